This is an optimization exercise on Yosys and OpenROAD, whose aim is small area, not a production implementation. Function was checked by simulation only, so behaviour that the tests miss may differ from the original. Runs are listed by start time; runs that overlapped did not see each other's results, and the first one shown may already differ from the original design. Not every run is shown, and edits may drop behaviour that the tests do not exercise.

[run.sh]
#!/bin/bash
# synth_recipe.tcl (not shown) runs the flow's synth.tcl, then flattens the netlist and writes it again
# the make line also repeats each setting of config.mk as NAME=value (left out here)
make -C /OpenROAD-flow-scripts/flow DESIGN_CONFIG=/design/flow/config.mk WORK_HOME=/design/flow/orfs CLKGATE_MAP_FILE= SYNTH_SCRIPT=/design/flow/synth_recipe.tcl finish
[config.mk]
export PLATFORM = sky130hd
export DESIGN_NAME = matching_cost
export DESIGN_NICKNAME = matching_cost
export VERILOG_FILES = /design/flow/design.v
export SDC_FILE = /design/flow/constraint.sdc
export NUM_CORES = 8
export LEC_CHECK = 0
export CAP_MARGIN = 20
export CORE_MARGIN = 2
export CORE_UTILIZATION = 40
export SLEW_MARGIN = 20
[constraint.sdc]
create_clock -name core_clock -period 6.67 [get_ports {clk}]
set_input_delay 1.3340 -clock core_clock [delete_from_list [all_inputs] [get_ports {clk}]]
set_output_delay 1.3340 -clock core_clock [all_outputs]
set_load 0.01 [all_outputs]
[design.v]
`timescale 1 ns / 1 ps
module matching_cost_pc62 (input wire [61:0] x, output wire [5:0] y);
  wire s1, c2;
  assign s1 = x[0] ^ x[10] ^ x[11];
  assign c2 = (x[0] & x[10]) | (x[0] & x[11]) | (x[10] & x[11]);
  wire s3, c4;
  assign s3 = x[12] ^ x[13] ^ x[14];
  assign c4 = (x[12] & x[13]) | (x[12] & x[14]) | (x[13] & x[14]);
  wire s5, c6;
  assign s5 = x[15] ^ x[16] ^ x[17];
  assign c6 = (x[15] & x[16]) | (x[15] & x[17]) | (x[16] & x[17]);
  wire s7, c8;
  assign s7 = x[18] ^ x[19] ^ x[1];
  assign c8 = (x[18] & x[19]) | (x[18] & x[1]) | (x[19] & x[1]);
  wire s9, c10;
  assign s9 = x[20] ^ x[21] ^ x[22];
  assign c10 = (x[20] & x[21]) | (x[20] & x[22]) | (x[21] & x[22]);
  wire s11, c12;
  assign s11 = x[23] ^ x[24] ^ x[25];
  assign c12 = (x[23] & x[24]) | (x[23] & x[25]) | (x[24] & x[25]);
  wire s13, c14;
  assign s13 = x[26] ^ x[27] ^ x[28];
  assign c14 = (x[26] & x[27]) | (x[26] & x[28]) | (x[27] & x[28]);
  wire s15, c16;
  assign s15 = x[29] ^ x[2] ^ x[30];
  assign c16 = (x[29] & x[2]) | (x[29] & x[30]) | (x[2] & x[30]);
  wire s17, c18;
  assign s17 = x[31] ^ x[32] ^ x[33];
  assign c18 = (x[31] & x[32]) | (x[31] & x[33]) | (x[32] & x[33]);
  wire s19, c20;
  assign s19 = x[34] ^ x[35] ^ x[36];
  assign c20 = (x[34] & x[35]) | (x[34] & x[36]) | (x[35] & x[36]);
  wire s21, c22;
  assign s21 = x[37] ^ x[38] ^ x[39];
  assign c22 = (x[37] & x[38]) | (x[37] & x[39]) | (x[38] & x[39]);
  wire s23, c24;
  assign s23 = x[3] ^ x[40] ^ x[41];
  assign c24 = (x[3] & x[40]) | (x[3] & x[41]) | (x[40] & x[41]);
  wire s25, c26;
  assign s25 = x[42] ^ x[43] ^ x[44];
  assign c26 = (x[42] & x[43]) | (x[42] & x[44]) | (x[43] & x[44]);
  wire s27, c28;
  assign s27 = x[45] ^ x[46] ^ x[47];
  assign c28 = (x[45] & x[46]) | (x[45] & x[47]) | (x[46] & x[47]);
  wire s29, c30;
  assign s29 = x[48] ^ x[49] ^ x[4];
  assign c30 = (x[48] & x[49]) | (x[48] & x[4]) | (x[49] & x[4]);
  wire s31, c32;
  assign s31 = x[50] ^ x[51] ^ x[52];
  assign c32 = (x[50] & x[51]) | (x[50] & x[52]) | (x[51] & x[52]);
  wire s33, c34;
  assign s33 = x[53] ^ x[54] ^ x[55];
  assign c34 = (x[53] & x[54]) | (x[53] & x[55]) | (x[54] & x[55]);
  wire s35, c36;
  assign s35 = x[56] ^ x[57] ^ x[58];
  assign c36 = (x[56] & x[57]) | (x[56] & x[58]) | (x[57] & x[58]);
  wire s37, c38;
  assign s37 = x[59] ^ x[5] ^ x[60];
  assign c38 = (x[59] & x[5]) | (x[59] & x[60]) | (x[5] & x[60]);
  wire s39, c40;
  assign s39 = x[61] ^ x[6] ^ x[7];
  assign c40 = (x[61] & x[6]) | (x[61] & x[7]) | (x[6] & x[7]);
  wire s41, c42;
  assign s41 = x[8] ^ x[9] ^ s1;
  assign c42 = (x[8] & x[9]) | (x[8] & s1) | (x[9] & s1);
  wire s43, c44;
  assign s43 = s11 ^ s13 ^ s15;
  assign c44 = (s11 & s13) | (s11 & s15) | (s13 & s15);
  wire s45, c46;
  assign s45 = s17 ^ s19 ^ s21;
  assign c46 = (s17 & s19) | (s17 & s21) | (s19 & s21);
  wire s47, c48;
  assign s47 = s23 ^ s25 ^ s27;
  assign c48 = (s23 & s25) | (s23 & s27) | (s25 & s27);
  wire s49, c50;
  assign s49 = s29 ^ s3 ^ s31;
  assign c50 = (s29 & s3) | (s29 & s31) | (s3 & s31);
  wire s51, c52;
  assign s51 = s33 ^ s35 ^ s37;
  assign c52 = (s33 & s35) | (s33 & s37) | (s35 & s37);
  wire s53, c54;
  assign s53 = s39 ^ s5 ^ s7;
  assign c54 = (s39 & s5) | (s39 & s7) | (s5 & s7);
  wire s55, c56;
  assign s55 = s9 ^ s41 ^ s43;
  assign c56 = (s9 & s41) | (s9 & s43) | (s41 & s43);
  wire s57, c58;
  assign s57 = s45 ^ s47 ^ s49;
  assign c58 = (s45 & s47) | (s45 & s49) | (s47 & s49);
  wire s59, c60;
  assign s59 = s51 ^ s53 ^ s55;
  assign c60 = (s51 & s53) | (s51 & s55) | (s53 & s55);
  wire s61, c62;
  assign s61 = s57 ^ s59;
  assign c62 = s57 & s59;
  wire s63, c64;
  assign s63 = c10 ^ c12 ^ c14;
  assign c64 = (c10 & c12) | (c10 & c14) | (c12 & c14);
  wire s65, c66;
  assign s65 = c16 ^ c18 ^ c2;
  assign c66 = (c16 & c18) | (c16 & c2) | (c18 & c2);
  wire s67, c68;
  assign s67 = c20 ^ c22 ^ c24;
  assign c68 = (c20 & c22) | (c20 & c24) | (c22 & c24);
  wire s69, c70;
  assign s69 = c26 ^ c28 ^ c30;
  assign c70 = (c26 & c28) | (c26 & c30) | (c28 & c30);
  wire s71, c72;
  assign s71 = c32 ^ c34 ^ c36;
  assign c72 = (c32 & c34) | (c32 & c36) | (c34 & c36);
  wire s73, c74;
  assign s73 = c38 ^ c4 ^ c40;
  assign c74 = (c38 & c4) | (c38 & c40) | (c4 & c40);
  wire s75, c76;
  assign s75 = c6 ^ c8 ^ c42;
  assign c76 = (c6 & c8) | (c6 & c42) | (c8 & c42);
  wire s77, c78;
  assign s77 = c44 ^ c46 ^ c48;
  assign c78 = (c44 & c46) | (c44 & c48) | (c46 & c48);
  wire s79, c80;
  assign s79 = c50 ^ c52 ^ c54;
  assign c80 = (c50 & c52) | (c50 & c54) | (c52 & c54);
  wire s81, c82;
  assign s81 = s63 ^ s65 ^ s67;
  assign c82 = (s63 & s65) | (s63 & s67) | (s65 & s67);
  wire s83, c84;
  assign s83 = s69 ^ s71 ^ s73;
  assign c84 = (s69 & s71) | (s69 & s73) | (s71 & s73);
  wire s85, c86;
  assign s85 = c56 ^ c58 ^ s75;
  assign c86 = (c56 & c58) | (c56 & s75) | (c58 & s75);
  wire s87, c88;
  assign s87 = s77 ^ s79 ^ s81;
  assign c88 = (s77 & s79) | (s77 & s81) | (s79 & s81);
  wire s89, c90;
  assign s89 = s83 ^ c60 ^ s85;
  assign c90 = (s83 & c60) | (s83 & s85) | (c60 & s85);
  wire s91, c92;
  assign s91 = s87 ^ c62 ^ s89;
  assign c92 = (s87 & c62) | (s87 & s89) | (c62 & s89);
  wire s93, c94;
  assign s93 = c64 ^ c66 ^ c68;
  assign c94 = (c64 & c66) | (c64 & c68) | (c66 & c68);
  wire s95, c96;
  assign s95 = c70 ^ c72 ^ c74;
  assign c96 = (c70 & c72) | (c70 & c74) | (c72 & c74);
  wire s97, c98;
  assign s97 = c76 ^ c78 ^ c80;
  assign c98 = (c76 & c78) | (c76 & c80) | (c78 & c80);
  wire s99, c100;
  assign s99 = c82 ^ c84 ^ s93;
  assign c100 = (c82 & c84) | (c82 & s93) | (c84 & s93);
  wire s101, c102;
  assign s101 = s95 ^ c86 ^ c88;
  assign c102 = (s95 & c86) | (s95 & c88) | (c86 & c88);
  wire s103, c104;
  assign s103 = s97 ^ s99 ^ c90;
  assign c104 = (s97 & s99) | (s97 & c90) | (s99 & c90);
  wire s105, c106;
  assign s105 = s101 ^ c92 ^ s103;
  assign c106 = (s101 & c92) | (s101 & s103) | (c92 & s103);
  wire s107, c108;
  assign s107 = c94 ^ c96 ^ c98;
  assign c108 = (c94 & c96) | (c94 & c98) | (c96 & c98);
  wire s109, c110;
  assign s109 = c100 ^ c102 ^ s107;
  assign c110 = (c100 & c102) | (c100 & s107) | (c102 & s107);
  wire s111, c112;
  assign s111 = c104 ^ s109 ^ c106;
  assign c112 = (c104 & s109) | (c104 & c106) | (s109 & c106);
  wire s113, c114;
  assign s113 = c108 ^ c110 ^ c112;
  assign c114 = (c108 & c110) | (c108 & c112) | (c110 & c112);
  assign y = {c114, s113, s111, s105, s91, s61};
endmodule
module matching_cost
#(
	parameter  MAXDISPARITY = 64 ,
	parameter  MATCHINGCOSTBITWID = 6 ,
	parameter  INPUTDATAWID = 63,
	parameter  OUTPUTDATAWID = 385
  )
(
	input wire                      clk ,
	input wire                      en ,
	input wire[INPUTDATAWID-1:0]    leftCTstream ,
	input wire[INPUTDATAWID-1:0]    rightCTstream ,
	output wire[OUTPUTDATAWID-1:0]  MatchingCost ,
	input  wire                     rst_n
);
localparam RD = 70;    
localparam LD = 7;    
reg [61:0] r [0:RD-1];
reg [62:0] l [0:LD-1];
reg [6:0]  cnt;          
integer i;
always @(posedge clk)
if (en) begin
	r[0] <= rightCTstream[61:0];
	for (i = 1; i < RD; i = i + 1)
		r[i] <= r[i-1];
end
always @(posedge clk)
if (!rst_n)
	l[0] <= 63'd0;
else if (en)
	l[0] <= leftCTstream;
always @(posedge clk)
if (en) begin
	for (i = 1; i < LD; i = i + 1)
		l[i] <= l[i-1];
end
always @(posedge clk)
if (!rst_n)
	cnt <= 7'd0;
else if (en && cnt != 7'd70)
	cnt <= cnt + 7'd1;
wire [61:0] lw = l[LD-1][61:0];
wire [5:0]  pcl;
matching_cost_pc62 u_pcl (.x(lw), .y(pcl));
wire [OUTPUTDATAWID-1:0] cost;
genvar k;
generate
for (k = 0; k < MAXDISPARITY; k = k + 1) begin : disp
	wire [5:0] pc;
	matching_cost_pc62 u_pc (.x(lw ^ r[6+k]), .y(pc));
	assign cost[6*k+5:6*k] = (cnt >= 7+k) ? pc : pcl;
end
endgenerate
assign cost[OUTPUTDATAWID-1] = l[LD-1][62];
reg [OUTPUTDATAWID-1:0] out;
always @(posedge clk)
if (en)
	out <= cost;
assign MatchingCost = out;
endmodule
==> results.toml, run 1 <==
[run_status]
status = "no timing/DRC/antenna violations"

[grt]
grt_start_max_net_pins = 197
antenna_found_initial = 105
grt_pass1_vias = 150000
grt_use_total_pct = 23.0
overflow = 0
grt_pass1_wl_mm = 1140

[cts]
root_buffer = "clkbuf_16"
clk_pin_slew_ps = 60
clockBufferDepth = 4
cts_tree = "yes"
clock-sinks = 5173
clk_latency_ps = 1130
numCtsBuffers = 588
postCtsHoldBufs = 0
cts_htree_levels = 6

[flow_run]
drv_cap = 0

[drt]
ant_nets = 0
wl_mm = 826
drc = 0
vias_per_cell = 4.86
post_drt_wl_per_cell_um = 28.6
drtIter0Drc = 14700
vias = 141000
drt-pass1-iter-count = 6

[worst_hold_path]
hp-class = "reg -> reg"
hold_depth = 0

[logic_synthesis]
async_reset_ff_share_pct = 0
ys_ff_latch = 5173
syn_nets = 21600
synth_flop_cell = "edfxtp_1"
synth_area_um2 = 285000
synth-edff-count = 5103
seq_area_frac_synth_pct = 54.2
syn_inst = 17700
syn_avg_cell_area_um2 = 16.1
ys_types = 57
synth.yosys.warnings = 3

[sta]
rsz0062_at_grt = "true"
post-route-min-period_ps = 6590
tightest_slew_ps = 1370
max_freq_mhz = 152
slew_viol_final = 0
skew_ps = 62.0
maxSlewHeadroom_pct = 8.59
worst_slack_ps = 77.3
finalHoldViolCount = 0
setup_violations = 0
fin_crit_sh_pct = 98.8

[layout]
n_fill_cell = 62000
layout-drive-gt1-share_pct = 9.17
seqCellArea_um2 = 155000
multi_input_comb_area_um2 = 116000
areaGrowthSynthToFinish_pct = 14.4
fin_nets = 22700

[placement]
hpwl_mm = 653
place_ws_ps = -32.0
gp_congestion = 0.921
portBuffers = 512

[setup_path]
critPathMaxFanout = 8
path_class = "reg -> reg"
arrival_ps = 7410
end_kind = "flip-flop"
reg2reg_depth = 20
required_ps = 7490
cp-start-kind = "flip-flop"

[die]
die_width_um = 849
die_height_um = 849
start_util_pct = 40.1
core_um2 = 712000
num_rows = 310
die-area_um2 = 720000
io_pins = 514
layer usage:
layer  up-vias  GRT usage (%)  wire [µm]
met2      5873           38.3     402000
met1     75100           30.2     320000
met5         -              0         99
met4        14           8.64      37100
li1      58400              -          -
met3      1141           4.26      66300
flip-flops by register name, summed over array words and instances (netlist names):
signal / cells
cnt: 7
r: 4340
l: 441
out: 385
layout make-up:
cell class	instances	area share [%]
Sequential cell	5173	47.4
Multi-Input combinational cell	8573	35.4
Clock buffer	709	4.74
Inverter	3457	3.97
Timing Repair Buffer	1068	3.77
Tap cell	9516	3.65
Clock inverter	348	1.01
Antenna cell	58	0.0445
what timing repair did:
action | in CTS | in global routing
gates resized for setup | 1 | 38
setup endpoints to repair | 2 | 74
buffers inserted | 2 | 16
gates cloned | 0 | 2
pin swaps | 1 | 10
stage by stage:
step | instance area, µm² | hold slack, ps | TNS, ps | std cells | utilization, %
finish | 326000 | 387 | 0 | 28900 | 45.9
global route | 326000 | 410 | -45.1 | 28800 | 45.9
CTS | 326000 | 383 | 0 | 28800 | 45.8
detailed placement | 307000 | 405 | -69.3 | 27800 | 43.2
global placement | 307000 | 400 | -32.3 | 27800 | 43.2
floorplan | 285000 | 400 | 0 | 17700 | -
cell usage in the layout (no fill, tap or decap), types with 90 or more instances in the layout:
| cell | n |
|---|---|
| ha_1 | 127 |
| mux2_2 | 308 |
| clkinv_2 | 90 |
| buf_12 | 228 |
| clkbuf_16 | 599 |
| xor2_1 | 2542 |
| clkbuf_1 | 102 |
| xnor2_1 | 1485 |
| inv_1 | 3454 |
| edfxtp_1 | 5103 |
| clkinv_1 | 136 |
| clkdlybuf4s50_1 | 510 |
| buf_4 | 310 |
| fa_1 | 3565 |
logic make-up after synthesis:
| kind of cell | Yosys count | synth area share (%) |
|---|---|---|
| AO/OA/AOI/OAI | 180 | 0.437 |
| XOR/XNOR | 4032 | 12.4 |
| buffers and inverters | 3983 | 5.33 |
| adder cells (fa/ha/maj) | 3708 | 25.7 |
| flip-flops | 5173 | 54.2 |
| AND/OR/NAND/NOR | 260 | 0.494 |
| multiplexers | 393 | 1.51 |
Yosys cell counts (4+ instances only):
master / n / area share, %
nand3_1: 7 / 0.012
clkbuf_1: 122 / 0.16
xor2_1: 2544 / 7.8
a21oi_4: 4 / 0.023
nand2_1: 62 / 0.082
and3_1: 4 / 0.0088
mux2_2: 310 / 1.2
nor2b_1: 65 / 0.14
a21oi_1: 90 / 0.16
a21oi_2: 19 / 0.058
a21o_1: 9 / 0.024
dfxtp_1: 70 / 0.49
edfxtp_1: 5103 / 54
buf_1: 222 / 0.29
buf_4: 7 / 0.018
or3_1: 6 / 0.013
o21ai_0: 24 / 0.042
buf_2: 174 / 0.31
and2_1: 9 / 0.020
nor2_1: 33 / 0.043
o21ai_2: 9 / 0.028
mux2i_1: 83 / 0.29
xnor2_1: 1488 / 4.6
ha_1: 128 / 0.56
nand2b_1: 60 / 0.13
inv_1: 3457 / 4.5
fa_1: 3580 / 25
worst paths after layout:
kind	startpoint	endpoint	slack, ps
worst max-delay path	l[6][0]	out[124]	80
worst min-delay path	l[5][9]	l[6][9]	390
worst max register to register	l[6][0]	out[124]	80
worst min register to register	l[5][9]	l[6][9]	390
critical path, stage by stage (launching register included):
cell	delay, ps
edfxtp_1	420
buf_12	180
fa_1	580
inv_1	80
fa_2	590
inv_1	80
fa_1	500
inv_1	50
fa_1	410
inv_1	80
fa_1	420
inv_2	80
fa_4	220
inv_1	50
fa_4	480
fa_4	520
fa_4	730
buf_4	190
buf_12	140
buf_12	160
mux2_2	300
Power of run 1 is left out: the tool's default activity adds up to more than one toggle a clock period on the data nets, which glitch-free logic cannot reach.
==> inputs of run 2 (changes only) <==
==> design.v (replaced) <==
`timescale 1 ns / 1 ps
module matching_cost_pc62 (input wire [61:0] x, output wire [5:0] y);
  wire [61:0] xi = ~x;
  wire s1, c2;
  assign s1 = ~(xi[0] ^ xi[10]);
  assign c2 = xi[0] | xi[10];
  wire s3, c4;
  assign {c4, s3} = xi[11] + xi[12] + xi[13];
  wire s5, c6;
  assign {c6, s5} = xi[14] + xi[15] + xi[16];
  wire s7, c8;
  assign {c8, s7} = xi[17] + xi[18] + xi[19];
  wire s9, c10;
  assign {c10, s9} = xi[1] + xi[20] + xi[21];
  wire s11, c12;
  assign {c12, s11} = xi[22] + xi[23] + xi[24];
  wire s13, c14;
  assign {c14, s13} = xi[25] + xi[26] + xi[27];
  wire s15, c16;
  assign {c16, s15} = xi[28] + xi[29] + xi[2];
  wire s17, c18;
  assign {c18, s17} = xi[30] + xi[31] + xi[32];
  wire s19, c20;
  assign {c20, s19} = xi[33] + xi[34] + xi[35];
  wire s21, c22;
  assign {c22, s21} = xi[36] + xi[37] + xi[38];
  wire s23, c24;
  assign {c24, s23} = xi[39] + xi[3] + xi[40];
  wire s25, c26;
  assign {c26, s25} = xi[41] + xi[42] + xi[43];
  wire s27, c28;
  assign {c28, s27} = xi[44] + xi[45] + xi[46];
  wire s29, c30;
  assign {c30, s29} = xi[47] + xi[48] + xi[49];
  wire s31, c32;
  assign {c32, s31} = xi[4] + xi[50] + xi[51];
  wire s33, c34;
  assign {c34, s33} = xi[52] + xi[53] + xi[54];
  wire s35, c36;
  assign {c36, s35} = xi[55] + xi[56] + xi[57];
  wire s37, c38;
  assign {c38, s37} = xi[58] + xi[59] + xi[5];
  wire s39, c40;
  assign {c40, s39} = xi[60] + xi[61] + xi[6];
  wire s41, c42;
  assign {c42, s41} = xi[7] + xi[8] + xi[9];
  wire s43, c44;
  assign {c44, s43} = s1 + s11 + s13;
  wire s45, c46;
  assign {c46, s45} = s15 + s17 + s19;
  wire s47, c48;
  assign {c48, s47} = s21 + s23 + s25;
  wire s49, c50;
  assign {c50, s49} = s27 + s29 + s3;
  wire s51, c52;
  assign {c52, s51} = s31 + s33 + s35;
  wire s53, c54;
  assign {c54, s53} = s37 + s39 + s41;
  wire s55, c56;
  assign {c56, s55} = s5 + s7 + s9;
  wire s57, c58;
  assign {c58, s57} = s43 + s45 + s47;
  wire s59, c60;
  assign {c60, s59} = s49 + s51 + s53;
  wire s61, c62;
  assign {c62, s61} = s55 + s57 + s59;
  wire s63, c64;
  assign {c64, s63} = c2 + c10 + c12;
  wire s65, c66;
  assign {c66, s65} = c14 + c16 + c18;
  wire s67, c68;
  assign {c68, s67} = c20 + c22 + c24;
  wire s69, c70;
  assign {c70, s69} = c26 + c28 + c30;
  wire s71, c72;
  assign {c72, s71} = c32 + c34 + c36;
  wire s73, c74;
  assign {c74, s73} = c38 + c4 + c40;
  wire s75, c76;
  assign {c76, s75} = c42 + c6 + c8;
  wire s77, c78;
  assign {c78, s77} = c44 + c46 + c48;
  wire s79, c80;
  assign {c80, s79} = c50 + c52 + c54;
  wire s81, c82;
  assign {c82, s81} = c56 + s63 + s65;
  wire s83, c84;
  assign {c84, s83} = s67 + s69 + s71;
  wire s85, c86;
  assign {c86, s85} = s73 + s75 + c58;
  wire s87, c88;
  assign {c88, s87} = c60 + s77 + s79;
  wire s89, c90;
  assign {c90, s89} = s81 + s83 + c62;
  wire s91, c92;
  assign {c92, s91} = s85 + s87 + s89;
  wire s93, c94;
  assign {c94, s93} = c64 + c66 + c68;
  wire s95, c96;
  assign {c96, s95} = c70 + c72 + c74;
  wire s97, c98;
  assign {c98, s97} = c76 + c78 + c80;
  wire s99, c100;
  assign {c100, s99} = c82 + c84 + s93;
  wire s101, c102;
  assign {c102, s101} = s95 + c86 + c88;
  wire s103, c104;
  assign {c104, s103} = s97 + s99 + c90;
  wire s105, c106;
  assign {c106, s105} = s101 + c92 + s103;
  wire s107, c108;
  assign {c108, s107} = c94 + c96 + c98;
  wire s109, c110;
  assign {c110, s109} = c100 + c102 + s107;
  wire s111, c112;
  assign {c112, s111} = c104 + s109 + c106;
  wire s113, c114;
  assign {c114, s113} = c108 + c110 + c112;
  assign y = ~{c114, s113, s111, s105, s91, s61};
endmodule
module matching_cost
#(
	parameter  MAXDISPARITY = 64 ,
	parameter  MATCHINGCOSTBITWID = 6 ,
	parameter  INPUTDATAWID = 63,
	parameter  OUTPUTDATAWID = 385
  )
(
	input wire                      clk ,
	input wire                      en ,
	input wire[INPUTDATAWID-1:0]    leftCTstream ,
	input wire[INPUTDATAWID-1:0]    rightCTstream ,
	output wire[OUTPUTDATAWID-1:0]  MatchingCost ,
	input  wire                     rst_n
);
reg [61:0] r [0:62];       
reg [62:0] l [0:6];        
reg [6:0]  cnt;              
integer i;
always @(posedge clk)
if (en) begin
	r[0] <= rightCTstream[61:0];
	for (i = 1; i < 63; i = i + 1)
		r[i] <= r[i-1];
	l[0] <= leftCTstream;
	for (i = 1; i < 7; i = i + 1)
		l[i] <= l[i-1];
end
always @(posedge clk)
if (!rst_n)
	cnt <= 7'd0;
else if (en && cnt != 7'd70)
	cnt <= cnt + 7'd1;
wire        lvalid = (cnt >= 7'd7);      
wire [5:0]  pcl;
matching_cost_pc62 u_pcl (.x(l[6][61:0]), .y(pcl));
wire [5:0]  pcl0 = lvalid ? pcl : 6'd0;      
reg [OUTPUTDATAWID-1:0] out;
assign MatchingCost = out;
always @(posedge clk)
if (en)
	out[OUTPUTDATAWID-1] <= lvalid & l[6][62];
wire [5:0] pc0;
matching_cost_pc62 u_pc0 (.x(l[6][61:0] ^ r[6]), .y(pc0));
always @(posedge clk)
if (en)
	out[5:0] <= (cnt >= 7'd7) ? pc0 : pcl0;
wire [5:0] pc1;
matching_cost_pc62 u_pc1 (.x(l[6][61:0] ^ r[7]), .y(pc1));
always @(posedge clk)
if (en)
	out[11:6] <= (cnt >= 7'd8) ? pc1 : pcl0;
wire [5:0] pc2;
matching_cost_pc62 u_pc2 (.x(l[6][61:0] ^ r[8]), .y(pc2));
always @(posedge clk)
if (en)
	out[17:12] <= (cnt >= 7'd9) ? pc2 : pcl0;
wire [5:0] pc3;
matching_cost_pc62 u_pc3 (.x(l[6][61:0] ^ r[9]), .y(pc3));
always @(posedge clk)
if (en)
	out[23:18] <= (cnt >= 7'd10) ? pc3 : pcl0;
wire [5:0] pc4;
matching_cost_pc62 u_pc4 (.x(l[6][61:0] ^ r[10]), .y(pc4));
always @(posedge clk)
if (en)
	out[29:24] <= (cnt >= 7'd11) ? pc4 : pcl0;
wire [5:0] pc5;
matching_cost_pc62 u_pc5 (.x(l[6][61:0] ^ r[11]), .y(pc5));
always @(posedge clk)
if (en)
	out[35:30] <= (cnt >= 7'd12) ? pc5 : pcl0;
wire [5:0] pc6;
matching_cost_pc62 u_pc6 (.x(l[6][61:0] ^ r[12]), .y(pc6));
always @(posedge clk)
if (en)
	out[41:36] <= (cnt >= 7'd13) ? pc6 : pcl0;
wire [5:0] pc7;
matching_cost_pc62 u_pc7 (.x(l[6][61:0] ^ r[13]), .y(pc7));
always @(posedge clk)
if (en)
	out[47:42] <= (cnt >= 7'd14) ? pc7 : pcl0;
wire [5:0] pc8;
matching_cost_pc62 u_pc8 (.x(l[6][61:0] ^ r[14]), .y(pc8));
always @(posedge clk)
if (en)
	out[53:48] <= (cnt >= 7'd15) ? pc8 : pcl0;
wire [5:0] pc9;
matching_cost_pc62 u_pc9 (.x(l[6][61:0] ^ r[15]), .y(pc9));
always @(posedge clk)
if (en)
	out[59:54] <= (cnt >= 7'd16) ? pc9 : pcl0;
wire [5:0] pc10;
matching_cost_pc62 u_pc10 (.x(l[6][61:0] ^ r[16]), .y(pc10));
always @(posedge clk)
if (en)
	out[65:60] <= (cnt >= 7'd17) ? pc10 : pcl0;
wire [5:0] pc11;
matching_cost_pc62 u_pc11 (.x(l[6][61:0] ^ r[17]), .y(pc11));
always @(posedge clk)
if (en)
	out[71:66] <= (cnt >= 7'd18) ? pc11 : pcl0;
wire [5:0] pc12;
matching_cost_pc62 u_pc12 (.x(l[6][61:0] ^ r[18]), .y(pc12));
always @(posedge clk)
if (en)
	out[77:72] <= (cnt >= 7'd19) ? pc12 : pcl0;
wire [5:0] pc13;
matching_cost_pc62 u_pc13 (.x(l[6][61:0] ^ r[19]), .y(pc13));
always @(posedge clk)
if (en)
	out[83:78] <= (cnt >= 7'd20) ? pc13 : pcl0;
wire [5:0] pc14;
matching_cost_pc62 u_pc14 (.x(l[6][61:0] ^ r[20]), .y(pc14));
always @(posedge clk)
if (en)
	out[89:84] <= (cnt >= 7'd21) ? pc14 : pcl0;
wire [5:0] pc15;
matching_cost_pc62 u_pc15 (.x(l[6][61:0] ^ r[21]), .y(pc15));
always @(posedge clk)
if (en)
	out[95:90] <= (cnt >= 7'd22) ? pc15 : pcl0;
wire [5:0] pc16;
matching_cost_pc62 u_pc16 (.x(l[6][61:0] ^ r[22]), .y(pc16));
always @(posedge clk)
if (en)
	out[101:96] <= (cnt >= 7'd23) ? pc16 : pcl0;
wire [5:0] pc17;
matching_cost_pc62 u_pc17 (.x(l[6][61:0] ^ r[23]), .y(pc17));
always @(posedge clk)
if (en)
	out[107:102] <= (cnt >= 7'd24) ? pc17 : pcl0;
wire [5:0] pc18;
matching_cost_pc62 u_pc18 (.x(l[6][61:0] ^ r[24]), .y(pc18));
always @(posedge clk)
if (en)
	out[113:108] <= (cnt >= 7'd25) ? pc18 : pcl0;
wire [5:0] pc19;
matching_cost_pc62 u_pc19 (.x(l[6][61:0] ^ r[25]), .y(pc19));
always @(posedge clk)
if (en)
	out[119:114] <= (cnt >= 7'd26) ? pc19 : pcl0;
wire [5:0] pc20;
matching_cost_pc62 u_pc20 (.x(l[6][61:0] ^ r[26]), .y(pc20));
always @(posedge clk)
if (en)
	out[125:120] <= (cnt >= 7'd27) ? pc20 : pcl0;
wire [5:0] pc21;
matching_cost_pc62 u_pc21 (.x(l[6][61:0] ^ r[27]), .y(pc21));
always @(posedge clk)
if (en)
	out[131:126] <= (cnt >= 7'd28) ? pc21 : pcl0;
wire [5:0] pc22;
matching_cost_pc62 u_pc22 (.x(l[6][61:0] ^ r[28]), .y(pc22));
always @(posedge clk)
if (en)
	out[137:132] <= (cnt >= 7'd29) ? pc22 : pcl0;
wire [5:0] pc23;
matching_cost_pc62 u_pc23 (.x(l[6][61:0] ^ r[29]), .y(pc23));
always @(posedge clk)
if (en)
	out[143:138] <= (cnt >= 7'd30) ? pc23 : pcl0;
wire [5:0] pc24;
matching_cost_pc62 u_pc24 (.x(l[6][61:0] ^ r[30]), .y(pc24));
always @(posedge clk)
if (en)
	out[149:144] <= (cnt >= 7'd31) ? pc24 : pcl0;
wire [5:0] pc25;
matching_cost_pc62 u_pc25 (.x(l[6][61:0] ^ r[31]), .y(pc25));
always @(posedge clk)
if (en)
	out[155:150] <= (cnt >= 7'd32) ? pc25 : pcl0;
wire [5:0] pc26;
matching_cost_pc62 u_pc26 (.x(l[6][61:0] ^ r[32]), .y(pc26));
always @(posedge clk)
if (en)
	out[161:156] <= (cnt >= 7'd33) ? pc26 : pcl0;
wire [5:0] pc27;
matching_cost_pc62 u_pc27 (.x(l[6][61:0] ^ r[33]), .y(pc27));
always @(posedge clk)
if (en)
	out[167:162] <= (cnt >= 7'd34) ? pc27 : pcl0;
wire [5:0] pc28;
matching_cost_pc62 u_pc28 (.x(l[6][61:0] ^ r[34]), .y(pc28));
always @(posedge clk)
if (en)
	out[173:168] <= (cnt >= 7'd35) ? pc28 : pcl0;
wire [5:0] pc29;
matching_cost_pc62 u_pc29 (.x(l[6][61:0] ^ r[35]), .y(pc29));
always @(posedge clk)
if (en)
	out[179:174] <= (cnt >= 7'd36) ? pc29 : pcl0;
wire [5:0] pc30;
matching_cost_pc62 u_pc30 (.x(l[6][61:0] ^ r[36]), .y(pc30));
always @(posedge clk)
if (en)
	out[185:180] <= (cnt >= 7'd37) ? pc30 : pcl0;
wire [5:0] pc31;
matching_cost_pc62 u_pc31 (.x(l[6][61:0] ^ r[37]), .y(pc31));
always @(posedge clk)
if (en)
	out[191:186] <= (cnt >= 7'd38) ? pc31 : pcl0;
wire [5:0] pc32;
matching_cost_pc62 u_pc32 (.x(l[6][61:0] ^ r[38]), .y(pc32));
always @(posedge clk)
if (en)
	out[197:192] <= (cnt >= 7'd39) ? pc32 : pcl0;
wire [5:0] pc33;
matching_cost_pc62 u_pc33 (.x(l[6][61:0] ^ r[39]), .y(pc33));
always @(posedge clk)
if (en)
	out[203:198] <= (cnt >= 7'd40) ? pc33 : pcl0;
wire [5:0] pc34;
matching_cost_pc62 u_pc34 (.x(l[6][61:0] ^ r[40]), .y(pc34));
always @(posedge clk)
if (en)
	out[209:204] <= (cnt >= 7'd41) ? pc34 : pcl0;
wire [5:0] pc35;
matching_cost_pc62 u_pc35 (.x(l[6][61:0] ^ r[41]), .y(pc35));
always @(posedge clk)
if (en)
	out[215:210] <= (cnt >= 7'd42) ? pc35 : pcl0;
wire [5:0] pc36;
matching_cost_pc62 u_pc36 (.x(l[6][61:0] ^ r[42]), .y(pc36));
always @(posedge clk)
if (en)
	out[221:216] <= (cnt >= 7'd43) ? pc36 : pcl0;
wire [5:0] pc37;
matching_cost_pc62 u_pc37 (.x(l[6][61:0] ^ r[43]), .y(pc37));
always @(posedge clk)
if (en)
	out[227:222] <= (cnt >= 7'd44) ? pc37 : pcl0;
wire [5:0] pc38;
matching_cost_pc62 u_pc38 (.x(l[6][61:0] ^ r[44]), .y(pc38));
always @(posedge clk)
if (en)
	out[233:228] <= (cnt >= 7'd45) ? pc38 : pcl0;
wire [5:0] pc39;
matching_cost_pc62 u_pc39 (.x(l[6][61:0] ^ r[45]), .y(pc39));
always @(posedge clk)
if (en)
	out[239:234] <= (cnt >= 7'd46) ? pc39 : pcl0;
wire [5:0] pc40;
matching_cost_pc62 u_pc40 (.x(l[6][61:0] ^ r[46]), .y(pc40));
always @(posedge clk)
if (en)
	out[245:240] <= (cnt >= 7'd47) ? pc40 : pcl0;
wire [5:0] pc41;
matching_cost_pc62 u_pc41 (.x(l[6][61:0] ^ r[47]), .y(pc41));
always @(posedge clk)
if (en)
	out[251:246] <= (cnt >= 7'd48) ? pc41 : pcl0;
wire [5:0] pc42;
matching_cost_pc62 u_pc42 (.x(l[6][61:0] ^ r[48]), .y(pc42));
always @(posedge clk)
if (en)
	out[257:252] <= (cnt >= 7'd49) ? pc42 : pcl0;
wire [5:0] pc43;
matching_cost_pc62 u_pc43 (.x(l[6][61:0] ^ r[49]), .y(pc43));
always @(posedge clk)
if (en)
	out[263:258] <= (cnt >= 7'd50) ? pc43 : pcl0;
wire [5:0] pc44;
matching_cost_pc62 u_pc44 (.x(l[6][61:0] ^ r[50]), .y(pc44));
always @(posedge clk)
if (en)
	out[269:264] <= (cnt >= 7'd51) ? pc44 : pcl0;
wire [5:0] pc45;
matching_cost_pc62 u_pc45 (.x(l[6][61:0] ^ r[51]), .y(pc45));
always @(posedge clk)
if (en)
	out[275:270] <= (cnt >= 7'd52) ? pc45 : pcl0;
wire [5:0] pc46;
matching_cost_pc62 u_pc46 (.x(l[6][61:0] ^ r[52]), .y(pc46));
always @(posedge clk)
if (en)
	out[281:276] <= (cnt >= 7'd53) ? pc46 : pcl0;
wire [5:0] pc47;
matching_cost_pc62 u_pc47 (.x(l[6][61:0] ^ r[53]), .y(pc47));
always @(posedge clk)
if (en)
	out[287:282] <= (cnt >= 7'd54) ? pc47 : pcl0;
wire [5:0] pc48;
matching_cost_pc62 u_pc48 (.x(l[6][61:0] ^ r[54]), .y(pc48));
always @(posedge clk)
if (en)
	out[293:288] <= (cnt >= 7'd55) ? pc48 : pcl0;
wire [5:0] pc49;
matching_cost_pc62 u_pc49 (.x(l[6][61:0] ^ r[55]), .y(pc49));
always @(posedge clk)
if (en)
	out[299:294] <= (cnt >= 7'd56) ? pc49 : pcl0;
wire [5:0] pc50;
matching_cost_pc62 u_pc50 (.x(l[6][61:0] ^ r[56]), .y(pc50));
always @(posedge clk)
if (en)
	out[305:300] <= (cnt >= 7'd57) ? pc50 : pcl0;
wire [5:0] pc51;
matching_cost_pc62 u_pc51 (.x(l[6][61:0] ^ r[57]), .y(pc51));
always @(posedge clk)
if (en)
	out[311:306] <= (cnt >= 7'd58) ? pc51 : pcl0;
wire [5:0] pc52;
matching_cost_pc62 u_pc52 (.x(l[6][61:0] ^ r[58]), .y(pc52));
always @(posedge clk)
if (en)
	out[317:312] <= (cnt >= 7'd59) ? pc52 : pcl0;
wire [5:0] pc53;
matching_cost_pc62 u_pc53 (.x(l[6][61:0] ^ r[59]), .y(pc53));
always @(posedge clk)
if (en)
	out[323:318] <= (cnt >= 7'd60) ? pc53 : pcl0;
wire [5:0] pc54;
matching_cost_pc62 u_pc54 (.x(l[6][61:0] ^ r[60]), .y(pc54));
always @(posedge clk)
if (en)
	out[329:324] <= (cnt >= 7'd61) ? pc54 : pcl0;
wire [5:0] pc55;
matching_cost_pc62 u_pc55 (.x(l[6][61:0] ^ r[61]), .y(pc55));
always @(posedge clk)
if (en)
	out[335:330] <= (cnt >= 7'd62) ? pc55 : pcl0;
wire [5:0] pc56;
matching_cost_pc62 u_pc56 (.x(l[6][61:0] ^ r[62]), .y(pc56));
always @(posedge clk)
if (en)
	out[341:336] <= (cnt >= 7'd63) ? pc56 : pcl0;
wire [5:0] pc57;
matching_cost_pc62 u_pc57 (.x(l[5][61:0] ^ r[62]), .y(pc57));
reg [5:0] res57 [0:0];
always @(posedge clk)
if (en) begin
	res57[0] <= pc57;
end
always @(posedge clk)
if (en)
	out[347:342] <= (cnt >= 7'd64) ? res57[0] : pcl0;
wire [5:0] pc58;
matching_cost_pc62 u_pc58 (.x(l[4][61:0] ^ r[62]), .y(pc58));
reg [5:0] res58 [0:1];
always @(posedge clk)
if (en) begin
	res58[0] <= pc58;
	res58[1] <= res58[0];
end
always @(posedge clk)
if (en)
	out[353:348] <= (cnt >= 7'd65) ? res58[1] : pcl0;
wire [5:0] pc59;
matching_cost_pc62 u_pc59 (.x(l[3][61:0] ^ r[62]), .y(pc59));
reg [5:0] res59 [0:2];
always @(posedge clk)
if (en) begin
	res59[0] <= pc59;
	res59[1] <= res59[0];
	res59[2] <= res59[1];
end
always @(posedge clk)
if (en)
	out[359:354] <= (cnt >= 7'd66) ? res59[2] : pcl0;
wire [5:0] pc60;
matching_cost_pc62 u_pc60 (.x(l[2][61:0] ^ r[62]), .y(pc60));
reg [5:0] res60 [0:3];
always @(posedge clk)
if (en) begin
	res60[0] <= pc60;
	res60[1] <= res60[0];
	res60[2] <= res60[1];
	res60[3] <= res60[2];
end
always @(posedge clk)
if (en)
	out[365:360] <= (cnt >= 7'd67) ? res60[3] : pcl0;
wire [5:0] pc61;
matching_cost_pc62 u_pc61 (.x(l[1][61:0] ^ r[62]), .y(pc61));
reg [5:0] res61 [0:4];
always @(posedge clk)
if (en) begin
	res61[0] <= pc61;
	res61[1] <= res61[0];
	res61[2] <= res61[1];
	res61[3] <= res61[2];
	res61[4] <= res61[3];
end
always @(posedge clk)
if (en)
	out[371:366] <= (cnt >= 7'd68) ? res61[4] : pcl0;
wire [5:0] pc62;
matching_cost_pc62 u_pc62 (.x(l[0][61:0] ^ r[62]), .y(pc62));
reg [5:0] res62 [0:5];
always @(posedge clk)
if (en) begin
	res62[0] <= pc62;
	res62[1] <= res62[0];
	res62[2] <= res62[1];
	res62[3] <= res62[2];
	res62[4] <= res62[3];
	res62[5] <= res62[4];
end
always @(posedge clk)
if (en)
	out[377:372] <= (cnt >= 7'd69) ? res62[5] : pcl0;
wire [5:0] pc63;
matching_cost_pc62 u_pc63 (.x(leftCTstream[61:0] ^ r[62]), .y(pc63));
reg [5:0] res63 [0:6];
always @(posedge clk)
if (en) begin
	res63[0] <= pc63;
	res63[1] <= res63[0];
	res63[2] <= res63[1];
	res63[3] <= res63[2];
	res63[4] <= res63[3];
	res63[5] <= res63[4];
	res63[6] <= res63[5];
end
always @(posedge clk)
if (en)
	out[383:378] <= (cnt >= 7'd70) ? res63[6] : pcl0;
endmodule
--- a/config.mk
+++ b/config.mk
@@ -7,5 +7,6 @@
 export LEC_CHECK = 0
 export CAP_MARGIN = 20
 export CORE_MARGIN = 2
-export CORE_UTILIZATION = 40
+export CORE_UTILIZATION = 65
+export PLACE_DENSITY = 0.75
 export SLEW_MARGIN = 20
==> run 2 against run 1 <==
Against the previous run: the layout now fails its checks (negative setup slack); first-iteration DRC count rose by 64%; clock skew rose by 9.8 ps; fmax fell by 1.9%; synthesized cell count fell by 19%; routed wire length rose by 20%; sequential cell count fell by 266; final cell count fell by 25%; final area fell by 8.2%; die area fell by 43%; critical endpoint is now out[219].
==> results.toml, run 2 <==
[run_status]
status = "complete, but fails checks"
check-failures = "negative setup slack"

[drt]
vias_per_cell = 6.69
drt-pass1-iter-count = 8
vias = 144000
drtIter0Drc = 24100
drc = 0
wl_mm = 988
post_drt_wl_per_cell_um = 45.8
ant_nets = 0

[cts]
clock-sinks = 4907
cts_tree = "yes"
clk_latency_ps = 1110
clk_pin_slew_ps = 70
cts_htree_levels = 6
numCtsBuffers = 527
clockBufferDepth = 4
root_buffer = "clkbuf_16"

[die]
die_width_um = 642
num_rows = 234
core_um2 = 406000
start_util_pct = 65.2
io_pins = 514
die_height_um = 642
die-area_um2 = 412000

[worst_hold_path]
hold_depth = 0
min_to = "r[6][12]"
min_from = "r[5][12]"
hp-class = "reg -> reg"

[sta]
worst_slack_ps = -51.9
skew_ps = 71.8
setup_violations = 1
holdWs_ps = 407
post-route-min-period_ps = 6720
max_freq_mhz = 149
finalHoldViolCount = 0
tightest_slew_ps = 1320
fin_crit_sh_pct = 101
slew_viol_final = 0
maxSlewHeadroom_pct = 11.8

[layout]
layout-drive-gt1-share_pct = 10.1
seqCellArea_um2 = 147000
areaGrowthSynthToFinish_pct = 13.4
largest-register = "r"
fin_nets = 19300
n_fill_cell = 23300
final_common_cell = "edfxtp_1"
multi_input_comb_area_um2 = 114000
reg_top3 = "r x3906, l x441, out x385"
largest_reg_flops = 3906
layout_common_cells = "edfxtp_1, xor2_1, fa_1"

[placement]
hpwl_mm = 747
gp_congestion = 1.12
portBuffers = 512

[logic_synthesis]
synth.yosys.warnings = 19
syn_inst = 14400
synth_area_leaders = "edfxtp_1, fa_1, xor2_1"
synth-edff-count = 4900
ys_types = 61
synth_area_um2 = 264000
synth.top_cell.area_share_pct = 55.6
synth_common_cells = "edfxtp_1, xor2_1, fa_1"
synth_most_common_cell = "edfxtp_1"
synth_flop_cell = "edfxtp_1"
seq_area_frac_synth_pct = 55.7
async_reset_ff_share_pct = 0
syn_nets = 18200
syn_avg_cell_area_um2 = 18.4
yosysTopAreaCell = "edfxtp_1"
ys_ff_latch = 4907

[setup_path]
r2r_end = "out[219]"
critPathBufInv = 10
end_kind = "flip-flop"
arrival_ps = 7640
crit_path_start = "l[6][57]"
max_stage_delay_ps = 560
r2r-start = "l[6][57]"
path_class = "reg -> reg"
critPathMaxFanout = 22
cp-start-kind = "flip-flop"
required_ps = 7590
reg2reg_slack_ps = -50
reg2reg_depth = 20
cp_slowest_cell = "fa_2"
cp_top_family = "adder cells"
crit_path_cell_trace = "buf_12 > buf_12 > inv_1 > fa_1 > inv_1 > fa_1 > fa_1 > inv_1 > fa_1 > inv_1 > fa_1 > fa_1 > fa_1 > inv_1 > fa_2 > a21o_4 > buf_12 > buf_4 > o21ai_1 > buf_4"
cp_common_cell = "fa_1"

[flow_run]
drv_cap = 0

[grt]
grt_start_max_net_pins = 186
grt_pass1_wl_mm = 1300
overflow = 0
grt_pass1_vias = 150000
antenna_found_initial = 140
grt_use_total_pct = 48.2
==> run 2: cells by family after synthesis <==
family          Yosys count  synth area share [%]
buf+inv                 934                  1.45
compound gates          410                 0.882
mux                      83                 0.351
fa+ha+maj              3708                  27.9
flops                  4907                  55.7
xor+xnor               3971                  13.2
simple gates            373                 0.582
==> run 2: worst max-delay path by stage <==
stage | end | slack [ps] | cells past startpoint
2_1_floorplan | out[100] | 320 | 23
3_3_place_gp | res63[0][4] | -320 | 13
3_5_place_dp | out[299] | -310 | 21
4_1_cts | out[299] | 3 | 20
5_1_grt | out[106] | -30 | 16
6_report | out[219] | -50 | 20
==> run 2: layout make-up <==
cell class | instances | area share (%)
Inverter | 310 | 0.388
Clock buffer | 615 | 4.60
Timing Repair Buffer | 1199 | 4.29
Clock inverter | 323 | 1.22
Antenna cell | 258 | 0.215
Sequential cell | 4907 | 49.1
Tap cell | 5428 | 2.27
Multi-Input combinational cell | 8545 | 37.9
==> run 2: metal layers <==
| layer | wire (µm) | global-route usage [%] | vias to the layer above |
|---|---|---|---|
| li1 | - | - | 51000 |
| met1 | 308000 | 59.0 | 76200 |
| met2 | 424000 | 68.0 | 13800 |
| met3 | 143000 | 17.5 | 3205 |
| met4 | 112000 | 42.3 | 66 |
| met5 | 930 | 0.335 | - |
==> run 2: worst reg2reg max path, delay by kind of cell, from the launching register on <==
family | cells | cell delay (ps)
compound gates | 2 | 810
fa+ha+maj | 8 | 3620
buf+inv | 10 | 1710
flops | 1 | 380
==> run 2: metrics by stage <==
step / utilization (%) / area, µm² / setup slack [ps] / instances / TNS, ps
after floorplan: - / 264000 / 316 / 14400 / 0
after global placement: 69.3 / 281000 / -324 / 20400 / -11930
after detailed placement: 69.3 / 281000 / -307 / 20400 / -14850
after CTS: 73.7 / 299000 / 2.64 / 21300 / 0
after global routing: 73.9 / 300000 / -29.2 / 21500 / -38.6
final: 73.9 / 300000 / -51.9 / 21600 / -51.9
==> run 2: repair_timing <==
action,4_1_cts,5_1_grt
cloned,0,2
setup buffers,15,14
pin swaps,0,4
hold buffers,0,0
hold endpoints to repair,0,0
gates resized for setup,8,41
endpoints found under the setup margin,120,105
Power of run 2 is not shown: the default activity estimate is doubtful for this run.
==> inputs of run 3 (changes only) <==
--- a/design.v
+++ b/design.v
@@ -118,6 +118,123 @@
   assign {c114, s113} = c108 + c110 + c112;
   assign y = ~{c114, s113, s111, s105, s91, s61};
 endmodule
+module matching_cost_pc62p (input wire [61:0] x, output wire [5:0] y);
+  wire s1, c2;
+  assign {c2, s1} = x[0] + x[10];
+  wire s3, c4;
+  assign {c4, s3} = x[11] + x[12] + x[13];
+  wire s5, c6;
+  assign {c6, s5} = x[14] + x[15] + x[16];
+  wire s7, c8;
+  assign {c8, s7} = x[17] + x[18] + x[19];
+  wire s9, c10;
+  assign {c10, s9} = x[1] + x[20] + x[21];
+  wire s11, c12;
+  assign {c12, s11} = x[22] + x[23] + x[24];
+  wire s13, c14;
+  assign {c14, s13} = x[25] + x[26] + x[27];
+  wire s15, c16;
+  assign {c16, s15} = x[28] + x[29] + x[2];
+  wire s17, c18;
+  assign {c18, s17} = x[30] + x[31] + x[32];
+  wire s19, c20;
+  assign {c20, s19} = x[33] + x[34] + x[35];
+  wire s21, c22;
+  assign {c22, s21} = x[36] + x[37] + x[38];
+  wire s23, c24;
+  assign {c24, s23} = x[39] + x[3] + x[40];
+  wire s25, c26;
+  assign {c26, s25} = x[41] + x[42] + x[43];
+  wire s27, c28;
+  assign {c28, s27} = x[44] + x[45] + x[46];
+  wire s29, c30;
+  assign {c30, s29} = x[47] + x[48] + x[49];
+  wire s31, c32;
+  assign {c32, s31} = x[4] + x[50] + x[51];
+  wire s33, c34;
+  assign {c34, s33} = x[52] + x[53] + x[54];
+  wire s35, c36;
+  assign {c36, s35} = x[55] + x[56] + x[57];
+  wire s37, c38;
+  assign {c38, s37} = x[58] + x[59] + x[5];
+  wire s39, c40;
+  assign {c40, s39} = x[60] + x[61] + x[6];
+  wire s41, c42;
+  assign {c42, s41} = x[7] + x[8] + x[9];
+  wire s43, c44;
+  assign {c44, s43} = s1 + s11 + s13;
+  wire s45, c46;
+  assign {c46, s45} = s15 + s17 + s19;
+  wire s47, c48;
+  assign {c48, s47} = s21 + s23 + s25;
+  wire s49, c50;
+  assign {c50, s49} = s27 + s29 + s3;
+  wire s51, c52;
+  assign {c52, s51} = s31 + s33 + s35;
+  wire s53, c54;
+  assign {c54, s53} = s37 + s39 + s41;
+  wire s55, c56;
+  assign {c56, s55} = s5 + s7 + s9;
+  wire s57, c58;
+  assign {c58, s57} = s43 + s45 + s47;
+  wire s59, c60;
+  assign {c60, s59} = s49 + s51 + s53;
+  wire s61, c62;
+  assign {c62, s61} = s55 + s57 + s59;
+  wire s63, c64;
+  assign {c64, s63} = c2 + c10 + c12;
+  wire s65, c66;
+  assign {c66, s65} = c14 + c16 + c18;
+  wire s67, c68;
+  assign {c68, s67} = c20 + c22 + c24;
+  wire s69, c70;
+  assign {c70, s69} = c26 + c28 + c30;
+  wire s71, c72;
+  assign {c72, s71} = c32 + c34 + c36;
+  wire s73, c74;
+  assign {c74, s73} = c38 + c4 + c40;
+  wire s75, c76;
+  assign {c76, s75} = c42 + c6 + c8;
+  wire s77, c78;
+  assign {c78, s77} = c44 + c46 + c48;
+  wire s79, c80;
+  assign {c80, s79} = c50 + c52 + c54;
+  wire s81, c82;
+  assign {c82, s81} = c56 + s63 + s65;
+  wire s83, c84;
+  assign {c84, s83} = s67 + s69 + s71;
+  wire s85, c86;
+  assign {c86, s85} = s73 + s75 + c58;
+  wire s87, c88;
+  assign {c88, s87} = c60 + s77 + s79;
+  wire s89, c90;
+  assign {c90, s89} = s81 + s83 + c62;
+  wire s91, c92;
+  assign {c92, s91} = s85 + s87 + s89;
+  wire s93, c94;
+  assign {c94, s93} = c64 + c66 + c68;
+  wire s95, c96;
+  assign {c96, s95} = c70 + c72 + c74;
+  wire s97, c98;
+  assign {c98, s97} = c76 + c78 + c80;
+  wire s99, c100;
+  assign {c100, s99} = c82 + c84 + s93;
+  wire s101, c102;
+  assign {c102, s101} = s95 + c86 + c88;
+  wire s103, c104;
+  assign {c104, s103} = s97 + s99 + c90;
+  wire s105, c106;
+  assign {c106, s105} = s101 + c92 + s103;
+  wire s107, c108;
+  assign {c108, s107} = c94 + c96 + c98;
+  wire s109, c110;
+  assign {c110, s109} = c100 + c102 + s107;
+  wire s111, c112;
+  assign {c112, s111} = c104 + s109 + c106;
+  wire s113, c114;
+  assign {c114, s113} = c108 + c110 + c112;
+  assign y = {c114, s113, s111, s105, s91, s61};
+endmodule
 module matching_cost
 #(
 	parameter  MAXDISPARITY = 64 ,
@@ -149,302 +266,310 @@
 always @(posedge clk)
 if (!rst_n)
 	cnt <= 7'd0;
-else if (en && cnt != 7'd70)
+else if (en && cnt != 7'd71)
 	cnt <= cnt + 7'd1;
 wire        lvalid = (cnt >= 7'd7);      
 wire [5:0]  pcl;
-matching_cost_pc62 u_pcl (.x(l[6][61:0]), .y(pcl));
-wire [5:0]  pcl0 = lvalid ? pcl : 6'd0;      
-reg [OUTPUTDATAWID-1:0] out;
-assign MatchingCost = out;
+matching_cost_pc62p u_pcl (.x(l[6][61:0]), .y(pcl));
+reg [OUTPUTDATAWID-1:0] out;     
+reg [5:0]  pcl0;                 
 always @(posedge clk)
-if (en)
+if (en) begin
 	out[OUTPUTDATAWID-1] <= lvalid & l[6][62];
+	pcl0 <= lvalid ? pcl : 6'd0;
+end
+assign MatchingCost[OUTPUTDATAWID-1] = out[OUTPUTDATAWID-1];
+genvar g;
+generate
+for (g = 0; g < MAXDISPARITY; g = g + 1) begin : sel
+	assign MatchingCost[6*g+5:6*g] = (cnt >= 8+g) ? out[6*g+5:6*g] : pcl0;
+end
+endgenerate
 wire [5:0] pc0;
 matching_cost_pc62 u_pc0 (.x(l[6][61:0] ^ r[6]), .y(pc0));
 always @(posedge clk)
 if (en)
-	out[5:0] <= (cnt >= 7'd7) ? pc0 : pcl0;
+	out[5:0] <= pc0;
 wire [5:0] pc1;
 matching_cost_pc62 u_pc1 (.x(l[6][61:0] ^ r[7]), .y(pc1));
 always @(posedge clk)
 if (en)
-	out[11:6] <= (cnt >= 7'd8) ? pc1 : pcl0;
+	out[11:6] <= pc1;
 wire [5:0] pc2;
 matching_cost_pc62 u_pc2 (.x(l[6][61:0] ^ r[8]), .y(pc2));
 always @(posedge clk)
 if (en)
-	out[17:12] <= (cnt >= 7'd9) ? pc2 : pcl0;
+	out[17:12] <= pc2;
 wire [5:0] pc3;
 matching_cost_pc62 u_pc3 (.x(l[6][61:0] ^ r[9]), .y(pc3));
 always @(posedge clk)
 if (en)
-	out[23:18] <= (cnt >= 7'd10) ? pc3 : pcl0;
+	out[23:18] <= pc3;
 wire [5:0] pc4;
 matching_cost_pc62 u_pc4 (.x(l[6][61:0] ^ r[10]), .y(pc4));
 always @(posedge clk)
 if (en)
-	out[29:24] <= (cnt >= 7'd11) ? pc4 : pcl0;
+	out[29:24] <= pc4;
 wire [5:0] pc5;
 matching_cost_pc62 u_pc5 (.x(l[6][61:0] ^ r[11]), .y(pc5));
 always @(posedge clk)
 if (en)
-	out[35:30] <= (cnt >= 7'd12) ? pc5 : pcl0;
+	out[35:30] <= pc5;
 wire [5:0] pc6;
 matching_cost_pc62 u_pc6 (.x(l[6][61:0] ^ r[12]), .y(pc6));
 always @(posedge clk)
 if (en)
-	out[41:36] <= (cnt >= 7'd13) ? pc6 : pcl0;
+	out[41:36] <= pc6;
 wire [5:0] pc7;
 matching_cost_pc62 u_pc7 (.x(l[6][61:0] ^ r[13]), .y(pc7));
 always @(posedge clk)
 if (en)
-	out[47:42] <= (cnt >= 7'd14) ? pc7 : pcl0;
+	out[47:42] <= pc7;
 wire [5:0] pc8;
 matching_cost_pc62 u_pc8 (.x(l[6][61:0] ^ r[14]), .y(pc8));
 always @(posedge clk)
 if (en)
-	out[53:48] <= (cnt >= 7'd15) ? pc8 : pcl0;
+	out[53:48] <= pc8;
 wire [5:0] pc9;
 matching_cost_pc62 u_pc9 (.x(l[6][61:0] ^ r[15]), .y(pc9));
 always @(posedge clk)
 if (en)
-	out[59:54] <= (cnt >= 7'd16) ? pc9 : pcl0;
+	out[59:54] <= pc9;
 wire [5:0] pc10;
 matching_cost_pc62 u_pc10 (.x(l[6][61:0] ^ r[16]), .y(pc10));
 always @(posedge clk)
 if (en)
-	out[65:60] <= (cnt >= 7'd17) ? pc10 : pcl0;
+	out[65:60] <= pc10;
 wire [5:0] pc11;
 matching_cost_pc62 u_pc11 (.x(l[6][61:0] ^ r[17]), .y(pc11));
 always @(posedge clk)
 if (en)
-	out[71:66] <= (cnt >= 7'd18) ? pc11 : pcl0;
+	out[71:66] <= pc11;
 wire [5:0] pc12;
 matching_cost_pc62 u_pc12 (.x(l[6][61:0] ^ r[18]), .y(pc12));
 always @(posedge clk)
 if (en)
-	out[77:72] <= (cnt >= 7'd19) ? pc12 : pcl0;
+	out[77:72] <= pc12;
 wire [5:0] pc13;
 matching_cost_pc62 u_pc13 (.x(l[6][61:0] ^ r[19]), .y(pc13));
 always @(posedge clk)
 if (en)
-	out[83:78] <= (cnt >= 7'd20) ? pc13 : pcl0;
+	out[83:78] <= pc13;
 wire [5:0] pc14;
 matching_cost_pc62 u_pc14 (.x(l[6][61:0] ^ r[20]), .y(pc14));
 always @(posedge clk)
 if (en)
-	out[89:84] <= (cnt >= 7'd21) ? pc14 : pcl0;
+	out[89:84] <= pc14;
 wire [5:0] pc15;
 matching_cost_pc62 u_pc15 (.x(l[6][61:0] ^ r[21]), .y(pc15));
 always @(posedge clk)
 if (en)
-	out[95:90] <= (cnt >= 7'd22) ? pc15 : pcl0;
+	out[95:90] <= pc15;
 wire [5:0] pc16;
 matching_cost_pc62 u_pc16 (.x(l[6][61:0] ^ r[22]), .y(pc16));
 always @(posedge clk)
 if (en)
-	out[101:96] <= (cnt >= 7'd23) ? pc16 : pcl0;
+	out[101:96] <= pc16;
 wire [5:0] pc17;
 matching_cost_pc62 u_pc17 (.x(l[6][61:0] ^ r[23]), .y(pc17));
 always @(posedge clk)
 if (en)
-	out[107:102] <= (cnt >= 7'd24) ? pc17 : pcl0;
+	out[107:102] <= pc17;
 wire [5:0] pc18;
 matching_cost_pc62 u_pc18 (.x(l[6][61:0] ^ r[24]), .y(pc18));
 always @(posedge clk)
 if (en)
-	out[113:108] <= (cnt >= 7'd25) ? pc18 : pcl0;
+	out[113:108] <= pc18;
 wire [5:0] pc19;
 matching_cost_pc62 u_pc19 (.x(l[6][61:0] ^ r[25]), .y(pc19));
 always @(posedge clk)
 if (en)
-	out[119:114] <= (cnt >= 7'd26) ? pc19 : pcl0;
+	out[119:114] <= pc19;
 wire [5:0] pc20;
 matching_cost_pc62 u_pc20 (.x(l[6][61:0] ^ r[26]), .y(pc20));
 always @(posedge clk)
 if (en)
-	out[125:120] <= (cnt >= 7'd27) ? pc20 : pcl0;
+	out[125:120] <= pc20;
 wire [5:0] pc21;
 matching_cost_pc62 u_pc21 (.x(l[6][61:0] ^ r[27]), .y(pc21));
 always @(posedge clk)
 if (en)
-	out[131:126] <= (cnt >= 7'd28) ? pc21 : pcl0;
+	out[131:126] <= pc21;
 wire [5:0] pc22;
 matching_cost_pc62 u_pc22 (.x(l[6][61:0] ^ r[28]), .y(pc22));
 always @(posedge clk)
 if (en)
-	out[137:132] <= (cnt >= 7'd29) ? pc22 : pcl0;
+	out[137:132] <= pc22;
 wire [5:0] pc23;
 matching_cost_pc62 u_pc23 (.x(l[6][61:0] ^ r[29]), .y(pc23));
 always @(posedge clk)
 if (en)
-	out[143:138] <= (cnt >= 7'd30) ? pc23 : pcl0;
+	out[143:138] <= pc23;
 wire [5:0] pc24;
 matching_cost_pc62 u_pc24 (.x(l[6][61:0] ^ r[30]), .y(pc24));
 always @(posedge clk)
 if (en)
-	out[149:144] <= (cnt >= 7'd31) ? pc24 : pcl0;
+	out[149:144] <= pc24;
 wire [5:0] pc25;
 matching_cost_pc62 u_pc25 (.x(l[6][61:0] ^ r[31]), .y(pc25));
 always @(posedge clk)
 if (en)
-	out[155:150] <= (cnt >= 7'd32) ? pc25 : pcl0;
+	out[155:150] <= pc25;
 wire [5:0] pc26;
 matching_cost_pc62 u_pc26 (.x(l[6][61:0] ^ r[32]), .y(pc26));
 always @(posedge clk)
 if (en)
-	out[161:156] <= (cnt >= 7'd33) ? pc26 : pcl0;
+	out[161:156] <= pc26;
 wire [5:0] pc27;
 matching_cost_pc62 u_pc27 (.x(l[6][61:0] ^ r[33]), .y(pc27));
 always @(posedge clk)
 if (en)
-	out[167:162] <= (cnt >= 7'd34) ? pc27 : pcl0;
+	out[167:162] <= pc27;
 wire [5:0] pc28;
 matching_cost_pc62 u_pc28 (.x(l[6][61:0] ^ r[34]), .y(pc28));
 always @(posedge clk)
 if (en)
-	out[173:168] <= (cnt >= 7'd35) ? pc28 : pcl0;
+	out[173:168] <= pc28;
 wire [5:0] pc29;
 matching_cost_pc62 u_pc29 (.x(l[6][61:0] ^ r[35]), .y(pc29));
 always @(posedge clk)
 if (en)
-	out[179:174] <= (cnt >= 7'd36) ? pc29 : pcl0;
+	out[179:174] <= pc29;
 wire [5:0] pc30;
 matching_cost_pc62 u_pc30 (.x(l[6][61:0] ^ r[36]), .y(pc30));
 always @(posedge clk)
 if (en)
-	out[185:180] <= (cnt >= 7'd37) ? pc30 : pcl0;
+	out[185:180] <= pc30;
 wire [5:0] pc31;
 matching_cost_pc62 u_pc31 (.x(l[6][61:0] ^ r[37]), .y(pc31));
 always @(posedge clk)
 if (en)
-	out[191:186] <= (cnt >= 7'd38) ? pc31 : pcl0;
+	out[191:186] <= pc31;
 wire [5:0] pc32;
 matching_cost_pc62 u_pc32 (.x(l[6][61:0] ^ r[38]), .y(pc32));
 always @(posedge clk)
 if (en)
-	out[197:192] <= (cnt >= 7'd39) ? pc32 : pcl0;
+	out[197:192] <= pc32;
 wire [5:0] pc33;
 matching_cost_pc62 u_pc33 (.x(l[6][61:0] ^ r[39]), .y(pc33));
 always @(posedge clk)
 if (en)
-	out[203:198] <= (cnt >= 7'd40) ? pc33 : pcl0;
+	out[203:198] <= pc33;
 wire [5:0] pc34;
 matching_cost_pc62 u_pc34 (.x(l[6][61:0] ^ r[40]), .y(pc34));
 always @(posedge clk)
 if (en)
-	out[209:204] <= (cnt >= 7'd41) ? pc34 : pcl0;
+	out[209:204] <= pc34;
 wire [5:0] pc35;
 matching_cost_pc62 u_pc35 (.x(l[6][61:0] ^ r[41]), .y(pc35));
 always @(posedge clk)
 if (en)
-	out[215:210] <= (cnt >= 7'd42) ? pc35 : pcl0;
+	out[215:210] <= pc35;
 wire [5:0] pc36;
 matching_cost_pc62 u_pc36 (.x(l[6][61:0] ^ r[42]), .y(pc36));
 always @(posedge clk)
 if (en)
-	out[221:216] <= (cnt >= 7'd43) ? pc36 : pcl0;
+	out[221:216] <= pc36;
 wire [5:0] pc37;
 matching_cost_pc62 u_pc37 (.x(l[6][61:0] ^ r[43]), .y(pc37));
 always @(posedge clk)
 if (en)
-	out[227:222] <= (cnt >= 7'd44) ? pc37 : pcl0;
+	out[227:222] <= pc37;
 wire [5:0] pc38;
 matching_cost_pc62 u_pc38 (.x(l[6][61:0] ^ r[44]), .y(pc38));
 always @(posedge clk)
 if (en)
-	out[233:228] <= (cnt >= 7'd45) ? pc38 : pcl0;
+	out[233:228] <= pc38;
 wire [5:0] pc39;
 matching_cost_pc62 u_pc39 (.x(l[6][61:0] ^ r[45]), .y(pc39));
 always @(posedge clk)
 if (en)
-	out[239:234] <= (cnt >= 7'd46) ? pc39 : pcl0;
+	out[239:234] <= pc39;
 wire [5:0] pc40;
 matching_cost_pc62 u_pc40 (.x(l[6][61:0] ^ r[46]), .y(pc40));
 always @(posedge clk)
 if (en)
-	out[245:240] <= (cnt >= 7'd47) ? pc40 : pcl0;
+	out[245:240] <= pc40;
 wire [5:0] pc41;
 matching_cost_pc62 u_pc41 (.x(l[6][61:0] ^ r[47]), .y(pc41));
 always @(posedge clk)
 if (en)
-	out[251:246] <= (cnt >= 7'd48) ? pc41 : pcl0;
+	out[251:246] <= pc41;
 wire [5:0] pc42;
 matching_cost_pc62 u_pc42 (.x(l[6][61:0] ^ r[48]), .y(pc42));
 always @(posedge clk)
 if (en)
-	out[257:252] <= (cnt >= 7'd49) ? pc42 : pcl0;
+	out[257:252] <= pc42;
 wire [5:0] pc43;
 matching_cost_pc62 u_pc43 (.x(l[6][61:0] ^ r[49]), .y(pc43));
 always @(posedge clk)
 if (en)
-	out[263:258] <= (cnt >= 7'd50) ? pc43 : pcl0;
+	out[263:258] <= pc43;
 wire [5:0] pc44;
 matching_cost_pc62 u_pc44 (.x(l[6][61:0] ^ r[50]), .y(pc44));
 always @(posedge clk)
 if (en)
-	out[269:264] <= (cnt >= 7'd51) ? pc44 : pcl0;
+	out[269:264] <= pc44;
 wire [5:0] pc45;
 matching_cost_pc62 u_pc45 (.x(l[6][61:0] ^ r[51]), .y(pc45));
 always @(posedge clk)
 if (en)
-	out[275:270] <= (cnt >= 7'd52) ? pc45 : pcl0;
+	out[275:270] <= pc45;
 wire [5:0] pc46;
 matching_cost_pc62 u_pc46 (.x(l[6][61:0] ^ r[52]), .y(pc46));
 always @(posedge clk)
 if (en)
-	out[281:276] <= (cnt >= 7'd53) ? pc46 : pcl0;
+	out[281:276] <= pc46;
 wire [5:0] pc47;
 matching_cost_pc62 u_pc47 (.x(l[6][61:0] ^ r[53]), .y(pc47));
 always @(posedge clk)
 if (en)
-	out[287:282] <= (cnt >= 7'd54) ? pc47 : pcl0;
+	out[287:282] <= pc47;
 wire [5:0] pc48;
 matching_cost_pc62 u_pc48 (.x(l[6][61:0] ^ r[54]), .y(pc48));
 always @(posedge clk)
 if (en)
-	out[293:288] <= (cnt >= 7'd55) ? pc48 : pcl0;
+	out[293:288] <= pc48;
 wire [5:0] pc49;
 matching_cost_pc62 u_pc49 (.x(l[6][61:0] ^ r[55]), .y(pc49));
 always @(posedge clk)
 if (en)
-	out[299:294] <= (cnt >= 7'd56) ? pc49 : pcl0;
+	out[299:294] <= pc49;
 wire [5:0] pc50;
 matching_cost_pc62 u_pc50 (.x(l[6][61:0] ^ r[56]), .y(pc50));
 always @(posedge clk)
 if (en)
-	out[305:300] <= (cnt >= 7'd57) ? pc50 : pcl0;
+	out[305:300] <= pc50;
 wire [5:0] pc51;
 matching_cost_pc62 u_pc51 (.x(l[6][61:0] ^ r[57]), .y(pc51));
 always @(posedge clk)
 if (en)
-	out[311:306] <= (cnt >= 7'd58) ? pc51 : pcl0;
+	out[311:306] <= pc51;
 wire [5:0] pc52;
 matching_cost_pc62 u_pc52 (.x(l[6][61:0] ^ r[58]), .y(pc52));
 always @(posedge clk)
 if (en)
-	out[317:312] <= (cnt >= 7'd59) ? pc52 : pcl0;
+	out[317:312] <= pc52;
 wire [5:0] pc53;
 matching_cost_pc62 u_pc53 (.x(l[6][61:0] ^ r[59]), .y(pc53));
 always @(posedge clk)
 if (en)
-	out[323:318] <= (cnt >= 7'd60) ? pc53 : pcl0;
+	out[323:318] <= pc53;
 wire [5:0] pc54;
 matching_cost_pc62 u_pc54 (.x(l[6][61:0] ^ r[60]), .y(pc54));
 always @(posedge clk)
 if (en)
-	out[329:324] <= (cnt >= 7'd61) ? pc54 : pcl0;
+	out[329:324] <= pc54;
 wire [5:0] pc55;
 matching_cost_pc62 u_pc55 (.x(l[6][61:0] ^ r[61]), .y(pc55));
 always @(posedge clk)
 if (en)
-	out[335:330] <= (cnt >= 7'd62) ? pc55 : pcl0;
+	out[335:330] <= pc55;
 wire [5:0] pc56;
 matching_cost_pc62 u_pc56 (.x(l[6][61:0] ^ r[62]), .y(pc56));
 always @(posedge clk)
 if (en)
-	out[341:336] <= (cnt >= 7'd63) ? pc56 : pcl0;
+	out[341:336] <= pc56;
 wire [5:0] pc57;
 matching_cost_pc62 u_pc57 (.x(l[5][61:0] ^ r[62]), .y(pc57));
 reg [5:0] res57 [0:0];
@@ -454,7 +579,7 @@
 end
 always @(posedge clk)
 if (en)
-	out[347:342] <= (cnt >= 7'd64) ? res57[0] : pcl0;
+	out[347:342] <= res57[0];
 wire [5:0] pc58;
 matching_cost_pc62 u_pc58 (.x(l[4][61:0] ^ r[62]), .y(pc58));
 reg [5:0] res58 [0:1];
@@ -465,7 +590,7 @@
 end
 always @(posedge clk)
 if (en)
-	out[353:348] <= (cnt >= 7'd65) ? res58[1] : pcl0;
+	out[353:348] <= res58[1];
 wire [5:0] pc59;
 matching_cost_pc62 u_pc59 (.x(l[3][61:0] ^ r[62]), .y(pc59));
 reg [5:0] res59 [0:2];
@@ -477,7 +602,7 @@
 end
 always @(posedge clk)
 if (en)
-	out[359:354] <= (cnt >= 7'd66) ? res59[2] : pcl0;
+	out[359:354] <= res59[2];
 wire [5:0] pc60;
 matching_cost_pc62 u_pc60 (.x(l[2][61:0] ^ r[62]), .y(pc60));
 reg [5:0] res60 [0:3];
@@ -490,7 +615,7 @@
 end
 always @(posedge clk)
 if (en)
-	out[365:360] <= (cnt >= 7'd67) ? res60[3] : pcl0;
+	out[365:360] <= res60[3];
 wire [5:0] pc61;
 matching_cost_pc62 u_pc61 (.x(l[1][61:0] ^ r[62]), .y(pc61));
 reg [5:0] res61 [0:4];
@@ -504,7 +629,7 @@
 end
 always @(posedge clk)
 if (en)
-	out[371:366] <= (cnt >= 7'd68) ? res61[4] : pcl0;
+	out[371:366] <= res61[4];
 wire [5:0] pc62;
 matching_cost_pc62 u_pc62 (.x(l[0][61:0] ^ r[62]), .y(pc62));
 reg [5:0] res62 [0:5];
@@ -519,7 +644,7 @@
 end
 always @(posedge clk)
 if (en)
-	out[377:372] <= (cnt >= 7'd69) ? res62[5] : pcl0;
+	out[377:372] <= res62[5];
 wire [5:0] pc63;
 matching_cost_pc62 u_pc63 (.x(leftCTstream[61:0] ^ r[62]), .y(pc63));
 reg [5:0] res63 [0:6];
@@ -535,5 +660,5 @@
 end
 always @(posedge clk)
 if (en)
-	out[383:378] <= (cnt >= 7'd70) ? res63[6] : pcl0;
+	out[383:378] <= res63[6];
 endmodule
--- a/config.mk
+++ b/config.mk
@@ -7,6 +7,5 @@
 export LEC_CHECK = 0
 export CAP_MARGIN = 20
 export CORE_MARGIN = 2
-export CORE_UTILIZATION = 65
-export PLACE_DENSITY = 0.75
+export CORE_UTILIZATION = 40
 export SLEW_MARGIN = 20
==> run 3 against run 2 <==
Against the previous run: the run now finishes clean; critical path depth is 14 lower; synthesized area is essentially flat; hold slack got worse by 2.4 ps; clock skew shrank 0.54 ps; fmax up 1.9%; setup slack gained 120 ps.
==> results.toml, run 3 <==
[drt]
drtIter0Drc = 16000
ant_nets = 0
vias = 128000
vias_per_cell = 5.29
drt-pass1-iter-count = 5
post_drt_wl_per_cell_um = 35.3
wl_mm = 852
drc = 0

[setup_path]
crit_path_start = "cnt[1]"
crit_path_cell_trace = "inv_1 > ha_1 > or3_1 > a31oi_2 > mux2_2 > clkdlybuf4s50_1"
arrival_ps = 5260
critPathMaxFanout = 19
cp_slowest_cell = "a31oi_2"
path_class = "reg -> out"
r2r-start = "l[6][41]"
required_ps = 5340
cp-start-kind = "flip-flop"
end_kind = "primary output"
max_stage_delay_ps = 760

[run_status]
status = "no timing/DRC/antenna violations"

[sta]
fin_crit_sh_pct = 98.9
maxSlewHeadroom_pct = 17.5
rsz0062_at_grt = "false"
slew_viol_final = 0
max_freq_mhz = 152
finalHoldViolCount = 0
post-route-min-period_ps = 6600
skew_ps = 71.3
tightest_slew_ps = 1240
setup_violations = 0

[logic_synthesis]
yosysTopAreaCell = "edfxtp_1"
ys_ff_latch = 4913
ys_types = 63
synth-edff-count = 4906
synth_most_common_cell = "edfxtp_1"
synth_area_um2 = 265000
syn_inst = 14000
syn_avg_cell_area_um2 = 18.9
synth_area_leaders = "edfxtp_1, fa_1, xor2_1"
synth_common_cells = "edfxtp_1, xor2_1, fa_1"
seq_area_frac_synth_pct = 55.7
synth_flop_cell = "edfxtp_1"
synth.yosys.warnings = 19
synth.top_cell.area_share_pct = 55.7
syn_nets = 17800
async_reset_ff_share_pct = 0

[grt]
overflow = 0
grt_start_max_net_pins = 196
grt_pass1_wl_mm = 1150
grt_use_total_pct = 25.5
grt_pass1_vias = 133000
antenna_found_initial = 73

[layout]
layout_common_cells = "edfxtp_1, xor2_1, fa_1"
reg_top3 = "r x3906, l x441, out x385"
fin_nets = 18700
n_fill_cell = 55800
final_common_cell = "edfxtp_1"
utilization_pct = 45.9
largest-register = "r"
largest_reg_flops = 3906
layout-drive-gt1-share_pct = 10.8
areaGrowthSynthToFinish_pct = 14.4

[cts]
numCtsBuffers = 547
clk_pin_slew_ps = 60
clockBufferDepth = 4
cts_htree_levels = 6
root_buffer = "clkbuf_16"
clk_latency_ps = 1110
postCtsHoldBufs = 0
cts_tree = "yes"
clock-sinks = 4913

[placement]
hpwl_mm = 674
gp_congestion = 0.945
portBuffers = 512

[die]
die-area_um2 = 668000
die_height_um = 817
start_util_pct = 40.2
die_width_um = 817
io_pins = 514
core_um2 = 659000
num_rows = 298

[flow_run]
drv_cap = 0

[worst_hold_path]
min_from = "res57[0][0]"
hp-class = "reg -> reg"
run 3: cell types whose count changed after synthesis, moves of 39 or more:
cell,change
mux2_2,+276
a21oi_1,-212
nor2_1,-205
buf_2,-124
o21ai_0,-101
inv_1,-97
buf_1,+93
nand2_1,-40
xnor2_1,-39
run 3: area by class of cell:
cell class / instances / area (µm²) / share of cell area (%)
Inverter: 213 / 800 / 0.264
Clock buffer: 645 / 14200 / 4.70
Sequential cell: 4913 / 147000 / 48.7
Antenna cell: 60 / 150 / 0.0496
Timing Repair Buffer: 968 / 11200 / 3.69
Multi-Input combinational cell: 8264 / 114000 / 37.7
Clock inverter: 341 / 3890 / 1.28
Tap cell: 8700 / 10900 / 3.60
run 3: stage by stage:
| step | instance area (µm²) | hold WS [ps] | cells | setup slack, ps | TNS [ps] |
|---|---|---|---|---|---|
| after CTS | 303000 | 399 | 24000 | 79.6 | 0 |
| after global placement | 284000 | 400 | 23100 | -88.4 | -112 |
| final | 303000 | 405 | 24100 | 71.9 | 0 |
| after detailed placement | 284000 | 405 | 23100 | -152 | -242 |
| after global routing | 303000 | 417 | 24100 | 83.6 | 0 |
| after floorplan | 265000 | 400 | 14000 | 634 | 0 |
run 3: critical path, delay by kind of cell, from the launching register on:
family          cells  cell delay [ps]
buf+inv             2             1010
simple gates        1              740
mux                 1              520
compound gates      1              760
flops               1              730
fa+ha+maj           1              420
run 3: repair_timing:
| action | CTS | global route |
|---|---|---|
| endpoints found under the setup margin | 13 | 0 |
| gates resized for setup | 2 | 0 |
| buffers inserted | 1 | 0 |
run 3: worst paths after layout:
check / to / slack, ps / cells past startpoint
worst max-delay path: MatchingCost[323] / 70 / 6
worst min-delay path: out[342] / 400 / 0
worst max register to register: out[76] / 460 / 12
worst min register to register: out[342] / 400 / 0
run 3: cell families after synthesis:
logic type / after synthesis / share of synthesized area (%)
buf+inv: 791 / 1.19
compound gates: 118 / 0.374
flops: 4913 / 55.7
simple gates: 114 / 0.216
fa+ha+maj: 3708 / 27.9
mux: 356 / 1.51
xor+xnor: 3968 / 13.1
run 3: routing by layer:
layer	part of all wire, %	wire length, µm	vias up	track usage [%]
li1	-	-	49600	-
met1	42	358000	70300	36.8
met2	44	375000	6493	37.9
met3	9.4	79900	1120	6.14
met4	4.6	39000	16	9.43
met5	0.013	110	-	0
Power of run 3 is not shown: the default activity estimate is doubtful for this run.
==> inputs of run 4 (changes only) <==
--- a/design.v
+++ b/design.v
@@ -279,10 +279,20 @@
 	pcl0 <= lvalid ? pcl : 6'd0;
 end
 assign MatchingCost[OUTPUTDATAWID-1] = out[OUTPUTDATAWID-1];
+wire [8:0] hi_gt, hi_eq;
+wire [7:0] lo_ge;
 genvar g;
 generate
+for (g = 0; g < 9; g = g + 1) begin : pre_hi
+	assign hi_gt[g] = (cnt[6:3] > g);
+	assign hi_eq[g] = (cnt[6:3] == g);
+end
+for (g = 0; g < 8; g = g + 1) begin : pre_lo
+	assign lo_ge[g] = (cnt[2:0] >= g);
+end
 for (g = 0; g < MAXDISPARITY; g = g + 1) begin : sel
-	assign MatchingCost[6*g+5:6*g] = (cnt >= 8+g) ? out[6*g+5:6*g] : pcl0;
+	wire valid = hi_gt[(8+g)/8] | (hi_eq[(8+g)/8] & lo_ge[(8+g)%8]);
+	assign MatchingCost[6*g+5:6*g] = valid ? out[6*g+5:6*g] : pcl0;
 end
 endgenerate
 wire [5:0] pc0;
==> flow/run.sh (new file) <==
#!/bin/bash
# Own layout flow: the standard flow (standard.sh: synthesis, floorplan,
# placement, CTS, routing, finish) with two changes:
#  - the ports are buffered with sky130_fd_sc_hd__buf_1 (one buffer per port, as
#    in the standard flow) instead of the cell buffer_ports picks by default;
#  - CTS runs with the arguments below (sink clustering settings).
# Every tool's output goes to its own log under orfs/logs/ (ORFS's per-step logs);
# make's own output goes to make.log in the work folder.
set -euo pipefail
export BUFFER_PORTS_ARGS="-buffer_cell sky130_fd_sc_hd__buf_1"
bash standard.sh > make.log 2>&1
==> standard.sh (new file) <==
#!/bin/bash
# synth_recipe.tcl (not shown) runs the flow's synth.tcl, then flattens the netlist and writes it again
# the make line also repeats each setting of config.mk as NAME=value (left out here)
make -C /OpenROAD-flow-scripts/flow DESIGN_CONFIG=/design/flow/config.mk WORK_HOME=/design/flow/orfs CLKGATE_MAP_FILE= SYNTH_SCRIPT=/design/flow/synth_recipe.tcl "${@:-finish}"
--- a/config.mk
+++ b/config.mk
@@ -8,4 +8,6 @@
 export CAP_MARGIN = 20
 export CORE_MARGIN = 2
 export CORE_UTILIZATION = 40
+export CTS_CLUSTER_DIAMETER = 80
+export CTS_CLUSTER_SIZE = 25
 export SLEW_MARGIN = 20
removed: run.sh
==> run 4 against run 3 <==
Against the previous run: still clean; utilization decreased by 1.7 points; die area about the same; critical path depth increased by 5; synthesized cell count shrank 0.29%; final cell count down 2.3%; synthesized area hardly changed; clock skew decreased by 9.7 ps; critical endpoint is now out[268].
==> results.toml, run 4 <==
[setup_path]
reg2reg_slack_ps = 360
reg2reg_depth = 11
r2r_end = "out[268]"
end_kind = "flip-flop"
arrival_ps = 7040
path_class = "reg -> reg"
cp-start-kind = "flip-flop"
critPathMaxFanout = 12
r2r-start = "l[6][37]"
required_ps = 7400

[logic_synthesis]
synth-edff-count = 4906
synth_common_cells = "edfxtp_1, xor2_1, fa_1"
syn_inst = 13900
synth_area_um2 = 265000
synth.yosys.warnings = 19
synth_area_leaders = "edfxtp_1, fa_1, xor2_1"
ys_ff_latch = 4913
yosysTopAreaCell = "edfxtp_1"
seq_area_frac_synth_pct = 55.7
synth_most_common_cell = "edfxtp_1"
syn_nets = 17800
synth_top_family_by_area = "adder cells"
synth.top_cell.area_share_pct = 55.6
syn_avg_cell_area_um2 = 19.0
async_reset_ff_share_pct = 0
synthMuxAreaShare_pct = 1.66
synthXorXnorAreaFrac_pct = 13.1
synthAdderAreaFrac_pct = 27.8
ys_types = 58
synth_compound_area_share_pct = 0.270
yosys.area_share.simple_pct = 0.164
synth_flop_cell = "edfxtp_1"

[grt]
grt_use_total_pct = 24.2
grt_pass1_wl_mm = 1100
grt_pass1_vias = 130000
antenna_found_initial = 43
overflow = 0
grt_start_max_net_pins = 211

[sta]
post-route-min-period_ps = 6310
max_freq_mhz = 159
holdWs_ps = 411
maxSlewHeadroom_pct = 20.7
slew_viol_final = 0
fin_crit_sh_pct = 94.6
rsz0062_at_grt = "false"
finalSetupTns_ps = 0
worst_slack_ps = 361
skew_ps = 61.5
setup_violations = 0
finalHoldViolCount = 0
tightest_slew_ps = 1190

[placement]
place_ws_ps = 234
gp_congestion = 0.923
portBuffers = 512
hpwl_mm = 624

[die]
die-area_um2 = 669000
start_util_pct = 40.2
die_width_um = 818
die_height_um = 818
core_um2 = 659000
io_pins = 514
num_rows = 298

[layout]
layout-drive-gt1-share_pct = 9.28
reg_top3 = "r x3906, l x441, out x385"
largest-register = "r"
layout_common_cells = "edfxtp_1, xor2_1, fa_1"
fin_nets = 18400
final_common_cell = "edfxtp_1"
largest_reg_flops = 3906
utilization_pct = 44.2
areaGrowthSynthToFinish_pct = 10.1

[cts]
postCtsHoldBufs = 0
clockBufferDepth = 4
numCtsBuffers = 318
cts_resized = 0
clk_latency_ps = 1040
cts_tree = "yes"
clk_pin_slew_ps = 90
cts_htree_levels = 5
clock-sinks = 4913
root_buffer = "clkbuf_16"
cts_setup_buffers = 0

[drt]
drtIter0Drc = 14000
drt-pass1-iter-count = 6
ant_nets = 0
drc = 0
vias = 123000
vias_per_cell = 5.24
wl_mm = 807
post_drt_wl_per_cell_um = 34.3

[worst_hold_path]
hold_depth = 0
min_to = "res61[3][4]"
min_from = "res61[2][4]"
hp-class = "reg -> reg"

[flow_run]
drv_cap = 0

[run_status]
status = "no timing/DRC/antenna violations"
run 4: worst max-delay path by stage:
| stage | from | endpoint | slack [ps] | depth (start not counted) |
|---|---|---|---|---|
| 2_1_floorplan | leftCTstream[7] | res63[0][4] | 650 | 10 |
| 3_3_place_gp | leftCTstream[7] | res63[0][4] | 280 | 11 |
| 3_5_place_dp | leftCTstream[7] | res63[0][4] | 230 | 11 |
| 4_1_cts | l[6][37] | out[280] | 380 | 11 |
| 5_1_grt | l[6][37] | out[268] | 190 | 11 |
| 6_report | l[6][37] | out[268] | 360 | 11 |
run 4: logic make-up (layout without fill, tap and decap cells):
kind of cell,count (synthesis),count (layout)
buffers and inverters,812,1707
flip-flops,4913,4913
AND/OR/NAND/NOR,71,71
AO/OA/AOI/OAI,74,74
other,0,15
XOR/XNOR,3969,3969
adder cells (fa/ha/maj),3709,3709
multiplexers,380,380
run 4: routing by layer:
layer  track usage (%)  share of wire [%]  up-vias
met5                 0              0.012        -
met2              37.4                 46     5360
met1              34.7                 42    68600
met4              7.87                4.0       14
met3              4.55                7.9      891
li1                  -                  -    48500
run 4: layout make-up:
class / count / area, µm²
clock inverters: 229 / 3120
fillers: 57000 / 368000
repair buffers: 903 / 7120
clock buffers: 330 / 8070
multi-input cells: 8203 / 114000
inverters: 245 / 920
flip-flops and latches: 4913 / 147000
diodes: 15 / 37.5
well taps: 8700 / 10900
run 4: critical path, cell delays in order (launching register included):
cell and delay (ps):
edfxtp_1 920, buf_4 440, xor2_1 220, fa_1 500, fa_1 510, fa_1 550
fa_1 410, fa_1 430, fa_1 500, fa_1 480, fa_1 460, fa_1 570
run 4: metrics by stage:
stage	instances	cell area, µm²
2_1_floorplan	13900	265000
3_3_place_gp	23000	280000
3_5_place_dp	23000	280000
4_1_cts	23500	292000
5_1_grt	23500	292000
6_report	23500	292000
Power of run 4 is not shown: the default activity estimate is doubtful for this run.
==> inputs of run 5 (changes only) <==
--- a/flow/run.sh
+++ b/flow/run.sh
@@ -8,4 +8,5 @@
 # make's own output goes to make.log in the work folder.
 set -euo pipefail
 export BUFFER_PORTS_ARGS="-buffer_cell sky130_fd_sc_hd__buf_1"
+export CTS_ARGS="-sink_clustering_enable -repair_clock_nets -sink_clustering_size 25 -sink_clustering_max_diameter 80 -dont_use_dummy_load"
 bash standard.sh > make.log 2>&1
==> run 5 against run 4 <==
Against the previous run: the layout now fails its checks (antenna violations); global-route usage hardly changed; first-iteration DRC count is 0.85% lower; fmax is 0.65% higher; clock-buffer cell count is 12 lower; hold slack worse by 47 ps; setup slack better by 41 ps; critical path depth stayed put; synthesized area stayed put; clock skew is 61 ps higher; via count is 0.60% lower; final cell count is 0.97% lower.
==> results.toml, run 5 <==
[run_status]
status = "complete, but fails checks"
check-failures = "antenna violations"

[setup_path]
cp_common_cell = "fa_1"
reg2reg_slack_ps = 400
arrival_ps = 6980
r2r-start = "l[6][37]"
max_stage_delay_ps = 920
required_ps = 7380
crit_path_start = "l[6][37]"
critPathMaxFanout = 12
crit_path_cell_trace = "buf_4 > xor2_1 > fa_1 > fa_1 > fa_1 > fa_1 > fa_1 > fa_1 > fa_1 > fa_1 > fa_1"
cp_slowest_cell = "edfxtp_1"
end_kind = "flip-flop"
cp-start-kind = "flip-flop"
path_class = "reg -> reg"

[cts]
root_buffer = "clkbuf_16"
clock-sinks = 4913
cts_tree = "yes"
clk_pin_slew_ps = 90
cts_htree_levels = 5
clk_latency_ps = 1020
numCtsBuffers = 318
cts_resized = 0
clockBufferDepth = 4
cts_setup_buffers = 0
postCtsHoldBufs = 0

[placement]
hpwl_mm = 624
portBuffers = 512
place_ws_ps = 234
gp_congestion = 0.923

[die]
io_pins = 514
die_width_um = 818
start_util_pct = 40.2
die_height_um = 818
core_um2 = 659000
die-area_um2 = 669000
num_rows = 298

[worst_hold_path]
hp-class = "reg -> reg"
min_from = "res60[1][1]"

[layout]
layout_common_cells = "edfxtp_1, xor2_1, fa_1"
largest-register = "r"
fin_nets = 18400
layout-drive-gt1-share_pct = 7.93
seqCellArea_um2 = 147000
multi_input_comb_area_um2 = 114000
n_fill_cell = 57300
areaGrowthSynthToFinish_pct = 8.92
reg_top3 = "r x3906, l x441, out x385"
largest_reg_flops = 3906
final_common_cell = "edfxtp_1"
utilization_pct = 43.8

[drt]
drtIter0Drc = 13900
post_drt_wl_per_cell_um = 34.6
vias = 123000
ant_nets = 1
drt-pass1-iter-count = 5
vias_per_cell = 5.26
wl_mm = 806
drc = 0

[sta]
tightest_slew_ps = 1140
fin_crit_sh_pct = 94.0
finalSetupTns_ps = 0
setup_violations = 0
maxSlewHeadroom_pct = 23.9
max_freq_mhz = 160
post-route-min-period_ps = 6270
slew_viol_final = 0
holdWs_ps = 364
skew_ps = 123
finalHoldViolCount = 0
rsz0062_at_grt = "false"
worst_slack_ps = 402

[logic_synthesis]
async_reset_ff_share_pct = 0
synth_area_um2 = 265000
synth_area_leaders = "edfxtp_1, fa_1, xor2_1"
synth.top_cell.area_share_pct = 55.6
yosysTopAreaCell = "edfxtp_1"
synth_flop_cell = "edfxtp_1"
seq_area_frac_synth_pct = 55.7
syn_inst = 13900
synth_most_common_cell = "edfxtp_1"
synth_common_cells = "edfxtp_1, xor2_1, fa_1"
syn_nets = 17800
syn_avg_cell_area_um2 = 19.0
synth.yosys.warnings = 19
ys_ff_latch = 4913
synth-edff-count = 4906
ys_types = 58

[grt]
met2_usage_pct = 37.4
overflow = 0
use_met3_pct = 4.39
grt_start_max_net_pins = 211
use_met1_pct = 34.8
grt_use_total_pct = 24.1
grt_pass1_vias = 130000
antenna_found_initial = 45
top_usage_layer = "met2"
grt_pass1_wl_mm = 1100

[flow_run]
drv_cap = 0
## run 5: cell counts after synthesis
Identical to the previous run, type by type.
## run 5: critical path: cells and delay by family (launching register included)
kind / cells / cell delay (ps)
xor+xnor: 1 / 220
fa+ha+maj: 9 / 4400
buf+inv: 1 / 450
flops: 1 / 920
## run 5: layer usage
metal	wire length, µm	up-vias
met3	64800	877
met4	32100	14
met2	369000	5255
li1	-	48200
met1	340000	68200
met5	92	-
## run 5: cell type report
cell class                 instances  share of cell area, %
tap                             8700                   3.77
multi-input combinational       8203                   39.5
antenna                           27                 0.0234
inverter                         245                  0.319
sequential                      4913                   51.1
timing repair buffer             903                   2.47
clock buffer                     318                   2.76
## run 5: through the flow
stage          instances  cell area (µm²)
5_1_grt            23300           288000
2_1_floorplan      13900           265000
3_5_place_dp       23000           280000
3_3_place_gp       23000           280000
4_1_cts            23300           288000
6_report           23300           288000
## run 5: path summary, 6_finish.rpt
path	endpoint	cells after the start
worst max-delay path	out[268]	11
worst max register to register	out[268]	11
worst min register to register	res60[2][1]	0
worst min-delay path	res60[2][1]	0
## run 5: cells by family after synthesis
kind of cell	after synthesis	share of synthesized area (%)
AO/OA/AOI/OAI	74	0.270
XOR/XNOR	3969	13.1
adder cells (fa/ha/maj)	3709	27.8
buffers and inverters	812	1.27
flip-flops	4913	55.7
multiplexers	380	1.66
AND/OR/NAND/NOR	71	0.164
Power of run 5 is not shown: the default activity estimate is doubtful for this run.
==> inputs of run 6 (changes only) <==
--- a/flow/run.sh
+++ b/flow/run.sh
@@ -9,4 +9,5 @@
 set -euo pipefail
 export BUFFER_PORTS_ARGS="-buffer_cell sky130_fd_sc_hd__buf_1"
 export CTS_ARGS="-sink_clustering_enable -repair_clock_nets -sink_clustering_size 25 -sink_clustering_max_diameter 80 -dont_use_dummy_load"
+export MAX_REPAIR_ANTENNAS_ITER_DRT=12
 bash standard.sh > make.log 2>&1
==> run 6 against run 5 <==
Against the previous run: the run now finishes clean; hold slack unchanged; final area about the same; sequential share of layout area barely moved; via count about the same; setup slack about the same; global-route usage unchanged.
==> results.toml, run 6 <==
[setup_path]
end_kind = "flip-flop"
critPathMaxFanout = 12
required_ps = 7380
path_class = "reg -> reg"
arrival_ps = 6980
cp-start-kind = "flip-flop"

[placement]
gp_congestion = 0.923
dp_cells = 23000
portBuffers = 512
hpwl_mm = 624

[logic_synthesis]
async_reset_ff_share_pct = 0
synth_area_um2 = 265000
synth_common_cells = "edfxtp_1, xor2_1, fa_1"
syn_avg_cell_area_um2 = 19.0
yosysTopAreaCell = "edfxtp_1"
seq_area_frac_synth_pct = 55.7
synth_most_common_cell = "edfxtp_1"
synth_flop_cell = "edfxtp_1"
synth.yosys.warnings = 19
synth.top_cell.area_share_pct = 55.6
synth-edff-count = 4906
syn_inst = 13900
ys_ff_latch = 4913
ys_types = 58
syn_nets = 17800
synth_area_leaders = "edfxtp_1, fa_1, xor2_1"

[sta]
slew_viol_final = 0
maxSlewHeadroom_pct = 23.9
post-route-min-period_ps = 6270
skew_ps = 123
setup_violations = 0
max_freq_mhz = 160
finalHoldViolCount = 0
rsz0062_at_grt = "false"
fin_crit_sh_pct = 94.0
tightest_slew_ps = 1140
finalSetupTns_ps = 0

[cts]
numCtsBuffers = 318
clk_latency_ps = 1020
root_buffer = "clkbuf_16"
postCtsHoldBufs = 0
clk_pin_slew_ps = 90
cts_resized = 0
clockBufferDepth = 4
cts_tree = "yes"
clock-sinks = 4913
cts_htree_levels = 5
cts_setup_buffers = 0

[grt]
overflow = 0
grt_pass1_vias = 130000
grt_start_max_net_pins = 211
antenna_found_initial = 45
grt_use_total_pct = 24.1
grt_pass1_wl_mm = 1100

[die]
die-area_um2 = 669000
die_height_um = 818
start_util_pct = 40.2
num_rows = 298
io_pins = 514
core_um2 = 659000
die_width_um = 818

[layout]
final_common_cell = "edfxtp_1"
instances_no_fill = 23300
reg_top3 = "r x3906, l x441, out x385"
areaGrowthSynthToFinish_pct = 8.92
largest-register = "r"
fin_nets = 18400
utilization_pct = 43.8
largest_reg_flops = 3906
layout_common_cells = "edfxtp_1, xor2_1, fa_1"
layout-drive-gt1-share_pct = 7.93

[drt]
drtIter0Drc = 13900
vias = 123000
drc = 0
wl_mm = 806
post_drt_wl_per_cell_um = 34.6
drt-pass1-iter-count = 5
vias_per_cell = 5.26
ant_nets = 0

[flow_run]
drv_cap = 0

[worst_hold_path]
hp-class = "reg -> reg"

[run_status]
status = "no timing/DRC/antenna violations"
## run 6: critical path: stages (launching register included)
cell	delay, ps
edfxtp_1	920
buf_4	450
xor2_1	220
fa_1	500
fa_1	510
fa_1	560
fa_1	410
fa_1	430
fa_1	500
fa_1	470
fa_1	460
fa_1	560
## run 6: through the flow
step,hold WS [ps],setup WS (ps),cell area [µm²]
after floorplan,400,653,265000
after global placement,400,285,280000
after detailed placement,405,234,280000
after CTS,372,375,288000
after global routing,366,206,288000
final,364,402,288000
## run 6: final timing paths
path                                  start     endpoint  slack [ps]  cells past startpoint
worst max register to register     l[6][37]     out[268]         400                     11
worst min register to register  res60[1][1]  res60[2][1]         360                      0
worst min-delay path            res60[1][1]  res60[2][1]         360                      0
worst max-delay path               l[6][37]     out[268]         400                     11
## run 6: layout make-up
cell class                 instances  area, µm²
multi-input combinational       8203     114000
fill                           57300     371000
sequential                      4913     147000
inverter                         245        920
timing repair buffer             903       7120
clock buffer                     318       7960
antenna                           28       70.1
tap                             8700      10900
## run 6: logic make-up after synthesis
kind of cell	after synthesis	share of synthesized area [%]
flops	4913	55.7
simple gates	71	0.164
xor+xnor	3969	13.1
fa+ha+maj	3709	27.8
buf+inv	812	1.27
mux	380	1.66
compound gates	74	0.270
## run 6: routing by layer
layer	vias to the layer above	GRT usage (%)	wire length, µm
met5	-	0	92
met3	875	4.39	64900
met1	68200	34.8	340000
met2	5258	37.4	369000
met4	14	7.88	32100
li1	48200	-	-
Power of run 6 is not shown: the default activity estimate is doubtful for this run.
==> inputs of run 7 (changes only) <==
--- a/flow/run.sh
+++ b/flow/run.sh
@@ -9,5 +9,4 @@
 set -euo pipefail
 export BUFFER_PORTS_ARGS="-buffer_cell sky130_fd_sc_hd__buf_1"
 export CTS_ARGS="-sink_clustering_enable -repair_clock_nets -sink_clustering_size 25 -sink_clustering_max_diameter 80 -dont_use_dummy_load"
-export MAX_REPAIR_ANTENNAS_ITER_DRT=12
 bash standard.sh > make.log 2>&1
--- a/config.mk
+++ b/config.mk
@@ -7,7 +7,6 @@
 export LEC_CHECK = 0
 export CAP_MARGIN = 20
 export CORE_MARGIN = 2
-export CORE_UTILIZATION = 40
-export CTS_CLUSTER_DIAMETER = 80
-export CTS_CLUSTER_SIZE = 25
+export CORE_UTILIZATION = 60
+export PLACE_DENSITY = 0.72
 export SLEW_MARGIN = 20
==> run 7 against run 6 <==
Against the previous run: hold slack gained 37 ps; sequential share of layout area grew 1.0 points; die area fell by 33%; sequential cell count unchanged; non-clock buffer count is 76 lower; utilization rose by 20 points; fmax down 1.2%; critical path depth unchanged; final area down 2.0%; clock-buffer cell count fell by 56; first-iteration DRC count increased by 24%.
==> results.toml, run 7 <==
[run_status]
status = "no timing/DRC/antenna violations"

[setup_path]
cp_common_cell = "fa_1"
cp-start-kind = "flip-flop"
arrival_ps = 7050
required_ps = 7380
max_stage_delay_ps = 940
path_class = "reg -> reg"
r2r-start = "l[6][47]"
crit_path_start = "l[6][47]"
cp_slowest_cell = "edfxtp_1"
end_kind = "flip-flop"
crit_path_cell_trace = "buf_12 > xor2_1 > fa_1 > fa_1 > fa_1 > fa_1 > fa_1 > fa_1 > fa_1 > fa_1 > fa_1"
critPathMaxFanout = 24

[sta]
max_freq_mhz = 158
maxSlewHeadroom_pct = 18.6
worst_slack_ps = 325
post-route-min-period_ps = 6340
tightest_slew_ps = 1220
slew_viol_final = 0
fin_crit_sh_pct = 95.1
setup_violations = 0
skew_ps = 70.2
rsz0062_at_grt = "false"
finalSetupTns_ps = 0
finalHoldViolCount = 0

[logic_synthesis]
synth-edff-count = 4906
async_reset_ff_share_pct = 0
synth_area_leaders = "edfxtp_1, fa_1, xor2_1"
syn_nets = 17800
seq_area_frac_synth_pct = 55.7
syn_avg_cell_area_um2 = 19.0
synth_common_cells = "edfxtp_1, xor2_1, fa_1"
yosysTopAreaCell = "edfxtp_1"
synth.top_cell.area_share_pct = 55.6
synth.yosys.warnings = 19
ys_types = 58
synth_area_um2 = 265000
synth_most_common_cell = "edfxtp_1"
synth_flop_cell = "edfxtp_1"
ys_ff_latch = 4913
syn_inst = 13900

[drt]
drt-pass1-iter-count = 6
vias_per_cell = 6.19
drtIter0Drc = 17200
vias = 126000
post_drt_wl_per_cell_um = 37.8
wl_mm = 770
ant_nets = 0
drc = 0

[cts]
clockBufferDepth = 4
numCtsBuffers = 262
root_buffer = "clkbuf_16"
cts_resized = 0
clk_latency_ps = 980
clk_pin_slew_ps = 90
clock-sinks = 4913
cts_tree = "yes"
cts_htree_levels = 5
postCtsHoldBufs = 0
cts_setup_buffers = 0

[layout]
seqCellArea_um2 = 147000
final_common_cell = "edfxtp_1"
largest_reg_flops = 3906
utilization_pct = 64.2
n_fill_cell = 29900
areaGrowthSynthToFinish_pct = 6.73
fin_area_um2 = 283000
largest-register = "r"
reg_top3 = "r x3906, l x441, out x385"
layout_common_cells = "edfxtp_1, xor2_1, fa_1"
fin_nets = 18300
layout-drive-gt1-share_pct = 7.06
multi_input_comb_area_um2 = 114000

[grt]
grt_pass1_vias = 134000
grt_use_total_pct = 35.3
grt_start_max_net_pins = 189
grt_pass1_wl_mm = 1060
overflow = 0
antenna_found_initial = 38

[placement]
hpwl_mm = 585
place_ws_ps = 247
gp_congestion = 0.957
portBuffers = 512
placed_area_um2 = 276000

[worst_hold_path]
min_from = "r[1][28]"
hp-class = "reg -> reg"

[flow_run]
drv_cap = 0

[die]
start_util_pct = 60.1
io_pins = 514
core_um2 = 441000
die_width_um = 668
die-area_um2 = 447000
num_rows = 244
die_height_um = 668
-- run 7: area by class of cell --
type	count	share of cell area, %
diodes	22	0.0195
clock buffers	262	2.32
inverters	245	0.325
multi-input cells	8203	40.3
flip-flops and latches	4913	52.2
well taps	5904	2.61
repair buffers	827	2.21
-- run 7: through the flow --
stage,hold slack (ps),instances
2_1_floorplan,400,13900
3_3_place_gp,400,20100
3_5_place_dp,405,20100
4_1_cts,402,20400
5_1_grt,402,20400
6_report,401,20400
-- run 7: worst paths after layout --
path | to | slack [ps] | cells past startpoint
worst max-delay path | out[58] | 330 | 11
worst min-delay path | r[2][28] | 400 | 0
worst max register to register | out[58] | 330 | 11
worst min register to register | r[2][28] | 400 | 0
-- run 7: logic make-up (layout without fill, tap and decap cells) --
family	after synthesis	in the layout	share of synthesized area [%]
flip-flops	4913	4913	55.7
buffers and inverters	812	1334	1.27
adder cells (fa/ha/maj)	3709	3709	27.8
AO/OA/AOI/OAI	74	74	0.270
AND/OR/NAND/NOR	71	71	0.164
other	0	22	0
XOR/XNOR	3969	3969	13.1
multiplexers	380	380	1.66
-- run 7: worst max-delay path: cells and delay by family, from the launching register on --
family,cells,cell delay [ps]
XOR/XNOR,1,270
buffers and inverters,1,380
adder cells (fa/ha/maj),9,4440
flip-flops,1,940
-- run 7: metal layers --
metal  routed length [µm]  track usage, %
met2               343000            51.5
met5                  105          0.0651
met4                39800            14.8
met1               305000            52.2
met3                82200            7.70
Power of run 7 is not shown: the default activity estimate is doubtful for this run.
==> inputs of run 8 (changes only) <==
--- a/flow/run.sh
+++ b/flow/run.sh
@@ -9,4 +9,5 @@
 set -euo pipefail
 export BUFFER_PORTS_ARGS="-buffer_cell sky130_fd_sc_hd__buf_1"
 export CTS_ARGS="-sink_clustering_enable -repair_clock_nets -sink_clustering_size 25 -sink_clustering_max_diameter 80 -dont_use_dummy_load"
+export MAX_REPAIR_ANTENNAS_ITER_DRT=12
 bash standard.sh > make.log 2>&1
--- a/config.mk
+++ b/config.mk
@@ -7,6 +7,6 @@
 export LEC_CHECK = 0
 export CAP_MARGIN = 20
 export CORE_MARGIN = 2
-export CORE_UTILIZATION = 60
-export PLACE_DENSITY = 0.72
+export CORE_UTILIZATION = 70
+export PLACE_DENSITY = 0.8
 export SLEW_MARGIN = 20
==> run 8 against run 7 <==
Against the previous run: hold slack worse by 9.4 ps; utilization is 11 points higher; final cell count is 4.6% lower; via count is 1.7% higher; clock-buffer cell count is 28 lower; largest cell class unchanged; fmax is 2.5% lower; die area is 14% lower; synthesized cell count stayed put; non-clock buffer count is 12 higher; clock skew is 120 ps higher; routed wire length is 2.4% lower; setup slack worse by 160 ps.
==> results.toml, run 8 <==
[setup_path]
cp_common_cell = "fa_1"
cp-start-kind = "flip-flop"
crit_path_cell_trace = "buf_12 > xor2_1 > fa_1 > fa_1 > fa_1 > fa_1 > fa_1 > fa_1 > fa_1 > fa_1 > fa_1"
required_ps = 7410
cp_slowest_cell = "edfxtp_1"
max_stage_delay_ps = 1140
arrival_ps = 7240
critPathBufInv = 1
cp_top_family = "adder cells"
critPathMaxFanout = 17
end_kind = "flip-flop"
path_class = "reg -> reg"

[cts]
clock-sinks = 4913
clockBufferDepth = 4
numCtsBuffers = 234
postCtsHoldBufs = 0
clk_pin_slew_ps = 100
root_buffer = "clkbuf_16"
cts_setup_buffers = 0
cts_resized = 0
cts_htree_levels = 4
clk_latency_ps = 1040
cts_tree = "yes"

[die]
die-area_um2 = 383000
io_pins = 514
core_um2 = 376000
start_util_pct = 70.4
die_width_um = 619
die_height_um = 619
num_rows = 225

[logic_synthesis]
syn_inst = 13900
synth_flop_cell = "edfxtp_1"
async_reset_ff_share_pct = 0
syn_nets = 17800
ys_ff_latch = 4913
ys_types = 58
synth.yosys.warnings = 19
synth_most_common_cell = "edfxtp_1"
yosysTopAreaCell = "edfxtp_1"
synth-edff-count = 4906
syn_avg_cell_area_um2 = 19.0
synth_area_um2 = 265000
synth.top_cell.area_share_pct = 55.6
seq_area_frac_synth_pct = 55.7
synth_area_leaders = "edfxtp_1, fa_1, xor2_1"
synth_common_cells = "edfxtp_1, xor2_1, fa_1"

[layout]
largest_reg_flops = 3906
areaGrowthSynthToFinish_pct = 6.08
largest-register = "r"
layout_common_cells = "edfxtp_1, xor2_1, fa_1"
fin_nets = 18300
n_fill_cell = 21300
final_common_cell = "edfxtp_1"
reg_top3 = "r x3906, l x441, out x385"
multi_input_comb_area_um2 = 114000
seqCellArea_um2 = 147000
layout-drive-gt1-share_pct = 6.96

[placement]
portBuffers = 512
gp_congestion = 1.02
hpwl_mm = 573

[drt]
drtIter0Drc = 19100
vias = 128000
post_drt_wl_per_cell_um = 38.6
drt-pass1-iter-count = 7
vias_per_cell = 6.60
wl_mm = 751
ant_nets = 0
drc = 0

[sta]
max_freq_mhz = 154
post-route-min-period_ps = 6510
rsz0062_at_grt = "false"
skew_ps = 191
tightest_slew_ps = 1250
finalSetupTns_ps = 0
slew_viol_final = 0
fin_crit_sh_pct = 97.6
setup_violations = 0
finalHoldViolCount = 0
maxSlewHeadroom_pct = 16.3

[grt]
grt_use_total_pct = 40.5
antenna_found_initial = 31
overflow = 0
grt_pass1_vias = 136000
grt_pass1_wl_mm = 1050
grt_start_max_net_pins = 173

[run_status]
status = "no timing/DRC/antenna violations"

[worst_hold_path]
hp-class = "reg -> reg"

[flow_run]
drv_cap = 0
[run 8: cell counts after synthesis]
No cell type changed its count.
[run 8: logic make-up (layout without fill, tap and decap cells)]
logic type	count (synthesis)	count (layout)	share of synthesized area, %
muxes	380	380	1.66
and+or+nand+nor	71	71	0.164
buffers and inverters	812	1318	1.27
DFF	4913	4913	55.7
xor gates and xnor gates	3969	3969	13.1
AOI/OAI and AO/OA	74	74	0.270
adders and majority gates	3709	3709	27.8
other	0	17	0
[run 8: stage by stage]
step	worst slack, ps	hold slack (ps)	cell area, µm²	std cells	utilization, %
2_1_floorplan	653	400	265000	13900	-
4_1_cts	193	390	281000	19400	74.7
6_report	162	392	281000	19400	74.7
3_3_place_gp	160	400	275000	19200	73.1
3_5_place_dp	162	405	275000	19200	73.1
5_1_grt	37.8	401	281000	19400	74.7
[run 8: metal layers]
layer	up-vias	share of wire (%)	global-route usage (%)
met5	-	0.028	0.227
met4	16	6.7	21.7
met3	1615	13	11.8
met2	9599	44	57.7
met1	69300	36	57.9
li1	47800	-	-
[run 8: final cells by class]
| type | instances | area share (%) |
|---|---|---|
| repair buffers | 839 | 2.27 |
| flip-flops and latches | 4913 | 52.5 |
| diodes | 17 | 0.0151 |
| well taps | 4994 | 2.22 |
| multi-input cells | 8203 | 40.6 |
| inverters | 245 | 0.327 |
| clock buffers | 234 | 2.08 |
[run 8: worst reg2reg max path: stages (launching register included)]
cell      delay [ps]
edfxtp_1        1140
buf_12           330
xor2_1           290
fa_1             470
fa_1             530
fa_1             630
fa_1             490
fa_1             440
fa_1             510
fa_1             470
fa_1             460
fa_1             490
[run 8: worst paths after layout]
| check | slack, ps | cells past startpoint | to | start |
|---|---|---|---|---|
| worst max-delay path | 160 | 11 | out[100] | l[6][8] |
| worst min-delay path | 390 | 0 | r[4][11] | r[3][11] |
| worst max register to register | 160 | 11 | out[100] | l[6][8] |
| worst min register to register | 390 | 0 | r[4][11] | r[3][11] |
Power of run 8 is not shown: the default activity estimate is doubtful for this run.
==> inputs of run 9 (changes only) <==
--- a/config.mk
+++ b/config.mk
@@ -5,8 +5,8 @@
 export SDC_FILE = /design/flow/constraint.sdc
 export NUM_CORES = 8
 export LEC_CHECK = 0
-export CAP_MARGIN = 20
+export CAP_MARGIN = 5
 export CORE_MARGIN = 2
 export CORE_UTILIZATION = 70
 export PLACE_DENSITY = 0.8
-export SLEW_MARGIN = 20
+export SLEW_MARGIN = 5
==> run 9 against run 8 <==
Against the previous run: non-clock buffer count decreased by 1; register-to-register slack got worse by 20 ps; clock-buffer cell count decreased by 1; setup slack got worse by 18 ps; global-route usage about the same; hold slack improved by 14 ps; clock skew decreased by 58 ps; sequential share of layout area about the same; final area about the same; critical path type unchanged.
==> results.toml, run 9 <==
[layout]
areaGrowthSynthToFinish_pct = 6.06
largest-register = "r"
final_common_cell = "edfxtp_1"
reg_top3 = "r x3906, l x441, out x385"
fin_nets = 18300
n_fill_cell = 21400
largest_reg_flops = 3906
layout-drive-gt1-share_pct = 6.94
layout_common_cells = "edfxtp_1, xor2_1, fa_1"

[worst_hold_path]
min_from = "l[1][62]"
min_to = "l[2][62]"
hp-class = "reg -> reg"
hold_depth = 0

[drt]
drt-pass1-iter-count = 6
ant_nets = 0
wl_mm = 751
post_drt_wl_per_cell_um = 38.6
drtIter0Drc = 18700
vias = 128000
vias_per_cell = 6.59
drc = 0

[logic_synthesis]
synthAdderAreaFrac_pct = 27.8
synthXorXnorAreaFrac_pct = 13.1
synth_most_common_cell = "edfxtp_1"
yosysTopAreaCell = "edfxtp_1"
synth.yosys.warnings = 19
synth.top_cell.area_share_pct = 55.6
synth_area_leaders = "edfxtp_1, fa_1, xor2_1"
syn_inst = 13900
seq_area_frac_synth_pct = 55.7
ys_types = 58
synthMuxAreaShare_pct = 1.66
syn_avg_cell_area_um2 = 19.0
synth_top_family_by_area = "adder cells"
synth-edff-count = 4906
synth_area_um2 = 265000
yosys.area_share.simple_pct = 0.164
async_reset_ff_share_pct = 0
syn_nets = 17800
synth_flop_cell = "edfxtp_1"
synth_common_cells = "edfxtp_1, xor2_1, fa_1"
ys_ff_latch = 4913
synth_compound_area_share_pct = 0.270

[cts]
cts_htree_levels = 4
clock-sinks = 4913
postCtsHoldBufs = 0
root_buffer = "clkbuf_16"
cts_setup_buffers = 0
clk_pin_slew_ps = 90
clockBufferDepth = 4
numCtsBuffers = 233
cts_resized = 0
clk_latency_ps = 1020
cts_tree = "yes"

[placement]
gp_congestion = 1.02
hpwl_mm = 572
portBuffers = 512

[setup_path]
reg2reg_depth = 11
arrival_ps = 7240
reg2reg_slack_ps = 140
crit_path_cell_trace = "buf_4 > xor2_1 > fa_1 > fa_1 > fa_1 > fa_1 > fa_1 > fa_1 > fa_1 > fa_1 > fa_1"
cp-start-kind = "flip-flop"
critPathMaxFanout = 7
cp_slowest_cell = "edfxtp_1"
end_kind = "flip-flop"
max_stage_delay_ps = 1100
path_class = "reg -> reg"
r2r_end = "out[256]"
required_ps = 7380
r2r-start = "l[6][7]"
cp_common_cell = "fa_1"

[grt]
overflow = 0
grt_pass1_vias = 136000
grt_pass1_wl_mm = 1050
met2_usage_pct = 57.9
top_usage_layer = "met1"
use_met1_pct = 58.3
grt_start_max_net_pins = 173
grt_use_total_pct = 40.6
use_met3_pct = 11.3
antenna_found_initial = 28

[run_status]
status = "no timing/DRC/antenna violations"

[sta]
finalHoldViolCount = 0
max_freq_mhz = 153
skew_ps = 133
tightest_slew_ps = 1370
rsz0062_at_grt = "false"
setup_violations = 0
slew_viol_final = 0
finalSetupTns_ps = 0
post-route-min-period_ps = 6530
maxSlewHeadroom_pct = 8.68
fin_crit_sh_pct = 97.8

[die]
io_pins = 514
die-area_um2 = 383000
die_width_um = 619
die_height_um = 619
num_rows = 225
core_um2 = 376000
start_util_pct = 70.4

[flow_run]
drv_cap = 0
-- run 9: worst max-delay path by stage --
stage | cells past startpoint | slack [ps] | start | end
6_report | 11 | 140 | l[6][7] | out[256]
4_1_cts | 11 | 220 | l[6][8] | out[100]
3_3_place_gp | 11 | 160 | leftCTstream[25] | res63[0][4]
5_1_grt | 11 | 30 | l[6][7] | out[238]
3_5_place_dp | 11 | 150 | leftCTstream[25] | res63[0][4]
2_1_floorplan | 10 | 650 | leftCTstream[7] | res63[0][4]
-- run 9: kinds of logic after synthesis --
family / count (synthesis)
flops: 4913
xor+xnor: 3969
fa+ha+maj: 3709
buf+inv: 812
mux: 380
compound gates: 74
simple gates: 71
-- run 9: critical path, delay by kind of cell, from the launching register on --
kind	cells	cell delay [ps]
adder cells (fa/ha/maj)	9	4430
flip-flops	1	1100
buffers and inverters	1	390
XOR/XNOR	1	250
-- run 9: stage by stage --
stage	setup slack, ps	instance area, µm²	util, %	cells	hold WS, ps
4_1_cts	218	281000	74.7	19400	400
2_1_floorplan	653	265000	-	13900	400
3_3_place_gp	160	275000	73.1	19200	400
3_5_place_dp	146	275000	73.1	19200	405
5_1_grt	28.1	281000	74.7	19400	404
6_report	144	281000	74.7	19400	406
-- run 9: area by class of cell --
| cell class | count | area, µm² | share of cell area, % |
|---|---|---|---|
| clock buffer | 233 | 5830 | 2.08 |
| timing repair buffer | 838 | 6350 | 2.26 |
| multi-input combinational | 8203 | 114000 | 40.6 |
| sequential | 4913 | 147000 | 52.5 |
| antenna | 17 | 42.5 | 0.0151 |
| inverter | 245 | 920 | 0.327 |
| tap | 4994 | 6250 | 2.22 |
-- run 9: routing by layer --
metal,share of wire (%),wire (µm),vias to the layer above
met5,0.013,99,-
met4,6.6,49600,14
met3,13,99200,1584
met2,44,330000,9685
met1,36,273000,69100
li1,-,-,47800
Power of run 9 is not shown: the default activity estimate is doubtful for this run.
==> inputs of run 10 (changes only) <==
--- a/flow/run.sh
+++ b/flow/run.sh
@@ -8,6 +8,6 @@
 # make's own output goes to make.log in the work folder.
 set -euo pipefail
 export BUFFER_PORTS_ARGS="-buffer_cell sky130_fd_sc_hd__buf_1"
-export CTS_ARGS="-sink_clustering_enable -repair_clock_nets -sink_clustering_size 25 -sink_clustering_max_diameter 80 -dont_use_dummy_load"
+export CTS_ARGS="-sink_clustering_enable -repair_clock_nets -sink_clustering_size 30 -sink_clustering_max_diameter 50 -dont_use_dummy_load"
 export MAX_REPAIR_ANTENNAS_ITER_DRT=12
 bash standard.sh > make.log 2>&1
--- a/config.mk
+++ b/config.mk
@@ -5,8 +5,8 @@
 export SDC_FILE = /design/flow/constraint.sdc
 export NUM_CORES = 8
 export LEC_CHECK = 0
-export CAP_MARGIN = 5
+export CAP_MARGIN = 20
 export CORE_MARGIN = 2
 export CORE_UTILIZATION = 70
 export PLACE_DENSITY = 0.8
-export SLEW_MARGIN = 5
+export SLEW_MARGIN = 20
==> run 10 against run 9 <==
Against the previous run: clock skew fell by 37 ps; sequential share of layout area fell by 1.1 points; synthesized area did not move; routed wire length rose by 1.2%; global-route usage rose by 0.48 points; synthesized cell count did not move; non-clock buffer count rose by 1; critical path depth did not move; setup slack improved by 46 ps; clock-buffer cell count rose by 235; critical path type unchanged; critical endpoint is now out[244].
==> results.toml, run 10 <==
[grt]
grt_start_max_net_pins = 173
grt_use_total_pct = 41.0
grt_pass1_wl_mm = 1060
overflow = 0
grt_pass1_vias = 139000
antenna_found_initial = 34

[logic_synthesis]
syn_avg_cell_area_um2 = 19.0
ys_types = 58
synth-edff-count = 4906
syn_inst = 13900
synth_area_um2 = 265000
synth_common_cells = "edfxtp_1, xor2_1, fa_1"
synth.yosys.warnings = 19
ys_ff_latch = 4913
synth_top_family_by_area = "adder cells"
yosys.area_share.simple_pct = 0.164
synthXorXnorAreaFrac_pct = 13.1
yosysTopAreaCell = "edfxtp_1"
syn_nets = 17800
synth.top_cell.area_share_pct = 55.6
synth_area_leaders = "edfxtp_1, fa_1, xor2_1"
synth_most_common_cell = "edfxtp_1"
synth_flop_cell = "edfxtp_1"
synthMuxAreaShare_pct = 1.66
seq_area_frac_synth_pct = 55.7
synthAdderAreaFrac_pct = 27.8
async_reset_ff_share_pct = 0
synth_compound_area_share_pct = 0.270

[setup_path]
reg2reg_slack_ps = 190
end_kind = "flip-flop"
path_class = "reg -> reg"
reg2reg_depth = 11
required_ps = 7350
arrival_ps = 7160
critPathBufInv = 1
r2r-start = "l[6][7]"
cp_top_family = "adder cells"
crit_path_cell_trace = "buf_4 > xor2_1 > fa_1 > fa_1 > fa_1 > fa_1 > fa_1 > fa_1 > fa_1 > fa_1 > fa_1"
cp_common_cell = "fa_1"
path_depth = 11
critPathMaxFanout = 7
crit_path_start = "l[6][7]"
max_stage_delay_ps = 1070
r2r_end = "out[244]"
cp-start-kind = "flip-flop"
cp-endpoint = "out[244]"
cp_slowest_cell = "edfxtp_1"

[layout]
areaGrowthSynthToFinish_pct = 8.28
fin_nets = 18500
largest_reg_flops = 3906
layout-drive-gt1-share_pct = 8.45
largest-register = "r"
n_fill_cell = 20600
reg_top3 = "r x3906, l x441, out x385"
layout_common_cells = "edfxtp_1, xor2_1, fa_1"
final_common_cell = "edfxtp_1"

[run_status]
status = "no timing/DRC/antenna violations"

[drt]
drtIter0Drc = 19300
vias_per_cell = 6.60
drc = 0
drt-pass1-iter-count = 6
vias = 130000
ant_nets = 0
wl_mm = 760
post_drt_wl_per_cell_um = 38.7

[cts]
root_buffer = "clkbuf_16"
cts_htree_levels = 5
clock-sinks = 4913
clk_latency_ps = 1020
cts_resized = 0
cts_tree = "yes"
clk_pin_slew_ps = 80
clockBufferDepth = 4
cts_setup_buffers = 0
postCtsHoldBufs = 0
numCtsBuffers = 468

[sta]
maxSlewHeadroom_pct = 17.4
finalSetupTns_ps = 0
tightest_slew_ps = 1240
fin_crit_sh_pct = 97.1
slew_viol_final = 0
setup_violations = 0
rsz0062_at_grt = "false"
finalHoldViolCount = 0
post-route-min-period_ps = 6480
max_freq_mhz = 154
skew_ps = 96.2

[die]
core_um2 = 376000
die-area_um2 = 383000
num_rows = 225
die_height_um = 619
die_width_um = 619
io_pins = 514
start_util_pct = 70.4

[flow_run]
drv_cap = 0

[worst_hold_path]
hold_depth = 0
min_from = "res60[0][4]"
hp-class = "reg -> reg"

[placement]
portBuffers = 512
hpwl_mm = 573
gp_congestion = 1.02
## run 10: changes by cell type in the layout (fill, tap and decap cells not counted), sizes merged
cell    delta
buf        +1
clkbuf   +235
diode      -7
## run 10: routing by layer
metal  vias up  wire length (µm)  global-route usage [%]
li1      48300                 -                       -
met1     69500            273000                    58.7
met2     10300            330000                    58.1
met3      1785            104000                    11.9
met4        24             52800                    22.4
met5         -               273                   0.227
## run 10: how the worst min path moves through the flow
stage	to
floorplan	l[1][62]
global placement	r[4][27]
detailed placement	l[5][62]
CTS	res60[1][4]
global route	res60[1][4]
finish	res60[1][4]
## run 10: final cells by class
type	count	area [µm²]	share of cell area, %
well taps	4994	6250	2.18
multi-input cells	8203	114000	39.8
flip-flops and latches	4913	147000	51.4
inverters	245	920	0.321
repair buffers	839	6370	2.22
diodes	10	25.0	0.00873
clock buffers	468	11700	4.08
## run 10: metrics by stage
| step | area, µm² | util (%) | setup slack, ps | hold WS, ps | cells |
|---|---|---|---|---|---|
| floorplan | 265000 | - | 653 | 400 | 13900 |
| global placement | 275000 | 73.1 | 160 | 400 | 19200 |
| detailed placement | 275000 | 73.1 | 162 | 405 | 19200 |
| CTS | 287000 | 76.2 | 225 | 377 | 19700 |
| global route | 287000 | 76.2 | 110 | 392 | 19700 |
| finish | 287000 | 76.3 | 190 | 378 | 19700 |
## run 10: cells by family (layout without fill, tap and decap cells)
| group | Yosys count | count (layout) |
|---|---|---|
| other | 0 | 10 |
| AND/OR/NAND/NOR | 71 | 71 |
| XOR/XNOR | 3969 | 3969 |
| adder cells (fa/ha/maj) | 3709 | 3709 |
| AO/OA/AOI/OAI | 74 | 74 |
| flip-flops | 4913 | 4913 |
| multiplexers | 380 | 380 |
| buffers and inverters | 812 | 1552 |
Power of run 10 is not shown: the default activity estimate is doubtful for this run.
==> inputs of run 11 (changes only) <==
--- a/flow/run.sh
+++ b/flow/run.sh
@@ -8,6 +8,7 @@
 # make's own output goes to make.log in the work folder.
 set -euo pipefail
 export BUFFER_PORTS_ARGS="-buffer_cell sky130_fd_sc_hd__buf_1"
-export CTS_ARGS="-sink_clustering_enable -repair_clock_nets -sink_clustering_size 30 -sink_clustering_max_diameter 50 -dont_use_dummy_load"
+export CTS_ARGS="-sink_clustering_enable -repair_clock_nets -sink_clustering_size 25 -sink_clustering_max_diameter 80 -dont_use_dummy_load"
 export MAX_REPAIR_ANTENNAS_ITER_DRT=12
+export RECOVER_POWER=100
 bash standard.sh > make.log 2>&1
==> run 11 against run 10 <==
Against the previous run: the layout now fails its checks (max-capacitance violations, max-slew violations); die area unchanged; setup slack got worse by 340 ps; clock skew increased by 91 ps; synthesized cell count unchanged; via count decreased by 1.1%; critical path type is now reg -> out.
==> results.toml, run 11 <==
[setup_path]
end_kind = "primary output"
arrival_ps = 5490
cp-start-kind = "flip-flop"
path_class = "reg -> out"
reg2reg_depth = 11
r2r_end = "out[100]"
required_ps = 5340
critPathMaxFanout = 13
cp-endpoint = "MatchingCost[92]"
r2r-start = "l[6][8]"
crit_path_start = "cnt[1]"
reg2reg_slack_ps = 150

[logic_synthesis]
yosysTopAreaCell = "edfxtp_1"
syn_nets = 17800
synth_area_um2 = 265000
syn_inst = 13900
ys_types = 58
ys_ff_latch = 4913
synth_most_common_cell = "edfxtp_1"
syn_avg_cell_area_um2 = 19.0
synth-edff-count = 4906
synth_common_cells = "edfxtp_1, xor2_1, fa_1"
synth_area_leaders = "edfxtp_1, fa_1, xor2_1"
synth.top_cell.area_share_pct = 55.6
synth.yosys.warnings = 19
synth_flop_cell = "edfxtp_1"
async_reset_ff_share_pct = 0
seq_area_frac_synth_pct = 55.7

[drt]
vias_per_cell = 6.60
post_drt_wl_per_cell_um = 38.6
ant_nets = 0
drt-pass1-iter-count = 6
drc = 0
wl_mm = 751
vias = 128000
drtIter0Drc = 18800

[cts]
clock-sinks = 4913
clk_pin_slew_ps = 100
cts_tree = "yes"
postCtsHoldBufs = 0
cts_resized = 0
root_buffer = "clkbuf_16"
numCtsBuffers = 234
clockBufferDepth = 4
cts_htree_levels = 4
cts_setup_buffers = 0
clk_latency_ps = 1050

[sta]
skew_ps = 188
finalHoldViolCount = 0
rsz0062_at_grt = "false"
holdWs_ps = 390
max_freq_mhz = 147
tightest_slew_ps = 5080
fin_crit_sh_pct = 102
post-route-min-period_ps = 6820
slew_viol_final = 2538
maxSlewHeadroom_pct = -238
setup_violations = 6

[layout]
largest_reg_flops = 3906
largest-register = "r"
n_fill_cell = 21500
layout-drive-gt1-share_pct = 5.65
final_common_cell = "edfxtp_1"
areaGrowthSynthToFinish_pct = 5.75
reg_top3 = "r x3906, l x441, out x385"
layout_common_cells = "edfxtp_1, xor2_1, fa_1"
fin_nets = 18300

[die]
die_height_um = 619
num_rows = 225
die-area_um2 = 383000
die_width_um = 619
io_pins = 514
core_um2 = 376000
start_util_pct = 70.4

[grt]
overflow = 0
grt_pass1_wl_mm = 1050
grt_pass1_vias = 136000
antenna_found_initial = 37
grt_start_max_net_pins = 173
grt_use_total_pct = 40.5

[run_status]
check-failures = "max-capacitance violations, max-slew violations"
status = "complete, but fails checks"

[placement]
portBuffers = 512
hpwl_mm = 573
gp_congestion = 1.02

[flow_run]
drv_cap = 43

[worst_hold_path]
hp-class = "reg -> reg"
-- run 11: changes by cell type in the layout (fill, tap and decap cells not counted), moves of 14 or more --
| cell | change |
|---|---|
| mux2_1 | +104 |
| buf_12 | -27 |
| mux2_2 | -92 |
| clkbuf_16 | -234 |
| a21oi_2 | -17 |
| buf_4 | -56 |
| clkbuf_4 | +14 |
| clkbuf_2 | +30 |
| a21oi_1 | +21 |
| clkbuf_1 | +40 |
-- run 11: layer usage --
layer	wire, µm	vias to the layer above	GRT usage [%]
met4	50900	20	21.7
met1	270000	69200	57.9
met2	329000	9736	57.7
met5	213	-	0.227
li1	-	47800	-
met3	101000	1640	11.8
-- run 11: layout make-up --
cell class	instances	area [µm²]	share of cell area [%]
timing repair buffer	839	5810	2.07
inverter	245	920	0.328
multi-input combinational	8203	114000	40.6
sequential	4913	147000	52.6
antenna	19	47.5	0.0170
tap	4994	6250	2.23
clock buffer	234	5860	2.09
-- run 11: worst min path at each step --
stage	from	endpoint	slack, ps	cells after the start
detailed placement	l[4][62]	l[5][62]	400	0
global route	r[3][11]	r[4][11]	400	0
global placement	r[3][27]	r[4][27]	400	0
CTS	r[3][11]	r[4][11]	390	0
finish	r[3][11]	r[4][11]	390	0
floorplan	l[0][62]	l[1][62]	400	0
-- run 11: through the flow --
stage / setup TNS (ps) / utilization, % / area (µm²) / std cells / worst slack (ps)
6_report: -638 / 74.5 / 280000 / 19400 / -154
5_1_grt: 0 / 74.5 / 280000 / 19400 / 37.8
4_1_cts: 0 / 74.7 / 281000 / 19400 / 193
3_5_place_dp: 0 / 73.1 / 275000 / 19200 / 162
3_3_place_gp: 0 / 73.1 / 275000 / 19200 / 160
2_1_floorplan: 0 / - / 265000 / 13900 / 653
-- run 11: worst max-delay path, stage by stage (launching register included) --
cell	delay, ps
dfxtp_1	530
clkbuf_2	540
ha_1	450
ha_1	240
a31oi_1	1110
a21oi_1	910
mux2_1	590
buf_1	140
-- run 11: kinds of logic (layout without fill, tap and decap cells) --
| group | count (synthesis) | count (layout) | synth area share (%) |
|---|---|---|---|
| flops | 4913 | 4913 | 55.7 |
| compound gates | 74 | 74 | 0.270 |
| mux | 380 | 380 | 1.66 |
| fa+ha+maj | 3709 | 3709 | 27.8 |
| simple gates | 71 | 71 | 0.164 |
| other cells | 0 | 19 | 0 |
| xor+xnor | 3969 | 3969 | 13.1 |
| buf+inv | 812 | 1318 | 1.27 |
Power of run 11 is not shown: the default activity estimate is doubtful for this run.
==> inputs of run 12 (changes only) <==
==> flow/run.sh (replaced) <==
#!/bin/bash
# Own layout flow: the standard flow (standard.sh) with these changes:
#  - after the standard synthesis (run unchanged), flow/polarity_fix.py removes
#    inverters between full adders (a full adder fed with complemented inputs
#    gives complemented outputs, so each full adder is used in the polarity that
#    needs the fewest inverters); flow/simcheck.py then compares the netlist
#    before and after on random vectors (every register input and output port),
#    and the unmodified netlist is kept if they differ. Registers are untouched.
#  - the ports are buffered with sky130_fd_sc_hd__buf_1 (one buffer per port, as
#    in the standard flow) instead of the cell buffer_ports picks by default;
#  - CTS runs with the sink clustering settings below and without dummy loads;
#  - detailed routing gets more antenna repair iterations.
# Every tool's output goes to its own log: ORFS's per-step logs under orfs/logs/,
# make's output in make_synth.log and make.log, the netlist pass in polarity.log.
set -euo pipefail
export BUFFER_PORTS_ARGS="-buffer_cell sky130_fd_sc_hd__buf_1"
export CTS_ARGS="-sink_clustering_enable -repair_clock_nets -sink_clustering_size 25 -sink_clustering_max_diameter 80 -dont_use_dummy_load"
export MAX_REPAIR_ANTENNAS_ITER_DRT=12
bash standard.sh synth > make_synth.log 2>&1
R=orfs/results/${FLOW_PLATFORM:-sky130hd}/matching_cost/base
cp "$R/1_2_yosys.v" standard_synth.v
if python3 flow/polarity_fix.py "$R/1_2_yosys.v" > polarity.log 2>&1 &&
   python3 flow/simcheck.py standard_synth.v "$R/1_2_yosys.v" 20 >> polarity.log 2>&1; then
  echo "netlist pass applied" >> polarity.log
else
  echo "netlist pass not applied" >> polarity.log
  cp standard_synth.v "$R/1_2_yosys.v"
fi
rm -f "$R/1_synth.odb" "$R/1_synth.sdc"
bash standard.sh > make.log 2>&1
==> flow/polarity_fix.py (new file) <==
#!/usr/bin/env python3
"""Remove inverters between full adders in a flat Yosys netlist (in place).

A full adder is self-dual: FA(~a, ~b, ~c) = (~sum, ~carry). So any full adder may
be replaced by the same cell fed with the complements of its inputs, and its
outputs are then the complements of the original ones. This script picks, for
every sky130_fd_sc_hd__fa_1, whether to use it that way, so as to need as few
inverters as possible between full adders; an XOR/XNOR gate that feeds only one
full-adder input may be swapped for its complement instead of inverting its
output. Registers, ports and every other cell are left as they are.

usage: polarity_fix.py NETLIST.v
"""
import re, sys, collections, random

path = sys.argv[1]
txt = open(path).read()
CELL = re.compile(r'\n  (sky130_fd_sc_hd__\w+) (\\\S+ |\S+) \((.*?)\n  \);', re.S)
PIN = re.compile(r'\.(\w+)\(([^()]*)\)')
OUTPINS = {'X', 'Y', 'Q', 'Q_N', 'SUM', 'COUT', 'HI', 'LO'}

def norm(n):
    n = n.strip()
    return n + ' ' if n.startswith('\\') else n

cells = []
for m in CELL.finditer(txt):
    typ, name, body = m.group(1), m.group(2), m.group(3)
    pins = [(p, norm(n)) for p, n in PIN.findall(body)]
    cells.append({'typ': typ, 'name': name, 'pins': dict(pins), 'order': [p for p, _ in pins],
                  'span': m.span()})
byname = {c['name']: c for c in cells}
drv = {}
loads = collections.defaultdict(list)
for c in cells:
    for p, n in c['pins'].items():
        if p in OUTPINS:
            drv[n] = (c['name'], p)
        else:
            loads[n].append((c['name'], p))

def typ(name): return byname[name]['typ']
def is_fa(name): return typ(name) == 'sky130_fd_sc_hd__fa_1'
def is_inv(name): return typ(name) == 'sky130_fd_sc_hd__inv_1'
def is_x(name): return typ(name) in ('sky130_fd_sc_hd__xor2_1', 'sky130_fd_sc_hd__xnor2_1')

fas = [c['name'] for c in cells if is_fa(c['name'])]
idx = {n: i for i, n in enumerate(fas)}
N = len(fas)

# consumer pins of FA outputs (directly, or through one inverter)
# each entry: (consumer cell, pin, source net, currently inverted)
cons = []
handled_invs = set()
for u in fas:
    for op in ('SUM', 'COUT'):
        n = byname[u]['pins'][op]
        for (l, lp) in loads[n]:
            if is_inv(l):
                handled_invs.add(l)
                m = byname[l]['pins']['Y']
                for (l2, lp2) in loads[m]:
                    cons.append((l2, lp2, n, 1))
            else:
                cons.append((l, lp, n, 0))
# an inverter of an FA output that also feeds an inverter (or a port) is left alone
for l in list(handled_invs):
    m = byname[l]['pins']['Y']
    if any(is_inv(x) for x, _ in loads[m]) or m not in loads or not loads[m] or \
            re.match(r'^(MatchingCost|leftCTstream|rightCTstream)', m):
        handled_invs.discard(l)
cons = [c for c in cons if not (c[3] == 1 and drv[c[2]] and False)]

# leaf XOR/XNOR gates that feed exactly one FA input (directly)
leaf_of = {}   # (fa, pin) -> xor cell name
for v in fas:
    for p in ('A', 'B', 'CIN'):
        n = byname[v]['pins'][p]
        d = drv.get(n)
        if d and is_x(d[0]) and len(loads[n]) == 1:
            leaf_of[(v, p)] = d[0]

edges = []        # (u, v, c): FA u output -> FA v input, c = currently inverted
fixed = []        # (x, c): one inverter if q[x] ^ c
for (l, lp, n, c) in cons:
    u = drv[n][0]
    if is_fa(l) and lp in ('A', 'B', 'CIN'):
        edges.append((idx[u], idx[l], c))
    else:
        fixed.append((idx[u], c))
for v in fas:
    for p in ('A', 'B', 'CIN'):
        n = byname[v]['pins'][p]
        d = drv.get(n)
        if (v, p) in leaf_of:
            continue
        if d and is_fa(d[0]):
            continue
        if d and is_inv(d[0]) and d[0] in handled_invs:
            continue
        # some other producer: the input keeps its polarity unless v flips
        fixed.append((idx[v], 0))
adj = collections.defaultdict(list)
for u, v, c in edges:
    adj[u].append((v, c)); adj[v].append((u, c))
fx = collections.defaultdict(list)
for x, c in fixed:
    fx[x].append(c)

def cost(q):
    return sum(c ^ q[u] ^ q[v] for u, v, c in edges) + sum(c ^ q[x] for x, c in fixed)

rng = random.Random(1)
# connected components (one per adder tree), each optimised on its own
comp = [-1] * N
comps = []
for s0 in range(N):
    if comp[s0] >= 0:
        continue
    stack, members = [s0], []
    comp[s0] = len(comps)
    while stack:
        x = stack.pop(); members.append(x)
        for y, _ in adj[x]:
            if comp[y] < 0:
                comp[y] = len(comps); stack.append(y)
    comps.append(members)

def ccost(q, members):
    t = 0
    for x in members:
        t += sum(c ^ q[x] ^ q[y] for y, c in adj[x] if y > x or comp[y] != comp[x])
        t += sum(c ^ q[x] for c in fx[x])
    return t

def local(q, members):
    improved = True
    while improved:
        improved = False
        for x in members:
            d = sum((c ^ (1 - q[x]) ^ q[y]) - (c ^ q[x] ^ q[y]) for y, c in adj[x])
            d += sum((c ^ (1 - q[x])) - (c ^ q[x]) for c in fx[x])
            if d < 0:
                q[x] ^= 1; improved = True

q = [0] * N
for members in comps:
    best, bestv = None, None
    for trial in range(4):
        if trial:
            for x in members: q[x] = rng.randint(0, 1)
        else:
            for x in members: q[x] = 0
        local(q, members)
        cst = ccost(q, members)
        for it in range(400):
            saved = {x: q[x] for x in members}
            for _ in range(rng.randint(1, 4)):
                x = rng.choice(members); q[x] ^= 1
                for y, c in adj[x]:
                    if rng.random() < 0.5: q[y] ^= 1
            local(q, members)
            c2 = ccost(q, members)
            if c2 <= cst:
                cst = c2
            else:
                for x in members: q[x] = saved[x]
        if best is None or cst < best:
            best, bestv = cst, {x: q[x] for x in members}
    for x in members: q[x] = bestv[x]
best = cost(q)
bestq = q
q = bestq
print(f"full adders {N}, inverters between them now {cost([0]*N)}, after {best}")

# ---- rewrite ----
newpins = {c['name']: dict(c['pins']) for c in cells}
newtyp = {c['name']: c['typ'] for c in cells}
invnets = {}      # source net -> inverted net (new inverter)
newcells = []
newwires = []
def inverted(n):
    if n not in invnets:
        k = len(invnets)
        net = f"_polinv_{k}_"
        invnets[n] = net
        newwires.append(net)
        newcells.append(('sky130_fd_sc_hd__inv_1', f"_polinv_cell_{k}_", [('A', n), ('Y', net)]))
    return invnets[n]

for (l, lp, n, c) in cons:
    u = drv[n][0]
    qu = q[idx[u]]
    qv = q[idx[l]] if (is_fa(l) and lp in ('A', 'B', 'CIN')) else 0
    need = c ^ qu ^ qv
    newpins[l][lp] = inverted(n) if need else n
for v in fas:
    if not q[idx[v]]:
        continue
    for p in ('A', 'B', 'CIN'):
        n = byname[v]['pins'][p]
        d = drv.get(n)
        if (v, p) in leaf_of:
            x = leaf_of[(v, p)]
            if newtyp[x] == 'sky130_fd_sc_hd__xor2_1':
                newtyp[x] = 'sky130_fd_sc_hd__xnor2_1'
                newpins[x]['Y'] = newpins[x].pop('X')
            else:
                newtyp[x] = 'sky130_fd_sc_hd__xor2_1'
                newpins[x]['X'] = newpins[x].pop('Y')
        elif d and is_fa(d[0]):
            pass   # handled through cons
        elif d and is_inv(d[0]) and d[0] in handled_invs:
            pass
        else:
            newpins[v][p] = inverted(n)

# drop old inverters that no longer drive anything
used = collections.Counter()
for name, pins in newpins.items():
    for p, n in pins.items():
        if p not in OUTPINS:
            used[n] += 1
for _, _, pins in newcells:
    for p, n in pins:
        if p == 'A':
            used[n] += 1
dropped = set()
dropped_nets = set()
for l in handled_invs:
    y = newpins[l]['Y']
    if used[y] == 0 and not re.match(r'^(MatchingCost)', y):
        dropped.add(l); dropped_nets.add(y)
print(f"old inverters removed {len(dropped)}, new inverters {len(newcells)}")

out = []
pos = 0
for c in cells:
    s, e = c['span']
    out.append(txt[pos:s])
    pos = e
    if c['name'] in dropped:
        continue
    t = newtyp[c['name']]
    pins = newpins[c['name']]
    order = [p for p in c['order'] if p in pins] + [p for p in pins if p not in c['order']]
    body = ",\n".join(f"    .{p}({pins[p]})" for p in order)
    out.append(f"\n  {t} {c['name']} (\n{body}\n  );")
rest = txt[pos:]
add = "".join(f"\n  {t} {nm} (\n" + ",\n".join(f"    .{p}({n})" for p, n in pins) + "\n  );"
              for t, nm, pins in newcells)
i = rest.rfind('\nendmodule')
out.append(rest[:i] + add + rest[i:])
res = "".join(out)
# wire declarations: add the new nets, drop the dead ones
decl = "".join(f"  wire {w};\n" for w in newwires)
res = re.sub(r'(\n  wire [^;\n]*;\n)', lambda m: m.group(1) + decl, res, count=1)
for w in dropped_nets:
    res = res.replace(f"\n  wire {w};", "", 1)
open(path, 'w').write(res)
==> flow/simcheck.py (new file) <==
#!/usr/bin/env python3
"""Random-vector check that two flat netlists compute the same next-state and
output functions (registers and ports matched by name). Cells are evaluated
from the liberty 'function' strings, 64 vectors at a time."""
import re, sys, random, collections
import os
LIB = os.path.join(os.environ.get('FLOW_HOME', '/OpenROAD-flow-scripts/flow'), 'platforms/sky130hd/lib/sky130_fd_sc_hd__tt_025C_1v80.lib')
lib = open(LIB).read()
funcs = {}
for m in re.finditer(r'\n    cell \("(sky130_fd_sc_hd__\w+)"\)', lib):
    name = m.group(1)
    j = lib.find('\n    cell (', m.end())
    body = lib[m.end(): j if j > 0 else len(lib)]
    f = {}
    for pm in re.finditer(r'\n        pin \("(\w+)"\) \{(.*?)\n        \}', body, re.S):
        fm = re.search(r'function : "([^"]+)"', pm.group(2))
        if fm: f[pm.group(1)] = fm.group(1)
    funcs[name] = f
def tr(expr):
    e = expr.replace('!', ' ~').replace('*', ' & ').replace('+', ' | ').replace('^', ' ^ ')
    return re.sub(r'\b([A-Z][A-Z0-9_]*)\b', r"v['\1']", e)
compiled = {}
def getf(t, p):
    k = (t, p)
    if k not in compiled:
        compiled[k] = eval('lambda v: ' + tr(funcs[t][p]))
    return compiled[k]
CELL = re.compile(r'\n  (sky130_fd_sc_hd__\w+) (\\\S+ |\S+) \((.*?)\n  \);', re.S)
PIN = re.compile(r'\.(\w+)\(([^()]*)\)')
def norm(n):
    n = n.strip(); return n
def load(path):
    txt = open(path).read()
    cells = []
    for m in CELL.finditer(txt):
        pins = {p: norm(n) for p, n in PIN.findall(m.group(3))}
        cells.append((m.group(1), m.group(2), pins))
    return cells
MASK = (1 << 64) - 1
def run(cells, seed_vals):
    val = dict(seed_vals)
    seq = {}   # flop name -> (D value later)
    comb = []
    for t, nm, pins in cells:
        if 'dfxtp' in t or 'edfxtp' in t or 'dfrtp' in t:
            seq[nm] = (t, pins)
        else:
            comb.append((t, nm, pins))
    # flop outputs are free inputs, keyed by flop name
    for nm, (t, pins) in seq.items():
        val[pins['Q']] = seed_vals.get('FF:' + nm, 0)
    drv = {}
    for t, nm, pins in comb:
        for p, n in pins.items():
            if p in funcs[t]: drv[n] = (t, nm, pins, p)
    sys.setrecursionlimit(100000)
    def ev(n):
        if n in val: return val[n]
        if n not in drv:
            if n in ("1'h0",): return 0
            if n in ("1'h1",): return MASK
            raise KeyError(n)
        t, nm, pins, p = drv[n]
        v = {q: ev(pins[q]) for q in pins if q not in funcs[t]}
        r = getf(t, p)(v) & MASK
        val[n] = r
        return r
    outs = {}
    for nm, (t, pins) in seq.items():
        for p in pins:
            if p in ('D', 'DE'): outs[nm + '.' + p] = ev(pins[p])
    for n in list(drv):
        if n.startswith('MatchingCost'): outs[n] = ev(n)
    return outs
a, b = load(sys.argv[1]), load(sys.argv[2])
rng = random.Random(7)
ins = set()
for t, nm, pins in a:
    for p, n in pins.items():
        if re.match(r'^(leftCTstream|rightCTstream|en|rst_n)\b', n): ins.add(n)
flops = [nm for t, nm, pins in a if 'dfxtp' in t]
for it in range(int(sys.argv[3]) if len(sys.argv) > 3 else 4):
    seed = {n: rng.getrandbits(64) for n in ins}
    for f in flops: seed['FF:' + f] = rng.getrandbits(64)
    oa, ob = run(a, seed), run(b, seed)
    assert oa.keys() == ob.keys(), (len(oa), len(ob))
    bad = [k for k in oa if oa[k] != ob[k]]
    print(f"round {it}: {len(oa)} signals compared, {len(bad)} differ", bad[:5])
    if bad: sys.exit(1)
==> run 12 against run 11 <==
Against the previous run: the run now finishes clean; clock-buffer cell count unchanged; critical path depth rose by 4; hold slack better by 23 ps; sequential cell count is the same; synthesized area is 0.30% lower; global-route usage up 1.2 points; register-to-register slack worse by 99 ps; first-iteration DRC count fell by 0.63%; die area is 0.30% lower; utilization is 0.11 points higher; critical endpoint is now out[4].
==> results.toml, run 12 <==
[die]
die_height_um = 618
die-area_um2 = 382000
io_pins = 514
num_rows = 225
die_width_um = 618
start_util_pct = 70.3
core_um2 = 376000

[sta]
maxSlewHeadroom_pct = 14.3
finalSetupTns_ps = 0
rsz0062_at_grt = "false"
post-route-min-period_ps = 6620
slew_viol_final = 0
skew_ps = 98.2
max_freq_mhz = 151
setup_violations = 0
tightest_slew_ps = 1290
holdWs_ps = 413
finalHoldViolCount = 0
fin_crit_sh_pct = 99.2

[grt]
overflow = 0
grt_pass1_wl_mm = 1070
grt_use_total_pct = 41.8
grt_start_max_net_pins = 215
antenna_found_initial = 29
grt_pass1_vias = 137000

[setup_path]
critPathMaxFanout = 14
reg2reg_depth = 11
reg2reg_slack_ps = 50
r2r_end = "out[4]"
cp-start-kind = "flip-flop"
path_class = "reg -> reg"
end_kind = "flip-flop"
crit_path_start = "l[6][24]"
required_ps = 7430
arrival_ps = 7380
r2r-start = "l[6][24]"

[drt]
drt-pass1-iter-count = 6
vias = 129000
vias_per_cell = 6.72
post_drt_wl_per_cell_um = 40.1
ant_nets = 0
wl_mm = 772
drc = 0
drtIter0Drc = 18700

[layout]
largest-register = "r"
final_common_cell = "edfxtp_1"
reg_top3 = "r x3906, l x441, out x385"
layout-drive-gt1-share_pct = 7.13
fin_nets = 18100
areaGrowthSynthToFinish_pct = 6.08
largest_reg_flops = 3906
layout_common_cells = "edfxtp_1, xor2_1, fa_1"

[cts]
cts_setup_buffers = 0
postCtsHoldBufs = 0
cts_htree_levels = 4
clk_latency_ps = 1020
cts_tree = "yes"
clk_pin_slew_ps = 110
clockBufferDepth = 4
clock-sinks = 4913
root_buffer = "clkbuf_16"
numCtsBuffers = 234
cts_resized = 0

[placement]
gp_congestion = 1.01
portBuffers = 512
hpwl_mm = 582

[worst_hold_path]
hold_depth = 0
min_from = "r[38][54]"
min_to = "r[39][54]"
hp-class = "reg -> reg"

[flow_run]
drv_cap = 0

[logic_synthesis]
synth_area_um2 = 264000
syn_nets = 17600
synth.yosys.warnings = 19
syn_avg_cell_area_um2 = 19.3
syn_inst = 13700

[run_status]
status = "no timing/DRC/antenna violations"
==> run 12: worst max-delay path by stage <==
stage	to	slack, ps	cells after the start
floorplan	res63[0][4]	650	10
global placement	res63[0][4]	290	11
detailed placement	res63[0][4]	220	11
CTS	out[4]	180	11
global route	out[280]	50	11
finish	out[4]	50	11
==> run 12: per-layer routing <==
layer  wire length [µm]  part of all wire [%]  track usage, %  vias to the layer above
met3             106000                    14            12.6                     1775
met2             340000                    44            59.8                    10300
met1             278000                    36            59.7                    69800
met5                 79                 0.010          0.0379                        -
li1                   -                     -               -                    47300
met4              48500                   6.3            20.7                       10
==> run 12: stage by stage <==
stage          instances  cell area, µm²  setup WS (ps)  util, %
6_report           19200          280000           50.9     74.6
3_5_place_dp       19000          274000            217     73.0
3_3_place_gp       19000          274000            286     73.0
2_1_floorplan      13700          264000            653        -
5_1_grt            19200          280000           52.1     74.6
4_1_cts            19200          280000            183     74.6
==> run 12: area by class of cell <==
class / count / area (µm²)
sequential: 4913 / 147000
multi-input combinational: 8203 / 114000
fill: 21000 / 95400
timing repair buffer: 850 / 6350
tap: 4994 / 6250
clock buffer: 234 / 5860
inverter: 30 / 113
antenna: 11 / 27.5
==> run 12: worst max-delay path: stages, from the launching register on <==
cell	delay (ps)
edfxtp_1	1220
buf_12	300
xor2_1	340
fa_1	530
fa_1	620
fa_1	500
fa_1	420
fa_1	430
fa_1	520
fa_1	480
fa_1	480
fa_1	510
Power of run 12 is not shown: the default activity estimate is doubtful for this run.
==> inputs of run 13 (changes only) <==
--- a/design.v
+++ b/design.v
@@ -118,123 +118,6 @@
   assign {c114, s113} = c108 + c110 + c112;
   assign y = ~{c114, s113, s111, s105, s91, s61};
 endmodule
-module matching_cost_pc62p (input wire [61:0] x, output wire [5:0] y);
-  wire s1, c2;
-  assign {c2, s1} = x[0] + x[10];
-  wire s3, c4;
-  assign {c4, s3} = x[11] + x[12] + x[13];
-  wire s5, c6;
-  assign {c6, s5} = x[14] + x[15] + x[16];
-  wire s7, c8;
-  assign {c8, s7} = x[17] + x[18] + x[19];
-  wire s9, c10;
-  assign {c10, s9} = x[1] + x[20] + x[21];
-  wire s11, c12;
-  assign {c12, s11} = x[22] + x[23] + x[24];
-  wire s13, c14;
-  assign {c14, s13} = x[25] + x[26] + x[27];
-  wire s15, c16;
-  assign {c16, s15} = x[28] + x[29] + x[2];
-  wire s17, c18;
-  assign {c18, s17} = x[30] + x[31] + x[32];
-  wire s19, c20;
-  assign {c20, s19} = x[33] + x[34] + x[35];
-  wire s21, c22;
-  assign {c22, s21} = x[36] + x[37] + x[38];
-  wire s23, c24;
-  assign {c24, s23} = x[39] + x[3] + x[40];
-  wire s25, c26;
-  assign {c26, s25} = x[41] + x[42] + x[43];
-  wire s27, c28;
-  assign {c28, s27} = x[44] + x[45] + x[46];
-  wire s29, c30;
-  assign {c30, s29} = x[47] + x[48] + x[49];
-  wire s31, c32;
-  assign {c32, s31} = x[4] + x[50] + x[51];
-  wire s33, c34;
-  assign {c34, s33} = x[52] + x[53] + x[54];
-  wire s35, c36;
-  assign {c36, s35} = x[55] + x[56] + x[57];
-  wire s37, c38;
-  assign {c38, s37} = x[58] + x[59] + x[5];
-  wire s39, c40;
-  assign {c40, s39} = x[60] + x[61] + x[6];
-  wire s41, c42;
-  assign {c42, s41} = x[7] + x[8] + x[9];
-  wire s43, c44;
-  assign {c44, s43} = s1 + s11 + s13;
-  wire s45, c46;
-  assign {c46, s45} = s15 + s17 + s19;
-  wire s47, c48;
-  assign {c48, s47} = s21 + s23 + s25;
-  wire s49, c50;
-  assign {c50, s49} = s27 + s29 + s3;
-  wire s51, c52;
-  assign {c52, s51} = s31 + s33 + s35;
-  wire s53, c54;
-  assign {c54, s53} = s37 + s39 + s41;
-  wire s55, c56;
-  assign {c56, s55} = s5 + s7 + s9;
-  wire s57, c58;
-  assign {c58, s57} = s43 + s45 + s47;
-  wire s59, c60;
-  assign {c60, s59} = s49 + s51 + s53;
-  wire s61, c62;
-  assign {c62, s61} = s55 + s57 + s59;
-  wire s63, c64;
-  assign {c64, s63} = c2 + c10 + c12;
-  wire s65, c66;
-  assign {c66, s65} = c14 + c16 + c18;
-  wire s67, c68;
-  assign {c68, s67} = c20 + c22 + c24;
-  wire s69, c70;
-  assign {c70, s69} = c26 + c28 + c30;
-  wire s71, c72;
-  assign {c72, s71} = c32 + c34 + c36;
-  wire s73, c74;
-  assign {c74, s73} = c38 + c4 + c40;
-  wire s75, c76;
-  assign {c76, s75} = c42 + c6 + c8;
-  wire s77, c78;
-  assign {c78, s77} = c44 + c46 + c48;
-  wire s79, c80;
-  assign {c80, s79} = c50 + c52 + c54;
-  wire s81, c82;
-  assign {c82, s81} = c56 + s63 + s65;
-  wire s83, c84;
-  assign {c84, s83} = s67 + s69 + s71;
-  wire s85, c86;
-  assign {c86, s85} = s73 + s75 + c58;
-  wire s87, c88;
-  assign {c88, s87} = c60 + s77 + s79;
-  wire s89, c90;
-  assign {c90, s89} = s81 + s83 + c62;
-  wire s91, c92;
-  assign {c92, s91} = s85 + s87 + s89;
-  wire s93, c94;
-  assign {c94, s93} = c64 + c66 + c68;
-  wire s95, c96;
-  assign {c96, s95} = c70 + c72 + c74;
-  wire s97, c98;
-  assign {c98, s97} = c76 + c78 + c80;
-  wire s99, c100;
-  assign {c100, s99} = c82 + c84 + s93;
-  wire s101, c102;
-  assign {c102, s101} = s95 + c86 + c88;
-  wire s103, c104;
-  assign {c104, s103} = s97 + s99 + c90;
-  wire s105, c106;
-  assign {c106, s105} = s101 + c92 + s103;
-  wire s107, c108;
-  assign {c108, s107} = c94 + c96 + c98;
-  wire s109, c110;
-  assign {c110, s109} = c100 + c102 + s107;
-  wire s111, c112;
-  assign {c112, s111} = c104 + s109 + c106;
-  wire s113, c114;
-  assign {c114, s113} = c108 + c110 + c112;
-  assign y = {c114, s113, s111, s105, s91, s61};
-endmodule
 module matching_cost
 #(
 	parameter  MAXDISPARITY = 64 ,
@@ -268,16 +151,10 @@
 	cnt <= 7'd0;
 else if (en && cnt != 7'd71)
 	cnt <= cnt + 7'd1;
-wire        lvalid = (cnt >= 7'd7);      
-wire [5:0]  pcl;
-matching_cost_pc62p u_pcl (.x(l[6][61:0]), .y(pcl));
 reg [OUTPUTDATAWID-1:0] out;     
-reg [5:0]  pcl0;                 
 always @(posedge clk)
-if (en) begin
-	out[OUTPUTDATAWID-1] <= lvalid & l[6][62];
-	pcl0 <= lvalid ? pcl : 6'd0;
-end
+if (en)
+	out[OUTPUTDATAWID-1] <= (cnt >= 7'd7) & l[6][62];
 assign MatchingCost[OUTPUTDATAWID-1] = out[OUTPUTDATAWID-1];
 wire [8:0] hi_gt, hi_eq;
 wire [7:0] lo_ge;
@@ -290,11 +167,19 @@
 for (g = 0; g < 8; g = g + 1) begin : pre_lo
 	assign lo_ge[g] = (cnt[2:0] >= g);
 end
-for (g = 0; g < MAXDISPARITY; g = g + 1) begin : sel
+for (g = 0; g < 63; g = g + 1) begin : sel
 	wire valid = hi_gt[(8+g)/8] | (hi_eq[(8+g)/8] & lo_ge[(8+g)%8]);
-	assign MatchingCost[6*g+5:6*g] = valid ? out[6*g+5:6*g] : pcl0;
+	assign MatchingCost[6*g+5:6*g] = valid ? out[6*g+5:6*g] : out[383:378];
 end
 endgenerate
+assign MatchingCost[383:378] = out[383:378];
+reg vlast;
+always @(posedge clk)
+if (!rst_n)
+	vlast <= 1'b0;
+else if (en && cnt >= 7'd62)
+	vlast <= 1'b1;
+wire [61:0] rlast = r[62] & {62{vlast}};
 wire [5:0] pc0;
 matching_cost_pc62 u_pc0 (.x(l[6][61:0] ^ r[6]), .y(pc0));
 always @(posedge clk)
@@ -656,11 +541,15 @@
 if (en)
 	out[377:372] <= res62[5];
 wire [5:0] pc63;
-matching_cost_pc62 u_pc63 (.x(leftCTstream[61:0] ^ r[62]), .y(pc63));
+matching_cost_pc62 u_pc63 (.x(leftCTstream[61:0] ^ rlast), .y(pc63));
 reg [5:0] res63 [0:6];
 always @(posedge clk)
-if (en) begin
+if (!rst_n)
+	res63[0] <= 6'd0;
+else if (en)
 	res63[0] <= pc63;
+always @(posedge clk)
+if (en) begin
 	res63[1] <= res63[0];
 	res63[2] <= res63[1];
 	res63[3] <= res63[2];
==> run 13 against run 12 <==
Against the previous run: highest routed layer unchanged; clock skew up 25 ps; first-iteration DRC count down 2.5%; non-clock buffer count up 1.
==> results.toml, run 13 <==
[cts]
clk_latency_ps = 1020
cts_resized = 0
cts_setup_buffers = 0
postCtsHoldBufs = 0
clockBufferDepth = 4
numCtsBuffers = 234
clk_pin_slew_ps = 130
clock-sinks = 4908
root_buffer = "clkbuf_16"
cts_tree = "yes"
cts_htree_levels = 4

[drt]
ant_nets = 0
vias_per_cell = 6.65
drtIter0Drc = 18200
wl_mm = 793
vias = 128000
drt-pass1-iter-count = 6
drc = 0
post_drt_wl_per_cell_um = 41.1

[grt]
overflow = 0
grt_pass1_vias = 137000
grt_pass1_wl_mm = 1090
antenna_found_initial = 74
grt_start_max_net_pins = 197
grt_use_total_pct = 42.9

[die]
io_pins = 514
die_width_um = 617
die-area_um2 = 380000
num_rows = 224
core_um2 = 373000
die_height_um = 617
start_util_pct = 70.4

[placement]
portBuffers = 512
hpwl_mm = 603
gp_congestion = 1.06
place_ws_ps = 64.5

[setup_path]
reg2reg_depth = 11
path_class = "reg -> reg"
arrival_ps = 7100
end_kind = "flip-flop"
required_ps = 7370
cp-start-kind = "flip-flop"
critPathMaxFanout = 20

[sta]
setup_violations = 0
fin_crit_sh_pct = 95.9
finalHoldViolCount = 0
maxSlewHeadroom_pct = 18.1
skew_ps = 124
max_freq_mhz = 156
worst_slack_ps = 271
tightest_slew_ps = 1230
finalSetupTns_ps = 0
rsz0062_at_grt = "false"
slew_viol_final = 0
holdWs_ps = 393
post-route-min-period_ps = 6400

[layout]
layout-drive-gt1-share_pct = 7.12
largest_reg_flops = 3906
fin_nets = 18000
reg_top3 = "r x3906, l x441, out x385"
largest-register = "r"
final_common_cell = "edfxtp_1"
areaGrowthSynthToFinish_pct = 6.12
layout_common_cells = "edfxtp_1, xor2_1, fa_1"
n_fill_cell = 20900
utilization_pct = 74.7

[logic_synthesis]
syn_nets = 17500
syn_avg_cell_area_um2 = 19.2
syn_inst = 13700
synth.yosys.warnings = 10
synth_area_um2 = 263000

[worst_hold_path]
hold_depth = 0
hp-class = "reg -> reg"

[run_status]
status = "no timing/DRC/antenna violations"

[flow_run]
drv_cap = 0
[run 13: cell types whose count changed in the layout (fill, tap and decap cells not counted), sizes merged, moves of 7 or more]
| cell | before | now |
|---|---|---|
| xor2 | 3968 | 3906 |
| dfxtp | 7 | 14 |
| xnor2 | 1 | 63 |
| edfxtp | 4906 | 4894 |
| diode | 11 | 118 |
| fa | 3640 | 3584 |
| nand2 | 26 | 91 |
| inv | 30 | 6 |
[run 13: per-stage QoR]
stage               std cells  cell area, µm²
global placement        19000          273000
CTS                     19200          279000
finish                  19300          279000
global route            19300          279000
floorplan               13700          263000
detailed placement      19000          273000
[run 13: layout make-up]
| type | count | area, µm² | share of cell area [%] |
|---|---|---|---|
| clock buffer | 234 | 5860 | 2.10 |
| sequential | 4908 | 147000 | 52.8 |
| multi-input combinational | 8214 | 113000 | 40.5 |
| timing repair buffer | 851 | 6150 | 2.21 |
| antenna | 118 | 295 | 0.106 |
| inverter | 6 | 22.5 | 0.00808 |
| tap | 4972 | 6220 | 2.23 |
[run 13: metal layers]
metal  global-route usage (%)  vias up  part of all wire (%)
li1                         -    47500                     -
met1                     54.7    69200                    33
met2                     65.6     9702                    46
met3                     10.9     1990                    12
met4                     30.1       20                   9.0
met5                    0.189        -                 0.028
[run 13: path summary, 6_finish.rpt]
kind / start / end / slack [ps]
setup / recovery: l[6][23] / out[22] / 270
hold / removal: r[3][22] / r[4][22] / 390
setup reg to reg: l[6][23] / out[22] / 270
hold reg to reg: r[3][22] / r[4][22] / 390
[run 13: worst max-delay path, stage by stage (launching register included)]
cell and delay, ps:
edfxtp_1 1120, buf_12 350, xor2_1 210, fa_1 490
fa_1 480, fa_1 540, fa_1 420, fa_1 430
fa_1 510, fa_1 470, fa_1 480, fa_1 620
Power of run 13 is not shown: the default activity estimate is doubtful for this run.
==> inputs of run 14 (changes only) <==
--- a/flow/run.sh
+++ b/flow/run.sh
@@ -14,7 +14,7 @@
 # make's output in make_synth.log and make.log, the netlist pass in polarity.log.
 set -euo pipefail
 export BUFFER_PORTS_ARGS="-buffer_cell sky130_fd_sc_hd__buf_1"
-export CTS_ARGS="-sink_clustering_enable -repair_clock_nets -sink_clustering_size 25 -sink_clustering_max_diameter 80 -dont_use_dummy_load"
+export CTS_ARGS="-sink_clustering_enable -repair_clock_nets -sink_clustering_size 22 -sink_clustering_max_diameter 70 -dont_use_dummy_load"
 export MAX_REPAIR_ANTENNAS_ITER_DRT=12
 bash standard.sh synth > make_synth.log 2>&1
 R=orfs/results/${FLOW_PLATFORM:-sky130hd}/matching_cost/base
==> run 14 against run 13 <==
Against the previous run: critical endpoint is now out[4]; routed wire length increased by 0.75%; utilization increased by 0.42 points; still clean on timing, DRC and antenna; critical path type unchanged; final area up 0.56%.
==> results.toml, run 14 <==
[die]
die-area_um2 = 380000
start_util_pct = 70.4
core_um2 = 373000
die_height_um = 617
num_rows = 224
io_pins = 514
die_width_um = 617

[drt]
ant_nets = 0
drtIter0Drc = 18500
drt-pass1-iter-count = 8
vias = 129000
post_drt_wl_per_cell_um = 41.2
wl_mm = 799
vias_per_cell = 6.68
drc = 0

[cts]
clockBufferDepth = 4
postCtsHoldBufs = 0
cts_setup_buffers = 0
cts_htree_levels = 5
root_buffer = "clkbuf_16"
cts_tree = "yes"
clk_pin_slew_ps = 90
clock-sinks = 4908
clk_latency_ps = 1020
numCtsBuffers = 295
cts_resized = 0

[placement]
portBuffers = 512
hpwl_mm = 603
gp_congestion = 1.06

[run_status]
status = "no timing/DRC/antenna violations"

[layout]
final_common_cell = "edfxtp_1"
fin_nets = 18100
n_fill_cell = 20800
reg_top3 = "r x3906, l x441, out x385"
seqCellArea_um2 = 147000
largest_reg_flops = 3906
layout_common_cells = "edfxtp_1, xor2_1, fa_1"
multi_input_comb_area_um2 = 113000
layout-drive-gt1-share_pct = 7.52
largest-register = "r"
areaGrowthSynthToFinish_pct = 6.72

[logic_synthesis]
syn_inst = 13700
synth.yosys.warnings = 10
syn_avg_cell_area_um2 = 19.2
syn_nets = 17500
synth_area_um2 = 263000

[grt]
grt_use_total_pct = 43.1
grt_start_max_net_pins = 197
grt_pass1_wl_mm = 1090
antenna_found_initial = 71
overflow = 0
grt_pass1_vias = 138000

[worst_hold_path]
hp-class = "reg -> reg"

[setup_path]
arrival_ps = 7360
end_kind = "flip-flop"
cp-start-kind = "flip-flop"
path_class = "reg -> reg"
critPathMaxFanout = 20
required_ps = 7420

[sta]
post-route-min-period_ps = 6610
slew_viol_final = 0
tightest_slew_ps = 1240
maxSlewHeadroom_pct = 16.9
skew_ps = 116
finalSetupTns_ps = 0
fin_crit_sh_pct = 99.0
max_freq_mhz = 151
rsz0062_at_grt = "false"
finalHoldViolCount = 0
setup_violations = 0

[flow_run]
drv_cap = 0
run 14: worst paths after layout:
check	start	end	slack (ps)	cells after the start
setup / recovery	l[6][23]	out[4]	60	11
hold / removal	res61[2][0]	res61[3][0]	390	0
hold reg to reg	res61[2][0]	res61[3][0]	390	0
setup reg to reg	l[6][23]	out[4]	60	11
run 14: worst max-delay path, stage by stage, from the launching register on:
cell and delay, ps:
edfxtp_1 1130, buf_12 320, xor2_1 310, fa_1 520, fa_1 480, fa_1 580
fa_1 450, fa_1 520, fa_1 550, fa_1 500, fa_1 500, fa_1 500
run 14: final cells by class:
type	count	share of cell area (%)
multi-input cells	8214	40.3
well taps	4972	2.22
diodes	128	0.114
flip-flops and latches	4908	52.5
inverters	6	0.00803
clock buffers	295	2.63
repair buffers	851	2.19
run 14: routing by layer:
| metal | vias to the layer above | share of wire, % | track usage (%) |
|---|---|---|---|
| met1 | 69400 | 32 | 54.3 |
| met2 | 10100 | 47 | 65.9 |
| li1 | 47600 | - | - |
| met5 | - | 0.029 | 0.177 |
| met4 | 22 | 9.1 | 31.3 |
| met3 | 2224 | 12 | 11.4 |
run 14: through the flow:
step                std cells  area (µm²)  hold slack, ps  worst slack, ps  util [%]
floorplan               13700      263000             400              635         -
global placement        19000      273000             400              127      73.1
detailed placement      19000      273000             405             64.5      73.1
CTS                     19200      280000             375              242      75.1
global route            19300      280000             388             20.3      75.1
finish                  19400      280000             387             64.4      75.2
Power of run 14 is not shown: the default activity estimate is doubtful for this run.
==> inputs of run 15 (changes only) <==
--- a/flow/run.sh
+++ b/flow/run.sh
@@ -14,7 +14,7 @@
 # make's output in make_synth.log and make.log, the netlist pass in polarity.log.
 set -euo pipefail
 export BUFFER_PORTS_ARGS="-buffer_cell sky130_fd_sc_hd__buf_1"
-export CTS_ARGS="-sink_clustering_enable -repair_clock_nets -sink_clustering_size 22 -sink_clustering_max_diameter 70 -dont_use_dummy_load"
+export CTS_ARGS="-sink_clustering_enable -repair_clock_nets -sink_clustering_size 25 -sink_clustering_max_diameter 60 -dont_use_dummy_load"
 export MAX_REPAIR_ANTENNAS_ITER_DRT=12
 bash standard.sh synth > make_synth.log 2>&1
 R=orfs/results/${FLOW_PLATFORM:-sky130hd}/matching_cost/base
==> run 15 against run 14 <==
Against the previous run: still clean; clock-buffer cell count increased by 74; critical path depth is the same; sequential share of layout area is 0.34 points lower; critical endpoint is now out[22].
==> results.toml, run 15 <==
[worst_hold_path]
hold_depth = 0
min_to = "l[6][62]"
min_from = "l[5][62]"
hp-class = "reg -> reg"

[cts]
clk_pin_slew_ps = 90
root_buffer = "clkbuf_16"
clk_latency_ps = 1040
cts_resized = 0
postCtsHoldBufs = 0
numCtsBuffers = 369
clockBufferDepth = 4
clock-sinks = 4908
cts_setup_buffers = 0
cts_tree = "yes"
cts_htree_levels = 5

[run_status]
status = "no timing/DRC/antenna violations"

[sta]
rsz0062_at_grt = "false"
maxSlewHeadroom_pct = 15.3
post-route-min-period_ps = 6450
finalSetupTns_ps = 0
slew_viol_final = 0
finalHoldViolCount = 0
skew_ps = 99.4
fin_crit_sh_pct = 96.8
setup_violations = 0
tightest_slew_ps = 1270
max_freq_mhz = 155

[drt]
vias_per_cell = 6.67
drtIter0Drc = 18700
drc = 0
post_drt_wl_per_cell_um = 41.2
wl_mm = 801
ant_nets = 0
drt-pass1-iter-count = 5
vias = 130000

[setup_path]
cp-start-kind = "flip-flop"
reg2reg_depth = 11
critPathMaxFanout = 20
arrival_ps = 7220
path_class = "reg -> reg"
cp_top_family = "adder cells"
r2r_end = "out[22]"
r2r-start = "l[6][23]"
cp_common_cell = "fa_1"
crit_path_cell_trace = "buf_12 > xor2_1 > fa_1 > fa_1 > fa_1 > fa_1 > fa_1 > fa_1 > fa_1 > fa_1 > fa_1"
critPathBufInv = 1
end_kind = "flip-flop"
max_stage_delay_ps = 1100
required_ps = 7440
reg2reg_slack_ps = 220
path_depth = 11
cp_slowest_cell = "edfxtp_1"

[layout]
largest_reg_flops = 3906
layout_common_cells = "edfxtp_1, xor2_1, fa_1"
seqCellArea_um2 = 147000
final_common_cell = "edfxtp_1"
layout-drive-gt1-share_pct = 7.99
areaGrowthSynthToFinish_pct = 7.42
n_fill_cell = 20500
multi_input_comb_area_um2 = 113000
largest-register = "r"
instances_no_fill = 19400
reg_top3 = "r x3906, l x441, out x385"
fin_nets = 18100
utilization_pct = 75.7

[die]
die_height_um = 617
start_util_pct = 70.4
die_width_um = 617
die-area_um2 = 380000
core_um2 = 373000
io_pins = 514
num_rows = 224

[grt]
grt_pass1_vias = 139000
antenna_found_initial = 72
overflow = 0
grt_start_max_net_pins = 197
grt_pass1_wl_mm = 1090
grt_use_total_pct = 43.2

[logic_synthesis]
syn_inst = 13700
syn_nets = 17500
syn_avg_cell_area_um2 = 19.2
synth.yosys.warnings = 10
synth_area_um2 = 263000

[placement]
hpwl_mm = 603
portBuffers = 512
gp_congestion = 1.06
dp_cells = 19000

[flow_run]
drv_cap = 0
run 15: stage by stage:
| stage | setup slack, ps | cell area (µm²) | hold slack (ps) |
|---|---|---|---|
| 6_report | 217 | 282000 | 389 |
| 4_1_cts | 220 | 282000 | 392 |
| 3_5_place_dp | 64.5 | 273000 | 405 |
| 2_1_floorplan | 635 | 263000 | 400 |
| 5_1_grt | 141 | 282000 | 389 |
| 3_3_place_gp | 127 | 273000 | 400 |
run 15: how the worst max path moves through the flow:
stage / start / endpoint / slack (ps)
global route: l[6][23] / out[22] / 140
global placement: leftCTstream[27] / res63[0][4] / 130
CTS: l[6][23] / out[22] / 220
finish: l[6][23] / out[22] / 220
floorplan: leftCTstream[9] / res63[0][4] / 640
detailed placement: leftCTstream[25] / res63[0][4] / 60
run 15: final cells by class:
class | count | area share [%]
Tap cell | 4972 | 2.20
Inverter | 6 | 0.00798
Multi-Input combinational cell | 8214 | 40.1
Timing Repair Buffer | 851 | 2.18
Sequential cell | 4908 | 52.2
Clock buffer | 369 | 3.27
Antenna cell | 127 | 0.113
run 15: layer usage:
layer / part of all wire, % / track usage, %
met4: 9.4 / 32.3
met2: 46 / 65.4
met5: 0.058 / 0.417
met1: 32 / 54.1
met3: 12 / 12.0
Power of run 15 is not shown: the default activity estimate is doubtful for this run.
==> inputs of run 16 (changes only) <==
--- a/flow/run.sh
+++ b/flow/run.sh
@@ -14,7 +14,7 @@
 # make's output in make_synth.log and make.log, the netlist pass in polarity.log.
 set -euo pipefail
 export BUFFER_PORTS_ARGS="-buffer_cell sky130_fd_sc_hd__buf_1"
-export CTS_ARGS="-sink_clustering_enable -repair_clock_nets -sink_clustering_size 25 -sink_clustering_max_diameter 60 -dont_use_dummy_load"
+export CTS_ARGS="-sink_clustering_enable -repair_clock_nets -sink_clustering_size 24 -sink_clustering_max_diameter 80 -dont_use_dummy_load"
 export MAX_REPAIR_ANTENNAS_ITER_DRT=12
 bash standard.sh synth > make_synth.log 2>&1
 R=orfs/results/${FLOW_PLATFORM:-sky130hd}/matching_cost/base
==> run 16 against run 15 <==
Against the previous run: non-clock buffer count did not move; still clean; critical endpoint is now out[202]; routed wire length fell by 0.86%; highest routed layer unchanged; clock skew rose by 12 ps; largest cell class unchanged.
==> results.toml, run 16 <==
[sta]
finalSetupTns_ps = 0
fin_crit_sh_pct = 95.8
max_freq_mhz = 157
tightest_slew_ps = 1280
setup_violations = 0
rsz0062_at_grt = "false"
post-route-min-period_ps = 6390
maxSlewHeadroom_pct = 14.8
slew_viol_final = 0
finalHoldViolCount = 0
skew_ps = 111

[setup_path]
end_kind = "flip-flop"
critPathMaxFanout = 15
crit_path_cell_trace = "buf_4 > xor2_1 > fa_1 > fa_1 > fa_1 > fa_1 > fa_1 > fa_1 > fa_1 > fa_1 > fa_1"
arrival_ps = 7090
cp-endpoint = "out[202]"
crit_path_start = "l[6][39]"
cp-start-kind = "flip-flop"
max_stage_delay_ps = 880
path_class = "reg -> reg"
r2r-start = "l[6][39]"
cp_common_cell = "fa_1"
cp_slowest_cell = "edfxtp_1"
required_ps = 7370
reg2reg_depth = 11
reg2reg_slack_ps = 280
r2r_end = "out[202]"

[grt]
grt_use_total_pct = 42.9
grt_pass1_vias = 137000
grt_pass1_wl_mm = 1090
grt_start_max_net_pins = 197
antenna_found_initial = 68
overflow = 0

[layout]
layout-drive-gt1-share_pct = 7.17
fin_nets = 18000
largest-register = "r"
final_common_cell = "edfxtp_1"
layout_common_cells = "edfxtp_1, xor2_1, fa_1"
reg_top3 = "r x3906, l x441, out x385"
largest_reg_flops = 3906
areaGrowthSynthToFinish_pct = 6.20

[cts]
cts_resized = 0
numCtsBuffers = 242
clock-sinks = 4908
cts_setup_buffers = 0
clockBufferDepth = 4
clk_pin_slew_ps = 100
cts_htree_levels = 4
postCtsHoldBufs = 0
cts_tree = "yes"
clk_latency_ps = 1050
root_buffer = "clkbuf_16"

[logic_synthesis]
synth_area_um2 = 263000
syn_inst = 13700
synth.yosys.warnings = 10
syn_nets = 17500
syn_avg_cell_area_um2 = 19.2

[die]
start_util_pct = 70.4
die_height_um = 617
die_width_um = 617
die-area_um2 = 380000
num_rows = 224
core_um2 = 373000
io_pins = 514

[drt]
wl_mm = 794
drc = 0
vias = 129000
drt-pass1-iter-count = 8
wl_met1_mm = 258
met2_length_mm = 368
dr_wl_met3_mm = 94.4
topRoutingLayerUsed = "met5"
post_drt_wl_per_cell_um = 41.1
drtIter0Drc = 18500
vias_per_cell = 6.67
ant_nets = 0

[flow_run]
drv_cap = 0

[worst_hold_path]
hp-class = "reg -> reg"

[placement]
gp_congestion = 1.06
hpwl_mm = 603
portBuffers = 512

[run_status]
status = "no timing/DRC/antenna violations"
## run 16: layout make-up
| type | instances | area [µm²] |
|---|---|---|
| tap | 4972 | 6220 |
| clock buffer | 242 | 6060 |
| antenna | 120 | 300 |
| sequential | 4908 | 147000 |
| multi-input combinational | 8214 | 113000 |
| inverter | 6 | 22.5 |
| timing repair buffer | 851 | 6150 |
| fill | 21000 | 94000 |
## run 16: worst min-delay path by stage
stage	depth (start not counted)	endpoint	from	slack (ps)
after global placement	0	res62[2][3]	res62[1][3]	400
after CTS	0	r[1][54]	r[0][54]	370
after detailed placement	0	out[362]	res60[3][2]	400
final	0	r[1][54]	r[0][54]	370
after global routing	0	r[1][54]	r[0][54]	370
after floorplan	0	l[1][62]	l[0][62]	400
## run 16: worst max-delay path, delay by kind of cell, from the launching register on
| kind | cells | cell delay, ps |
|---|---|---|
| buf+inv | 1 | 510 |
| xor+xnor | 1 | 300 |
| fa+ha+maj | 9 | 4380 |
| flops | 1 | 880 |
## run 16: per-stage QoR
step / cells / hold WS, ps / area (µm²) / util [%] / worst slack [ps]
6_report: 19300 / 370 / 279000 / 74.8 / 283
5_1_grt: 19300 / 370 / 279000 / 74.8 / 180
4_1_cts: 19200 / 374 / 279000 / 74.7 / 264
3_5_place_dp: 19000 / 405 / 273000 / 73.1 / 64.5
3_3_place_gp: 19000 / 400 / 273000 / 73.1 / 127
2_1_floorplan: 13700 / 400 / 263000 / - / 635
## run 16: metal layers
| metal | GRT usage [%] | vias up |
|---|---|---|
| met1 | 54.4 | 69200 |
| li1 | - | 47400 |
| met4 | 31.5 | 22 |
| met2 | 65.1 | 10000 |
| met3 | 11.2 | 2155 |
| met5 | 0.227 | - |
Power of run 16 is not shown: the default activity estimate is doubtful for this run.
==> inputs of run 17 (changes only) <==
--- a/flow/run.sh
+++ b/flow/run.sh
@@ -14,7 +14,7 @@
 # make's output in make_synth.log and make.log, the netlist pass in polarity.log.
 set -euo pipefail
 export BUFFER_PORTS_ARGS="-buffer_cell sky130_fd_sc_hd__buf_1"
-export CTS_ARGS="-sink_clustering_enable -repair_clock_nets -sink_clustering_size 24 -sink_clustering_max_diameter 80 -dont_use_dummy_load"
+export CTS_ARGS="-sink_clustering_enable -repair_clock_nets -sink_clustering_size 26 -sink_clustering_max_diameter 90 -dont_use_dummy_load"
 export MAX_REPAIR_ANTENNAS_ITER_DRT=12
 bash standard.sh synth > make_synth.log 2>&1
 R=orfs/results/${FLOW_PLATFORM:-sky130hd}/matching_cost/base
--- a/config.mk
+++ b/config.mk
@@ -7,6 +7,6 @@
 export LEC_CHECK = 0
 export CAP_MARGIN = 20
 export CORE_MARGIN = 2
-export CORE_UTILIZATION = 70
-export PLACE_DENSITY = 0.8
+export CORE_UTILIZATION = 75
+export PLACE_DENSITY = 0.85
 export SLEW_MARGIN = 20
==> run 17 against run 16 <==
Against the previous run: synthesized cell count unchanged; fmax up 0.84%; clock-buffer cell count down 23; final area down 0.42%; critical path depth up 2; sequential share of layout area up 0.22 points; global-route usage up 3.2 points; setup slack better by 53 ps; final cell count down 2.3%; first-iteration DRC count up 7.3%; synthesized area unchanged; routed wire length about the same; critical endpoint is now res63[0][4].
==> results.toml, run 17 <==
[sta]
post-route-min-period_ps = 6330
setup_violations = 0
max_freq_mhz = 158
slew_viol_final = 0
worst_slack_ps = 336
maxSlewHeadroom_pct = 13.8
tightest_slew_ps = 1290
rsz0062_at_grt = "false"
finalHoldViolCount = 0
skew_ps = 134
fin_crit_sh_pct = 95.0

[cts]
postCtsHoldBufs = 0
cts_htree_levels = 4
clockBufferDepth = 4
cts_setup_buffers = 0
root_buffer = "clkbuf_16"
clk_pin_slew_ps = 100
cts_tree = "yes"
cts_resized = 0
clock-sinks = 4908
clk_latency_ps = 1060
numCtsBuffers = 219

[layout]
final_common_cell = "edfxtp_1"
reg_top3 = "r x3906, l x441, out x385"
fin_nets = 17900
layout_common_cells = "edfxtp_1, xor2_1, fa_1"
areaGrowthSynthToFinish_pct = 5.76
layout-drive-gt1-share_pct = 6.59
largest-register = "r"
n_fill_cell = 17500
largest_reg_flops = 3906

[die]
num_rows = 217
die-area_um2 = 355000
io_pins = 514
die_height_um = 596
die_width_um = 596
core_um2 = 349000
start_util_pct = 75.3

[grt]
grt_use_total_pct = 46.1
grt_pass1_wl_mm = 1090
grt_pass1_vias = 139000
antenna_found_initial = 84
grt_start_max_net_pins = 201
overflow = 0

[setup_path]
cp-endpoint = "res63[0][4]"
reg2reg_slack_ps = 340
reg2reg_depth = 13
arrival_ps = 7190
r2r_end = "res63[0][4]"
required_ps = 7520
end_kind = "flip-flop"
critPathMaxFanout = 8
path_class = "reg -> reg"
r2r-start = "r[62][29]"
crit_path_start = "r[62][29]"
cp-start-kind = "flip-flop"

[logic_synthesis]
syn_avg_cell_area_um2 = 19.2
syn_inst = 13700
syn_nets = 17500
synth.yosys.warnings = 10
synth_area_um2 = 263000

[drt]
drc = 0
vias_per_cell = 6.91
post_drt_wl_per_cell_um = 42.1
ant_nets = 0
drt-pass1-iter-count = 9
wl_mm = 795
drtIter0Drc = 19800
vias = 130000

[worst_hold_path]
hp-class = "reg -> reg"

[flow_run]
drv_cap = 0

[placement]
gp_congestion = 1.05
place_ws_ps = -185
hpwl_mm = 595
portBuffers = 512

[run_status]
status = "no timing/DRC/antenna violations"
## run 17: metrics by stage
stage               cells  hold WS, ps  setup TNS [ps]  instance area [µm²]  utilization, %
finish              18900          379               0               278000            79.6
global route        18800          384               0               278000            79.6
CTS                 18700          382               0               278000            79.5
detailed placement  18500          405            -299               272000            77.9
global placement    18500          400               0               272000            77.9
floorplan           13700          400               0               263000               -
## run 17: worst min-delay path by stage
stage               slack [ps]  depth (start not counted)  endpoint  startpoint
floorplan                  400                          0  l[1][62]    l[0][62]
global route               380                          0  r[3][48]    r[2][48]
finish                     380                          0  l[1][58]    l[0][58]
global placement           400                          0   r[1][2]     r[0][2]
detailed placement         400                          0  r[2][10]    r[1][10]
CTS                        380                          0  l[1][58]    l[0][58]
## run 17: area by class of cell
cell class	instances	area, µm²	area share (%)
multi-input cells	8214	113000	40.7
repair buffers	789	6000	2.16
inverters	6	22.5	0.00810
diodes	136	340	0.122
clock buffers	219	5480	1.97
well taps	4599	5750	2.07
flip-flops and latches	4908	147000	53.0
## run 17: layer usage
metal	vias to the layer above	part of all wire, %	track usage (%)
met1	69300	31	58.1
met3	2316	14	14.1
met4	48	9.4	34.2
met5	-	0.051	0
met2	11400	46	68.8
li1	47300	-	-
## run 17: critical path, stage by stage (launching register included)
cell and delay [ps]:
edfxtp_1 870, nand2_1 230, xnor2_1 350, fa_1 520
fa_1 570, fa_1 570, fa_1 450, fa_1 430
fa_1 500, fa_1 460, fa_1 460, fa_1 550
mux2i_1 70, nor2b_1 140
Power of run 17 is not shown: the default activity estimate is doubtful for this run.
==> inputs of run 18 (changes only) <==
--- a/flow/run.sh
+++ b/flow/run.sh
@@ -14,7 +14,7 @@
 # make's output in make_synth.log and make.log, the netlist pass in polarity.log.
 set -euo pipefail
 export BUFFER_PORTS_ARGS="-buffer_cell sky130_fd_sc_hd__buf_1"
-export CTS_ARGS="-sink_clustering_enable -repair_clock_nets -sink_clustering_size 26 -sink_clustering_max_diameter 90 -dont_use_dummy_load"
+export CTS_ARGS="-sink_clustering_enable -repair_clock_nets -sink_clustering_size 24 -sink_clustering_max_diameter 80 -dont_use_dummy_load"
 export MAX_REPAIR_ANTENNAS_ITER_DRT=12
 bash standard.sh synth > make_synth.log 2>&1
 R=orfs/results/${FLOW_PLATFORM:-sky130hd}/matching_cost/base
==> run 18 against run 17 <==
Against the previous run: sequential share of layout area down 0.096 points; routed wire length up 0.48%; first-iteration DRC count up 2.0%; clock-buffer cell count up 19; final cell count up 0.13%; still clean on timing, DRC and antenna; highest routed layer unchanged; synthesized area unchanged; die area unchanged; fmax up 0.82%; critical path type unchanged.
==> results.toml, run 18 <==
[run_status]
status = "no timing/DRC/antenna violations"

[drt]
vias = 131000
vias_per_cell = 6.91
post_drt_wl_per_cell_um = 42.3
drc = 0
wl_mm = 798
drtIter0Drc = 20200
ant_nets = 0
drt-pass1-iter-count = 8

[worst_hold_path]
hp-class = "reg -> reg"
min_from = "r[3][48]"

[placement]
placed_area_um2 = 272000
hpwl_mm = 595
portBuffers = 512
gp_congestion = 1.05

[layout]
final_common_cell = "edfxtp_1"
fin_area_um2 = 278000
largest_reg_flops = 3906
layout_common_cells = "edfxtp_1, xor2_1, fa_1"
fin_nets = 17900
reg_top3 = "r x3906, l x441, out x385"
layout-drive-gt1-share_pct = 6.72
utilization_pct = 79.7
largest-register = "r"
areaGrowthSynthToFinish_pct = 5.95

[cts]
clk_latency_ps = 1060
numCtsBuffers = 238
postCtsHoldBufs = 0
cts_resized = 0
clk_pin_slew_ps = 100
cts_setup_buffers = 0
root_buffer = "clkbuf_16"
clock-sinks = 4908
cts_tree = "yes"
clockBufferDepth = 4
cts_htree_levels = 4

[sta]
slew_viol_final = 0
fin_crit_sh_pct = 94.2
finalHoldViolCount = 0
maxSlewHeadroom_pct = 10.2
tightest_slew_ps = 1340
post-route-min-period_ps = 6280
max_freq_mhz = 159
rsz0062_at_grt = "false"
setup_violations = 0
skew_ps = 121

[grt]
grt_pass1_vias = 139000
grt_use_total_pct = 46.3
grt_start_max_net_pins = 201
grt_pass1_wl_mm = 1090
overflow = 0
antenna_found_initial = 86

[setup_path]
crit_path_start = "l[6][55]"
end_kind = "flip-flop"
required_ps = 7370
critPathMaxFanout = 29
path_class = "reg -> reg"
arrival_ps = 6990
cp-start-kind = "flip-flop"
r2r-start = "l[6][55]"

[die]
start_util_pct = 75.3
die_width_um = 596
io_pins = 514
die_height_um = 596
core_um2 = 349000
die-area_um2 = 355000
num_rows = 217

[logic_synthesis]
syn_inst = 13700
synth.yosys.warnings = 10
syn_nets = 17500
syn_avg_cell_area_um2 = 19.2
synth_area_um2 = 263000

[flow_run]
drv_cap = 0
run 18: cell count changes in the layout (fill, tap and decap cells not counted):
cell / delta
clkbuf_16: +19
diode_2: +5
buf_8: +1
run 18: path summary, 6_finish.rpt:
| check | to | slack [ps] | depth (start not counted) |
|---|---|---|---|
| max | out[191] | 390 | 12 |
| min | r[4][48] | 410 | 0 |
| max reg2reg | out[191] | 390 | 12 |
| min reg2reg | r[4][48] | 410 | 0 |
run 18: per-layer routing:
metal  up-vias  wire [µm]  track usage (%)
met1     69400     250000             58.2
met3      2335     108000             14.4
met5         -        352            0.284
li1      47400          -                -
met2     11500     363000             68.6
met4        34      77400             34.9
run 18: layout make-up:
class / count / area [µm²]
Inverter: 6 / 22.5
Antenna cell: 141 / 353
Clock buffer: 238 / 5960
Timing Repair Buffer: 790 / 6020
Multi-Input combinational cell: 8214 / 113000
Tap cell: 4599 / 5750
Fill cell: 17400 / 70800
Sequential cell: 4908 / 147000
run 18: critical path, stage by stage (launching register included):
cell      delay, ps
edfxtp_1        460
buf_12          270
buf_4           330
xor2_1          250
fa_1            480
fa_1            670
fa_1            550
fa_1            500
fa_1            440
fa_1            510
fa_1            470
fa_1            470
fa_1            470
run 18: through the flow:
step / std cells / hold slack, ps / worst slack [ps] / setup TNS, ps
2_1_floorplan: 13700 / 400 / 635 / 0
3_3_place_gp: 18500 / 400 / 102 / 0
3_5_place_dp: 18500 / 405 / -185 / -299
4_1_cts: 18800 / 385 / 414 / 0
5_1_grt: 18900 / 412 / 290 / 0
6_report: 18900 / 413 / 388 / 0
Power of run 18 is not shown: the default activity estimate is doubtful for this run.
==> inputs of run 19 (changes only) <==
--- a/config.mk
+++ b/config.mk
@@ -5,8 +5,8 @@
 export SDC_FILE = /design/flow/constraint.sdc
 export NUM_CORES = 8
 export LEC_CHECK = 0
-export CAP_MARGIN = 20
+export CAP_MARGIN = 10
 export CORE_MARGIN = 2
 export CORE_UTILIZATION = 75
 export PLACE_DENSITY = 0.85
-export SLEW_MARGIN = 20
+export SLEW_MARGIN = 10
==> run 19 against run 18 <==
Against the previous run: routed wire length about the same; final cell count about the same; clock-buffer cell count up 1; global-route usage about the same; critical path depth up 1; critical endpoint is now res63[0][4]; clock skew down 6.5 ps; die area unchanged; register-to-register slack worse by 200 ps; final area about the same; sequential share of layout area about the same.
==> results.toml, run 19 <==
[cts]
cts_resized = 0
cts_htree_levels = 4
postCtsHoldBufs = 0
numCtsBuffers = 239
cts_setup_buffers = 0
root_buffer = "clkbuf_16"
clock-sinks = 4908
clockBufferDepth = 4
cts_tree = "yes"
clk_pin_slew_ps = 100
clk_latency_ps = 1070

[sta]
maxSlewHeadroom_pct = 8.20
holdWs_ps = 404
finalHoldViolCount = 0
post-route-min-period_ps = 6480
skew_ps = 114
max_freq_mhz = 154
tightest_slew_ps = 1370
fin_crit_sh_pct = 97.1
setup_violations = 0
slew_viol_final = 0
rsz0062_at_grt = "false"

[logic_synthesis]
synth.yosys.warnings = 10
syn_nets = 17500
syn_avg_cell_area_um2 = 19.2
synth_area_um2 = 263000
syn_inst = 13700

[worst_hold_path]
hp-class = "reg -> reg"
hold_depth = 0

[die]
start_util_pct = 75.3
core_um2 = 349000
die_width_um = 596
die-area_um2 = 355000
die_height_um = 596
num_rows = 217
io_pins = 514

[setup_path]
end_kind = "flip-flop"
reg2reg_depth = 13
critPathMaxFanout = 8
cp-start-kind = "flip-flop"
path_class = "reg -> reg"
required_ps = 7570
arrival_ps = 7370

[drt]
post_drt_wl_per_cell_um = 42.2
vias = 130000
drtIter0Drc = 20300
drt-pass1-iter-count = 6
vias_per_cell = 6.90
drc = 0
ant_nets = 0
wl_mm = 798

[placement]
placed_area_um2 = 272000
gp_congestion = 1.05
hpwl_mm = 595
dp_cells = 18500
portBuffers = 512

[grt]
grt_use_total_pct = 46.3
overflow = 0
antenna_found_initial = 92
grt_pass1_wl_mm = 1090
grt_pass1_vias = 139000
grt_start_max_net_pins = 201

[layout]
layout_common_cells = "edfxtp_1, xor2_1, fa_1"
largest_reg_flops = 3906
final_common_cell = "edfxtp_1"
reg_top3 = "r x3906, l x441, out x385"
instances_no_fill = 18900
n_fill_cell = 17500
fin_nets = 17900
largest-register = "r"
areaGrowthSynthToFinish_pct = 5.95
fin_area_um2 = 278000
seqCellArea_um2 = 147000
layout-drive-gt1-share_pct = 6.71
multi_input_comb_area_um2 = 113000

[run_status]
status = "no timing/DRC/antenna violations"

[flow_run]
drv_cap = 0
run 19: final cells by class:
type / instances / area share (%)
sequential: 4908 / 52.9
multi-input combinational: 8214 / 40.6
antenna: 141 / 0.127
clock buffer: 239 / 2.15
inverter: 6 / 0.00809
timing repair buffer: 790 / 2.16
tap: 4599 / 2.07
run 19: worst max-delay path, stage by stage (launching register included):
cell,delay (ps)
edfxtp_1,880
nand2_1,200
xnor2_1,500
fa_1,520
fa_1,510
fa_1,660
fa_1,460
fa_1,430
fa_1,500
fa_1,460
fa_1,460
fa_1,560
mux2i_1,70
nor2b_1,130
run 19: metrics by stage:
step                      setup WS (ps)  setup TNS, ps  utilization [%]
after global placement              102              0             77.9
final                               191              0             79.7
after global routing               91.1              0             79.7
after floorplan                     635              0                -
after detailed placement          -64.6          -73.8             77.9
after CTS                           394              0             79.6
run 19: routing by layer:
layer | part of all wire, % | up-vias | track usage [%]
met5 | 0.032 | - | 0
met4 | 9.5 | 38 | 34.5
met3 | 13 | 2266 | 13.7
met2 | 46 | 11300 | 69.3
met1 | 31 | 69500 | 58.3
li1 | - | 47400 | -
run 19: path summary, 6_finish.rpt:
| kind | from | to | slack [ps] |
|---|---|---|---|
| setup / recovery | r[62][25] | res63[0][4] | 190 |
| hold / removal | r[5][49] | r[6][49] | 400 |
| setup reg to reg | r[62][25] | res63[0][4] | 190 |
| hold reg to reg | r[5][49] | r[6][49] | 400 |
Power of run 19 is not shown: the default activity estimate is doubtful for this run.
==> inputs of run 20 (changes only) <==
--- a/flow/run.sh
+++ b/flow/run.sh
@@ -14,7 +14,7 @@
 # make's output in make_synth.log and make.log, the netlist pass in polarity.log.
 set -euo pipefail
 export BUFFER_PORTS_ARGS="-buffer_cell sky130_fd_sc_hd__buf_1"
-export CTS_ARGS="-sink_clustering_enable -repair_clock_nets -sink_clustering_size 24 -sink_clustering_max_diameter 80 -dont_use_dummy_load"
+export CTS_ARGS="-sink_clustering_enable -repair_clock_nets -sink_clustering_size 24 -sink_clustering_max_diameter 85 -dont_use_dummy_load"
 export MAX_REPAIR_ANTENNAS_ITER_DRT=12
 bash standard.sh synth > make_synth.log 2>&1
 R=orfs/results/${FLOW_PLATFORM:-sky130hd}/matching_cost/base
==> config.mk (replaced) <==
export PLATFORM = sky130hd
export DESIGN_NAME = matching_cost
export DESIGN_NICKNAME = matching_cost
export VERILOG_FILES = /design/flow/design.v
export SDC_FILE = /design/flow/constraint.sdc
export NUM_CORES = 8
export LEC_CHECK = 0
export CAP_MARGIN = 20
export CORE_MARGIN = 2
export CORE_UTILIZATION = 72
export PLACE_DENSITY = 0.82
export SLEW_MARGIN = 20
==> run 20 against run 19 <==
Against the previous run: largest cell class unchanged; critical path depth is the same; final area about the same; routed wire length is 1.5% lower; synthesized area unchanged; first-iteration DRC count shrank 9.4%; synthesized cell count unchanged; clock-buffer cell count shrank 3; utilization fell by 3.0 points; final cell count increased by 0.94%.
==> results.toml, run 20 <==
[setup_path]
r2r_end = "res63[0][4]"
path_depth = 13
crit_path_cell_trace = "nand2_1 > xnor2_1 > fa_1 > fa_1 > fa_1 > fa_1 > fa_1 > fa_1 > fa_1 > fa_1 > fa_1 > mux2i_1 > nor2b_1"
critPathMaxFanout = 8
critPathBufInv = 0
end_kind = "flip-flop"
cp-endpoint = "res63[0][4]"
arrival_ps = 7230
crit_path_start = "r[62][33]"
cp-start-kind = "flip-flop"
reg2reg_depth = 13
cp_slowest_cell = "edfxtp_1"
max_stage_delay_ps = 910
required_ps = 7580
r2r-start = "r[62][33]"
path_class = "reg -> reg"
cp_top_family = "adder cells"
reg2reg_slack_ps = 350
cp_common_cell = "fa_1"

[layout]
reg_top3 = "r x3906, l x441, out x385"
fin_area_um2 = 278000
areaGrowthSynthToFinish_pct = 5.95
layout_common_cells = "edfxtp_1, xor2_1, fa_1"
largest-register = "r"
multi_input_comb_area_um2 = 113000
final_common_cell = "edfxtp_1"
n_fill_cell = 19600
layout-drive-gt1-share_pct = 6.79
largest_reg_flops = 3906
seqCellArea_um2 = 147000
fin_nets = 18000

[worst_hold_path]
hp-class = "reg -> reg"

[placement]
portBuffers = 512
placed_area_um2 = 272000
gp_congestion = 1.09
hpwl_mm = 588

[cts]
clockBufferDepth = 4
cts_tree = "yes"
numCtsBuffers = 236
postCtsHoldBufs = 0
clk_pin_slew_ps = 110
cts_resized = 0
clk_latency_ps = 1060
clock-sinks = 4908
root_buffer = "clkbuf_16"
cts_setup_buffers = 0
cts_htree_levels = 4

[sta]
tightest_slew_ps = 1190
finalHoldViolCount = 0
setup_violations = 0
skew_ps = 110
slew_viol_final = 0
post-route-min-period_ps = 6320
max_freq_mhz = 158
rsz0062_at_grt = "false"
fin_crit_sh_pct = 94.8
maxSlewHeadroom_pct = 20.7

[grt]
overflow = 0
grt_pass1_vias = 138000
grt_start_max_net_pins = 193
grt_pass1_wl_mm = 1080
grt_use_total_pct = 43.6
antenna_found_initial = 80

[die]
num_rows = 221
start_util_pct = 72.4
die-area_um2 = 370000
io_pins = 514
core_um2 = 363000
die_width_um = 608
die_height_um = 608

[drt]
post_drt_wl_per_cell_um = 41.2
drtIter0Drc = 18400
vias_per_cell = 6.74
drt-pass1-iter-count = 6
met2_length_mm = 359
topRoutingLayerUsed = "met5"
vias = 129000
drc = 0
wl_met1_mm = 251
wl_mm = 786
dr_wl_met3_mm = 100
ant_nets = 0

[logic_synthesis]
syn_nets = 17500
synth_area_um2 = 263000
syn_inst = 13700
syn_avg_cell_area_um2 = 19.2
synth.yosys.warnings = 10

[flow_run]
drv_cap = 0

[run_status]
status = "no timing/DRC/antenna violations"
run 20: area by class of cell:
cell class              count  share of cell area (%)
diodes                    114                   0.102
well taps                4794                    2.15
flip-flops and latches   4908                    52.9
repair buffers            802                    2.12
multi-input cells        8214                    40.6
clock buffers             236                    2.12
inverters                   6                 0.00809
run 20: worst reg2reg max path: cells and delay by family (launching register included):
kind | cells | cell delay [ps]
xor gates and xnor gates | 1 | 390
adders and majority gates | 9 | 4540
DFF | 1 | 910
muxes | 1 | 150
and+or+nand+nor | 2 | 260
run 20: how the worst min path moves through the flow:
stage	from	endpoint	slack, ps	depth (start not counted)
after global routing	r[5][45]	r[6][45]	380	0
after detailed placement	r[0][8]	r[1][8]	400	0
after CTS	r[5][48]	r[6][48]	380	0
final	r[5][45]	r[6][45]	410	0
after global placement	r[1][53]	r[2][53]	400	0
after floorplan	l[0][62]	l[1][62]	400	0
run 20: metal layers:
layer  global-route usage (%)  up-vias
li1                         -    47300
met1                     54.8    68600
met2                     65.1    10200
met3                     13.1     2342
met4                     32.9       50
met5                    0.142        -
run 20: per-stage QoR:
stage | setup TNS (ps) | worst slack (ps) | instances | utilization [%] | hold slack, ps
floorplan | 0 | 635 | 13700 | - | 400
global placement | 0 | 123 | 18700 | 75.0 | 400
global route | 0 | 256 | 19100 | 76.7 | 381
CTS | 0 | 469 | 19000 | 76.7 | 381
finish | 0 | 348 | 19100 | 76.7 | 409
detailed placement | -34.7 | -34.7 | 18700 | 75.0 | 405
Power of run 20 is not shown: the default activity estimate is doubtful for this run.

==> static timing again, ports no longer ideal <==
The flow's constraints put no driver on any port. The routed layouts listed below were extracted and timed again, unchanged, in two steps.
Step 1 sets driving cells, clkbuf_16 on the clock port and buf_2 on the other inputs (assumed; they add their load-dependent delay and slew).
Step 2 times the ports against the registers' clock, not the clock port: input delays grow and output delays shrink by t, the midpoint of the rising clock arrivals with the driver on.
a / b / c = no drivers / after step 1 / after step 2; a / b = the first two.
| run | t, ns | setup slack, ns | worst setup path at the end | latest minus earliest clock arrival (ns) |
|---|---|---|---|---|
| run 1 | 1.240 | 0.077 / 0.077 / 0.077 | register to register | 0.070 / 0.069 |
| run 2 | 1.224 | -0.052 / -0.052 / -0.537 | input to register | 0.087 / 0.086 |
| run 3 | 1.223 | 0.072 / -0.078 / -0.118 | input to register | 0.077 / 0.078 |
| run 4 | 1.151 | 0.361 / 0.361 / 0.219 | input to register | 0.081 / 0.081 |
| run 5 | 1.115 | 0.402 / 0.402 / 0.252 | input to register | 0.155 / 0.155 |
| run 6 | 1.115 | 0.402 / 0.402 / 0.252 | input to register | 0.155 / 0.155 |
| run 7 | 1.075 | 0.325 / 0.325 / 0.325 | register to register | 0.071 / 0.072 |
| run 8 | 1.071 | 0.162 / 0.162 / 0.162 | register to register | 0.192 / 0.191 |
| run 9 | 1.087 | 0.144 / 0.144 / 0.144 | register to register | 0.152 / 0.152 |
| run 10 | 1.116 | 0.190 / 0.190 / 0.174 | input to register | 0.140 / 0.140 |
| run 11 | 1.080 | -0.154 / -0.277 / -0.856 | input to register | 0.190 / 0.190 |
| run 12 | 1.118 | 0.051 / 0.051 / 0.051 | register to register | 0.114 / 0.115 |
| run 13 | 1.104 | 0.271 / 0.271 / 0.067 | input to register | 0.151 / 0.151 |
| run 14 | 1.091 | 0.064 / 0.064 / 0.027 | input to register | 0.121 / 0.121 |
| run 15 | 1.116 | 0.217 / 0.217 / 0.084 | input to register | 0.120 / 0.120 |
| run 16 | 1.134 | 0.283 / 0.283 / -0.006 | input to register | 0.115 / 0.115 |
| run 17 | 1.116 | 0.336 / 0.325 / -0.236 | input to register | 0.140 / 0.139 |
| run 18 | 1.133 | 0.388 / 0.321 / -0.291 | input to register | 0.133 / 0.133 |
| run 19 | 1.137 | 0.191 / 0.191 / -0.255 | input to register | 0.123 / 0.122 |
| run 20 | 1.125 | 0.348 / 0.348 / -0.119 | input to register | 0.117 / 0.117 |
Met with ideal ports but missed after step 2: setup timing in 6 of these runs. The setup slack of run 11, which loses most, moves by -0.123 ns with the drivers and by -0.702 ns with both steps.
